Background: an optimization exercise with open tools, aiming at small area, a short achievable clock period and few clock cycles per item. Do not read the settings as production practice. In this exercise RTL edits were held to simulation tests only and were not proved equivalent to the original. Order is by start time. A run may have started before the one above it ended, and the first run may already hold edits. Not every run is shown, and edits may drop behaviour that the tests do not exercise. No activity file was given, so power comes from the tool's default toggle rates.

## run.sh

```bash
#!/bin/bash
# synth_recipe.tcl (not shown) runs the flow's synth.tcl, then flattens the netlist and writes it again
# the make line also repeats each setting of config.mk as NAME=value (left out here)
make -C /OpenROAD-flow-scripts/flow DESIGN_CONFIG=/design/flow/config.mk WORK_HOME=/design/flow/orfs CLKGATE_MAP_FILE= SYNTH_SCRIPT=/design/flow/synth_recipe.tcl finish
```

## config.mk

```make
export PLATFORM = sky130hd
export DESIGN_NAME = top
export DESIGN_NICKNAME = top
export VERILOG_FILES = /design/flow/design.v
export SDC_FILE = /design/flow/constraint.sdc
export NUM_CORES = 4
export LEC_CHECK = 0
export CAP_MARGIN = 20
export CORE_MARGIN = 2
export CORE_UTILIZATION = 40
export SLEW_MARGIN = 20
```

## constraint.sdc

```tcl
create_clock -name core_clock -period 6.0 [get_ports {s00_axis_aclk}]
set_input_delay 1.2000 -clock core_clock [delete_from_list [all_inputs] [get_ports {s00_axis_aclk}]]
set_output_delay 1.2000 -clock core_clock [all_outputs]
set_load 0.01 [all_outputs]
```

## design.v

```verilog
module PE #(
    parameter DATA_WIDTH = 16,
    parameter OUT_WIDTH = 16
)(
    input  wire                  clk,
    input  wire                  aresetn,
    input  wire                  load,        
    input  wire [DATA_WIDTH-1:0] matrix_in,   
    input  wire [DATA_WIDTH-1:0] top_in, 
    input  wire [OUT_WIDTH-1:0]  left_in,
    output reg  [DATA_WIDTH-1:0] down_out,  
    output reg  [OUT_WIDTH-1:0]  partial_out  
);
    reg [DATA_WIDTH-1:0] matrix_val;
    always @(posedge clk or negedge aresetn) begin
        if (!aresetn) begin
            partial_out <= 0;
            down_out    <= 0;
        end
        else begin
          partial_out <= left_in + (matrix_val * top_in);
          down_out    <= top_in;   
        end
    end
    always @(posedge clk or negedge aresetn) begin
        if (!aresetn) begin
            matrix_val  <= 0;
        end
        else begin
            if (load)
                matrix_val <= matrix_in;
        end
    end
endmodule
module SystolicArray #(
    parameter DATA_WIDTH = 16,
    parameter OUT_WIDTH  = 16
)(
    input  wire                  clk,
    input  wire                  aresetn,
    input  wire                  load_matrix,
    input  wire [DATA_WIDTH-1:0] a00, a01, a02, a03,
    input  wire [DATA_WIDTH-1:0] a10, a11, a12, a13,
    input  wire [DATA_WIDTH-1:0] a20, a21, a22, a23,
    input  wire [DATA_WIDTH-1:0] vec_in0,   
    input  wire [DATA_WIDTH-1:0] vec_in1,   
    input  wire [DATA_WIDTH-1:0] vec_in2,   
    input  wire [DATA_WIDTH-1:0] vec_in3,   
    output wire [OUT_WIDTH-1:0]  result0, result1, result2
);
    wire [DATA_WIDTH-1:0] mat_val [0:2][0:3];
    assign mat_val[0][0]=a00; assign mat_val[0][1]=a01; assign mat_val[0][2]=a02; assign mat_val[0][3]=a03;
    assign mat_val[1][0]=a10; assign mat_val[1][1]=a11; assign mat_val[1][2]=a12; assign mat_val[1][3]=a13;
    assign mat_val[2][0]=a20; assign mat_val[2][1]=a21; assign mat_val[2][2]=a22; assign mat_val[2][3]=a23;
    wire [OUT_WIDTH-1:0]  partial  [0:2][0:3];
    wire [DATA_WIDTH-1:0] down_val [0:2][0:3];
    wire [DATA_WIDTH-1:0] top_in_sig  [0:2][0:3];
    wire [OUT_WIDTH-1:0]  left_in_sig [0:2][0:3];
    genvar i, j;
    generate
        assign top_in_sig[0][0] = vec_in0;
        assign top_in_sig[0][1] = vec_in1;
        assign top_in_sig[0][2] = vec_in2;
        assign top_in_sig[0][3] = vec_in3;
        for (i = 1; i < 3; i = i + 1) begin : DOWN_FEED
            for (j = 0; j < 4; j = j + 1) begin : DOWN_FEED_COL
                assign top_in_sig[i][j] = down_val[i-1][j];
            end
        end
        for (i = 0; i < 3; i = i + 1) begin : LEFT_BOUNDARY
            assign left_in_sig[i][0] = {OUT_WIDTH{1'b0}};
        end
        for (i = 0; i < 3; i = i + 1) begin : RIGHT_FEED_ROW
            for (j = 1; j < 4; j = j + 1) begin : RIGHT_FEED
                assign left_in_sig[i][j] = partial[i][j-1];
            end
        end
        for (i = 0; i < 3; i = i + 1) begin : ROW
            for (j = 0; j < 4; j = j + 1) begin : COL
                PE #(.DATA_WIDTH(DATA_WIDTH), .OUT_WIDTH(OUT_WIDTH)) pe_inst (
                    .clk        (clk),
                    .aresetn    (aresetn),
                    .load       (load_matrix),
                    .matrix_in  (mat_val[i][j]),
                    .top_in     (top_in_sig[i][j]),
                    .left_in    (left_in_sig[i][j]),
                    .down_out   (down_val[i][j]),
                    .partial_out(partial[i][j])
                );
            end
        end
    endgenerate
    assign result0 = partial[0][3];
    assign result1 = partial[1][3];
    assign result2 = partial[2][3];
endmodule
module SRT #(
    parameter DATA_WIDTH = 16,
    parameter OUT_WIDTH  = 16
)(
    input  wire                  aclk,
    input  wire                  aresetn,
    input  wire                  load_matrix,
    input  wire [DATA_WIDTH-1:0] a00, a01, a02, a03,
    input  wire [DATA_WIDTH-1:0] a10, a11, a12, a13,
    input  wire [DATA_WIDTH-1:0] a20, a21, a22, a23,
    input  wire [4*DATA_WIDTH-1:0] vector,
    output wire [OUT_WIDTH-1:0]  result0, result1, result2
);
    wire [DATA_WIDTH-1:0] vec_in0 = vector[DATA_WIDTH*1-1:DATA_WIDTH*0];
    wire [DATA_WIDTH-1:0] vec_in1 = vector[DATA_WIDTH*2-1:DATA_WIDTH*1];
    wire [DATA_WIDTH-1:0] vec_in2 = vector[DATA_WIDTH*3-1:DATA_WIDTH*2];
    wire [DATA_WIDTH-1:0] vec_in3 = vector[DATA_WIDTH*4-1:DATA_WIDTH*3];
    reg [DATA_WIDTH-1:0] in_01, in_02, in_03, in_12, in_13, in_23;
    reg [OUT_WIDTH-1:0] out_00, out_01, out_10;
    wire [OUT_WIDTH-1:0] temp0, temp1;
    always @(posedge aclk or negedge aresetn) begin
      if(!aresetn) begin
        in_01<=0; in_02<=0; in_03<=0; in_12<=0; in_13<=0; in_23<=0;
      end
      else begin
        in_01 <= vec_in1;
        in_12 <= vec_in2;
        in_02 <= in_12;
        in_23 <= vec_in3;
        in_13 <= in_23;
        in_03 <= in_13;
      end
    end
    always @(posedge aclk or negedge aresetn) begin
      if(!aresetn) begin
        out_00<=0; out_01<=0; out_10<=0;
      end
      else begin
        out_00 <= temp0;
        out_01 <= out_00; 
        out_10 <= temp1;
      end
    end
    assign result0 = out_01;
    assign result1 = out_10;
    SystolicArray #(.DATA_WIDTH(DATA_WIDTH), .OUT_WIDTH(OUT_WIDTH)) sa3x4 (
        .clk        (aclk),
        .aresetn      (aresetn),
        .load_matrix(load_matrix),
        .a00(a00), .a01(a01), .a02(a02), .a03(a03),
        .a10(a10), .a11(a11), .a12(a12), .a13(a13),
        .a20(a20), .a21(a21), .a22(a22), .a23(a23),
        .vec_in0(vec_in0), .vec_in1(in_01), .vec_in2(in_02), .vec_in3(in_03),
        .result0(temp0), .result1(temp1), .result2(result2)
    );
endmodule
module process #(
    parameter integer DATA_WIDTH = 16,
    parameter integer OUT_WIDTH  = 16,
    parameter integer LANES      = 4,
    parameter integer PIPE_LAT   = 6
)(
    input  wire                          aclk,
    input  wire                          aresetn,
    input  wire [LANES*DATA_WIDTH-1:0]   s_tdata,
    input  wire                          s_tvalid,
    output wire                          s_tready,
    input  wire                          s_tlast,
    output wire [LANES*OUT_WIDTH-1:0]    m_tdata,
    output wire                          m_tvalid,
    output wire                          m_tlast
);
    wire [DATA_WIDTH-1:0] lane0 = s_tdata[DATA_WIDTH*1-1:DATA_WIDTH*0];
    wire [DATA_WIDTH-1:0] lane1 = s_tdata[DATA_WIDTH*2-1:DATA_WIDTH*1];
    wire [DATA_WIDTH-1:0] lane2 = s_tdata[DATA_WIDTH*3-1:DATA_WIDTH*2];
    wire [DATA_WIDTH-1:0] lane3 = s_tdata[DATA_WIDTH*4-1:DATA_WIDTH*3];
    assign s_tready = 1'b1;
    wire   s_hand        = s_tvalid & s_tready;
    localparam [1:0] ST_IDLE   = 2'b00;
    localparam [1:0] ST_LOAD   = 2'b01;
    localparam [1:0] ST_STREAM = 2'b10;
    reg [1:0] state, next_state;
    reg [DATA_WIDTH-1:0] mat [0:11];
    reg [3:0]            mat_idx, next_mat_idx;
    reg                  ip_load_matrix;
    reg [PIPE_LAT-1:0] vld_sr;
    reg [PIPE_LAT-1:0] lst_sr;
    always @* begin
        next_state = state;
        case (state)
            ST_IDLE: begin
                if (s_hand) next_state = ST_LOAD;
            end
            ST_LOAD: begin
                if ((mat_idx == 4'd8) && s_hand)
                    next_state = ST_STREAM;
                else
                    next_state = ST_LOAD;
            end
            ST_STREAM: begin
                if (m_tlast)
                    next_state = ST_IDLE;
            end
            default: next_state = ST_IDLE;
        endcase
    end
    always @* begin
        next_mat_idx = mat_idx;
        if (next_state == ST_IDLE)
            next_mat_idx = 4'd0;
        else if (next_state == ST_LOAD && s_hand) begin
            if (mat_idx <= 4'd12)
                next_mat_idx = mat_idx + 4'd4;
        end
    end
    integer i;
    always @(posedge aclk or negedge aresetn) begin
        if (!aresetn) begin
            state     <= ST_IDLE;
            mat_idx   <= 4'd0;
            vld_sr    <= {PIPE_LAT{1'b0}};
            lst_sr    <= {PIPE_LAT{1'b0}};
        end else begin
            state   <= next_state;
            mat_idx <= next_mat_idx;
            if (state == ST_STREAM) begin
                vld_sr <= {vld_sr[PIPE_LAT-2:0], s_hand};
                lst_sr <= {lst_sr[PIPE_LAT-2:0], (s_hand & s_tlast)};
            end else begin
                vld_sr <= {PIPE_LAT{1'b0}};
                lst_sr <= {PIPE_LAT{1'b0}};
            end
        end
    end
    always @(negedge aclk or negedge aresetn) begin
        if (!aresetn)
            for (i=0; i<12; i=i+1) mat[i] <= {DATA_WIDTH{1'b0}};
        else begin
            if (ip_load_matrix) begin
                if (mat_idx <= 4'd8) begin
                    mat[mat_idx+0] <= lane0;
                    mat[mat_idx+1] <= lane1;
                    mat[mat_idx+2] <= lane2;
                    mat[mat_idx+3] <= lane3;
                end
            end
        end
    end
    wire [DATA_WIDTH-1:0]  a00,a01,a02,a03,
                           a10,a11,a12,a13,
                           a20,a21,a22,a23;
    assign a00 = mat[ 0]; assign a01 = mat[ 1]; assign a02 = mat[ 2]; assign a03 = mat[ 3];
    assign a10 = mat[ 4]; assign a11 = mat[ 5]; assign a12 = mat[ 6]; assign a13 = mat[ 7];
    assign a20 = mat[ 8]; assign a21 = mat[ 9]; assign a22 = mat[10]; assign a23 = mat[11];
    wire [LANES*DATA_WIDTH-1:0] ip_vector =
        (state == ST_STREAM) ? s_tdata : {LANES*DATA_WIDTH{1'b0}};
    always @(*) begin
      if (!aresetn)
        ip_load_matrix = 0;
      else begin
        if (state == ST_STREAM)
          ip_load_matrix = 0;
        else if (s_hand)
          ip_load_matrix = 1;
        else
          ip_load_matrix = 0;
      end    
    end
    wire [OUT_WIDTH-1:0] result0, result1, result2;
    SRT #(
        .DATA_WIDTH (DATA_WIDTH),
        .OUT_WIDTH  (OUT_WIDTH)
    ) srt (
        .aclk        (aclk),
        .aresetn     (aresetn),
        .load_matrix (ip_load_matrix),
        .a00(a00), .a01(a01), .a02(a02), .a03(a03),
        .a10(a10), .a11(a11), .a12(a12), .a13(a13),
        .a20(a20), .a21(a21), .a22(a22), .a23(a23),
        .vector      (ip_vector),
        .result0     (result0),
        .result1     (result1),
        .result2     (result2)
    );
    assign m_tdata  = {result2, result1, result0};
    assign m_tvalid = vld_sr[PIPE_LAT-1];
    assign m_tlast  = lst_sr[PIPE_LAT-1];
endmodule
module top #(
    parameter integer C_S00_AXIS_TDATA_WIDTH = 64,
    parameter integer C_M00_AXIS_TDATA_WIDTH = 64
)(
    input  wire                                 s00_axis_aclk,     
    input  wire                                 s00_axis_aresetn,  
    output wire                                 s00_axis_tready,
    input  wire [C_S00_AXIS_TDATA_WIDTH-1:0]    s00_axis_tdata,
    input  wire                                 s00_axis_tlast,
    input  wire                                 s00_axis_tvalid,
    output wire                                 m00_axis_tvalid,
    output wire [C_M00_AXIS_TDATA_WIDTH-1:0]    m00_axis_tdata,
    output wire                                 m00_axis_tlast
);
    wire aclk    = s00_axis_aclk;
    wire aresetn = s00_axis_aresetn;
    process proc (
        .aclk     (aclk),
        .aresetn  (aresetn),
        .s_tdata  (s00_axis_tdata),
        .s_tlast  (s00_axis_tlast),
        .s_tvalid (s00_axis_tvalid),
        .s_tready (s00_axis_tready),
        .m_tdata  (m00_axis_tdata),
        .m_tlast  (m00_axis_tlast),
        .m_tvalid (m00_axis_tvalid)
    );
endmodule
```

==> results of run 1 <==
-- cell usage in the layout (no fill, tap or decap), types with 6 or more instances in the layout --
cell type,n
o41ai_1,6
xor2_1,77
clkinv_2,15
o31ai_1,7
a21oi_1,222
inv_1,1698
fa_1,1086
mux2_1,42
clkdlybuf4s50_1,114
and2_1,642
buf_4,235
o21bai_1,16
xnor2_1,391
nor2b_1,64
dfrtn_1,192
o21ai_1,14
and3_1,64
clkbuf_1,23
clkbuf_8,18
ha_1,617
a211oi_1,6
clkbuf_16,98
a21o_1,18
buf_12,22
nand2b_1,17
a21boi_1,7
nor2_1,76
mux2_2,198
a31o_2,7
a21boi_0,8
nor3_1,30
conb_1,17
bufinv_16,6
o21ai_0,194
nand2_1,1167
o21a_1,32
dfrtp_1,671
-- cells by family (layout without fill, tap and decap cells) --
| logic type | count (synthesis) | in the layout | share of synthesized area (%) |
|---|---|---|---|
| and+or+nand+nor | 2080 | 2082 | 12.53 |
| buffers and inverters | 2023 | 2254 | 9.769 |
| adders and majority gates | 1707 | 1707 | 37.47 |
| DFF | 864 | 864 | 27.45 |
| AOI/OAI and AO/OA | 565 | 565 | 4.135 |
| xor gates and xnor gates | 468 | 468 | 5.204 |
| muxes | 241 | 241 | 3.444 |
| other | 2 | 21 | 0.009534 |
-- cell type report --
| type | count | area (µm²) |
|---|---|---|
| clock inverters | 43 | 548.0 |
| fillers | 18673 | 107800 |
| diodes | 4 | 10.01 |
| repair buffers | 374 | 3386 |
| inverters | 1698 | 6374 |
| multi-input cells | 5080 | 49580 |
| well taps | 2624 | 3283 |
| flip-flops and latches | 864 | 21620 |
| clock buffers | 139 | 2786 |
-- through the flow --
| step | hold WS (ps) | total power, mW | std cells | setup slack, ps |
|---|---|---|---|---|
| after detailed placement | 334.7 | 19.14 | 10636 | -619.6 |
| after global placement | 332.1 | 18.94 | 10636 | -593.9 |
| after global routing | 340.0 | 26.99 | 10823 | 14.56 |
| final | 324.9 | 25.23 | 10826 | 223.2 |
| after floorplan | 331.2 | 14.85 | 7965 | 73.62 |
| after CTS | 317.1 | 25.40 | 10818 | 86.21 |
-- flip-flops by register name, summed over array words and instances, names as in the netlist --
| signal | count |
|---|---|
| proc.mat_idx | 2 |
| proc.srt.out_01 | 16 |
| proc.srt.sa3x4.ROW.COL.pe_inst.matrix_val | 192 |
| proc.state | 2 |
| proc.srt.in_03 | 16 |
| proc.mat | 192 |
| proc.vld_sr | 6 |
| proc.srt.in_01 | 16 |
| proc.srt.in_23 | 16 |
| proc.srt.in_02 | 16 |
| proc.lst_sr | 6 |
| proc.srt.sa3x4.ROW.COL.pe_inst.down_out | 128 |
| proc.srt.out_00 | 16 |
| proc.srt.in_13 | 16 |
| proc.srt.sa3x4.ROW.COL.pe_inst.partial_out | 192 |
| proc.srt.in_12 | 16 |
| proc.srt.out_10 | 16 |
-- worst register-to-register path, cell delays in order (launching register included) --
cell and delay, ps:
dfrtp_1 470, nor2b_4 250, buf_4 260, and2_1 240, nand2_1 110, fa_1 560
inv_1 60, fa_1 490, inv_1 50, fa_1 560, fa_1 440, fa_1 490
fa_1 400, xnor2_1 140, xnor2_1 190, xnor2_1 160, xnor2_1 160, xnor2_1 150
xnor2_1 160, xnor2_1 160, xnor2_1 140
-- layer usage --
layer	part of all wire (%)	GRT usage, %
met3	4.8	3.327
met4	4.2	7.712
met1	42	27.25
met5	0.012	0
met2	49	36.99
-- worst paths after layout --
| check | start | endpoint | slack [ps] | depth (start not counted) |
|---|---|---|---|---|
| worst max-delay path | s00_axis_tdata[6] | register | 220 | 21 |
| worst min-delay path | proc.srt.in_12[8]$_DFF_PN0_ | proc.srt.in_02[8]$_DFF_PN0_ | 320 | 0 |
| worst max register to register | proc.state[0]$_DFF_PN0_ | register | 310 | 20 |
| worst min register to register | proc.srt.in_12[8]$_DFF_PN0_ | proc.srt.in_02[8]$_DFF_PN0_ | 320 | 0 |
| max in group asynchronous | s00_axis_aresetn | proc.mat[0][12]$_DFFE_NN0P_ | 1480 | 3 |
| min in group asynchronous | s00_axis_aresetn | proc.srt.sa3x4.ROW[1].COL[2].pe_inst.down_out[9]$_DFF_PN0_ | 760 | 3 |
-- synth_stat cells, drive strengths merged, types with 2 or more instances --
library cell  number  share of area (%)
or3                2              0.016
o21ai            209                1.3
ha               621                9.9
nand2b            17               0.14
a211oi             6              0.057
and2             644                5.1
a211o              2              0.022
buf               63               0.43
inv             1698                8.1
mux2             240                3.4
nor4               2              0.016
o41a               2              0.029
a21boi            15               0.14
and3              65               0.52
nand2           1170                5.6
a21oi            226                1.5
o211ai             5              0.048
a31o              10               0.11
conb               2             0.0095
nor2b             65               0.52
xnor2            391                4.3
dfrtn            192                6.1
fa              1086                 28
o31ai              9              0.098
clkbuf           262                1.2
o21a              32               0.30
nor3              31               0.20
nor2              76               0.36
or2                5              0.040
dfrtp            672                 21
a21o              19               0.18
xor2              77               0.86
o41ai              8               0.11
o21bai            16               0.15
-- report_power, final --
| group | leakage, nW | internal (mW) | switching, mW |
|---|---|---|---|
| Combinational | 30.2 | 3.80 | 4.99 |
| Sequential | 11.4 | 7.65 | 2.64 |
| Clock | 1.62 | 3.53 | 2.62 |
-- timing repair --
item	CTS	global route
setup buffers	0	2
setup endpoints to repair	0	3
gates resized for setup	0	6
==> flow_summary_export.csv, run 1 <==
group,metric,value,unit
cts,clock-sinks,864,
global_route,grt-ovfl-total,0,
layout,fin_area,87590,µm²
cts,htreeDepth,3,
setup_path,crit_buf_inv,6,
logic_synthesis,synth_seq_area_share,27.45,%
logic_synthesis,syn_area,78770,µm²
sta,layout_min_cycle_time,5777,ps
die,die_y,447.8,µm
drt,dr.pass1.iters,7,
logic_synthesis,yosysWarningCount,5,
sta,clock_skew,88.92,ps
setup_path,startpoint_type,"input port",
layout,area_growth,11.20,%
global_route,grt_pass1_vias,56558,
setup_path,path_class,"input port to register",
power_and_ir_drop,power.density,288.0,nW/µm²
power_and_ir_drop,leakagePower,43.19,nW
drt,ant_nets,0,
die,core_area,195400,µm²
sta,max_freq,0.1731,GHz
die,die_w,447.8,µm
sta,max_slew.worst_pin.slew,971.1,ps
placed_design,dp_hpwl,168.1,mm
setup_path,critPathTopFamily,"adder cells",
drt,drt_iter0_drc,3220,
drt,vias_per_cell,4.840,
global_route,grtUsageTotal,21.46,%
sta,slew_headroom,35.26,%
logic_synthesis,syn_inst,7950,
layout,post-route-util,44.83,%
global_route,grt_pass1_wl,330.2,mm
die,dieArea,200500,µm²
outcome,outcome,"complete, no violations",
sta,fin_crit_sh,96.28,%
setup_path,path_cells,"clkdlybuf4s50_1 > buf_12 > and2_1 > nand2_1 > fa_1 > inv_1 > fa_1 > ha_1 > fa_1 > inv_1 > fa_1 > fa_1 > inv_1 > ha_1 > o21ai_1 > inv_1 > o31ai_1 > nand2b_1 > a31o_2 > o41a_1 > xnor2_1",
global_route,antenna_found_initial,7,
setup_path,critPathSlowestCell,"clkdlybuf4s50_1",
layout,final_layout_size_suffix_gt1_share,7.953,%
placed_design,place_area,84210,µm²
sta,rsz0062_at_grt,"no",
sta,drv_slew,0,
run,cap_violations,0,
cts,root_buffer,"clkbuf_16",
logic_synthesis,syn_avg_cell_area,9.908,µm²
setup_path,end_kind,"register",
cts,insertion_delay,750,ps
worst_hold_path,holdCritPathClass,"register to register",
logic_synthesis,synthFlopType,"dfrtp_1",
power_and_ir_drop,peakVddDrop,0.2634,mV
sta,setup_tns,0,ps
cts,clock_path_buffers,3,
sta,hold_viol_final,0,
cts,path_clk_slew,60,ps
setup_path,cp.required,6600,ps
placed_design,gp_congestion,0.9148,
logic_synthesis,async_flop_share,100.0,%
layout,layout.nets,9889,
die,rows,162,
cts,cts_buffers,96,
logic_synthesis,ys_ff_latch,864,
die,ios,135,
cts,cts_tree,"built",
global_route,grt_start_max_net_pins,145,
placed_design,port-buffer-count,117,
drt,wire_per_inst,19.22,µm
logic_synthesis,synth-edff-count,0,
drt,drc,0,
setup_path,crit_fanout,5,
sta,setup_violations,0,
logic_synthesis,ys_types,58,
setup_path,cpPeakStageDelay,520,ps
cts,hold_buffers,0,
die,initial_core_util,40.31,%
setup_path,arrival,6380,ps
drt,dr_total_vias,52396,
setup_path,critPathMostFrequentCell,"fa_1",
drt,routed_wl,208.1,mm
Testbench counts, summed over its fixed seeds: cycles 9,480, items 7,752.
--- run 2: outline of the changes from run 1 ---
design.v: 312 -> 4750 lines; modules unchanged: 0
  fa: new, 4 lines
  top: edited, 28 -> 4746 lines, shown in part
  removed: PE, SystolicArray, SRT, process
==> module fa as of run 2 <==
module fa (input wire a, input wire b, input wire c, output wire s, output wire co);
    assign s  = a ^ b ^ c;
    assign co = (a & b) | (c & (a ^ b));
endmodule
==> module top, changes in run 2, first 48 of 4754 lines <==
@@ -4,4 +4,4 @@
 )(
-    input  wire                                 s00_axis_aclk,     
-    input  wire                                 s00_axis_aresetn,  
+    input  wire                                 s00_axis_aclk,
+    input  wire                                 s00_axis_aresetn,
     output wire                                 s00_axis_tready,
@@ -14,15 +14,4733 @@
 );
-    wire aclk    = s00_axis_aclk;
-    wire aresetn = s00_axis_aresetn;
-    process proc (
-        .aclk     (aclk),
-        .aresetn  (aresetn),
-        .s_tdata  (s00_axis_tdata),
-        .s_tlast  (s00_axis_tlast),
-        .s_tvalid (s00_axis_tvalid),
-        .s_tready (s00_axis_tready),
-        .m_tdata  (m00_axis_tdata),
-        .m_tlast  (m00_axis_tlast),
-        .m_tvalid (m00_axis_tvalid)
-    );
+    wire clk = s00_axis_aclk;
+    wire rstn = s00_axis_aresetn;
+    assign s00_axis_tready = 1'b1;
+    reg  [1:0] mrow;
+    wire       beat  = s00_axis_tvalid;
+    wire       vbeat = beat & (mrow == 2'd0);
+    always @(posedge clk or negedge rstn) begin
+        if (!rstn)
+            mrow <= 2'd3;
+        else if (beat) begin
+            if (mrow != 2'd0)
+                mrow <= mrow - 2'd1;
+            else if (s00_axis_tlast)
+                mrow <= 2'd3;
+        end
+    end
+    reg [63:0] vq;
+    always @(posedge clk) vq <= s00_axis_tdata;
+    reg [15:0] a00, a01, a02, a03, a10, a11, a12, a13, a20, a21, a22, a23;
+    always @(posedge clk) begin
+        if (beat && mrow == 2'd3) begin
+            a00 <= s00_axis_tdata[15:0];  a01 <= s00_axis_tdata[31:16];
+            a02 <= s00_axis_tdata[47:32]; a03 <= s00_axis_tdata[63:48];
+        end
+        if (beat && mrow == 2'd2) begin
+            a10 <= s00_axis_tdata[15:0];  a11 <= s00_axis_tdata[31:16];
==> flow_summary_export.csv, run 2 <==
group,metric,value,unit
cts,clock-sinks,1139,
global_route,met3_usage,3.356,%
worst_hold_path,holdCritPathClass,"register to register",
global_route,grt_start_max_net_pins,73,
logic_synthesis,netlist.area_leader.share,24.44,%
sta,fin_crit_sh,65.78,%
logic_synthesis,syn_area,71930,µm²
drt,dr.pass1.iters,7,
setup_path,cp.required,6670,ps
logic_synthesis,ys_ff_latch,1139,
drt,routed_wl,209.9,mm
logic_synthesis,synth.area.top_cells,"dfxtp_1 (24%), fa_1 (14%), edfxtp_1 (10%), ha_1 (6.1%), xnor2_1 (5.0%)",
layout,fin_area,79320,µm²
logic_synthesis,synth-edff-count,240,
logic_synthesis,synthXorXnorAreaFrac,6.886,%
placed_design,gp_congestion,0.9219,
die,die_y,428.1,µm
layout,layout.nets,8665,
sta,setup_tns,0,ps
sta,slew_headroom,21.86,%
layout,largest_reg_flops,64,
layout,fillers,16929,
logic_synthesis,syn_avg_cell_area,9.075,µm²
logic_synthesis,ys_top_cells_by_count,"inv_1 (896), dfxtp_1 (878), nand2_1 (747)",
placed_design,port-buffer-count,117,
sta,max_freq,0.2534,GHz
sta,max_slew.worst_pin.slew,1164,ps
drt,drt_iter0_drc,4526,
sta,rsz0062_at_grt,"no",
drt,drc,0,
logic_synthesis,ys_types,85,
cts,cts_tree,"built",
logic_synthesis,synth_most_common_cell,"inv_1",
global_route,grtUsageTotal,22.58,%
setup_path,path_class,"register to register",
sta,drv_slew,0,
logic_synthesis,muxShareOfSynthArea,0.1148,%
placed_design,dp_hpwl,158.0,mm
logic_synthesis,synthFlopType,"dfxtp_1",
sta,clock_skew,38.08,ps
logic_synthesis,synth_fa_ha_area_share,22.31,%
cts,clock_path_buffers,3,
outcome,outcome,"complete, no violations",
layout,area_growth,10.27,%
logic_synthesis,synth-compound-area-share,15.53,%
die,rows,155,
drt,vias_per_cell,5.353,
sta,setup_violations,0,
logic_synthesis,synth_top_area_cell,"dfxtp_1",
logic_synthesis,synth_seq_area_share,35.19,%
global_route,grt-ovfl-total,0,
die,core_area,178600,µm²
setup_path,arrival,4620,ps
logic_synthesis,yosysWarningCount,1,
setup_path,startpoint_type,"register",
logic_synthesis,synth_top_family_by_area,"adder cells",
logic_synthesis,syn_inst,7926,
layout,largest_register,"vq",
sta,layout_min_cycle_time,3947,ps
global_route,antenna_found_initial,8,
setup_path,crit_fanout,3,
global_route,grt_util_met2,38.12,%
layout,final_cell_mix,"inv_1 (896), dfxtp_1 (852), nand2_1 (747)",
cts,insertion_delay,800,ps
global_route,busiest_layer,"met2",
cts,cts-resized-gates,0,
cts,cts_setup_buffers,0,
die,initial_core_util,40.27,%
cts,root_buffer,"clkbuf_16",
layout,final_common_cell,"inv_1",
global_route,grt_pass1_vias,52215,
cts,cts_buffers,135,
logic_synthesis,synth-simple-area-share,12.31,%
die,die_w,428.1,µm
cts,htreeDepth,4,
placed_design,place_area,74820,µm²
layout,multiInputGateArea,41260,µm²
cts,path_clk_slew,60,ps
die,dieArea,183200,µm²
drt,ant_nets,0,
run,cap_violations,0,
die,ios,135,
cts,hold_buffers,0,
logic_synthesis,async_flop_share,1.844,%
drt,dr_total_vias,54714,
drt,wire_per_inst,20.53,µm
global_route,use_met1,29.10,%
layout,ff_latch_area,25340,µm²
sta,hold_viol_final,0,
global_route,grt_pass1_wl,317.7,mm
setup_path,end_kind,"register",
layout,final_layout_size_suffix_gt1_share,4.859,%
## run 2: per-stage QoR
step | util (%) | setup slack (ps) | std cells | hold slack (ps)
floorplan | - | 2571 | 7941 | 325.8
global placement | 41.88 | 1744 | 9970 | 332.3
detailed placement | 41.89 | 1762 | 9970 | 334.7
CTS | 44.40 | 2133 | 10217 | 347.9
global route | 44.41 | 1833 | 10220 | 350.3
finish | 44.41 | 2053 | 10221 | 345.3
## run 2: cell type report
type / instances / area share, %
clock buffer: 192 / 4.914
multi-input combinational: 5362 / 52.02
clock inverter: 55 / 0.7366
antenna: 4 / 0.01262
inverter: 900 / 4.259
timing repair buffer: 214 / 2.394
tap: 2355 / 3.715
sequential: 1139 / 31.95
## run 2: cell families after synthesis
| group | Yosys count |
|---|---|
| XOR/XNOR | 564 |
| multiplexers | 8 |
| AND/OR/NAND/NOR | 1947 |
| other | 2 |
| flip-flops | 1139 |
| buffers and inverters | 1440 |
| adder cells (fa/ha/maj) | 1020 |
| AO/OA/AOI/OAI | 1806 |
## run 2: worst paths after layout
path,from,to,slack (ps),cells after the start
min reg2reg,vsr[0]$_DFF_PN0_,vsr[1]$_DFF_PN0_,350,0
min in group asynchronous,s00_axis_aresetn,lsr[2]$_DFF_PN0_,800,2
max,r2089$_DFF_P_,r2561$_DFF_P_,2050,12
max in group asynchronous,s00_axis_aresetn,mw1[2]$_DFF_PN0_,4850,2
max reg2reg,r2089$_DFF_P_,r2561$_DFF_P_,2050,12
min,vsr[0]$_DFF_PN0_,vsr[1]$_DFF_PN0_,350,0
## run 2: metal layers
metal	up-vias	share of wire (%)
li1	26212	-
met1	26455	43
met2	1740	48
met3	305	5.9
met4	2	3.7
met5	-	0.0048
## run 2: worst max-delay path, cell delays in order (launching register included)
cell,delay (ps)
dfxtp_1,300
ha_1,220
fa_1,430
a21o_1,180
a21oi_1,330
o21ai_0,180
nand2_1,90
o32ai_1,100
o41ai_1,940
xnor2_1,210
buf_4,250
fa_1,550
inv_1,40
Testbench counts for the RTL of run 2, summed over its fixed seeds: cycles 9,288, items 7,752.
Power of run 2 is not shown: the default activity estimate is doubtful for this run.
==> run 3: changes to the inputs <==
--- a/config.mk
+++ b/config.mk
@@ -7,2 +7,3 @@
 export LEC_CHECK = 0
+export ABC_CLOCK_PERIOD_IN_PS = 3000
 export CAP_MARGIN = 20
@@ -10,2 +11,3 @@
 export CORE_UTILIZATION = 40
+export SETUP_SLACK_MARGIN = 2.5
 export SLEW_MARGIN = 20
==> flow_summary_export.csv, run 3 <==
group,metric,value,unit
outcome,outcome,"complete, no violations",
logic_synthesis,synth_top_area_cell,"dfxtp_1",
setup_path,startpoint,"vq[3]$_DFF_P_",
drt,wl_met3,12.54,mm
logic_synthesis,syn_inst,7926,
global_route,grt_pass1_wl,317.8,mm
setup_path,cp.required,6690,ps
cts,cts_buffers,135,
drt,dr_total_vias,54826,
logic_synthesis,ys_ff_latch,1139,
logic_synthesis,synth_fa_ha_area_share,22.31,%
drt,routed_wl,210.8,mm
die,initial_core_util,40.27,%
die,dieArea,183200,µm²
sta,setup_violations,0,
worst_hold_path,holdCritPathClass,"register to register",
logic_synthesis,syn_area,71930,µm²
layout,area_growth,10.85,%
logic_synthesis,synth_top_family_by_area,"adder cells",
sta,hold_viol_final,0,
drt,wl_met2,100.6,mm
worst_hold_path,min_from,"vsr[0]$_DFF_PN0_",
die,ios,135,
layout,ff_latch_area,25400,µm²
placed_design,port-buffer-count,117,
setup_path,arrival,4090,ps
sta,fin_crit_sh,56.58,%
logic_synthesis,ys_top_cells_by_count,"inv_1 (896), dfxtp_1 (878), nand2_1 (747)",
global_route,grt_start_max_net_pins,73,
die,core_area,178600,µm²
layout,fillers,16886,
die,rows,155,
drt,drt_iter0_drc,4768,
drt,dr.pass1.iters,6,
sta,rsz0062_at_grt,"yes",
logic_synthesis,ys_types,85,
setup_path,startpoint_type,"register",
sta,drv_slew,0,
global_route,grt-ovfl-total,0,
global_route,antenna_found_initial,10,
logic_synthesis,synth_seq_area_share,35.19,%
layout,largest_register,"vq",
layout,multiInputGateArea,41390,µm²
cts,htreeDepth,4,
cts,root_buffer,"clkbuf_16",
logic_synthesis,synth_most_common_cell,"inv_1",
global_route,grt_pass1_vias,52193,
layout,final_cell_mix,"inv_1 (894), dfxtp_1 (834), nand2_1 (747)",
logic_synthesis,synth.area.top_cells,"dfxtp_1 (24%), fa_1 (14%), edfxtp_1 (10%), ha_1 (6.1%), xnor2_1 (5.0%)",
setup_path,end_kind,"register",
logic_synthesis,yosysWarningCount,1,
worst_hold_path,min_to,"vsr[1]$_DFF_PN0_",
logic_synthesis,synthFlopType,"dfxtp_1",
logic_synthesis,netlist.area_leader.share,24.44,%
drt,drc,0,
setup_path,r2r_cells,13,
logic_synthesis,synth-edff-count,240,
setup_path,reg2reg_from,"vq[3]$_DFF_P_",
setup_path,path_class,"register to register",
drt,wire_per_inst,20.59,µm
drt,vias_per_cell,5.357,
sta,setup_tns,0,ps
layout,final_layout_size_suffix_gt1_share,5.449,%
logic_synthesis,syn_avg_cell_area,9.075,µm²
die,die_w,428.1,µm
die,die_y,428.1,µm
sta,clock_skew,39.79,ps
run,cap_violations,0,
layout,largest_reg_flops,64,
sta,slew_headroom,23.66,%
drt,drt-met1-wl,89.12,mm
logic_synthesis,synth-simple-area-share,12.31,%
layout,layout.nets,8676,
logic_synthesis,synth-compound-area-share,15.53,%
cts,insertion_delay,810,ps
global_route,grtUsageTotal,22.60,%
setup_path,crit_fanout,64,
layout,final_common_cell,"inv_1",
cts,cts_tree,"built",
placed_design,dp_hpwl,158.0,mm
sta,max_slew.worst_pin.slew,1140,ps
drt,ant_nets,0,
drt,maxUsedRoutingLayer,"met5",
sta,layout_min_cycle_time,3395,ps
cts,path_clk_slew,60,ps
logic_synthesis,muxShareOfSynthArea,0.1148,%
logic_synthesis,synthXorXnorAreaFrac,6.886,%
logic_synthesis,async_flop_share,1.844,%
placed_design,gp_congestion,0.9219,
worst_hold_path,hold_path_depth,0,
setup_path,r2r-end,"r1365$_DFF_P_",
setup_path,r2r_slack,2610,ps
cts,clock_path_buffers,3,
sta,max_freq,0.2946,GHz
cts,clock-sinks,1139,
## run 3: cell count changes in the layout (fill, tap and decap cells not counted), moves of 6 or more
cell,previous run,this run
dfxtp_1,852,834
clkdlybuf4s50_1,117,111
dlymetal6s2s_1,0,6
dfxtp_4,0,14
## run 3: cells by family after synthesis
| family | after synthesis |
|---|---|
| simple gates | 1947 |
| compound gates | 1806 |
| buf+inv | 1440 |
| flops | 1139 |
| fa+ha+maj | 1020 |
| xor+xnor | 564 |
| mux | 8 |
| other cells | 2 |
## run 3: worst max-delay path by stage
stage                                  end  slack (ps)
after CTS                    r2561$_DFF_P_        2500
after global placement    pq20[14]$_DFF_P_        1740
after global routing         r1365$_DFF_P_        2340
after floorplan              r1541$_DFF_P_        2570
after detailed placement  pq23[14]$_DFF_P_        1760
final                        r1365$_DFF_P_        2610
## run 3: layout make-up
class	count	share of cell area, %
multi-input cells	5362	51.90
diodes	6	0.01883
flip-flops and latches	1139	31.86
repair buffers	225	2.655
well taps	2355	3.696
clock inverters	55	0.7328
inverters	900	4.246
clock buffers	192	4.888
## run 3: routing by layer
metal	up-vias	track usage, %
li1	26239	-
met1	26521	29.14
met4	2	8.621
met5	-	0
met2	1731	38.19
met3	333	3.380
## run 3: worst max-delay path, stage by stage (launching register included)
cell and delay [ps]:
dfxtp_2 320, clkbuf_8 370, nor2b_2 330, nand2_1 90, o21ai_0 110, nand2_1 80
o221ai_1 130, fa_1 490, fa_1 450, xnor2_1 150, xnor2_1 160, xnor2_1 140
xnor2_1 250, xnor2_1 190
## run 3: repair_timing
item                                   in CTS  in global routing
gates resized for setup                    25                 58
cloned                                      0                  1
endpoints found under the hold margin       0                  0
pin swaps                                   0                  3
setup endpoints to repair                  29                 33
hold buffers                                0                  0
buffers inserted                            2                  8
## run 3: through the flow
step	instance area (µm²)	cells	utilization [%]	worst slack (ps)	hold slack, ps
after floorplan	71990	7941	-	2571	325.8
after global placement	74800	9970	41.88	1744	332.3
after detailed placement	74820	9970	41.89	1762	334.7
after CTS	79390	10219	44.45	2504	347.9
after global routing	79730	10231	44.64	2341	350.4
final	79730	10234	44.64	2605	345.3
Power of run 3 is not shown: the default activity estimate is doubtful for this run.
--- run 4: outline of the changes from run 3 ---
design.v: 4750 -> 4734 lines; modules unchanged: 1
  top: edited, 4746 -> 4730 lines, shown in part
==> module top, changes in run 4, first 106 of 3845 lines <==
@@ -1271,90 +1271,90 @@
     wire n1192;
-    wire n1193;
-    wire n1194;
-    wire n1195;
-    wire n1196;
-    wire n1197;
-    wire n1198;
-    wire n1199;
-    wire n1200;
-    wire n1201;
-    wire n1202;
-    wire n1203;
-    wire n1204;
-    wire n1205;
-    wire n1206;
-    wire n1207;
-    wire n1208;
-    wire n1209;
-    wire n1210;
-    wire n1211;
-    wire n1212;
-    wire n1213;
-    wire n1214;
-    wire n1215;
-    wire n1216;
-    wire n1217;
-    wire n1218;
-    wire n1219;
-    wire n1220;
-    wire n1221;
-    wire n1222;
-    wire n1223;
-    wire n1224;
-    wire n1225;
-    wire n1226;
-    wire n1227;
-    wire n1228;
-    wire n1229;
-    wire n1230;
-    wire n1231;
-    wire n1232;
-    wire n1233;
-    wire n1234;
-    wire n1235;
-    wire n1236;
-    wire n1237;
-    wire n1238;
-    wire n1239;
-    wire n1240;
-    wire n1241;
-    wire n1242;
-    wire n1243;
-    wire n1244;
-    wire n1245;
-    wire n1246;
-    wire n1247;
-    wire n1248;
-    wire n1249;
-    wire n1250;
-    wire n1251;
-    wire n1252;
-    wire n1253;
-    wire n1254;
-    wire n1255;
-    wire n1256;
-    wire n1257;
-    wire n1258;
-    wire n1259;
-    wire n1260;
-    wire n1261;
-    wire n1262;
-    wire n1263;
-    wire n1264;
-    wire n1265;
-    wire n1266;
-    wire n1267;
-    wire n1268;
-    wire n1269;
-    wire n1270;
-    wire n1271;
-    wire n1272;
-    wire n1273;
-    wire n1274;
+    reg r1193;
+    reg r1194;
+    reg r1195;
+    reg r1196;
+    reg r1197;
+    reg r1198;
+    reg r1199;
+    reg r1200;
+    reg r1201;
+    reg r1202;
+    reg r1203;
+    reg r1204;
+    reg r1205;
+    reg r1206;
+    reg r1207;
+    reg r1208;
+    reg r1209;
+    reg r1210;
+    reg r1211;
+    reg r1212;
+    reg r1213;
+    reg r1214;
--- a/config.mk
+++ b/config.mk
@@ -7,3 +7,3 @@
 export LEC_CHECK = 0
-export ABC_CLOCK_PERIOD_IN_PS = 3000
+export ABC_CLOCK_PERIOD_IN_PS = 2500
 export CAP_MARGIN = 20
@@ -11,3 +11,3 @@
 export CORE_UTILIZATION = 40
-export SETUP_SLACK_MARGIN = 2.5
+export SETUP_SLACK_MARGIN = 3.2
 export SLEW_MARGIN = 20
==> flow_summary_export.csv, run 4 <==
group,metric,value,unit
logic_synthesis,synth_top_area_cell,"dfxtp_1",
logic_synthesis,ys_top_cells_by_count,"inv_1 (940), dfxtp_1 (934), a21oi_1 (684)",
setup_path,critPathTopFamily,"compound AO/OA/AOI/OAI gates",
setup_path,path_class,"register to register",
layout,final_cell_mix,"inv_1 (911), dfxtp_1 (801), a21oi_1 (642)",
logic_synthesis,synth_seq_area_share,36.08,%
worst_hold_path,holdCritPathClass,"register to register",
cts,htreeDepth,4,
logic_synthesis,netlist.area_leader.share,25.52,%
logic_synthesis,yosysWarningCount,1,
layout,final_layout_size_suffix_gt1_share,11.56,%
setup_path,reg2reg_from,"r2419$_DFF_P_",
setup_path,arrival,3510,ps
layout,final_common_cell,"inv_1",
outcome,outcome,"complete, no violations",
cts,clock-sinks,1195,
sta,drv_slew,0,
worst_hold_path,min_from,"nrc2[0]$_DFFE_PP_",
drt,drc,0,
sta,layout_min_cycle_time,2856,ps
sta,fin_crit_sh,47.60,%
drt,vias_per_cell,5.467,
setup_path,r2r-end,"y2[13]$_DFF_P_",
setup_path,cpPeakStageDelay,600,ps
die,dieArea,186600,µm²
sta,setup_violations,0,
logic_synthesis,ys_types,85,
cts,insertion_delay,780,ps
layout,fillers,16974,
setup_path,r2r_slack,3140,ps
worst_hold_path,min_to,"r2416$_DFF_P_",
sta,max_slew.worst_pin.slew,1105,ps
global_route,grtUsageTotal,23.99,%
sta,hold_ws,341.8,ps
drt,wire_per_inst,22.02,µm
die,die_y,432.0,µm
setup_path,crit_fanout,3,
placed_design,dp_hpwl,164.7,mm
global_route,grt_pass1_wl,338.0,mm
sta,slew_headroom,25.95,%
logic_synthesis,async_flop_share,1.757,%
sta,rsz0062_at_grt,"yes",
logic_synthesis,ys_ff_latch,1195,
layout,post-route-util,46.37,%
logic_synthesis,syn_inst,7934,
setup_path,crit_buf_inv,0,
die,die_w,432.0,µm
die,initial_core_util,40.15,%
sta,max_freq,0.3502,GHz
run,cap_violations,0,
drt,dr_total_vias,56855,
setup_path,startpoint,"r2419$_DFF_P_",
cts,path_clk_slew,60,ps
logic_synthesis,synthFlopType,"dfxtp_1",
die,rows,157,
placed_design,gp_congestion,0.9494,
placed_design,port-buffer-count,117,
global_route,grt-ovfl-total,0,
layout,largest_reg_flops,64,
global_route,grt_start_max_net_pins,72,
cts,hold_buffers,0,
cts,root_buffer,"clkbuf_16",
drt,dr.pass1.iters,7,
layout,largest_register,"vq",
logic_synthesis,synth.area.top_cells,"dfxtp_1 (26%), fa_1 (14%), edfxtp_1 (9.8%), ha_1 (6.0%), xnor2_1 (5.3%)",
worst_hold_path,hold_path_depth,0,
logic_synthesis,synth_most_common_cell,"inv_1",
die,ios,135,
global_route,antenna_found_initial,16,
logic_synthesis,syn_avg_cell_area,9.234,µm²
sta,hold_viol_final,0,
cts,cts_buffers,134,
logic_synthesis,synth-edff-count,240,
die,core_area,182500,µm²
sta,clock_skew,32.17,ps
layout,layout.nets,8811,
cts,cts_tree,"built",
sta,setup_tns,0,ps
drt,ant_nets,0,
setup_path,cp.required,6650,ps
setup_path,critPathSlowestCell,"fa_2",
setup_path,end_kind,"register",
logic_synthesis,syn_area,73260,µm²
setup_path,startpoint_type,"register",
drt,routed_wl,229.0,mm
setup_path,r2r_cells,10,
layout,area_growth,15.51,%
cts,clock_path_buffers,3,
drt,drt_iter0_drc,5736,
global_route,grt_pass1_vias,53586,
setup_path,critPathMostFrequentCell,"a21o_1",
setup_path,path_cells,"fa_2 > ha_4 > a21o_1 > a211oi_2 > o21ai_2 > a21o_1 > a21oi_2 > o21bai_1 > a21o_1 > xor2_4",
-- run 4: cell types whose count changed in the layout (fill, tap and decap cells not counted), sizes merged, moves of 53 or more --
cell / before / now
a21oi: 473 / 691
buf: 105 / 229
clkdlybuf4s50: 111 / 20
dfxtp: 878 / 934
dlygate4sd2: 0 / 53
nand2: 747 / 606
nand2b: 130 / 61
nor2: 510 / 449
o21ai: 513 / 451
-- run 4: layer usage --
metal,global-route usage (%),part of all wire [%]
met5,0,0.0061
met4,9.613,4.1
met3,4.126,8.2
met2,36.58,44
met1,33.71,44
-- run 4: worst register-to-register path: cells and delay by family, from the launching register on --
kind                       cells  cell delay (ps)
AOI/OAI and AO/OA              7             1290
adders and majority gates      2              810
DFF                            1              370
xor gates and xnor gates       1              280
-- run 4: timing repair --
| action | 4_1_cts | 5_1_grt |
|---|---|---|
| buffers inserted | 58 | 59 |
| gates resized for setup | 426 | 252 |
| endpoints found under the setup margin | 319 | 182 |
| pin swaps | 28 | 71 |
| gates cloned | 21 | 4 |
| endpoints found under the hold margin | 0 | 0 |
-- run 4: stage by stage --
stage	setup slack (ps)	area [µm²]	cells
after global placement	1701	76910	10005
after global routing	3082	84620	10398
after floorplan	2804	74270	7949
after detailed placement	1695	76910	10005
after CTS	3161	83360	10331
final	3144	84630	10400
-- run 4: cell families after synthesis --
kind of cell | Yosys count | synth area share (%)
AO/OA/AOI/OAI | 2052 | 17.34
XOR/XNOR | 644 | 7.718
adder cells (fa/ha/maj) | 1007 | 21.73
buffers and inverters | 1494 | 7.769
flip-flops | 1195 | 36.08
multiplexers | 2 | 0.02733
other | 2 | 0.01025
AND/OR/NAND/NOR | 1538 | 9.331
-- run 4: final cells by class --
class | count | area [µm²] | share of cell area [%]
Multi-Input combinational cell | 5260 | 42740 | 50.51
Inverter | 949 | 3616 | 4.273
Sequential cell | 1195 | 26730 | 31.58
Clock inverter | 68 | 726.9 | 0.8590
Antenna cell | 6 | 15.01 | 0.01774
Tap cell | 2385 | 2984 | 3.526
Timing Repair Buffer | 358 | 3989 | 4.713
Clock buffer | 179 | 3824 | 4.518
-- run 4: worst max-delay path by stage --
stage                            end  slack (ps)  cells past startpoint
floorplan           pq01[15]$_DFF_P_        2800                      9
global placement    pq01[15]$_DFF_P_        1700                     10
detailed placement  pq23[14]$_DFF_P_        1690                     11
CTS                   y2[13]$_DFF_P_        3160                     10
global route          y2[13]$_DFF_P_        3080                     10
finish                y2[13]$_DFF_P_        3140                     10
Testbench counts for the RTL of run 4, summed over its fixed seeds: cycles 9,288, items 7,752.
Power of run 4 is not shown: the default activity estimate is doubtful for this run.
==> run 5: changes to the inputs <==
--- a/config.mk
+++ b/config.mk
@@ -7,2 +7,3 @@
 export LEC_CHECK = 0
+export ABC_AREA = 1
 export ABC_CLOCK_PERIOD_IN_PS = 2500
==> flow_summary_export.csv, run 5 <==
group,metric,value,unit
setup_path,cp.required,6650,ps
sta,fin_crit_sh,46.67,%
drt,ant_nets,0,
global_route,grt_pass1_vias,44687,
drt,drt_iter0_drc,3884,
die,ios,135,
logic_synthesis,syn_inst,6552,
worst_hold_path,holdCritPathClass,"register to register",
sta,hold_viol_final,0,
logic_synthesis,ys_top_cells_by_count,"inv_1 (1173), dfxtp_1 (934), nand2_1 (844)",
layout,largest_reg_flops,64,
cts,clock-sinks,1195,
logic_synthesis,syn_area,64750,µm²
sta,setup_tns,0,ps
sta,setup_violations,0,
layout,area_growth,15.29,%
logic_synthesis,synth.area.top_cells,"dfxtp_1 (29%), fa_1 (15%), edfxtp_1 (11%), xor2_1 (9.4%), inv_1 (6.8%)",
logic_synthesis,yosysWarningCount,1,
outcome,outcome,"complete, no violations",
drt,drc,0,
setup_path,arrival,3450,ps
setup_path,cpPeakStageDelay,600,ps
drt,dr.pass1.iters,8,
cts,cts_buffers,136,
logic_synthesis,synth-edff-count,240,
logic_synthesis,ys_ff_latch,1195,
placed_design,placed_cells,8715,
cts,insertion_delay,790,ps
cts,path_clk_slew,60,ps
drt,vias_per_cell,5.012,
layout,layout.nets,7699,
cts,cts_tree,"built",
logic_synthesis,async_flop_share,1.757,%
logic_synthesis,netlist.area_leader.share,28.88,%
global_route,grt_pass1_wl,286.0,mm
sta,clock_skew,33.61,ps
global_route,grtUsageTotal,23.60,%
sta,slew_headroom,30.56,%
logic_synthesis,synthFlopType,"dfxtp_1",
die,die_w,406.3,µm
layout,ff_latch_area,26570,µm²
die,dieArea,165100,µm²
layout,largest_register,"vq",
sta,layout_min_cycle_time,2800,ps
logic_synthesis,ys_types,58,
layout,final_cell_mix,"inv_1 (1146), dfxtp_1 (873), nand2_1 (799)",
cts,clock_path_buffers,3,
logic_synthesis,synth_top_area_cell,"dfxtp_1",
cts,htreeDepth,4,
logic_synthesis,synth_most_common_cell,"inv_1",
setup_path,path_cells,"inv_1 > o22ai_2 > xor2_1 > fa_1 > fa_1 > inv_2 > fa_1",
global_route,grt_start_max_net_pins,36,
logic_synthesis,synth_seq_area_share,40.82,%
die,core_area,160600,µm²
sta,max_slew.worst_pin.slew,1038,ps
layout,final_common_cell,"inv_1",
layout,final_layout_size_suffix_gt1_share,9.780,%
setup_path,path_class,"register to register",
setup_path,crit_fanout,4,
setup_path,startpoint_type,"register",
drt,routed_wl,195.2,mm
die,die_y,406.3,µm
placed_design,gp_congestion,0.9412,
setup_path,end_kind,"register",
sta,rsz0062_at_grt,"yes",
setup_path,critPathSlowestCell,"dfxtp_1",
sta,drv_slew,0,
sta,max_freq,0.3571,GHz
global_route,grt-ovfl-total,0,
layout,multiInputGateArea,33510,µm²
logic_synthesis,syn_avg_cell_area,9.882,µm²
drt,dr_total_vias,45495,
placed_design,dp_hpwl,152.7,mm
die,initial_core_util,40.32,%
global_route,antenna_found_initial,35,
cts,root_buffer,"clkbuf_16",
layout,final_cells,9077,
drt,wire_per_inst,21.50,µm
die,rows,147,
run,cap_violations,0,
layout,fillers,14895,
placed_design,port-buffer-count,117,
setup_path,critPathMostFrequentCell,"fa_1",
-- run 5: cell count changes after synthesis, moves of 238 or more --
cell | previous run | this run
xor2_1 | 196 | 698
xnor2_1 | 447 | 127
o22ai_1 | 173 | 443
a21oi_1 | 684 | 233
o21ai_0 | 439 | 112
nor2_1 | 449 | 148
nand2_1 | 606 | 844
clkbuf_1 | 389 | 77
-- run 5: worst paths after layout --
kind / from / to / slack (ps) / cells after the start
max: pq20[11]$_DFF_P_ / r1556$_DFF_P_ / 3200 / 7
min: nrc1[0]$_DFFE_PP_ / r2367$_DFF_P_ / 340 / 0
max reg2reg: pq20[11]$_DFF_P_ / r1556$_DFF_P_ / 3200 / 7
min reg2reg: nrc1[0]$_DFFE_PP_ / r2367$_DFF_P_ / 340 / 0
max in group asynchronous: s00_axis_aresetn / mrow[1]$_DFFE_PN1P_ / 4900 / 2
min in group asynchronous: s00_axis_aresetn / mw0[0]$_DFF_PN0_ / 800 / 2
-- run 5: cell families after synthesis --
| logic type | after synthesis | synth area share (%) |
|---|---|---|
| fa+ha+maj | 845 | 22.08 |
| compound gates | 963 | 8.862 |
| simple gates | 1309 | 8.420 |
| xor+xnor | 825 | 11.16 |
| buf+inv | 1413 | 8.642 |
| flops | 1195 | 40.82 |
| other cells | 2 | 0.01160 |
-- run 5: critical path, delay by kind of cell, from the launching register on --
kind | cells | cell delay, ps
adders and majority gates | 3 | 1400
DFF | 1 | 600
buffers and inverters | 2 | 250
AOI/OAI and AO/OA | 1 | 220
xor gates and xnor gates | 1 | 210
-- run 5: timing repair --
item / in CTS / in global routing
pin swaps: 21 / 53
hold buffers: 0 / 0
setup endpoints to repair: 247 / 166
setup buffers: 61 / 29
gates resized for setup: 261 / 175
cloned: 1 / 2
-- run 5: stage by stage --
stage	hold slack [ps]	utilization, %	area [µm²]	setup slack (ps)
global placement	331.5	42.41	68100	2176
finish	343.3	46.49	74650	3200
floorplan	323.3	-	64890	3142
global route	355.2	46.47	74620	3136
CTS	347.2	46.00	73870	3135
detailed placement	332.9	42.43	68140	2124
-- run 5: cell type report --
| cell class | count | share of cell area [%] |
|---|---|---|
| clock inverter | 59 | 1.093 |
| tap | 2160 | 3.620 |
| sequential | 1195 | 35.60 |
| antenna | 15 | 0.05028 |
| timing repair inverter | 3 | 0.02347 |
| multi-input combinational | 3959 | 44.88 |
| clock buffer | 195 | 5.377 |
| inverter | 1256 | 6.522 |
| timing repair buffer | 235 | 2.831 |
-- run 5: routing by layer --
metal | track usage (%) | vias to the layer above | part of all wire (%)
li1 | - | 21375 | -
met1 | 33.73 | 22253 | 45
met2 | 36.57 | 1578 | 44
met3 | 3.989 | 273 | 7.3
met4 | 6.946 | 16 | 2.8
met5 | 0 | - | 0.054
Power of run 5 is not shown: the default activity estimate is doubtful for this run.
==> run 6: changes to the inputs <==
--- a/config.mk
+++ b/config.mk
@@ -8,3 +8,2 @@
 export ABC_AREA = 1
-export ABC_CLOCK_PERIOD_IN_PS = 2500
 export CAP_MARGIN = 20
@@ -14 +13,3 @@
 export SLEW_MARGIN = 20
+export SYNTH_HIERARCHICAL = 1
+export SYNTH_MINIMUM_KEEP_SIZE = 0
==> flow_summary_export.csv, run 6 <==
group,metric,value,unit
global_route,grt-ovfl-total,0,
die,core_area,153500,µm²
die,dieArea,157200,µm²
setup_path,cp.required,6640,ps
layout,final_layout_size_suffix_gt1_share,9.469,%
sta,clock_skew,36.78,ps
placed_design,port-buffer-count,117,
sta,max_freq,0.3535,GHz
sta,rsz0062_at_grt,"yes",
cts,htreeDepth,4,
sta,fin_crit_sh,47.14,%
drt,ant_nets,0,
logic_synthesis,syn_area,61630,µm²
logic_synthesis,ys_ff_latch,1195,
drt,drc,0,
cts,clock-sinks,1195,
placed_design,dp_hpwl,140.1,mm
global_route,grt_start_max_net_pins,45,
logic_synthesis,ys_top_cells_by_count,"dfxtp_1 (934), nand2_1 (848), xor2_1 (694)",
layout,post-route-util,46.33,%
placed_design,gp_congestion,0.9433,
cts,root_buffer,"clkbuf_16",
run,cap_violations,0,
sta,slew_headroom,29.30,%
logic_synthesis,synth_seq_area_share,42.89,%
drt,drt_iter0_drc,3658,
setup_path,crit_fanout,10,
sta,setup_tns,0,ps
drt,dr.pass1.iters,7,
logic_synthesis,synth-edff-count,240,
logic_synthesis,synth_most_common_cell,"dfxtp_1",
layout,final_cell_mix,"dfxtp_1 (876), nand2_1 (817), xor2_1 (674)",
die,ios,135,
cts,cts_buffers,137,
cts,cts_tree,"built",
cts,hold_buffers,0,
setup_path,arrival,3470,ps
drt,routed_wl,182.0,mm
logic_synthesis,synthFlopType,"dfxtp_1",
logic_synthesis,yosysWarningCount,7,
global_route,antenna_found_initial,22,
sta,max_slew.worst_pin.slew,1060,ps
sta,layout_min_cycle_time,2829,ps
outcome,outcome,"complete, no violations",
drt,vias_per_cell,5.160,
setup_path,path_class,"register to register",
logic_synthesis,synth_top_area_cell,"dfxtp_1",
sta,setup_violations,0,
die,die_w,396.5,µm
layout,fillers,14123,
layout,largest_reg_flops,64,
setup_path,startpoint_type,"register",
setup_path,end_kind,"register",
cts,clock_path_buffers,3,
global_route,grtUsageTotal,23.12,%
sta,hold_viol_final,0,
die,die_y,396.5,µm
layout,final_common_cell,"dfxtp_1",
logic_synthesis,async_flop_share,1.757,%
logic_synthesis,ys_types,45,
cts,insertion_delay,790,ps
logic_synthesis,syn_inst,5795,
layout,area_growth,15.38,%
worst_hold_path,holdCritPathClass,"register to register",
layout,largest_register,"vq",
cts,path_clk_slew,60,ps
logic_synthesis,netlist.area_leader.share,30.34,%
logic_synthesis,synth.area.top_cells,"dfxtp_1 (30%), fa_1 (16%), edfxtp_1 (12%), xor2_1 (9.9%), ha_1 (7.1%)",
drt,dr_total_vias,42170,
global_route,grt_pass1_wl,269.2,mm
layout,layout.nets,6911,
die,rows,144,
sta,drv_slew,0,
die,initial_core_util,40.15,%
logic_synthesis,syn_avg_cell_area,10.64,µm²
global_route,grt_pass1_vias,41970,
drt,wire_per_inst,22.26,µm
run 6: changes by cell type after synthesis, moves of 11 or more:
cell	change
nand2_2	-19
o211ai_1	-12
a21oi_1	+21
nand3_1	-21
o21ai_0	-22
inv_2	-18
inv_1	-691
buf_6	-11
nor2_1	-15
buf_1	+11
buf_2	+11
o21ai_1	+53
a31oi_1	-15
run 6: worst max-delay path, stage by stage (launching register included):
cell,delay (ps)
dfxtp_1,430
inv_1,80
nand2_2,100
and2_4,190
clkinv_8,80
o22ai_4,120
xor2_2,200
fa_2,520
fa_1,540
fa_1,410
run 6: cell families after synthesis:
| group | count (synthesis) | share of synthesized area [%] |
|---|---|---|
| flops | 1195 | 42.89 |
| buf+inv | 704 | 4.598 |
| simple gates | 1251 | 8.346 |
| other cells | 2 | 0.01219 |
| fa+ha+maj | 845 | 23.20 |
| compound gates | 965 | 9.099 |
| xor+xnor | 833 | 11.86 |
run 6: final timing paths:
kind                       slack, ps              from          endpoint  depth (start not counted)
min reg2reg                      350  lsr[1]$_DFF_PN0_  lsr[2]$_DFF_PN0_                          0
max                             3170     vq[4]$_DFF_P_     r1271$_DFF_P_                          9
max in group asynchronous       4520  s00_axis_aresetn  mw1[1]$_DFF_PN0_                          1
min in group asynchronous        920  s00_axis_aresetn  vsr[4]$_DFF_PN0_                          1
min                              350  lsr[1]$_DFF_PN0_  lsr[2]$_DFF_PN0_                          0
max reg2reg                     3170     vq[4]$_DFF_P_     r1271$_DFF_P_                          9
run 6: metrics by stage:
stage / hold slack [ps] / std cells / area [µm²] / setup WS (ps)
6_report: 346.3 / 8173 / 71110 / 3171
5_1_grt: 348.6 / 8165 / 71090 / 3103
3_5_place_dp: 334.7 / 7830 / 64960 / 2019
4_1_cts: 348.2 / 8137 / 70530 / 3130
3_3_place_gp: 328.2 / 7830 / 64900 / 1971
2_1_floorplan: 323.3 / 5810 / 61710 / 3213
run 6: per-module statistics from Yosys (local to each module, per instance):
module,area (µm²),copies in the design,flops+latches,cells inside
top,52020,1,1195,5315
fa,20.02,480,0,1
run 6: layout make-up:
class / instances / area (µm²) / share of cell area [%]
Inverter: 536 / 2110 / 2.966
Tap cell: 2044 / 2557 / 3.596
Sequential cell: 1195 / 26590 / 37.39
Clock inverter: 66 / 837.1 / 1.177
Multi-Input combinational cell: 3911 / 33080 / 46.51
Timing Repair Buffer: 217 / 1943 / 2.732
Antenna cell: 14 / 35.03 / 0.04926
Clock buffer: 190 / 3965 / 5.576
run 6: what timing repair did:
| item | in CTS | in global routing |
|---|---|---|
| gates resized for setup | 256 | 141 |
| pin swaps | 9 | 29 |
| gates cloned | 1 | 0 |
| setup buffers | 50 | 22 |
| endpoints found under the setup margin | 256 | 118 |
run 6: routing by layer:
metal  track usage, %  vias up  wire length, µm  share of wire, %
li1                 -    19652                -                 -
met1            31.99    20671            81020                45
met2            35.06     1557            79510                44
met3            4.748      282            13510               7.4
met4            9.947        8             7886               4.3
met5                0        -               36             0.020
Power of run 6 is not shown: the default activity estimate is doubtful for this run.
==> run 7: changes to the inputs <==
--- a/config.mk
+++ b/config.mk
@@ -11,2 +11,4 @@
 export CORE_UTILIZATION = 40
+export CTS_CLUSTER_DIAMETER = 120
+export CTS_CLUSTER_SIZE = 30
 export SETUP_SLACK_MARGIN = 3.2
==> flow_summary_export.csv, run 7 <==
group,metric,value,unit
sta,layout_min_cycle_time,2792,ps
setup_path,arrival,3380,ps
placed_design,gp_congestion,0.9433,
drt,vias_per_cell,5.188,
die,rows,144,
setup_path,cp.required,6590,ps
die,die_y,396.5,µm
layout,final_layout_size_suffix_gt1_share,7.264,%
cts,path_clk_slew,120,ps
logic_synthesis,synthXorXnorAreaFrac,11.86,%
setup_path,end_kind,"register",
logic_synthesis,synth_most_common_cell,"dfxtp_1",
global_route,use_met1,31.95,%
logic_synthesis,ys_ff_latch,1195,
drt,dr_total_vias,41507,
layout,final_cells,8000,
drt,ant_nets,0,
global_route,busiest_layer,"met2",
cts,clock_path_buffers,3,
die,initial_core_util,40.15,%
cts,cts_buffers,49,
logic_synthesis,ys_top_cells_by_count,"dfxtp_1 (934), nand2_1 (848), xor2_1 (694)",
cts,root_buffer,"clkbuf_16",
cts,insertion_delay,710,ps
setup_path,reg2reg_from,"vq[3]$_DFF_P_",
logic_synthesis,synth-compound-area-share,9.099,%
cts,clock-sinks,1195,
layout,layout.nets,6819,
placed_design,port-buffer-count,117,
layout,largest_register,"vq",
setup_path,crit_end,"r1271$_DFF_P_",
drt,wire_per_inst,22.41,µm
die,die_w,396.5,µm
logic_synthesis,netlist.area_leader.share,30.34,%
logic_synthesis,synth-simple-area-share,8.346,%
global_route,met3_usage,3.387,%
setup_path,crit_fanout,10,
sta,rsz0062_at_grt,"yes",
logic_synthesis,muxShareOfSynthArea,0,%
layout,ff_latch_area,26600,µm²
drt,drc,0,
logic_synthesis,synth-edff-count,240,
sta,max_slew.worst_pin.slew,1032,ps
outcome,outcome,"complete, no violations",
setup_path,r2r_slack,3210,ps
logic_synthesis,synth_top_family_by_area,"adder cells",
layout,area_growth,10.05,%
logic_synthesis,yosysWarningCount,7,
sta,max_freq,0.3582,GHz
die,core_area,153500,µm²
logic_synthesis,synth_top_area_cell,"dfxtp_1",
logic_synthesis,ys_types,45,
logic_synthesis,syn_avg_cell_area,10.64,µm²
logic_synthesis,syn_inst,5795,
logic_synthesis,synth.area.top_cells,"dfxtp_1 (30%), fa_1 (16%), edfxtp_1 (12%), xor2_1 (9.9%), ha_1 (7.1%)",
global_route,grt_start_max_net_pins,45,
layout,fillers,14445,
global_route,grt-ovfl-total,0,
logic_synthesis,synth_fa_ha_area_share,23.20,%
drt,dr.pass1.iters,8,
drt,drt_iter0_drc,3568,
setup_path,r2r-end,"r1271$_DFF_P_",
setup_path,path_class,"register to register",
logic_synthesis,synthFlopType,"dfxtp_1",
placed_design,placed_cells,7830,
sta,setup_violations,0,
sta,drv_slew,0,
sta,hold_viol_final,0,
logic_synthesis,async_flop_share,1.757,%
cts,htreeDepth,2,
drt,routed_wl,179.3,mm
placed_design,dp_hpwl,140.1,mm
sta,slew_headroom,30.96,%
sta,fin_crit_sh,46.53,%
logic_synthesis,syn_area,61630,µm²
layout,final_cell_mix,"dfxtp_1 (874), nand2_1 (818), xor2_1 (674)",
die,dieArea,157200,µm²
global_route,antenna_found_initial,24,
global_route,grt_pass1_vias,40848,
setup_path,startpoint_type,"register",
global_route,grt_pass1_wl,264.4,mm
worst_hold_path,holdCritPathClass,"register to register",
layout,final_common_cell,"dfxtp_1",
run,cap_violations,0,
sta,clock_skew,38.30,ps
layout,largest_reg_flops,64,
global_route,grtUsageTotal,22.58,%
sta,setup_tns,0,ps
global_route,grt_util_met2,35.00,%
sta,hold_ws,353.7,ps
logic_synthesis,synth_seq_area_share,42.89,%
layout,multiInputGateArea,33100,µm²
setup_path,r2r_cells,10,
cts,cts_tree,"built",
die,ios,135,
setup_path,startpoint,"vq[3]$_DFF_P_",
-- run 7: layout make-up --
class,count,area share [%]
multi-input cells,3911,48.80
repair buffers,213,2.806
diodes,9,0.03320
inverters,536,3.127
flip-flops and latches,1195,39.21
well taps,2044,3.770
clock inverters,15,0.2804
clock buffers,77,1.977
-- run 7: worst min-delay path by stage --
stage / startpoint / end / slack, ps / cells after the start
after floorplan: nrc0[0]$_DFFE_PP_ / r2318$_DFF_P_ / 320 / 0
after global placement: nrc2[0]$_DFFE_PP_ / r2416$_DFF_P_ / 330 / 0
after detailed placement: mw0[0]$_DFF_PN0_ / mw0[1]$_DFF_PN0_ / 330 / 0
after CTS: vsr[3]$_DFF_PN0_ / vsr[4]$_DFF_PN0_ / 360 / 0
after global routing: vsr[2]$_DFF_PN0_ / vsr[3]$_DFF_PN0_ / 370 / 0
final: vsr[3]$_DFF_PN0_ / vsr[4]$_DFF_PN0_ / 350 / 0
-- run 7: critical path: stages (launching register included) --
cell	delay [ps]
dfxtp_2	370
buf_12	130
inv_4	40
nand2_2	70
and2_4	190
clkinv_8	80
o22ai_2	140
xor2_2	190
fa_2	530
fa_1	520
fa_1	410
-- run 7: logic make-up (layout without fill, tap and decap cells) --
group / Yosys count / in the layout
simple gates: 1251 / 1251
other cells: 2 / 26
fa+ha+maj: 845 / 845
buf+inv: 704 / 841
compound gates: 965 / 965
flops: 1195 / 1195
xor+xnor: 833 / 833
-- run 7: through the flow --
stage | util [%] | instance area [µm²] | worst slack [ps]
2_1_floorplan | - | 61710 | 3213
3_3_place_gp | 42.28 | 64900 | 1971
3_5_place_dp | 42.31 | 64960 | 2019
4_1_cts | 43.82 | 67270 | 3124
5_1_grt | 44.17 | 67810 | 3114
6_report | 44.19 | 67830 | 3208
-- run 7: what timing repair did --
action	in CTS	in global routing
resized for setup	252	167
hold buffers	0	0
cloned	1	0
pin swaps	11	20
setup buffers	49	19
setup endpoints to repair	261	127
-- run 7: per-module statistics from Yosys (local to each module, per instance) --
module,cell area (µm²),flops+latches,cells,copies in the design
fa,20.02,0,1,480
top,52020,1195,5315,1
-- run 7: metal layers --
| layer | up-vias | wire [µm] | part of all wire (%) |
|---|---|---|---|
| li1 | 19375 | - | - |
| met2 | 1440 | 78870 | 44 |
| met4 | 10 | 7504 | 4.2 |
| met3 | 262 | 11870 | 6.6 |
| met5 | - | 63 | 0.035 |
| met1 | 20420 | 80980 | 45 |
Power of run 7 is not shown: the default activity estimate is doubtful for this run.
==> run 8: changes to the inputs <==
--- a/config.mk
+++ b/config.mk
@@ -12,3 +12,3 @@
 export CTS_CLUSTER_DIAMETER = 120
-export CTS_CLUSTER_SIZE = 30
+export CTS_CLUSTER_SIZE = 24
 export SETUP_SLACK_MARGIN = 3.2
==> flow_summary_export.csv, run 8 <==
group,metric,value,unit
logic_synthesis,synth_seq_area_share,42.89,%
cts,insertion_delay,720,ps
sta,setup_tns,0,ps
logic_synthesis,ys_types,45,
cts,root_buffer,"clkbuf_16",
die,initial_core_util,40.15,%
setup_path,crit_fanout,7,
setup_path,crit_buf_inv,2,
worst_hold_path,min_to,"mw2[2]$_DFF_PN0_",
drt,drt_iter0_drc,3643,
worst_hold_path,holdCritPathClass,"register to register",
layout,largest_register,"vq",
sta,setup_violations,0,
cts,cts_buffers,58,
logic_synthesis,synth_most_common_cell,"dfxtp_1",
setup_path,critPathSlowestCell,"dlygate4sd2_1",
global_route,antenna_found_initial,18,
logic_synthesis,synth_top_family_by_area,"adder cells",
sta,clock_skew,37.92,ps
run,cap_violations,0,
logic_synthesis,yosysWarningCount,7,
sta,drv_slew,0,
layout,final_common_cell,"dfxtp_1",
drt,ant_nets,0,
setup_path,cpPeakStageDelay,550,ps
global_route,grt_pass1_vias,40963,
sta,hold_viol_final,0,
logic_synthesis,ys_top_cells_by_count,"dfxtp_1 (934), nand2_1 (848), xor2_1 (694)",
worst_hold_path,min_from,"mw2[1]$_DFF_PN0_",
placed_design,port-buffer-count,117,
die,ios,135,
setup_path,end_kind,"register",
logic_synthesis,synth_fa_ha_area_share,23.20,%
layout,layout.nets,6830,
setup_path,cp.required,6590,ps
drt,dr.pass1.iters,6,
cts,clock-sinks,1195,
setup_path,reg2reg_from,"vq[4]$_DFF_P_",
logic_synthesis,syn_area,61630,µm²
sta,hold_ws,352.1,ps
sta,max_freq,0.3570,GHz
setup_path,startpoint_type,"input port",
logic_synthesis,syn_inst,5795,
layout,final_layout_size_suffix_gt1_share,7.246,%
drt,dr_total_vias,41486,
layout,final_cell_mix,"dfxtp_1 (875), nand2_1 (816), xor2_1 (674)",
setup_path,r2r-end,"r1271$_DFF_P_",
logic_synthesis,synthXorXnorAreaFrac,11.86,%
logic_synthesis,synth-compound-area-share,9.099,%
sta,rsz0062_at_grt,"yes",
cts,cts_tree,"built",
logic_synthesis,synth_top_area_cell,"dfxtp_1",
global_route,grt-ovfl-total,0,
layout,largest_reg_flops,64,
drt,routed_wl,179.4,mm
worst_hold_path,hold_path_depth,0,
cts,clock_path_buffers,3,
cts,path_clk_slew,100,ps
setup_path,r2r_slack,3200,ps
die,dieArea,157200,µm²
drt,drc,0,
placed_design,dp_hpwl,140.1,mm
setup_path,path_class,"input port to register",
logic_synthesis,muxShareOfSynthArea,0,%
die,die_w,396.5,µm
logic_synthesis,async_flop_share,1.757,%
logic_synthesis,synthFlopType,"dfxtp_1",
die,rows,144,
logic_synthesis,syn_avg_cell_area,10.64,µm²
setup_path,r2r_cells,9,
sta,layout_min_cycle_time,2801,ps
placed_design,gp_congestion,0.9433,
logic_synthesis,ys_ff_latch,1195,
logic_synthesis,synth-simple-area-share,8.346,%
die,core_area,153500,µm²
setup_path,path_cells,"dlygate4sd2_1 > ha_1 > nand2_1 > inv_1 > a21oi_1 > o21ai_1 > a21boi_1 > o21ai_1 > xor2_1",
outcome,outcome,"complete, no violations",
setup_path,critPathTopFamily,"compound AO/OA/AOI/OAI gates",
setup_path,critPathMostFrequentCell,"o21ai_1",
cts,htreeDepth,2,
sta,fin_crit_sh,46.68,%
sta,slew_headroom,31.24,%
global_route,grt_start_max_net_pins,45,
global_route,grtUsageTotal,22.62,%
layout,fillers,14426,
global_route,grt_pass1_wl,264.9,mm
setup_path,arrival,3400,ps
drt,vias_per_cell,5.177,
logic_synthesis,synth.area.top_cells,"dfxtp_1 (30%), fa_1 (16%), edfxtp_1 (12%), xor2_1 (9.9%), ha_1 (7.1%)",
setup_path,startpoint,"s00_axis_tdata[4]",
logic_synthesis,netlist.area_leader.share,30.34,%
sta,max_slew.worst_pin.slew,1028,ps
drt,wire_per_inst,22.39,µm
layout,fin_area,68010,µm²
logic_synthesis,synth-edff-count,240,
die,die_y,396.5,µm
layout,area_growth,10.35,%
placed_design,place_area,64960,µm²
## run 8: cell counts after synthesis
No cell type changed its count.
## run 8: through the flow
| stage | setup slack [ps] | util [%] | instances |
|---|---|---|---|
| 2_1_floorplan | 3213 | - | 5810 |
| 3_3_place_gp | 1971 | 42.28 | 7830 |
| 3_5_place_dp | 2019 | 42.31 | 7830 |
| 4_1_cts | 3147 | 43.95 | 7985 |
| 5_1_grt | 3107 | 44.30 | 8008 |
| 6_report | 3199 | 44.31 | 8013 |
## run 8: per-layer routing
metal | global-route usage [%] | vias to the layer above | share of wire (%)
met5 | 0 | - | 0.022
met4 | 8.256 | 6 | 4.1
met3 | 3.571 | 234 | 6.5
met2 | 34.86 | 1417 | 44
met1 | 32.09 | 20431 | 45
li1 | - | 19398 | -
## run 8: worst register-to-register path, stage by stage (launching register included)
cell	delay (ps)
dfxtp_1	440
inv_1	80
nand2_2	80
and2_4	190
clkinv_8	80
o22ai_4	120
xor2_2	200
fa_2	520
fa_1	540
fa_1	410
## run 8: worst max-delay path by stage
stage / end / depth (start not counted) / slack (ps)
2_1_floorplan: r1556$_DFF_P_ / 10 / 3210
3_3_place_gp: pq00[11]$_DFF_P_ / 9 / 1970
3_5_place_dp: pq00[11]$_DFF_P_ / 9 / 2020
4_1_cts: r1265$_DFF_P_ / 8 / 3150
5_1_grt: r1271$_DFF_P_ / 10 / 3110
6_report: pq21[11]$_DFF_P_ / 9 / 3200
## run 8: logic make-up (layout without fill, tap and decap cells)
| group | Yosys count | after routing |
|---|---|---|
| AO/OA/AOI/OAI | 965 | 965 |
| XOR/XNOR | 833 | 833 |
| adder cells (fa/ha/maj) | 845 | 845 |
| buffers and inverters | 704 | 856 |
| flip-flops | 1195 | 1195 |
| other | 2 | 24 |
| AND/OR/NAND/NOR | 1251 | 1251 |
## run 8: final cells by class
class	count	area [µm²]	area share [%]
antenna	7	17.52	0.02576
clock buffer	94	1608	2.364
clock inverter	11	152.6	0.2244
inverter	536	2111	3.103
multi-input combinational	3911	33110	48.68
sequential	1195	26590	39.10
tap	2044	2557	3.760
timing repair buffer	215	1863	2.739
## run 8: timing repair
action,4_1_cts,5_1_grt
endpoints found under the hold margin,0,0
hold buffers,0,0
endpoints found under the setup margin,276,113
resized for setup,270,150
pin swaps,10,21
setup buffers,49,21
cloned,1,0
## run 8: per-module statistics from Yosys, one instance, submodules excluded
| module | cells | copies in the design | area (µm²) |
|---|---|---|---|
| top | 5315 | 1 | 52020 |
| fa | 1 | 480 | 20.02 |
Power of run 8 is not shown: the default activity estimate is doubtful for this run.
==> run 9: changes to the inputs <==
--- a/design.v
+++ b/design.v
@@ -2400,92 +2400,92 @@
     wire n2317;
-    reg r2318;
-    reg r2319;
-    reg r2320;
-    reg r2321;
-    reg r2322;
-    reg r2323;
-    reg r2324;
-    reg r2325;
-    reg r2326;
-    reg r2327;
-    reg r2328;
-    reg r2329;
-    reg r2330;
-    reg r2331;
-    reg r2332;
-    reg r2333;
-    reg r2334;
-    reg r2335;
-    reg r2336;
-    reg r2337;
-    reg r2338;
-    reg r2339;
-    reg r2340;
-    reg r2341;
-    reg r2342;
-    reg r2343;
-    reg r2344;
-    reg r2345;
-    reg r2346;
-    reg r2347;
-    reg r2348;
-    reg r2349;
-    reg r2350;
-    reg r2351;
-    reg r2352;
-    reg r2353;
-    reg r2354;
-    reg r2355;
-    reg r2356;
-    reg r2357;
-    reg r2358;
-    reg r2359;
-    reg r2360;
-    reg r2361;
-    reg r2362;
+    wire n2318;
+    wire n2319;
+    wire n2320;
+    wire n2321;
+    wire n2322;
+    wire n2323;
+    wire n2324;
+    wire n2325;
+    wire n2326;
+    wire n2327;
+    wire n2328;
+    wire n2329;
+    wire n2330;
+    wire n2331;
+    wire n2332;
+    wire n2333;
+    wire n2334;
+    wire n2335;
+    wire n2336;
+    wire n2337;
+    wire n2338;
+    wire n2339;
+    wire n2340;
+    wire n2341;
+    wire n2342;
+    wire n2343;
+    wire n2344;
+    wire n2345;
+    wire n2346;
+    wire n2347;
+    wire n2348;
+    wire n2349;
+    wire n2350;
+    wire n2351;
+    wire n2352;
+    wire n2353;
+    wire n2354;
+    wire n2355;
+    wire n2356;
+    wire n2357;
+    wire n2358;
+    wire n2359;
+    wire n2360;
+    wire n2361;
+    wire n2362;
     wire n2363;
-    reg r2364;
-    reg r2365;
-    reg r2366;
-    reg r2367;
-    reg r2368;
-    reg r2369;
-    reg r2370;
-    reg r2371;
-    reg r2372;
-    reg r2373;
-    reg r2374;
-    reg r2375;
-    reg r2376;
-    reg r2377;
-    reg r2378;
-    reg r2379;
-    reg r2380;
-    reg r2381;
-    reg r2382;
-    reg r2383;
-    reg r2384;
-    reg r2385;
-    reg r2386;
-    reg r2387;
-    reg r2388;
-    reg r2389;
-    reg r2390;
-    reg r2391;
-    reg r2392;
-    reg r2393;
-    reg r2394;
-    reg r2395;
-    reg r2396;
-    reg r2397;
-    reg r2398;
-    reg r2399;
-    reg r2400;
-    reg r2401;
-    reg r2402;
-    reg r2403;
-    reg r2404;
-    reg r2405;
-    reg r2406;
-    reg r2407;
+    wire n2364;
+    wire n2365;
+    wire n2366;
+    wire n2367;
+    wire n2368;
+    wire n2369;
+    wire n2370;
+    wire n2371;
+    wire n2372;
+    wire n2373;
+    wire n2374;
+    wire n2375;
+    wire n2376;
+    wire n2377;
+    wire n2378;
+    wire n2379;
+    wire n2380;
+    wire n2381;
+    wire n2382;
+    wire n2383;
+    wire n2384;
+    wire n2385;
+    wire n2386;
+    wire n2387;
+    wire n2388;
+    wire n2389;
+    wire n2390;
+    wire n2391;
+    wire n2392;
+    wire n2393;
+    wire n2394;
+    wire n2395;
+    wire n2396;
+    wire n2397;
+    wire n2398;
+    wire n2399;
+    wire n2400;
+    wire n2401;
+    wire n2402;
+    wire n2403;
+    wire n2404;
+    wire n2405;
+    wire n2406;
+    wire n2407;
     reg r2408;
@@ -2494,3 +2494,3 @@
     reg r2411;
-    wire n2412;
+    reg r2412;
     reg r2413;
@@ -2520,3 +2520,3 @@
     reg r2437;
-    reg r2438;
+    wire n2438;
     reg r2439;
@@ -2543,3 +2543,3 @@
     reg r2460;
-    wire n2461;
+    reg r2461;
     reg r2462;
@@ -2547,98 +2547,56 @@
     reg r2464;
-    wire n2465;
-    wire n2466;
-    wire n2467;
-    wire n2468;
-    wire n2469;
-    wire n2470;
-    wire n2471;
-    wire n2472;
+    reg r2465;
+    reg r2466;
+    reg r2467;
+    reg r2468;
+    reg r2469;
+    reg r2470;
+    reg r2471;
+    reg r2472;
     wire n2473;
-    wire n2474;
-    wire n2475;
-    wire n2476;
-    wire n2477;
-    wire n2478;
-    wire n2479;
-    wire n2480;
-    wire n2481;
-    wire n2482;
-    wire n2483;
-    wire n2484;
-    wire n2485;
-    wire n2486;
-    wire n2487;
-    wire n2488;
-    wire n2489;
-    wire n2490;
-    wire n2491;
-    wire n2492;
-    wire n2493;
-    wire n2494;
-    wire n2495;
-    wire n2496;
-    wire n2497;
-    wire n2498;
-    wire n2499;
-    wire n2500;
-    wire n2501;
-    wire n2502;
-    wire n2503;
-    wire n2504;
-    wire n2505;
-    wire n2506;
-    wire n2507;
+    reg r2474;
+    reg r2475;
+    reg r2476;
+    reg r2477;
+    reg r2478;
+    reg r2479;
+    reg r2480;
+    reg r2481;
+    reg r2482;
+    reg r2483;
+    reg r2484;
+    reg r2485;
+    reg r2486;
+    reg r2487;
+    reg r2488;
+    reg r2489;
+    reg r2490;
+    reg r2491;
+    reg r2492;
+    reg r2493;
+    reg r2494;
+    reg r2495;
+    reg r2496;
+    reg r2497;
+    reg r2498;
+    reg r2499;
+    reg r2500;
+    reg r2501;
+    reg r2502;
+    reg r2503;
+    reg r2504;
+    reg r2505;
+    reg r2506;
+    reg r2507;
     wire n2508;
-    wire n2509;
-    wire n2510;
-    wire n2511;
-    wire n2512;
+    reg r2509;
+    reg r2510;
+    reg r2511;
+    reg r2512;
     wire n2513;
-    wire n2514;
+    wire [15:0] sum2514;
     wire n2515;
-    wire n2516;
+    wire [15:0] sum2516;
     wire n2517;
-    wire n2518;
-    wire n2519;
-    wire n2520;
-    wire n2521;
-    wire n2522;
-    wire n2523;
-    wire n2524;
-    wire n2525;
-    wire n2526;
-    wire n2527;
-    wire n2528;
-    wire n2529;
-    wire n2530;
-    wire n2531;
-    wire n2532;
-    wire n2533;
-    wire n2534;
-    wire n2535;
-    wire n2536;
-    wire n2537;
-    wire n2538;
-    wire n2539;
-    wire n2540;
-    wire n2541;
-    wire n2542;
-    wire n2543;
-    wire n2544;
-    wire n2545;
-    wire n2546;
-    wire n2547;
-    wire n2548;
-    wire n2549;
-    wire n2550;
-    wire n2551;
-    wire n2552;
-    wire n2553;
-    wire n2554;
-    wire n2555;
-    wire [15:0] sum2556;
-    wire n2557;
-    wire [15:0] sum2558;
-    wire n2559;
-    wire [15:0] sum2560;
+    wire [15:0] sum2518;
     assign n1 = vq[0];
@@ -3918,147 +3876,147 @@
     fa u2201 (.a(nrc0[14]), .b(n2169), .c(n2170), .s(n2200), .co(n2201));
-    assign n2202 = 1'b1 ^ r2071;
-    assign n2203 = 1'b1 & r2071;
-    assign n2204 = r2073 ^ r2074;
-    assign n2205 = r2073 & r2074;
-    assign n2206 = r2075 ^ r2076;
-    assign n2207 = r2075 & r2076;
-    assign n2208 = r2077 ^ r2078;
-    assign n2209 = r2077 & r2078;
-    assign n2210 = r2079 ^ r2080;
-    assign n2211 = r2079 & r2080;
-    assign n2212 = r2081 ^ r2082;
-    assign n2213 = r2081 & r2082;
-    assign n2214 = r2083 ^ r2084;
-    assign n2215 = r2083 & r2084;
-    assign n2216 = r2085 ^ r2086;
-    assign n2217 = r2085 & r2086;
-    assign n2218 = r2087 ^ r2088;
-    assign n2219 = r2087 & r2088;
-    assign n2220 = r2089 ^ r2090;
-    assign n2221 = r2089 & r2090;
-    assign n2222 = r2091 ^ r2092;
-    assign n2223 = r2091 & r2092;
-    assign n2224 = r2093 ^ r2094;
-    assign n2225 = r2093 & r2094;
-    assign n2226 = r2095 ^ r2096;
-    assign n2227 = r2095 & r2096;
-    assign n2228 = r2097 ^ r2098;
-    assign n2229 = r2097 & r2098;
-    assign n2230 = r2069 ^ r2070;
-    assign n2231 = r2069 & r2070;
-    fa u2233 (.a(r2072), .b(nrc1[1]), .c(n2202), .s(n2232), .co(n2233));
-    fa u2235 (.a(nrc1[2]), .b(n2203), .c(n2204), .s(n2234), .co(n2235));
-    fa u2237 (.a(nrc1[3]), .b(n2205), .c(n2206), .s(n2236), .co(n2237));
-    fa u2239 (.a(nrc1[4]), .b(n2207), .c(n2208), .s(n2238), .co(n2239));
-    fa u2241 (.a(nrc1[5]), .b(n2209), .c(n2210), .s(n2240), .co(n2241));
-    fa u2243 (.a(nrc1[6]), .b(n2211), .c(n2212), .s(n2242), .co(n2243));
-    fa u2245 (.a(nrc1[7]), .b(n2213), .c(n2214), .s(n2244), .co(n2245));
-    fa u2247 (.a(nrc1[8]), .b(n2215), .c(n2216), .s(n2246), .co(n2247));
-    fa u2249 (.a(nrc1[9]), .b(n2217), .c(n2218), .s(n2248), .co(n2249));
-    fa u2251 (.a(nrc1[10]), .b(n2219), .c(n2220), .s(n2250), .co(n2251));
-    fa u2253 (.a(nrc1[11]), .b(n2221), .c(n2222), .s(n2252), .co(n2253));
-    fa u2255 (.a(nrc1[12]), .b(n2223), .c(n2224), .s(n2254), .co(n2255));
-    fa u2257 (.a(nrc1[13]), .b(n2225), .c(n2226), .s(n2256), .co(n2257));
-    fa u2259 (.a(nrc1[14]), .b(n2227), .c(n2228), .s(n2258), .co(n2259));
-    assign n2260 = 1'b1 ^ r2107;
-    assign n2261 = 1'b1 & r2107;
-    assign n2262 = r2109 ^ r2110;
-    assign n2263 = r2109 & r2110;
-    assign n2264 = r2111 ^ r2112;
-    assign n2265 = r2111 & r2112;
-    assign n2266 = r2113 ^ r2114;
-    assign n2267 = r2113 & r2114;
-    assign n2268 = r2115 ^ r2116;
-    assign n2269 = r2115 & r2116;
-    assign n2270 = r2117 ^ r2118;
-    assign n2271 = r2117 & r2118;
-    assign n2272 = r2119 ^ r2120;
-    assign n2273 = r2119 & r2120;
-    assign n2274 = r2121 ^ r2122;
-    assign n2275 = r2121 & r2122;
-    assign n2276 = r2123 ^ r2124;
-    assign n2277 = r2123 & r2124;
-    assign n2278 = r2125 ^ r2126;
-    assign n2279 = r2125 & r2126;
-    assign n2280 = r2127 ^ r2128;
-    assign n2281 = r2127 & r2128;
-    assign n2282 = r2129 ^ r2130;
-    assign n2283 = r2129 & r2130;
-    assign n2284 = r2131 ^ r2132;
-    assign n2285 = r2131 & r2132;
-    assign n2286 = r2133 ^ r2134;
-    assign n2287 = r2133 & r2134;
-    assign n2288 = r2105 ^ r2106;
-    assign n2289 = r2105 & r2106;
-    fa u2291 (.a(r2108), .b(nrc2[1]), .c(n2260), .s(n2290), .co(n2291));
-    fa u2293 (.a(nrc2[2]), .b(n2261), .c(n2262), .s(n2292), .co(n2293));
-    fa u2295 (.a(nrc2[3]), .b(n2263), .c(n2264), .s(n2294), .co(n2295));
-    fa u2297 (.a(nrc2[4]), .b(n2265), .c(n2266), .s(n2296), .co(n2297));
-    fa u2299 (.a(nrc2[5]), .b(n2267), .c(n2268), .s(n2298), .co(n2299));
-    fa u2301 (.a(nrc2[6]), .b(n2269), .c(n2270), .s(n2300), .co(n2301));
-    fa u2303 (.a(nrc2[7]), .b(n2271), .c(n2272), .s(n2302), .co(n2303));
-    fa u2305 (.a(nrc2[8]), .b(n2273), .c(n2274), .s(n2304), .co(n2305));
-    fa u2307 (.a(nrc2[9]), .b(n2275), .c(n2276), .s(n2306), .co(n2307));
-    fa u2309 (.a(nrc2[10]), .b(n2277), .c(n2278), .s(n2308), .co(n2309));
-    fa u2311 (.a(nrc2[11]), .b(n2279), .c(n2280), .s(n2310), .co(n2311));
-    fa u2313 (.a(nrc2[12]), .b(n2281), .c(n2282), .s(n2312), .co(n2313));
-    fa u2315 (.a(nrc2[13]), .b(n2283), .c(n2284), .s(n2314), .co(n2315));
-    fa u2317 (.a(nrc2[14]), .b(n2285), .c(n2286), .s(n2316), .co(n2317));
-    assign n2363 = r2064 ^ r2065 ^ r2066 ^ r2067 ^ r2068 ^ nc2143[15] ^ nrc0[15];
-    assign n2412 = r2100 ^ r2101 ^ r2102 ^ r2103 ^ r2104 ^ nc2143[15] ^ nrc1[15];
-    assign n2461 = r2136 ^ r2137 ^ r2138 ^ r2139 ^ r2140 ^ nc2143[15] ^ nrc2[15];
-    assign n2465 = r2318 ^ r2319;
-    assign n2466 = r2318 & r2319;
-    fa u2468 (.a(r2321), .b(r2322), .c(r2323), .s(n2467), .co(n2468));
-    fa u2470 (.a(r2324), .b(r2325), .c(r2326), .s(n2469), .co(n2470));
-    fa u2472 (.a(r2327), .b(r2328), .c(r2329), .s(n2471), .co(n2472));
-    fa u2474 (.a(r2330), .b(r2331), .c(r2332), .s(n2473), .co(n2474));
-    fa u2476 (.a(r2333), .b(r2334), .c(r2335), .s(n2475), .co(n2476));
-    fa u2478 (.a(r2336), .b(r2337), .c(r2338), .s(n2477), .co(n2478));
-    fa u2480 (.a(r2339), .b(r2340), .c(r2341), .s(n2479), .co(n2480));
-    fa u2482 (.a(r2342), .b(r2343), .c(r2344), .s(n2481), .co(n2482));
-    fa u2484 (.a(r2345), .b(r2346), .c(r2347), .s(n2483), .co(n2484));
-    fa u2486 (.a(r2348), .b(r2349), .c(r2350), .s(n2485), .co(n2486));
-    fa u2488 (.a(r2351), .b(r2352), .c(r2353), .s(n2487), .co(n2488));
-    fa u2490 (.a(r2354), .b(r2355), .c(r2356), .s(n2489), .co(n2490));
-    fa u2492 (.a(r2357), .b(r2358), .c(r2359), .s(n2491), .co(n2492));
-    fa u2494 (.a(r2360), .b(r2361), .c(r2362), .s(n2493), .co(n2494));
-    assign n2495 = r2367 ^ r2368;
-    assign n2496 = r2367 & r2368;
-    fa u2498 (.a(r2370), .b(r2371), .c(r2372), .s(n2497), .co(n2498));
-    fa u2500 (.a(r2373), .b(r2374), .c(r2375), .s(n2499), .co(n2500));
-    fa u2502 (.a(r2376), .b(r2377), .c(r2378), .s(n2501), .co(n2502));
-    fa u2504 (.a(r2379), .b(r2380), .c(r2381), .s(n2503), .co(n2504));
-    fa u2506 (.a(r2382), .b(r2383), .c(r2384), .s(n2505), .co(n2506));
-    fa u2508 (.a(r2385), .b(r2386), .c(r2387), .s(n2507), .co(n2508));
-    fa u2510 (.a(r2388), .b(r2389), .c(r2390), .s(n2509), .co(n2510));
-    fa u2512 (.a(r2391), .b(r2392), .c(r2393), .s(n2511), .co(n2512));
-    fa u2514 (.a(r2394), .b(r2395), .c(r2396), .s(n2513), .co(n2514));
-    fa u2516 (.a(r2397), .b(r2398), .c(r2399), .s(n2515), .co(n2516));
-    fa u2518 (.a(r2400), .b(r2401), .c(r2402), .s(n2517), .co(n2518));
-    fa u2520 (.a(r2403), .b(r2404), .c(r2405), .s(n2519), .co(n2520));
-    fa u2522 (.a(r2406), .b(r2407), .c(r2408), .s(n2521), .co(n2522));
-    fa u2524 (.a(r2409), .b(r2410), .c(r2411), .s(n2523), .co(n2524));
-    assign n2525 = r2416 ^ r2417;
-    assign n2526 = r2416 & r2417;
-    fa u2528 (.a(r2419), .b(r2420), .c(r2421), .s(n2527), .co(n2528));
-    fa u2530 (.a(r2422), .b(r2423), .c(r2424), .s(n2529), .co(n2530));
-    fa u2532 (.a(r2425), .b(r2426), .c(r2427), .s(n2531), .co(n2532));
-    fa u2534 (.a(r2428), .b(r2429), .c(r2430), .s(n2533), .co(n2534));
-    fa u2536 (.a(r2431), .b(r2432), .c(r2433), .s(n2535), .co(n2536));
-    fa u2538 (.a(r2434), .b(r2435), .c(r2436), .s(n2537), .co(n2538));
-    fa u2540 (.a(r2437), .b(r2438), .c(r2439), .s(n2539), .co(n2540));
-    fa u2542 (.a(r2440), .b(r2441), .c(r2442), .s(n2541), .co(n2542));
-    fa u2544 (.a(r2443), .b(r2444), .c(r2445), .s(n2543), .co(n2544));
-    fa u2546 (.a(r2446), .b(r2447), .c(r2448), .s(n2545), .co(n2546));
-    fa u2548 (.a(r2449), .b(r2450), .c(r2451), .s(n2547), .co(n2548));
-    fa u2550 (.a(r2452), .b(r2453), .c(r2454), .s(n2549), .co(n2550));
-    fa u2552 (.a(r2455), .b(r2456), .c(r2457), .s(n2551), .co(n2552));
-    fa u2554 (.a(r2458), .b(r2459), .c(r2460), .s(n2553), .co(n2554));
-    assign n2555 = r2364 ^ r2365 ^ r2366 ^ n2494;
-    assign sum2556 = {n2555, n2493, n2491, n2489, n2487, n2485, n2483, n2481, n2479, n2477, n2475, n2473, n2471, n2469, n2467, r2320} + {1'b0, n2492, n2490, n2488, n2486, n2484, n2482, n2480, n2478, n2476, n2474, n2472, n2470, n2468, n2466, n2465};
-    assign n2557 = r2413 ^ r2414 ^ r2415 ^ n2524;
-    assign sum2558 = {n2557, n2523, n2521, n2519, n2517, n2515, n2513, n2511, n2509, n2507, n2505, n2503, n2501, n2499, n2497, r2369} + {1'b0, n2522, n2520, n2518, n2516, n2514, n2512, n2510, n2508, n2506, n2504, n2502, n2500, n2498, n2496, n2495};
-    assign n2559 = r2462 ^ r2463 ^ r2464 ^ n2554;
-    assign sum2560 = {n2559, n2553, n2551, n2549, n2547, n2545, n2543, n2541, n2539, n2537, n2535, n2533, n2531, n2529, n2527, r2418} + {1'b0, n2552, n2550, n2548, n2546, n2544, n2542, n2540, n2538, n2536, n2534, n2532, n2530, n2528, n2526, n2525};
+    assign n2202 = nrc0[0] ^ n2172;
+    assign n2203 = nrc0[0] & n2172;
+    fa u2205 (.a(n2173), .b(n2174), .c(nc2143[1]), .s(n2204), .co(n2205));
+    fa u2207 (.a(n2175), .b(n2176), .c(nc2143[2]), .s(n2206), .co(n2207));
+    fa u2209 (.a(n2177), .b(n2178), .c(nc2143[3]), .s(n2208), .co(n2209));
+    fa u2211 (.a(n2179), .b(n2180), .c(nc2143[4]), .s(n2210), .co(n2211));
+    fa u2213 (.a(n2181), .b(n2182), .c(nc2143[5]), .s(n2212), .co(n2213));
+    fa u2215 (.a(n2183), .b(n2184), .c(nc2143[6]), .s(n2214), .co(n2215));
+    fa u2217 (.a(n2185), .b(n2186), .c(nc2143[7]), .s(n2216), .co(n2217));
+    fa u2219 (.a(n2187), .b(n2188), .c(nc2143[8]), .s(n2218), .co(n2219));
+    fa u2221 (.a(n2189), .b(n2190), .c(nc2143[9]), .s(n2220), .co(n2221));
+    fa u2223 (.a(n2191), .b(n2192), .c(nc2143[10]), .s(n2222), .co(n2223));
+    fa u2225 (.a(n2193), .b(n2194), .c(nc2143[11]), .s(n2224), .co(n2225));
+    fa u2227 (.a(n2195), .b(n2196), .c(nc2143[12]), .s(n2226), .co(n2227));
+    fa u2229 (.a(n2197), .b(n2198), .c(nc2143[13]), .s(n2228), .co(n2229));
+    fa u2231 (.a(n2199), .b(n2200), .c(nc2143[14]), .s(n2230), .co(n2231));
+    assign n2232 = 1'b1 ^ r2071;
+    assign n2233 = 1'b1 & r2071;
+    assign n2234 = r2073 ^ r2074;
+    assign n2235 = r2073 & r2074;
+    assign n2236 = r2075 ^ r2076;
+    assign n2237 = r2075 & r2076;
+    assign n2238 = r2077 ^ r2078;
+    assign n2239 = r2077 & r2078;
+    assign n2240 = r2079 ^ r2080;
+    assign n2241 = r2079 & r2080;
+    assign n2242 = r2081 ^ r2082;
+    assign n2243 = r2081 & r2082;
+    assign n2244 = r2083 ^ r2084;
+    assign n2245 = r2083 & r2084;
+    assign n2246 = r2085 ^ r2086;
+    assign n2247 = r2085 & r2086;
+    assign n2248 = r2087 ^ r2088;
+    assign n2249 = r2087 & r2088;
+    assign n2250 = r2089 ^ r2090;
+    assign n2251 = r2089 & r2090;
+    assign n2252 = r2091 ^ r2092;
+    assign n2253 = r2091 & r2092;
+    assign n2254 = r2093 ^ r2094;
+    assign n2255 = r2093 & r2094;
+    assign n2256 = r2095 ^ r2096;
+    assign n2257 = r2095 & r2096;
+    assign n2258 = r2097 ^ r2098;
+    assign n2259 = r2097 & r2098;
+    assign n2260 = r2069 ^ r2070;
+    assign n2261 = r2069 & r2070;
+    fa u2263 (.a(r2072), .b(nrc1[1]), .c(n2232), .s(n2262), .co(n2263));
+    fa u2265 (.a(nrc1[2]), .b(n2233), .c(n2234), .s(n2264), .co(n2265));
+    fa u2267 (.a(nrc1[3]), .b(n2235), .c(n2236), .s(n2266), .co(n2267));
+    fa u2269 (.a(nrc1[4]), .b(n2237), .c(n2238), .s(n2268), .co(n2269));
+    fa u2271 (.a(nrc1[5]), .b(n2239), .c(n2240), .s(n2270), .co(n2271));
+    fa u2273 (.a(nrc1[6]), .b(n2241), .c(n2242), .s(n2272), .co(n2273));
+    fa u2275 (.a(nrc1[7]), .b(n2243), .c(n2244), .s(n2274), .co(n2275));
+    fa u2277 (.a(nrc1[8]), .b(n2245), .c(n2246), .s(n2276), .co(n2277));
+    fa u2279 (.a(nrc1[9]), .b(n2247), .c(n2248), .s(n2278), .co(n2279));
+    fa u2281 (.a(nrc1[10]), .b(n2249), .c(n2250), .s(n2280), .co(n2281));
+    fa u2283 (.a(nrc1[11]), .b(n2251), .c(n2252), .s(n2282), .co(n2283));
+    fa u2285 (.a(nrc1[12]), .b(n2253), .c(n2254), .s(n2284), .co(n2285));
+    fa u2287 (.a(nrc1[13]), .b(n2255), .c(n2256), .s(n2286), .co(n2287));
+    fa u2289 (.a(nrc1[14]), .b(n2257), .c(n2258), .s(n2288), .co(n2289));
+    assign n2290 = nrc1[0] ^ n2260;
+    assign n2291 = nrc1[0] & n2260;
+    fa u2293 (.a(n2261), .b(n2262), .c(nc2143[1]), .s(n2292), .co(n2293));
+    fa u2295 (.a(n2263), .b(n2264), .c(nc2143[2]), .s(n2294), .co(n2295));
+    fa u2297 (.a(n2265), .b(n2266), .c(nc2143[3]), .s(n2296), .co(n2297));
+    fa u2299 (.a(n2267), .b(n2268), .c(nc2143[4]), .s(n2298), .co(n2299));
+    fa u2301 (.a(n2269), .b(n2270), .c(nc2143[5]), .s(n2300), .co(n2301));
+    fa u2303 (.a(n2271), .b(n2272), .c(nc2143[6]), .s(n2302), .co(n2303));
+    fa u2305 (.a(n2273), .b(n2274), .c(nc2143[7]), .s(n2304), .co(n2305));
+    fa u2307 (.a(n2275), .b(n2276), .c(nc2143[8]), .s(n2306), .co(n2307));
+    fa u2309 (.a(n2277), .b(n2278), .c(nc2143[9]), .s(n2308), .co(n2309));
+    fa u2311 (.a(n2279), .b(n2280), .c(nc2143[10]), .s(n2310), .co(n2311));
+    fa u2313 (.a(n2281), .b(n2282), .c(nc2143[11]), .s(n2312), .co(n2313));
+    fa u2315 (.a(n2283), .b(n2284), .c(nc2143[12]), .s(n2314), .co(n2315));
+    fa u2317 (.a(n2285), .b(n2286), .c(nc2143[13]), .s(n2316), .co(n2317));
+    fa u2319 (.a(n2287), .b(n2288), .c(nc2143[14]), .s(n2318), .co(n2319));
+    assign n2320 = 1'b1 ^ r2107;
+    assign n2321 = 1'b1 & r2107;
+    assign n2322 = r2109 ^ r2110;
+    assign n2323 = r2109 & r2110;
+    assign n2324 = r2111 ^ r2112;
+    assign n2325 = r2111 & r2112;
+    assign n2326 = r2113 ^ r2114;
+    assign n2327 = r2113 & r2114;
+    assign n2328 = r2115 ^ r2116;
+    assign n2329 = r2115 & r2116;
+    assign n2330 = r2117 ^ r2118;
+    assign n2331 = r2117 & r2118;
+    assign n2332 = r2119 ^ r2120;
+    assign n2333 = r2119 & r2120;
+    assign n2334 = r2121 ^ r2122;
+    assign n2335 = r2121 & r2122;
+    assign n2336 = r2123 ^ r2124;
+    assign n2337 = r2123 & r2124;
+    assign n2338 = r2125 ^ r2126;
+    assign n2339 = r2125 & r2126;
+    assign n2340 = r2127 ^ r2128;
+    assign n2341 = r2127 & r2128;
+    assign n2342 = r2129 ^ r2130;
+    assign n2343 = r2129 & r2130;
+    assign n2344 = r2131 ^ r2132;
+    assign n2345 = r2131 & r2132;
+    assign n2346 = r2133 ^ r2134;
+    assign n2347 = r2133 & r2134;
+    assign n2348 = r2105 ^ r2106;
+    assign n2349 = r2105 & r2106;
+    fa u2351 (.a(r2108), .b(nrc2[1]), .c(n2320), .s(n2350), .co(n2351));
+    fa u2353 (.a(nrc2[2]), .b(n2321), .c(n2322), .s(n2352), .co(n2353));
+    fa u2355 (.a(nrc2[3]), .b(n2323), .c(n2324), .s(n2354), .co(n2355));
+    fa u2357 (.a(nrc2[4]), .b(n2325), .c(n2326), .s(n2356), .co(n2357));
+    fa u2359 (.a(nrc2[5]), .b(n2327), .c(n2328), .s(n2358), .co(n2359));
+    fa u2361 (.a(nrc2[6]), .b(n2329), .c(n2330), .s(n2360), .co(n2361));
+    fa u2363 (.a(nrc2[7]), .b(n2331), .c(n2332), .s(n2362), .co(n2363));
+    fa u2365 (.a(nrc2[8]), .b(n2333), .c(n2334), .s(n2364), .co(n2365));
+    fa u2367 (.a(nrc2[9]), .b(n2335), .c(n2336), .s(n2366), .co(n2367));
+    fa u2369 (.a(nrc2[10]), .b(n2337), .c(n2338), .s(n2368), .co(n2369));
+    fa u2371 (.a(nrc2[11]), .b(n2339), .c(n2340), .s(n2370), .co(n2371));
+    fa u2373 (.a(nrc2[12]), .b(n2341), .c(n2342), .s(n2372), .co(n2373));
+    fa u2375 (.a(nrc2[13]), .b(n2343), .c(n2344), .s(n2374), .co(n2375));
+    fa u2377 (.a(nrc2[14]), .b(n2345), .c(n2346), .s(n2376), .co(n2377));
+    assign n2378 = nrc2[0] ^ n2348;
+    assign n2379 = nrc2[0] & n2348;
+    fa u2381 (.a(n2349), .b(n2350), .c(nc2143[1]), .s(n2380), .co(n2381));
+    fa u2383 (.a(n2351), .b(n2352), .c(nc2143[2]), .s(n2382), .co(n2383));
+    fa u2385 (.a(n2353), .b(n2354), .c(nc2143[3]), .s(n2384), .co(n2385));
+    fa u2387 (.a(n2355), .b(n2356), .c(nc2143[4]), .s(n2386), .co(n2387));
+    fa u2389 (.a(n2357), .b(n2358), .c(nc2143[5]), .s(n2388), .co(n2389));
+    fa u2391 (.a(n2359), .b(n2360), .c(nc2143[6]), .s(n2390), .co(n2391));
+    fa u2393 (.a(n2361), .b(n2362), .c(nc2143[7]), .s(n2392), .co(n2393));
+    fa u2395 (.a(n2363), .b(n2364), .c(nc2143[8]), .s(n2394), .co(n2395));
+    fa u2397 (.a(n2365), .b(n2366), .c(nc2143[9]), .s(n2396), .co(n2397));
+    fa u2399 (.a(n2367), .b(n2368), .c(nc2143[10]), .s(n2398), .co(n2399));
+    fa u2401 (.a(n2369), .b(n2370), .c(nc2143[11]), .s(n2400), .co(n2401));
+    fa u2403 (.a(n2371), .b(n2372), .c(nc2143[12]), .s(n2402), .co(n2403));
+    fa u2405 (.a(n2373), .b(n2374), .c(nc2143[13]), .s(n2404), .co(n2405));
+    fa u2407 (.a(n2375), .b(n2376), .c(nc2143[14]), .s(n2406), .co(n2407));
+    assign n2438 = r2064 ^ r2065 ^ r2066 ^ r2067 ^ r2068 ^ nc2143[15] ^ nrc0[15];
+    assign n2473 = r2100 ^ r2101 ^ r2102 ^ r2103 ^ r2104 ^ nc2143[15] ^ nrc1[15];
+    assign n2508 = r2136 ^ r2137 ^ r2138 ^ r2139 ^ r2140 ^ nc2143[15] ^ nrc2[15];
+    assign n2513 = r2439 ^ r2440 ^ r2441 ^ r2442;
+    assign sum2514 = {n2513, r2436, r2434, r2432, r2430, r2428, r2426, r2424, r2422, r2420, r2418, r2416, r2414, r2412, r2410, r2408} + {1'b0, r2437, r2435, r2433, r2431, r2429, r2427, r2425, r2423, r2421, r2419, r2417, r2415, r2413, r2411, r2409};
+    assign n2515 = r2474 ^ r2475 ^ r2476 ^ r2477;
+    assign sum2516 = {n2515, r2471, r2469, r2467, r2465, r2463, r2461, r2459, r2457, r2455, r2453, r2451, r2449, r2447, r2445, r2443} + {1'b0, r2472, r2470, r2468, r2466, r2464, r2462, r2460, r2458, r2456, r2454, r2452, r2450, r2448, r2446, r2444};
+    assign n2517 = r2509 ^ r2510 ^ r2511 ^ r2512;
+    assign sum2518 = {n2517, r2506, r2504, r2502, r2500, r2498, r2496, r2494, r2492, r2490, r2488, r2486, r2484, r2482, r2480, r2478} + {1'b0, r2507, r2505, r2503, r2501, r2499, r2497, r2495, r2493, r2491, r2489, r2487, r2485, r2483, r2481, r2479};
     always @(posedge clk) begin
@@ -4580,146 +4538,104 @@
         r2140 <= n1996;
-        r2318 <= nrc0[0];
-        r2319 <= nc2143[0];
-        r2320 <= n2172;
-        r2321 <= nc2143[1];
-        r2322 <= n2174;
-        r2323 <= n2173;
-        r2324 <= nc2143[2];
-        r2325 <= n2176;
-        r2326 <= n2175;
-        r2327 <= nc2143[3];
-        r2328 <= n2178;
-        r2329 <= n2177;
-        r2330 <= nc2143[4];
-        r2331 <= n2180;
-        r2332 <= n2179;
-        r2333 <= nc2143[5];
-        r2334 <= n2182;
-        r2335 <= n2181;
-        r2336 <= nc2143[6];
-        r2337 <= n2184;
-        r2338 <= n2183;
-        r2339 <= nc2143[7];
-        r2340 <= n2186;
-        r2341 <= n2185;
-        r2342 <= nc2143[8];
-        r2343 <= n2188;
-        r2344 <= n2187;
-        r2345 <= nc2143[9];
-        r2346 <= n2190;
-        r2347 <= n2189;
-        r2348 <= nc2143[10];
-        r2349 <= n2192;
-        r2350 <= n2191;
-        r2351 <= nc2143[11];
-        r2352 <= n2194;
-        r2353 <= n2193;
-        r2354 <= nc2143[12];
-        r2355 <= n2196;
-        r2356 <= n2195;
-        r2357 <= nc2143[13];
-        r2358 <= n2198;
-        r2359 <= n2197;
-        r2360 <= nc2143[14];
-        r2361 <= n2200;
-        r2362 <= n2199;
-        r2364 <= n2363;
-        r2365 <= n2171;
-        r2366 <= n2201;
-        r2367 <= nrc1[0];
-        r2368 <= nc2143[0];
-        r2369 <= n2230;
-        r2370 <= nc2143[1];
-        r2371 <= n2232;
-        r2372 <= n2231;
-        r2373 <= nc2143[2];
-        r2374 <= n2234;
-        r2375 <= n2233;
-        r2376 <= nc2143[3];
-        r2377 <= n2236;
-        r2378 <= n2235;
-        r2379 <= nc2143[4];
-        r2380 <= n2238;
-        r2381 <= n2237;
-        r2382 <= nc2143[5];
-        r2383 <= n2240;
-        r2384 <= n2239;
-        r2385 <= nc2143[6];
-        r2386 <= n2242;
-        r2387 <= n2241;
-        r2388 <= nc2143[7];
-        r2389 <= n2244;
-        r2390 <= n2243;
-        r2391 <= nc2143[8];
-        r2392 <= n2246;
-        r2393 <= n2245;
-        r2394 <= nc2143[9];
-        r2395 <= n2248;
-        r2396 <= n2247;
-        r2397 <= nc2143[10];
-        r2398 <= n2250;
-        r2399 <= n2249;
-        r2400 <= nc2143[11];
-        r2401 <= n2252;
-        r2402 <= n2251;
-        r2403 <= nc2143[12];
-        r2404 <= n2254;
-        r2405 <= n2253;
-        r2406 <= nc2143[13];
-        r2407 <= n2256;
-        r2408 <= n2255;
-        r2409 <= nc2143[14];
-        r2410 <= n2258;
-        r2411 <= n2257;
-        r2413 <= n2412;
-        r2414 <= n2229;
-        r2415 <= n2259;
-        r2416 <= nrc2[0];
-        r2417 <= nc2143[0];
-        r2418 <= n2288;
-        r2419 <= nc2143[1];
-        r2420 <= n2290;
-        r2421 <= n2289;
-        r2422 <= nc2143[2];
-        r2423 <= n2292;
-        r2424 <= n2291;
-        r2425 <= nc2143[3];
-        r2426 <= n2294;
-        r2427 <= n2293;
-        r2428 <= nc2143[4];
-        r2429 <= n2296;
-        r2430 <= n2295;
-        r2431 <= nc2143[5];
-        r2432 <= n2298;
-        r2433 <= n2297;
-        r2434 <= nc2143[6];
-        r2435 <= n2300;
-        r2436 <= n2299;
-        r2437 <= nc2143[7];
-        r2438 <= n2302;
-        r2439 <= n2301;
-        r2440 <= nc2143[8];
-        r2441 <= n2304;
-        r2442 <= n2303;
-        r2443 <= nc2143[9];
-        r2444 <= n2306;
-        r2445 <= n2305;
-        r2446 <= nc2143[10];
-        r2447 <= n2308;
-        r2448 <= n2307;
-        r2449 <= nc2143[11];
-        r2450 <= n2310;
-        r2451 <= n2309;
-        r2452 <= nc2143[12];
-        r2453 <= n2312;
-        r2454 <= n2311;
-        r2455 <= nc2143[13];
-        r2456 <= n2314;
-        r2457 <= n2313;
-        r2458 <= nc2143[14];
-        r2459 <= n2316;
-        r2460 <= n2315;
-        r2462 <= n2461;
-        r2463 <= n2287;
-        r2464 <= n2317;
+        r2408 <= nc2143[0];
+        r2409 <= n2202;
+        r2410 <= n2204;
+        r2411 <= n2203;
+        r2412 <= n2206;
+        r2413 <= n2205;
+        r2414 <= n2208;
+        r2415 <= n2207;
+        r2416 <= n2210;
+        r2417 <= n2209;
+        r2418 <= n2212;
+        r2419 <= n2211;
+        r2420 <= n2214;
+        r2421 <= n2213;
+        r2422 <= n2216;
+        r2423 <= n2215;
+        r2424 <= n2218;
+        r2425 <= n2217;
+        r2426 <= n2220;
+        r2427 <= n2219;
+        r2428 <= n2222;
+        r2429 <= n2221;
+        r2430 <= n2224;
+        r2431 <= n2223;
+        r2432 <= n2226;
+        r2433 <= n2225;
+        r2434 <= n2228;
+        r2435 <= n2227;
+        r2436 <= n2230;
+        r2437 <= n2229;
+        r2439 <= n2438;
+        r2440 <= n2171;
+        r2441 <= n2201;
+        r2442 <= n2231;
+        r2443 <= nc2143[0];
+        r2444 <= n2290;
+        r2445 <= n2292;
+        r2446 <= n2291;
+        r2447 <= n2294;
+        r2448 <= n2293;
+        r2449 <= n2296;
+        r2450 <= n2295;
+        r2451 <= n2298;
+        r2452 <= n2297;
+        r2453 <= n2300;
+        r2454 <= n2299;
+        r2455 <= n2302;
+        r2456 <= n2301;
+        r2457 <= n2304;
+        r2458 <= n2303;
+        r2459 <= n2306;
+        r2460 <= n2305;
+        r2461 <= n2308;
+        r2462 <= n2307;
+        r2463 <= n2310;
+        r2464 <= n2309;
+        r2465 <= n2312;
+        r2466 <= n2311;
+        r2467 <= n2314;
+        r2468 <= n2313;
+        r2469 <= n2316;
+        r2470 <= n2315;
+        r2471 <= n2318;
+        r2472 <= n2317;
+        r2474 <= n2473;
+        r2475 <= n2259;
+        r2476 <= n2289;
+        r2477 <= n2319;
+        r2478 <= nc2143[0];
+        r2479 <= n2378;
+        r2480 <= n2380;
+        r2481 <= n2379;
+        r2482 <= n2382;
+        r2483 <= n2381;
+        r2484 <= n2384;
+        r2485 <= n2383;
+        r2486 <= n2386;
+        r2487 <= n2385;
+        r2488 <= n2388;
+        r2489 <= n2387;
+        r2490 <= n2390;
+        r2491 <= n2389;
+        r2492 <= n2392;
+        r2493 <= n2391;
+        r2494 <= n2394;
+        r2495 <= n2393;
+        r2496 <= n2396;
+        r2497 <= n2395;
+        r2498 <= n2398;
+        r2499 <= n2397;
+        r2500 <= n2400;
+        r2501 <= n2399;
+        r2502 <= n2402;
+        r2503 <= n2401;
+        r2504 <= n2404;
+        r2505 <= n2403;
+        r2506 <= n2406;
+        r2507 <= n2405;
+        r2509 <= n2508;
+        r2510 <= n2347;
+        r2511 <= n2377;
+        r2512 <= n2407;
     end
@@ -4731,3 +4647,3 @@
     reg [15:0] y0, y1, y2;
-    always @(posedge clk) begin y0 <= sum2556; y1 <= sum2558; y2 <= sum2560; end
+    always @(posedge clk) begin y0 <= sum2514; y1 <= sum2516; y2 <= sum2518; end
     assign m00_axis_tdata = {16'h0000, y2, y1, y0};
==> flow_summary_export.csv, run 9 <==
group,metric,value,unit
logic_synthesis,netlist.area_leader.share,29.83,%
logic_synthesis,ys_types,55,
layout,final_common_cell,"dfxtp_1",
global_route,grt-ovfl-total,0,
sta,hold_ws,359.6,ps
cts,hold_buffers,0,
logic_synthesis,synth.area.top_cells,"dfxtp_1 (30%), fa_1 (16%), edfxtp_1 (12%), xor2_1 (9.9%), ha_1 (7.1%)",
logic_synthesis,synthFlopType,"dfxtp_1",
setup_path,critPathSlowestCell,"fa_1",
outcome,outcome,"complete, no violations",
sta,rsz0062_at_grt,"yes",
layout,final_layout_size_suffix_gt1_share,7.263,%
worst_hold_path,min_from,"lsr[0]$_DFF_PN0_",
run,cap_violations,0,
logic_synthesis,syn_area,61750,µm²
die,dieArea,157500,µm²
drt,dr.pass1.iters,7,
drt,drt_iter0_drc,3800,
sta,clock_skew,42.94,ps
logic_synthesis,async_flop_share,1.778,%
sta,hold_viol_final,0,
setup_path,cpPeakStageDelay,530,ps
die,rows,144,
setup_path,path_cells,"buf_12 > or2_4 > nand2_2 > nand2_4 > o22ai_4 > xor2_2 > fa_1 > fa_1 > fa_1",
sta,setup_violations,0,
drt,wire_per_inst,21.58,µm
layout,largest_register,"vq",
sta,fin_crit_sh,47.16,%
setup_path,cp.required,6600,ps
sta,setup_tns,0,ps
logic_synthesis,ys_top_cells_by_count,"dfxtp_1 (920), nand2_1 (883), xor2_1 (700)",
global_route,grt_pass1_vias,41470,
drt,vias_per_cell,5.187,
logic_synthesis,synth-edff-count,240,
layout,area_growth,9.945,%
die,ios,135,
layout,final_cell_mix,"dfxtp_1 (872), nand2_1 (844), xor2_1 (689)",
setup_path,arrival,3430,ps
sta,slew_headroom,31.21,%
placed_design,port-buffer-count,117,
setup_path,reg2reg_from,"pq01[1]$_DFF_P_",
worst_hold_path,holdCritPathClass,"register to register",
placed_design,gp_congestion,0.8979,
layout,layout.nets,6871,
logic_synthesis,synth_most_common_cell,"dfxtp_1",
cts,cts_tree,"built",
setup_path,startpoint_type,"register",
setup_path,critPathMostFrequentCell,"fa_1",
die,core_area,153700,µm²
logic_synthesis,yosysWarningCount,7,
drt,dr_total_vias,41782,
sta,max_freq,0.3534,GHz
setup_path,r2r_slack,3170,ps
placed_design,dp_hpwl,132.6,mm
global_route,grt_start_max_net_pins,66,
setup_path,path_class,"register to register",
setup_path,r2r-end,"r1366$_DFF_P_",
sta,max_slew.worst_pin.slew,1032,ps
logic_synthesis,syn_avg_cell_area,10.57,µm²
logic_synthesis,syn_inst,5840,
cts,clock-sinks,1181,
worst_hold_path,hold_path_depth,0,
die,die_y,396.9,µm
cts,clock_path_buffers,3,
drt,ant_nets,0,
logic_synthesis,ys_ff_latch,1181,
worst_hold_path,min_to,"lsr[1]$_DFF_PN0_",
global_route,antenna_found_initial,19,
sta,drv_slew,0,
layout,fin_area,67890,µm²
cts,htreeDepth,2,
layout,fillers,14473,
setup_path,r2r_cells,9,
logic_synthesis,synth_top_area_cell,"dfxtp_1",
cts,path_clk_slew,100,ps
cts,insertion_delay,730,ps
placed_design,place_area,64910,µm²
setup_path,end_kind,"register",
global_route,grtUsageTotal,22.03,%
layout,largest_reg_flops,64,
cts,root_buffer,"clkbuf_16",
die,initial_core_util,40.18,%
cts,cts_buffers,56,
drt,drc,0,
die,die_w,396.9,µm
global_route,grt_pass1_wl,260.3,mm
drt,routed_wl,173.8,mm
logic_synthesis,synth_seq_area_share,42.35,%
setup_path,crit_fanout,11,
sta,layout_min_cycle_time,2830,ps
==> run 9: what timing repair did <==
action / 4_1_cts / 5_1_grt
endpoints found under the hold margin: 0 / 0
setup buffers: 38 / 27
gates resized for setup: 243 / 153
pin swaps: 15 / 20
cloned: 1 / 0
setup endpoints to repair: 261 / 109
==> run 9: per-stage QoR <==
stage / cells / util, % / setup slack, ps
2_1_floorplan: 5855 / - / 3207
3_3_place_gp: 7877 / 42.24 / 2127
3_5_place_dp: 7877 / 42.24 / 2058
4_1_cts: 8019 / 43.75 / 3134
5_1_grt: 8048 / 44.16 / 3098
6_report: 8055 / 44.17 / 3170
==> run 9: how the worst max path moves through the flow <==
stage	from	end	cells past startpoint
CTS	pq21[1]$_DFF_P_	r1556$_DFF_P_	8
detailed placement	s00_axis_tdata[1]	pq21[12]$_DFF_P_	9
global placement	s00_axis_tdata[3]	pq21[12]$_DFF_P_	9
floorplan	pq01[1]$_DFF_P_	r1366$_DFF_P_	10
global route	pq01[1]$_DFF_P_	r1366$_DFF_P_	9
finish	pq01[1]$_DFF_P_	r1366$_DFF_P_	9
==> run 9: metal layers <==
layer / wire [µm] / GRT usage, % / share of wire, %
met1: 80840 / 32.40 / 47
met2: 74510 / 33.17 / 43
met5: 64 / 0 / 0.037
met4: 6380 / 7.353 / 3.7
met3: 12040 / 3.161 / 6.9
==> run 9: modules after synthesis, one instance, submodules excluded <==
| module | cell area [µm²] | copies in the design | cells inside | flip-flops and latches |
|---|---|---|---|---|
| top | 52140 | 1 | 5360 | 1181 |
| fa | 20.02 | 480 | 1 | 0 |
==> run 9: area by class of cell <==
| cell class | count | area (µm²) | area share [%] |
|---|---|---|---|
| Multi-Input combinational cell | 3958 | 33300 | 49.05 |
| Sequential cell | 1181 | 26290 | 38.73 |
| Tap cell | 2044 | 2557 | 3.767 |
| Timing Repair Buffer | 216 | 1872 | 2.757 |
| Clock buffer | 97 | 1599 | 2.355 |
| Clock inverter | 6 | 118.9 | 0.1751 |
| Antenna cell | 8 | 20.02 | 0.02949 |
| Inverter | 545 | 2130 | 3.137 |
==> run 9: critical path: cells and delay by family (launching register included) <==
| kind | cells | cell delay (ps) |
|---|---|---|
| adder cells (fa/ha/maj) | 3 | 1430 |
| AO/OA/AOI/OAI | 1 | 120 |
| XOR/XNOR | 1 | 210 |
| flip-flops | 1 | 360 |
| AND/OR/NAND/NOR | 3 | 430 |
| buffers and inverters | 1 | 150 |
==> run 9: cell families after synthesis <==
kind of cell,count (synthesis),synth area share [%]
simple gates,1312,8.812
flops,1181,42.35
compound gates,963,9.264
fa+ha+maj,845,23.15
xor+xnor,821,11.67
buf+inv,716,4.735
other cells,2,0.01216
Testbench counts for the RTL of run 9, summed over its fixed seeds: cycles 9,288, items 7,752.
Power of run 9 is not shown: the default activity estimate is doubtful for this run.
==> run 10: changes to the inputs <==
--- a/config.mk
+++ b/config.mk
@@ -13,3 +13,3 @@
 export CTS_CLUSTER_SIZE = 24
-export SETUP_SLACK_MARGIN = 3.2
+export SETUP_SLACK_MARGIN = 3.3
 export SLEW_MARGIN = 20
==> flow_summary_export.csv, run 10 <==
group,metric,value,unit
cts,cts_buffers,56,
sta,fin_crit_sh,48.08,%
sta,setup_violations,0,
die,die_y,396.9,µm
cts,htreeDepth,2,
drt,vias_per_cell,5.208,
logic_synthesis,synth_most_common_cell,"dfxtp_1",
logic_synthesis,syn_avg_cell_area,10.57,µm²
logic_synthesis,yosysWarningCount,7,
drt,wire_per_inst,21.84,µm
layout,area_growth,10.85,%
setup_path,arrival,3480,ps
layout,final_cell_mix,"dfxtp_1 (866), nand2_1 (834), xor2_1 (681)",
setup_path,reg2reg_from,"vq[5]$_DFF_P_",
sta,hold_viol_final,0,
logic_synthesis,synth.area.top_cells,"dfxtp_1 (30%), fa_1 (16%), edfxtp_1 (12%), xor2_1 (9.9%), ha_1 (7.1%)",
setup_path,cp.required,6590,ps
cts,path_clk_slew,100,ps
global_route,grtUsageTotal,22.19,%
global_route,grt_pass1_vias,41856,
sta,clock_skew,37.31,ps
setup_path,r2r_slack,3120,ps
cts,cts_tree,"built",
drt,drc,0,
cts,hold_buffers,0,
logic_synthesis,synth-edff-count,240,
sta,rsz0062_at_grt,"yes",
sta,layout_min_cycle_time,2885,ps
placed_design,dp_hpwl,134.5,mm
setup_path,path_cells,"buf_12 > nor2_4 > inv_2 > o21ai_2 > inv_2 > o22ai_4 > xor2_2 > fa_1 > fa_1 > fa_2",
drt,dr_total_vias,42079,
sta,drv_slew,0,
placed_design,port-buffer-count,117,
die,rows,144,
die,die_w,396.9,µm
sta,setup_tns,0,ps
setup_path,crit_buf_inv,3,
cts,insertion_delay,740,ps
global_route,grt_start_max_net_pins,66,
die,initial_core_util,40.18,%
worst_hold_path,hold_path_depth,0,
drt,routed_wl,176.4,mm
cts,clock-sinks,1181,
sta,max_freq,0.3467,GHz
setup_path,end_kind,"register",
layout,largest_reg_flops,64,
outcome,outcome,"complete, no violations",
global_route,antenna_found_initial,9,
layout,final_layout_size_suffix_gt1_share,9.266,%
worst_hold_path,min_to,"mw1[2]$_DFF_PN0_",
global_route,grt-ovfl-total,0,
layout,layout.nets,6906,
placed_design,gp_congestion,0.9390,
run,cap_violations,0,
logic_synthesis,ys_top_cells_by_count,"dfxtp_1 (920), nand2_1 (883), xor2_1 (700)",
die,core_area,153700,µm²
setup_path,r2r_cells,10,
logic_synthesis,ys_ff_latch,1181,
setup_path,startpoint_type,"register",
worst_hold_path,holdCritPathClass,"register to register",
layout,final_common_cell,"dfxtp_1",
sta,slew_headroom,22.61,%
sta,max_slew.worst_pin.slew,1161,ps
logic_synthesis,ys_types,55,
setup_path,cpPeakStageDelay,530,ps
logic_synthesis,synth_seq_area_share,42.35,%
drt,dr.pass1.iters,6,
setup_path,critPathTopFamily,"adder cells",
cts,root_buffer,"clkbuf_16",
logic_synthesis,synthFlopType,"dfxtp_1",
setup_path,startpoint,"vq[5]$_DFF_P_",
logic_synthesis,syn_inst,5840,
setup_path,r2r-end,"r1271$_DFF_P_",
logic_synthesis,async_flop_share,1.778,%
logic_synthesis,syn_area,61750,µm²
cts,clock_path_buffers,3,
logic_synthesis,netlist.area_leader.share,29.83,%
drt,ant_nets,0,
die,ios,135,
setup_path,crit_fanout,5,
setup_path,critPathSlowestCell,"fa_1",
worst_hold_path,min_from,"mw1[1]$_DFF_PN0_",
logic_synthesis,synth_top_area_cell,"dfxtp_1",
setup_path,path_class,"register to register",
drt,drt_iter0_drc,3932,
layout,largest_register,"vq",
global_route,grt_pass1_wl,262.5,mm
die,dieArea,157500,µm²
run 10: cell families after synthesis:
kind of cell / after synthesis / share of synthesized area, %
xor+xnor: 821 / 11.67
buf+inv: 716 / 4.735
simple gates: 1312 / 8.812
other cells: 2 / 0.01216
flops: 1181 / 42.35
fa+ha+maj: 845 / 23.15
compound gates: 963 / 9.264
run 10: worst max path at each step:
stage                                  end  slack [ps]  depth (start not counted)
after CTS                    r2502$_DFF_P_        3200                         16
after floorplan              r1461$_DFF_P_        3300                         10
after global routing         r1271$_DFF_P_        3060                         10
final                        r1271$_DFF_P_        3120                         10
after global placement    pq01[13]$_DFF_P_        2130                         11
after detailed placement  pq01[13]$_DFF_P_        2130                         11
run 10: final cells by class:
type | instances | area [µm²]
inverters | 545 | 2136
repair buffers | 250 | 2172
multi-input cells | 3959 | 33600
flip-flops and latches | 1181 | 26310
diodes | 2 | 5.005
clock buffers | 91 | 1554
well taps | 2044 | 2557
fillers | 14350 | 85240
clock inverters | 7 | 112.6
run 10: Yosys stat by module (local to each module, per instance):
module / cells inside / area, µm²
top: 5360 / 52140
fa: 1 / 20.02
run 10: worst register-to-register path: stages, from the launching register on:
cell and delay [ps]:
dfxtp_2 360, buf_12 130, nor2_4 140, inv_2 50, o21ai_2 180, inv_2 90, o22ai_4 150, xor2_2 200
fa_1 470, fa_1 530, fa_2 440
run 10: what timing repair did:
item / CTS / global route
buffers inserted: 57 / 39
gates resized for setup: 294 / 195
endpoints found under the setup margin: 327 / 136
endpoints found under the hold margin: 0 / 0
cloned: 2 / 3
pin swaps: 26 / 45
run 10: metrics by stage:
stage	util, %	hold WS (ps)	cell area, µm²	setup WS [ps]	std cells
floorplan	-	325.8	61920	3302	5855
global placement	42.31	334.7	65020	2134	7878
detailed placement	42.31	335.7	65020	2133	7878
CTS	44.01	351.6	67640	3199	8035
global route	44.53	364.7	68440	3063	8077
finish	44.54	348.8	68450	3115	8079
run 10: per-layer routing:
metal	GRT usage, %	up-vias	wire (µm)
li1	-	19632	-
met1	33.00	20832	82770
met2	33.41	1385	75920
met3	3.170	226	12410
met4	6.498	4	5307
met5	0	-	31
Power of run 10 is not shown: the default activity estimate is doubtful for this run.
==> run 11: changes to the inputs <==
--- a/config.mk
+++ b/config.mk
@@ -8,3 +8,3 @@
 export ABC_AREA = 1
-export CAP_MARGIN = 20
+export CAP_MARGIN = 5
 export CORE_MARGIN = 2
@@ -13,4 +13,4 @@
 export CTS_CLUSTER_SIZE = 24
-export SETUP_SLACK_MARGIN = 3.3
-export SLEW_MARGIN = 20
+export SETUP_SLACK_MARGIN = 3.2
+export SLEW_MARGIN = 5
 export SYNTH_HIERARCHICAL = 1
==> flow_summary_export.csv, run 11 <==
group,metric,value,unit
placed_design,port-buffer-count,117,
drt,drc,0,
logic_synthesis,yosysWarningCount,7,
logic_synthesis,syn_inst,5840,
sta,layout_min_cycle_time,2824,ps
setup_path,startpoint_type,"register",
cts,clock-sinks,1181,
logic_synthesis,async_flop_share,1.778,%
drt,routed_wl,173.9,mm
global_route,grt-ovfl-total,0,
setup_path,startpoint,"pq01[1]$_DFF_P_",
cts,cts_tree,"built",
logic_synthesis,ys_ff_latch,1181,
setup_path,crit_fanout,11,
setup_path,reg2reg_from,"pq01[1]$_DFF_P_",
drt,ant_nets,0,
logic_synthesis,synth_seq_area_share,42.35,%
layout,area_growth,9.929,%
logic_synthesis,synthFlopType,"dfxtp_1",
setup_path,end_kind,"register",
die,initial_core_util,40.18,%
die,die_w,396.9,µm
global_route,grt_pass1_wl,260.3,mm
cts,htreeDepth,2,
sta,drv_slew,0,
sta,max_freq,0.3541,GHz
run,cap_violations,0,
logic_synthesis,synth_most_common_cell,"dfxtp_1",
sta,fin_crit_sh,47.07,%
sta,rsz0062_at_grt,"yes",
logic_synthesis,syn_area,61750,µm²
drt,dr.pass1.iters,6,
cts,root_buffer,"clkbuf_16",
worst_hold_path,min_from,"lsr[0]$_DFF_PN0_",
sta,setup_tns,0,ps
sta,hold_ws,359.7,ps
layout,layout.nets,6870,
layout,final_cell_mix,"dfxtp_1 (872), nand2_1 (844), xor2_1 (689)",
layout,final_common_cell,"dfxtp_1",
logic_synthesis,synth.area.top_cells,"dfxtp_1 (30%), fa_1 (16%), edfxtp_1 (12%), xor2_1 (9.9%), ha_1 (7.1%)",
layout,largest_reg_flops,64,
cts,path_clk_slew,100,ps
worst_hold_path,holdCritPathClass,"register to register",
setup_path,arrival,3420,ps
die,rows,144,
outcome,outcome,"complete, no violations",
cts,insertion_delay,730,ps
layout,largest_register,"vq",
drt,wire_per_inst,21.59,µm
layout,final_layout_size_suffix_gt1_share,7.231,%
logic_synthesis,synth-edff-count,240,
cts,clock_path_buffers,3,
logic_synthesis,ys_types,55,
die,die_y,396.9,µm
logic_synthesis,synth_top_area_cell,"dfxtp_1",
die,ios,135,
layout,fillers,14475,
die,dieArea,157500,µm²
sta,slew_headroom,21.14,%
logic_synthesis,syn_avg_cell_area,10.57,µm²
drt,drt_iter0_drc,3681,
setup_path,cp.required,6600,ps
global_route,grt_start_max_net_pins,66,
die,core_area,153700,µm²
placed_design,gp_congestion,0.8979,
global_route,grtUsageTotal,22.03,%
sta,max_slew.worst_pin.slew,1183,ps
global_route,grt_pass1_vias,41470,
placed_design,dp_hpwl,132.6,mm
sta,clock_skew,46.37,ps
setup_path,path_class,"register to register",
cts,cts_buffers,56,
global_route,antenna_found_initial,19,
sta,hold_viol_final,0,
logic_synthesis,ys_top_cells_by_count,"dfxtp_1 (920), nand2_1 (883), xor2_1 (700)",
logic_synthesis,netlist.area_leader.share,29.83,%
drt,dr_total_vias,41686,
sta,setup_violations,0,
drt,vias_per_cell,5.176,
## run 11: stage by stage
step | cell area (µm²) | std cells | utilization, % | worst slack [ps]
after floorplan | 61820 | 5855 | - | 3207
after global placement | 64910 | 7877 | 42.24 | 2127
after detailed placement | 64910 | 7877 | 42.24 | 2058
after CTS | 67240 | 8019 | 43.75 | 3134
after global routing | 67860 | 8047 | 44.16 | 3098
final | 67880 | 8054 | 44.17 | 3176
## run 11: timing repair
item                       CTS  global route
setup buffers               38            27
gates resized for setup    243           153
hold endpoints to repair     0             0
hold buffers                 0             0
setup endpoints to repair  261           109
gates cloned                 1             0
pin swaps                   15            20
## run 11: area by class of cell
type | instances | area, µm² | share of cell area (%)
Tap cell | 2044 | 2557 | 3.768
Inverter | 545 | 2130 | 3.137
Clock buffer | 97 | 1599 | 2.356
Timing Repair Buffer | 215 | 1862 | 2.743
Multi-Input combinational cell | 3958 | 33300 | 49.06
Sequential cell | 1181 | 26290 | 38.73
Antenna cell | 8 | 20.02 | 0.02949
Clock inverter | 6 | 118.9 | 0.1751
## run 11: final timing paths
| path | end | slack, ps | depth (start not counted) |
|---|---|---|---|
| setup / recovery | r1366$_DFF_P_ | 3180 | 9 |
| hold / removal | lsr[1]$_DFF_PN0_ | 360 | 0 |
| setup reg to reg | r1366$_DFF_P_ | 3180 | 9 |
| hold reg to reg | lsr[1]$_DFF_PN0_ | 360 | 0 |
| max in group asynchronous | mw1[2]$_DFF_PN0_ | 4370 | 1 |
| min in group asynchronous | lsr[2]$_DFF_PN0_ | 1020 | 1 |
## run 11: logic make-up after synthesis
family	count (synthesis)	share of synthesized area, %
other	2	0.01216
flip-flops	1181	42.35
buffers and inverters	716	4.735
adder cells (fa/ha/maj)	845	23.15
AND/OR/NAND/NOR	1312	8.812
AO/OA/AOI/OAI	963	9.264
XOR/XNOR	821	11.67
## run 11: per-module statistics from Yosys, one instance, submodules excluded
module,flip-flops and latches,area [µm²]
fa,0,20.02
top,1181,52140
## run 11: routing by layer
metal / up-vias / track usage [%] / part of all wire (%)
li1: 19566 / - / -
met1: 20520 / 32.40 / 47
met2: 1372 / 33.17 / 43
met3: 218 / 3.161 / 6.9
met4: 10 / 7.353 / 3.5
met5: - / 0 / 0.037
## run 11: worst max-delay path, stage by stage, from the launching register on
cell and delay (ps):
dfxtp_2 360, buf_12 150, or2_4 260, nand2_2 90, nand2_4 80, o22ai_4 120, xor2_2 210, fa_1 470
fa_1 520, fa_1 430
Power of run 11 is not shown: the default activity estimate is doubtful for this run.
==> run 12: changes to the inputs <==
--- a/config.mk
+++ b/config.mk
@@ -8,9 +8,9 @@
 export ABC_AREA = 1
-export CAP_MARGIN = 5
+export CAP_MARGIN = 20
 export CORE_MARGIN = 2
 export CORE_UTILIZATION = 40
-export CTS_CLUSTER_DIAMETER = 120
-export CTS_CLUSTER_SIZE = 24
+export CTS_CLUSTER_DIAMETER = 100
+export CTS_CLUSTER_SIZE = 28
 export SETUP_SLACK_MARGIN = 3.2
-export SLEW_MARGIN = 5
+export SLEW_MARGIN = 20
 export SYNTH_HIERARCHICAL = 1
==> flow_summary_export.csv, run 12 <==
group,metric,value,unit
outcome,outcome,"complete, no violations",
die,die_w,396.9,µm
cts,insertion_delay,710,ps
logic_synthesis,synth_top_area_cell,"dfxtp_1",
sta,max_slew.worst_pin.slew,1030,ps
cts,cts_tree,"built",
global_route,grtUsageTotal,21.97,%
worst_hold_path,min_from,"lsr[0]$_DFF_PN0_",
placed_design,place_area,64910,µm²
logic_synthesis,syn_inst,5840,
drt,drc,0,
drt,dr_total_vias,41621,
die,die_y,396.9,µm
placed_design,dp_hpwl,132.6,mm
die,core_area,153700,µm²
placed_design,port-buffer-count,117,
global_route,grt_util_met2,33.38,%
worst_hold_path,hold_path_depth,0,
setup_path,r2r_cells,9,
sta,setup_violations,0,
placed_design,gp_congestion,0.8979,
layout,final_layout_size_suffix_gt1_share,7.425,%
drt,dr.pass1.iters,6,
layout,layout.nets,6864,
logic_synthesis,synth.area.top_cells,"dfxtp_1 (30%), fa_1 (16%), edfxtp_1 (12%), xor2_1 (9.9%), ha_1 (7.1%)",
setup_path,end_kind,"register",
drt,routed_wl,173.1,mm
cts,cts_buffers,53,
logic_synthesis,ys_ff_latch,1181,
layout,fillers,14425,
sta,rsz0062_at_grt,"yes",
cts,htreeDepth,2,
setup_path,reg2reg_from,"pq01[1]$_DFF_P_",
setup_path,startpoint_type,"register",
drt,vias_per_cell,5.177,
die,dieArea,157500,µm²
logic_synthesis,synthFlopType,"dfxtp_1",
setup_path,arrival,3400,ps
logic_synthesis,netlist.area_leader.share,29.83,%
setup_path,startpoint,"pq01[1]$_DFF_P_",
sta,slew_headroom,31.32,%
logic_synthesis,async_flop_share,1.778,%
layout,final_cell_mix,"dfxtp_1 (871), nand2_1 (844), xor2_1 (690)",
die,ios,135,
logic_synthesis,ys_top_cells_by_count,"dfxtp_1 (920), nand2_1 (883), xor2_1 (700)",
layout,area_growth,10.00,%
logic_synthesis,yosysWarningCount,7,
global_route,antenna_found_initial,20,
sta,clock_skew,41.71,ps
drt,ant_nets,0,
layout,largest_reg_flops,64,
logic_synthesis,synth_seq_area_share,42.35,%
logic_synthesis,synth_most_common_cell,"dfxtp_1",
drt,drt_iter0_drc,3569,
logic_synthesis,synth-edff-count,240,
layout,fin_area,67920,µm²
sta,hold_viol_final,0,
setup_path,crit_fanout,11,
global_route,use_met1,32.17,%
cts,root_buffer,"clkbuf_16",
sta,layout_min_cycle_time,2810,ps
worst_hold_path,holdCritPathClass,"register to register",
sta,fin_crit_sh,46.84,%
cts,clock_path_buffers,3,
die,initial_core_util,40.18,%
global_route,grt_pass1_vias,41449,
sta,drv_slew,0,
cts,hold_buffers,0,
logic_synthesis,syn_avg_cell_area,10.57,µm²
logic_synthesis,ys_types,55,
setup_path,cp.required,6590,ps
layout,final_common_cell,"dfxtp_1",
cts,path_clk_slew,110,ps
run,cap_violations,0,
global_route,grt-ovfl-total,0,
layout,largest_register,"vq",
logic_synthesis,syn_area,61750,µm²
setup_path,path_class,"register to register",
sta,max_freq,0.3558,GHz
drt,wire_per_inst,21.53,µm
die,rows,144,
global_route,busiest_layer,"met2",
sta,setup_tns,0,ps
global_route,met3_usage,3.190,%
cts,clock-sinks,1181,
global_route,grt_start_max_net_pins,66,
global_route,grt_pass1_wl,259.6,mm
==> run 12: worst paths after layout <==
check	slack [ps]	endpoint
max in group asynchronous	5200	mrow[1]$_DFFE_PN1P_
setup reg to reg	3190	r1366$_DFF_P_
hold / removal	360	lsr[1]$_DFF_PN0_
setup / recovery	3190	r1366$_DFF_P_
hold reg to reg	360	lsr[1]$_DFF_PN0_
min in group asynchronous	440	mw1[1]$_DFF_PN0_
==> run 12: modules after synthesis, one instance, submodules excluded <==
module | flops+latches | times used
fa | 0 | 480
top | 1181 | 1
==> run 12: logic make-up after synthesis <==
kind of cell    synth area share (%)
xor+xnor                       11.67
buf+inv                        4.735
other cells                  0.01216
simple gates                   8.812
flops                          42.35
compound gates                 9.264
fa+ha+maj                      23.15
==> run 12: final cells by class <==
type | count | area (µm²) | area share [%]
well taps | 2044 | 2557 | 3.765
multi-input cells | 3958 | 33300 | 49.03
inverters | 545 | 2132 | 3.139
repair buffers | 212 | 1867 | 2.748
clock inverters | 17 | 267.8 | 0.3942
diodes | 2 | 5.005 | 0.007368
clock buffers | 80 | 1500 | 2.209
flip-flops and latches | 1181 | 26290 | 38.71
==> run 12: what timing repair did <==
action,CTS,global route
cloned,1,0
gates resized for setup,243,160
buffers inserted,39,22
pin swaps,13,27
setup endpoints to repair,264,104
==> run 12: routing by layer <==
| layer | routed length [µm] | part of all wire (%) |
|---|---|---|
| met2 | 74500 | 43 |
| met1 | 79770 | 46 |
| met5 | 78 | 0.045 |
| met4 | 6064 | 3.5 |
| met3 | 12640 | 7.3 |
==> run 12: metrics by stage <==
| stage | setup slack (ps) | hold slack, ps | cells | utilization, % |
|---|---|---|---|---|
| 6_report | 3190 | 360.0 | 8039 | 44.20 |
| 5_1_grt | 3108 | 365.2 | 8038 | 44.19 |
| 4_1_cts | 3146 | 360.2 | 8014 | 43.79 |
| 3_5_place_dp | 2058 | 335.5 | 7877 | 42.24 |
| 3_3_place_gp | 2127 | 332.1 | 7877 | 42.24 |
| 2_1_floorplan | 3207 | 325.8 | 5855 | - |
==> run 12: worst max-delay path, stage by stage, from the launching register on <==
cell	delay [ps]
dfxtp_2	360
buf_12	150
or2_4	260
nand2_2	90
nand2_4	80
o22ai_4	120
xor2_2	210
fa_1	470
fa_1	530
fa_1	430
Power of run 12 is not shown: the default activity estimate is doubtful for this run.

## afterwards: timing with drivers on the ports
How much do the figures lean on ideal ports? The routed layouts below were timed once more, with nothing changed but the port constraints.
Step 1, drivers: a clkbuf_16 drives s00_axis_aclk and a buf_2 each remaining input, both assumed.
Step 2 times the ports against the registers' clock, not the clock port: input delays grow and output delays shrink by t, the midpoint of the rising clock arrivals with the driver on.
Slacks: no drivers / after step 1 / after step 2; pairs: no drivers / after step 1.
run | t, ns | setup WS [ns] | worst hold slack (ns) | worst setup path after step 2
run 2 | 0.865 | 2.053 / 2.053 / 1.613 | 0.345 / 0.345 / 0.345 | input to register
run 3 | 0.867 | 2.605 / 2.605 / 1.788 | 0.345 / 0.345 / 0.345 | input to register
run 4 | 0.842 | 3.144 / 3.144 / 2.415 | 0.342 / 0.342 / 0.342 | input to register
run 5 | 0.851 | 3.200 / 3.200 / 2.419 | 0.343 / 0.343 / 0.343 | input to register
run 6 | 0.859 | 3.171 / 3.171 / 2.443 | 0.346 / 0.346 / 0.346 | input to register
run 7 | 0.774 | 3.208 / 3.181 / 2.512 | 0.354 / 0.354 / 0.354 | input to register
run 8 | 0.785 | 3.199 / 3.202 / 2.425 | 0.352 / 0.352 / 0.352 | input to register
run 9 | 0.778 | 3.170 / 3.170 / 2.501 | 0.360 / 0.360 / 0.360 | input to register
run 10 | 0.789 | 3.115 / 3.115 / 2.622 | 0.349 / 0.349 / 0.349 | input to register
run 11 | 0.778 | 3.176 / 3.176 / 2.508 | 0.360 / 0.360 / 0.360 | input to register
run 12 | 0.764 | 3.190 / 3.181 / 2.465 | 0.360 / 0.360 / 0.360 | input to register
After both steps every run listed still meets setup and hold. For run 3, which loses most, drivers alone change the setup slack by 0.000 ns; drivers and shift together by -0.817 ns.
